Background: an optimization exercise with open tools, aiming at small area and few clock cycles per item. Do not read the settings as production practice. At most, simulation tests tie the RTL to the original design; equivalence was not proved. Runs are listed by start time; runs that overlapped did not see each other's results, and the first one shown may already differ from the original design. Some runs may be left out. An edit can pass the tests and still lose a function that they never use. The RTL of runs 9 and 10 was laid out without a check of its function. No activity file was given, so power comes from the tool's default toggle rates.

==> design/flow/design.v <==
module cmpmac(
	input				wb_clk_i,
	input				rst_i,
	input  [2:0]	wb_adr_i,
	input  [15:0]	wb_dat_i,
	output [15:0]	wb_dat_o,
	input				wb_cyc_i,
	input				wb_we_i,
	input				wb_stb_i,
	input  [1:0]	wb_sel_i,
	output			wb_ack_o,
	input	 [1:0]	eth_pms_i,
	input				eth_macr_i,
	input  [47:0]	eth_macd_i,
	output			cmp_done_o,
	output			cmp_res_o
);
reg [47:0]	slot[0:13];        
reg [3:0]	rot;               
reg [3:0]	adr;
wire stpac   = eth_pms_i[0];
wire promisc = eth_pms_i[1] | eth_pms_i[0];
reg  [1:0]	ack;
always @(posedge wb_clk_i) begin
	ack[0] <= wb_cyc_i & wb_stb_i;
	ack[1] <= wb_cyc_i & ack[0];
end
assign wb_ack_o = wb_cyc_i & wb_stb_i & ack[1];
wire bus_write = wb_cyc_i & wb_stb_i & ~wb_ack_o & stpac & wb_we_i & wb_sel_i[1];
wire tab_write = bus_write & ~ack[0] & ~rst_i & ~wb_adr_i[2] & (wb_adr_i[1:0] != 2'b00);
wire [3:0]	rot1 = (rot >= 4'd13) ? 4'd0 : rot + 4'd1;
wire [4:0]	sum  = adr + rot1;
reg  [3:0]	sadr;
wire [3:0]	sadr1 = (sadr >= 4'd13) ? 4'd0 : sadr + 4'd1;
always @(posedge wb_clk_i) begin
	rot  <= rot1;
	sadr <= (sum >= 5'd14) ? sum - 5'd14 : sum[3:0];
end
reg [15:0]	pd;                
reg [1:0]	pw;                
reg [3:0]	pt;                
reg			pv;                
wire ins0  = pv & (pt == 4'd13);
wire ins4  = pv & (pt == 4'd3);
wire ins8  = pv & (pt == 4'd7);
wire ins11 = pv & (pt == 4'd10);
wire ins   = ins0 | ins4 | ins8 | ins11;
always @(posedge wb_clk_i) begin
	if(tab_write) begin
		pd <= wb_dat_i;
		pw <= wb_adr_i[1:0];
		pt <= sadr1;
		pv <= 1'b1;
	end
	else begin
		pt <= (pt >= 4'd13) ? 4'd0 : pt + 4'd1;
		if(ins)
			pv <= 1'b0;
	end
end
function [47:0] merge(input [47:0] e, input go);
	begin
		merge = e;
		if(go) begin
			case(pw)
				2'd1: merge[15:0]  = pd;
				2'd2: merge[31:16] = pd;
				2'd3: merge[47:32] = pd;
				default: ;
			endcase
		end
	end
endfunction
integer i;
always @(posedge wb_clk_i) begin
	for(i = 1; i < 14; i = i + 1)
		slot[i] <= slot[i-1];
	slot[0]  <= merge(slot[13], ins0);
	slot[4]  <= merge(slot[3],  ins4);
	slot[8]  <= merge(slot[7],  ins8);
	slot[11] <= merge(slot[10], ins11);
end
always @(posedge wb_clk_i, posedge rst_i) begin
	if(rst_i)
		adr <= 4'b0;
	else if(bus_write && wb_adr_i[2:0] == 3'b000)
		adr <= wb_dat_i[3:0];
end
reg [15:0] rdat;
always @(*) begin
	rdat = 16'b0;
	for(i = 0; i < 14; i = i + 1)
		if(sadr == i)
			case(wb_adr_i[1:0])
				2'b01: rdat = slot[i][15:0];
				2'b10: rdat = slot[i][31:16];
				default: rdat = slot[i][47:32];
			endcase
	if(wb_adr_i[1:0] == 2'b00)
		rdat = {12'b0, adr};
end
assign wb_dat_o = rdat;
reg hit;
always @(*) begin
	hit = 1'b0;
	for(i = 0; i < 14; i = i + 1)
		if(eth_macd_i == slot[i])
			hit = 1'b1;
end
assign cmp_done_o = promisc | ~pv;
assign cmp_res_o  = promisc | hit;
endmodule
==> design/flow/run.sh <==
#!/bin/bash
# synth_recipe.tcl (not shown) runs the flow's synth.tcl, then flattens the netlist and writes it again
# the make line also repeats each setting of config.mk as NAME=value (left out here)
make -C /OpenROAD-flow-scripts/flow DESIGN_CONFIG=/design/flow/config.mk WORK_HOME=/design/flow/orfs CLKGATE_MAP_FILE= SYNTH_SCRIPT=/design/flow/synth_recipe.tcl finish
==> design/flow/config.mk <==
export PLATFORM = sky130hd
export DESIGN_NAME = cmpmac
export DESIGN_NICKNAME = cmpmac
export VERILOG_FILES = /design/flow/design.v
export SDC_FILE = /design/flow/constraint.sdc
export NUM_CORES = 4
export LEC_CHECK = 0
export ABC_AREA = 1
export CAP_MARGIN = 20
export CORE_MARGIN = 2
export CORE_UTILIZATION = 40
export SLEW_MARGIN = 20
==> design/flow/constraint.sdc <==
create_clock -name core_clock -period 8.0 [get_ports {wb_clk_i}]
set_input_delay 1.6000 -clock core_clock [delete_from_list [all_inputs] [get_ports {wb_clk_i}]]
set_output_delay 1.6000 -clock core_clock [all_outputs]
set_load 0.01 [all_outputs]
==> results of run 1 <==
==> through the flow <==
step                std cells  area [um2]  power, uW
CTS                      5051       37000       9220
floorplan                3882       32100       4770
detailed placement       4908       34400       5540
global placement         4908       34400       5540
global route             5051       37000       9520
finish                   5054       37000       9330
==> final cells by class <==
class                           instances  area share
Antenna cell                            3    0.000203
Clock buffer                          110      0.0604
Clock inverter                         33     0.00997
Inverter                              254      0.0259
Multi-Input combinational cell       2655       0.422
Sequential cell                       709       0.389
Tap cell                             1050      0.0355
Timing Repair Buffer                  240      0.0578
==> worst reg2reg max path, stage by stage, from the launching register on <==
cell and delay [ns]:
edfxtp_1 0.51, nand2_1 0.14, buf_4 0.33, clkinv_1 0.78, nand2_1 1.10, o21ai_0 0.50
==> metal layers <==
| layer | wire length [um] | track usage | vias up |
|---|---|---|---|
| met5 | 37 | 0 | - |
| met4 | 14700 | 0.283 | 6 |
| met3 | 24300 | 0.137 | 627 |
| met2 | 72000 | 0.604 | 2604 |
| met1 | 69000 | 0.553 | 15048 |
| li1 | - | - | 13236 |
==> cell usage after synthesis (18+ instances only) <==
cell type / number
o22ai_1: 58
inv_1: 243
nor4_1: 42
a22o_1: 22
o21ai_0: 386
dfxtp_1: 687
xnor2_1: 432
edfxtp_1: 18
clkbuf_1: 113
nor2_1: 142
o211ai_1: 58
o2111ai_1: 55
nand4_1: 115
a221o_1: 22
nand3_1: 118
xor2_1: 88
nand2_1: 741
ha_1: 19
o221ai_1: 26
a221oi_1: 36
buf_2: 121
or2_2: 21
nor3_1: 30
a21oi_1: 184
==> where the power goes <==
part	switching, uW	leakage, uW	internal (uW)
logic	1060	0.00709	514
registers	250	0.00581	3740
clock network	1610	0.00128	2150
total	2920	0.0142	6400
==> registers in the layout (all words and copies together) (netlist names) <==
name and flops:
sadr 4, pw 2, rot 4, pd 16, pv 1, adr 4, pt 4, ack 2
slot 672
==> path summary, 6_finish.rpt <==
kind	end	from	slack, ns	cells after the start
max	wb_dat_o[11]	wb_adr_i[0]	0.34	20
min	slot[1][21]	slot[0][21]	0.34	0
max reg2reg	slot[4][5]	pw[0]	4.38	5
min reg2reg	slot[1][21]	slot[0][21]	0.34	0
max in group asynchronous	adr[3]	rst_i	6.67	2
min in group asynchronous	adr[2]	rst_i	1.17	2
==> cells by family (layout without fill, tap and decap cells) <==
kind of cell | Yosys count | in the layout | synth area share
AND/OR/NAND/NOR | 1225 | 1225 | 0.165
flip-flops | 709 | 709 | 0.448
adder cells (fa/ha/maj) | 20 | 20 | 0.00802
other | 0 | 3 | 0
buffers and inverters | 518 | 637 | 0.0677
multiplexers | 4 | 4 | 0.00140
XOR/XNOR | 520 | 520 | 0.142
AO/OA/AOI/OAI | 886 | 886 | 0.168
==> results.txt, run 1 <==
status complete, no violations; Top delay family on crit path simple AND/OR/NAND/NOR gates; EDFF count, synth 18; Core ar. 79,300 um2; FF+latch area 14,400 um2; Clk Latency, worst-skew pair 0.66 ns; hpwl dp 135,000 um; Most used DFF post-synth dfxtp_1; # nets final 4,037; Synth Cell Area 32,100 um2; most frequent CP cell nand2_1; All-Layer GR Usage 0.427; CP max stage cell clkdlybuf4s50_1; antenna viol nets, final 0; first-pass GRT wire length 241,000 um; Peak VDD IR 0.210 mV; Final Max Tran Viols 0; area leader, netlist dfxtp_1; average size of a mapped cell 8.28 um2; clock net sink count 709; gpl congestion 1.05; initial DRC count 4,887; DIE WIDTH 287 um; Critical Path, Cell by Cell clkdlybuf4s50_1 -> inv_1 -> ha_4 -> buf_4 -> nand2_1 -> a21oi_1 -> o311ai_0 -> nand2_1 -> nand2_1 -> nand2_1 -> nand2_1 -> nand2_1 -> nand2_1 -> nand2_1 -> nand2_1 -> nand2_1 -> nand3_1 -> nand2_1 -> inv_1 -> clkdlybuf4s50_1; path type of the worst min-delay path flip-flop to flip-flop; setup TNS 0 ns; Filler cells 7,898; crit path time final 7.66 ns; root buffer cell clkbuf_16; CTS Buffer Depth 3; startpoint types input pin; Max Fanout on Critical Path 33; # hold bufs at CTS 0; CTS tree built; die height 287 um; drt pass-1 iters 7; WS Path Type input pin to output pin; Multi-input gate area 15,600 um2; CTS H-tree lvls 3; Routed Wire Length 180,000 um; Buf/Inv on CP 5; Crit path arrival time 6.06 ns; fmax 131 MHz; Power Density 252 nW/um2; RSZ-0062 raised after global routing false; post-route setup slack 0.342 ns; post-CTS setup buffers 0; Yosys cell types 53; clk slew on worst S/H paths 0.06 ns; top cell type's share of synthesized area 0.428; DR WL/cell 35.6 um; cells after synthesis 3,882; Place WS 0.581 ns; final core utilization 0.467; post-CTS resize count 0; top post-synthesis cells by area dfxtp_1, xnor2_1, nand2_1, o21ai_0, a21oi_1; layout cells sized above 1 0.0822; Slew headroom 0.221; Boundary Pins 96; Via Count 31,521; sequential share of the synthesized area 0.448; largest net degree at the start of global routing 79; vias in the first global route 29,091; Final Cycle Share 0.957; drc violations 0; ys async rst share 0.00564; number of synthesized register bits 709; Yosys Warn Count 2; IO Port Bufs 93; area delta synth->final 15.3%; Die ar. 82,600 um2; Final Hold Fails 0; Pleak 0.0142 uW; final clock skew 0.0291 ns; WHS 0.341 ns; CP required 6.40 ns; max_cap viols 0; Largest stage delay, worst path 0.55 ns; TritonCTS Buffers 80; Crit. End Element output pin; post-DR vias/cell 6.24; num rows 103; endpoints failing setup 0; initial core utilization 0.405; commonest non-fill, non-tap cell in the layout nand2_1; Worst Tran Pin Value 1.16 ns; initial antenna violation count 14; GRT overflow 0; most frequent cells in the layout nand2_1, dfxtp_1, xnor2_1, o21ai_0, inv_1
Testbench counts, summed over its fixed seeds: cycles 18,432, lookups 9,216.
==> inputs of run 2 (changes only) <==
--- a/design/flow/config.mk
+++ b/design/flow/config.mk
@@ -11,2 +11,4 @@
 export CORE_UTILIZATION = 40
+export CTS_BUF_LIST = sky130_fd_sc_hd__clkbuf_4
+export CTS_CLUSTER_SIZE = 30
 export SLEW_MARGIN = 20
==> run 2 against run 1 <==
  * Still clean
  * Clock skew increased by 0.048 ns
  * Routed wire length increased by 0.48%
  * Die area unchanged
==> results.txt, run 2 <==
worst hold start slot[0][21] (unchanged); average size of a mapped cell 8.28 um2 (unchanged); Boundary Pins 96 (unchanged); RR Endpoint slot[4][12] (was slot[4][5]); Via Count 32,425 (was 31,521); WP depth 23 (was 20); total power draw 8860 uW (was 9330 uW); Synth Cell Area 32,100 um2 (unchanged); initial core utilization 0.405 (unchanged); CTS Buffer Depth 3 (unchanged); endpoints failing setup 0 (unchanged); clock net sink count 709 (unchanged); Largest stage delay, worst path 0.57 ns (was 0.55 ns); drt pass-1 iters 6 (was 7); path type of the worst min-delay path flip-flop to flip-flop (unchanged); vias in the first global route 29,995 (was 29,091); post-CTS setup buffers 0 (unchanged); DIE WIDTH 287 um (unchanged); top post-synthesis cells by area dfxtp_1, xnor2_1, nand2_1, o21ai_0, a21oi_1 (unchanged); Commonest cells post-synth nand2_1, dfxtp_1, xnor2_1 (unchanged); CP max stage cell clkdlybuf4s50_1 (unchanged); Pleak 0.0143 uW (was 0.0142 uW); Power Density 241 nW/um2 (was 252 nW/um2); WS Path Type input pin to output pin (unchanged); post-DR vias/cell 6.19 (was 6.24); TritonCTS Buffers 189 (was 80); post-CTS resize count 0 (unchanged); cells after synthesis 3,882 (unchanged); Yosys cell types 53 (unchanged); CTS tree built (unchanged); DR WL/cell 34.5 um (was 35.6 um); final clock skew 0.0770 ns (was 0.0291 ns); Max Fanout on Critical Path 27 (was 33); Slew headroom 0.196 (was 0.221); Critical Path Source wb_adr_i[0] (unchanged); sequential share of the synthesized area 0.448 (unchanged); status complete, no violations (unchanged); fmax 130 MHz (was 131 MHz); Reg with most FFs slot (unchanged); GRT overflow 0 (unchanged); EDFF count, synth 18 (unchanged); initial antenna violation count 17 (was 14); startpoint types input pin (unchanged); Core ar. 79,300 um2 (unchanged); root buffer cell clkbuf_4 (was clkbuf_16); Clk Latency, worst-skew pair 1.09 ns (was 0.66 ns); Critical Path, Cell by Cell clkdlybuf4s50_1 -> inv_1 -> ha_4 -> buf_4 -> nand2_1 -> nand3_1 -> nand3_1 -> nand3_1 -> nand3_1 -> nand3_1 -> nand2_1 -> nand3_1 -> nand2_1 -> nand3_1 -> nand2_1 -> nand2_1 -> nand2_1 -> nand2_1 -> nand2_1 -> nand3_1 -> nand2_1 -> a21oi_1 -> clkdlybuf4s50_1 (was clkdlybuf4s50_1 -> inv_1 -> ha_4 -> buf_4 -> nand2_1 -> a21oi_1 -> o311ai_0 -> nand2_1 -> nand2_1 -> nand2_1 -> nand2_1 -> nand2_1 -> nand2_1 -> nand2_1 -> nand2_1 -> nand2_1 -> nand3_1 -> nand2_1 -> inv_1 -> clkdlybuf4s50_1); hpwl dp 135,000 um (unchanged); Finished Layout Cells 5,242 (was 5,054); RSZ-0062 raised after global routing false (unchanged); top flop regs slot (672), pd (16) (unchanged); first-pass GRT wire length 243,000 um (was 241,000 um); gpl congestion 1.05 (unchanged); CP required 6.40 ns (about the same); Routed Wire Length 181,000 um (was 180,000 um); Top delay family on crit path simple AND/OR/NAND/NOR gates (unchanged); setup TNS 0 ns (unchanged); Buf/Inv on CP 4 (was 5); top cell type's share of synthesized area 0.428 (unchanged); num rows 103 (unchanged); Largest register FFs 672 (unchanged); R2R setup slack 4.33 ns (was 4.38 ns); worst r2r src pw[1] (was pw[0]); Most used DFF post-synth dfxtp_1 (unchanged); Peak VDD IR 0.160 mV (was 0.210 mV); most frequent CP cell nand2_1 (unchanged); layout cells sized above 1 0.123 (was 0.0822); drc violations 0 (unchanged); reg2reg path depth 6 (was 5); # nets final 4,146 (was 4,037); area delta synth->final 14.7% (was 15.3%); Final Cycle Share 0.960 (was 0.957); All-Layer GR Usage 0.429 (was 0.427); largest net degree at the start of global routing 79 (unchanged); max_cap viols 0 (unchanged); final core utilization 0.465 (was 0.467); initial DRC count 4,757 (was 4,887); ys async rst share 0.00564 (unchanged); crit path time final 7.68 ns (was 7.66 ns); count leader, synth nand2_1 (unchanged); CTS H-tree lvls 4 (was 3); number of synthesized register bits 709 (unchanged); Worst Tran Pin Value 1.20 ns (was 1.16 ns); commonest non-fill, non-tap cell in the layout nand2_1 (unchanged); Crit path arrival time 6.08 ns (was 6.06 ns); most frequent cells in the layout nand2_1, dfxtp_1, xnor2_1, o21ai_0, clkbuf_4 (was nand2_1, dfxtp_1, xnor2_1, o21ai_0, inv_1); antenna viol nets, final 0 (unchanged); Die ar. 82,600 um2 (unchanged); placed insts 4,908 (unchanged); Yosys Warn Count 2 (unchanged); clk slew on worst S/H paths 0.06 ns (about the same); Final Max Tran Viols 0 (unchanged); die height 287 um (unchanged); IO Port Bufs 93 (unchanged); # hold bufs at CTS 0 (unchanged); crit path to wb_dat_o[2] (was wb_dat_o[11]); Final Hold Fails 0 (unchanged); Crit. End Element output pin (unchanged); area leader, netlist dfxtp_1 (unchanged)
[run 2: cell counts after synthesis]
No cell type changed its count.
[run 2: power breakdown]
part	switching, uW	total, uW	leakage [uW]	internal [uW]
logic	1070	1580	0.00709	514
clock network	1630	3300	0.00142	1660
registers	249	3980	0.00581	3730
total	2950	8860	0.0143	5910
[run 2: worst reg2reg max path: stages, from the launching register on]
cell	delay (ns)
edfxtp_1	0.48
inv_1	0.09
nand2_1	0.08
buf_4	0.35
clkinv_1	0.81
nand2_1	1.12
o21ai_0	0.49
[run 2: layer usage]
layer / track usage / wire [um]
met1: 0.550 / 68800
met2: 0.600 / 71700
met3: 0.148 / 25000
met4: 0.303 / 15300
met5: 0 / 108
[run 2: worst min-delay path by stage]
stage | endpoint | depth (start not counted) | slack, ns
2_1_floorplan | slot[10][27] | 0 | 0.33
3_3_place_gp | slot[10][9] | 0 | 0.33
3_5_place_dp | slot[5][20] | 0 | 0.34
4_1_cts | slot[1][21] | 0 | 0.30
5_1_grt | slot[1][21] | 0 | 0.29
6_report | slot[1][21] | 0 | 0.30
[run 2: metrics by stage]
stage               area, um2  setup slack [ns]  hold slack, ns
floorplan               32100              2.91           0.331
global placement        34400             0.567           0.333
detailed placement      34400             0.581           0.336
CTS                     36800             0.552           0.295
global route            36800             0.159           0.293
finish                  36800             0.322           0.297
[run 2: logic make-up (layout without fill, tap and decap cells)]
logic type	Yosys count	count (layout)	synth area share
multiplexers	4	4	0.00140
buffers and inverters	518	825	0.0677
AND/OR/NAND/NOR	1225	1225	0.165
AO/OA/AOI/OAI	886	886	0.168
XOR/XNOR	520	520	0.142
other	0	3	0
flip-flops	709	709	0.448
adder cells (fa/ha/maj)	20	20	0.00802
[run 2: area by class of cell]
class	count	area [um2]
multi-input cells	2655	15600
clock buffers	286	2150
inverters	254	961
fillers	8022	42400
flip-flops and latches	709	14400
clock inverters	45	259
repair buffers	240	2140
well taps	1050	1310
diodes	3	7.51
==> inputs of run 3 (changes only) <==
--- a/design/flow/config.mk
+++ b/design/flow/config.mk
@@ -7,3 +7,2 @@
 export LEC_CHECK = 0
-export ABC_AREA = 1
 export CAP_MARGIN = 20
@@ -11,4 +10,2 @@
 export CORE_UTILIZATION = 40
-export CTS_BUF_LIST = sky130_fd_sc_hd__clkbuf_4
-export CTS_CLUSTER_SIZE = 30
 export SLEW_MARGIN = 20
==> run 3 against run 2 <==
  * Still clean
  * Register-to-register slack improved by 0.74 ns
  * Clock-buffer cell count fell by 162
  * Sequential power is 6.5% lower
  * Hold slack better by 0.075 ns
  * First-iteration DRC count decreased by 29%
  * Die area fell by 2.5%
  * Clock skew down 0.062 ns
  * Final cell count fell by 20%
  * Routed wire length down 17%
  * Sequential cell count did not move
  * Utilization rose by 0.15 points
  * Global-route usage decreased by 6.7 points
  * Largest cell class unchanged
==> results.txt, run 3 <==
post-CTS setup buffers 0 (unchanged); Largest stage delay, worst path 1.07 ns (was 0.57 ns); CP max stage cell clkdlybuf4s50_1 (unchanged); Commonest cells post-synth dfxtp_1, xor2_1, a22oi_1 (was nand2_1, dfxtp_1, xnor2_1); Final Cycle Share 0.909 (was 0.960); # nets final 3,194 (was 4,146); CTS Buffer Depth 3 (unchanged); top cell type's share of synthesized area 0.439 (was 0.428); max_cap viols 0 (unchanged); DIE WIDTH 284 um (was 287 um); CP required 6.40 ns (about the same); largest net degree at the start of global routing 113 (was 79); Worst Tran Pin Value 1.16 ns (was 1.20 ns); post-CTS resize count 0 (unchanged); endpoints failing setup 0 (unchanged); num rows 102 (was 103); Largest register FFs 672 (unchanged); Place WS 0.877 ns (was 0.581 ns); # hold bufs at CTS 0 (unchanged); initial antenna violation count 6 (was 17); post-DR vias/cell 6.17 (was 6.19); setup TNS 0 ns (unchanged); Crit. End Element output pin (unchanged); ys async rst share 0.00564 (unchanged); top flop regs slot (672), pd (16) (unchanged); Synth Cell Area 31,300 um2 (was 32,100 um2); hpwl dp 117,000 um (was 135,000 um); antenna viol nets, final 0 (unchanged); Critical Path, Cell by Cell clkdlybuf4s50_1 -> xor2_1 -> nor4_1 -> nand4_1 -> o31ai_1 -> nor3_1 -> nand4_1 -> clkdlybuf4s50_1 (was clkdlybuf4s50_1 -> inv_1 -> ha_4 -> buf_4 -> nand2_1 -> nand3_1 -> nand3_1 -> nand3_1 -> nand3_1 -> nand3_1 -> nand2_1 -> nand3_1 -> nand2_1 -> nand3_1 -> nand2_1 -> nand2_1 -> nand2_1 -> nand2_1 -> nand2_1 -> nand3_1 -> nand2_1 -> a21oi_1 -> clkdlybuf4s50_1); number of synthesized register bits 709 (unchanged); Final Hold Fails 0 (unchanged); Clk Latency, worst-skew pair 0.64 ns (was 1.09 ns); DR WL/cell 35.7 um (was 34.5 um); initial core utilization 0.404 (was 0.405); initial DRC count 3,359 (was 4,757); worst r2r src rot[0] (was pw[1]); area delta synth->final 15.4% (was 14.7%); Core ar. 77,500 um2 (was 79,300 um2); EDFF count, synth 18 (unchanged); average size of a mapped cell 10.2 um2 (was 8.28 um2); crit path time final 7.27 ns (was 7.68 ns); IO Port Bufs 93 (unchanged); CTS H-tree lvls 3 (was 4); WS Path Type input pin to output pin (unchanged); sequential share of the synthesized area 0.460 (was 0.448); internal power 6250 uW (was 5910 uW); All-Layer GR Usage 0.362 (was 0.429); Via Count 25,900 (was 32,425); drt pass-1 iters 6 (unchanged); clk slew on worst S/H paths 0.06 ns (about the same); Most used DFF post-synth dfxtp_1 (unchanged); root buffer cell clkbuf_16 (was clkbuf_4); Sw Ratio 0.277 (was 0.333); TritonCTS Buffers 81 (was 189); sequential power share 0.430 (was 0.449); Reg with most FFs slot (unchanged); Top delay family on crit path buffers and inverters (was simple AND/OR/NAND/NOR gates); status complete, no violations (unchanged); area leader, netlist dfxtp_1 (unchanged); Yosys Warn Count 2 (unchanged); Comb pwr share 0.122 (was 0.179); gpl congestion 1.05 (about the same); Routed Wire Length 150,000 um (was 181,000 um); Boundary Pins 96 (unchanged); RSZ-0062 raised after global routing false (unchanged); vias in the first global route 24,825 (was 29,995); Pleak 0.0153 uW (was 0.0143 uW); most frequent cells in the layout dfxtp_1, xor2_1, a22oi_1, mux2_2, nor4_1 (was nand2_1, dfxtp_1, xnor2_1, o21ai_0, clkbuf_4); Max Fanout on Critical Path 11 (was 27); Final Max Tran Viols 0 (unchanged); layout cells sized above 1 0.148 (was 0.123); die height 284 um (was 287 um); GRT overflow 0 (unchanged); cells after synthesis 3,069 (was 3,882); Crit path arrival time 5.67 ns (was 6.08 ns); Peak VDD IR 0.149 mV (was 0.160 mV); Slew headroom 0.221 (was 0.196); Yosys cell types 71 (was 53); clock net sink count 709 (unchanged); first-pass GRT wire length 203,000 um (was 243,000 um); final clock skew 0.0151 ns (was 0.0770 ns); NetSw 2390 uW (was 2950 uW); Critical Path Source eth_macd_i[18] (was wb_adr_i[0]); Clk network pwr share 0.448 (was 0.372); Buf/Inv on CP 2 (was 4); startpoint types input pin (unchanged); drc violations 0 (unchanged); count leader, synth dfxtp_1 (was nand2_1); worst hold start slot[11][47] (was slot[0][21]); path type of the worst min-delay path flip-flop to flip-flop (unchanged); CTS tree built (unchanged); post-route setup slack 0.729 ns (was 0.322 ns); Die ar. 80,500 um2 (was 82,600 um2); commonest non-fill, non-tap cell in the layout dfxtp_1 (was nand2_1); Power Density 239 nW/um2 (was 241 nW/um2); top post-synthesis cells by area dfxtp_1, xor2_1, mux2_2, a22oi_1, nor4_1 (was dfxtp_1, xnor2_1, nand2_1, o21ai_0, a21oi_1); fmax 138 MHz (was 130 MHz)
## run 3: per-layer routing
layer	GRT usage	routed length (um)	vias up
met2	0.548	64300	1563
met1	0.494	63300	13023
met3	0.0886	15100	293
met5	0	107	-
li1	-	-	11011
met4	0.145	7120	10
## run 3: metrics by stage
step                total power [uW]  hold WS (ns)  utilization  area, um2  instances
finish                          8640         0.372        0.466      36100       4201
global route                    8820         0.384        0.466      36100       4200
CTS                             8610         0.370        0.466      36100       4200
detailed placement              4790         0.368        0.431      33400       4054
global placement                4790         0.367        0.431      33400       4054
floorplan                       4310         0.357            -      31300       3069
## run 3: cells by family after synthesis
logic type                 share of synthesized area
xor gates and xnor gates                       0.190
buffers and inverters                         0.0401
adders and majority gates                    0.00823
DFF                                            0.460
and+or+nand+nor                               0.0920
muxes                                         0.0731
AOI/OAI and AO/OA                              0.137
## run 3: final cells by class
cell class | count | area [um2]
timing repair buffer | 212 | 1900
sequential | 709 | 14400
clock buffer | 124 | 2490
tap | 1040 | 1300
multi-input combinational | 2074 | 15700
clock inverter | 22 | 249
fill | 7380 | 41300
antenna | 1 | 2.50
inverter | 19 | 71.3
## run 3: final timing paths
kind | end | slack [ns] | depth (start not counted)
max in group asynchronous | adr[1] | 6.63 | 2
min in group asynchronous | adr[0] | 1.22 | 2
hold / removal | slot[12][47] | 0.37 | 0
setup / recovery | cmp_res_o | 0.73 | 8
setup reg to reg | sadr[2] | 5.07 | 11
hold reg to reg | slot[12][47] | 0.37 | 0
## run 3: power groups by stage
stage	clock network [uW]	registers (uW)	logic [uW]
after floorplan	0	3740	571
after global placement	0	3790	1000
after detailed placement	0	3790	1000
after CTS	3890	3710	1010
after global routing	4020	3720	1080
final	3870	3720	1050
==> inputs of run 4 (changes only) <==
==> design/flow/flow/run.sh (new file) <==
#!/bin/bash
# Standard layout with smaller port buffers, larger clock-sink clusters
# without dummy loads, and power recovery (downsizing) after global route.
bash standard.sh \
  BUFFER_PORTS_ARGS="-buffer_cell sky130_fd_sc_hd__buf_2" \
  CTS_ARGS="-sink_clustering_enable -repair_clock_nets -buf_list sky130_fd_sc_hd__clkbuf_16 -sink_clustering_size 30 -sink_clustering_max_diameter 100 -dont_use_dummy_load" \
  RECOVER_POWER=100 \
  finish > standard.log 2>&1
==> design/flow/standard.sh (new file) <==
#!/bin/bash
# synth_recipe.tcl (not shown) runs the flow's synth.tcl, then flattens the netlist and writes it again
# the make line also repeats each setting of config.mk as NAME=value (left out here)
make -C /OpenROAD-flow-scripts/flow DESIGN_CONFIG=/design/flow/config.mk WORK_HOME=/design/flow/orfs CLKGATE_MAP_FILE= SYNTH_SCRIPT=/design/flow/synth_recipe.tcl "${@:-finish}"
removed: design/flow/run.sh
==> run 4 against run 3 <==
  * The layout now fails its checks (max-capacitance violations, max-slew violations)
  * Non-clock buffer count decreased by 74
  * Utilization decreased by 4.0 points
  * Routed wire length decreased by 12%
  * Clock power decreased by 53%
  * Global-route usage decreased by 5.0 points
  * Synthesized area unchanged
  * Design area decreased by 8.6%
  * Via count decreased by 3.3%
==> results.txt, run 4 <==
Compound-Gate Fraction of Synth Area 0.137 (unchanged); endpoints failing setup 0 (unchanged); startpoint types input pin (unchanged); sequential share of the synthesized area 0.460 (unchanged); area leader, netlist dfxtp_1 (unchanged); CTS H-tree lvls 1 (was 3); hpwl dp 101,000 um (was 117,000 um); IO Port Bufs 93 (unchanged); antenna viol nets, final 0 (unchanged); layout cells sized above 1 0.120 (was 0.148); DIE WIDTH 284 um (unchanged); Largest stage delay, worst path 0.97 ns (was 1.07 ns); post-CTS resize count 0 (unchanged); adder-cell area share of the yosys netlist 0.00823 (unchanged); setup TNS 0 ns (unchanged); Worst Tran Pin Value 2.33 ns (was 1.16 ns); Filler cells 7,618 (was 7,380); fmax 148 MHz (was 138 MHz); Synth Cell Area 31,300 um2 (unchanged); R2R setup slack 4.80 ns (was 5.07 ns); DR WL/cell 32.8 um (was 35.7 um); Final Max Tran Viols 101 (was 0); Final Hold Fails 0 (unchanged); CTS tree built (unchanged); Commonest cells post-synth dfxtp_1, xor2_1, a22oi_1 (unchanged); Reg with most FFs slot (unchanged); vias in the first global route 22,854 (was 24,825); Clk Latency, worst-skew pair 0.67 ns (was 0.64 ns); gpl congestion 1.04 (was 1.05); initial core utilization 0.404 (unchanged); FF+latch area 14,400 um2 (unchanged); Pleak 0.0138 uW (was 0.0153 uW); Via Count 25,040 (was 25,900); top cell type's share of synthesized area 0.439 (unchanged); Core ar. 77,500 um2 (unchanged); Max Fanout on Critical Path 77 (was 11); average size of a mapped cell 10.2 um2 (unchanged); RSZ-0062 raised after global routing false (unchanged); most frequent cells in the layout dfxtp_1, xor2_1, a22oi_1, mux2_2, nor4_1 (unchanged); top post-synthesis cells by area dfxtp_1, xor2_1, mux2_2, a22oi_1, nor4_1 (unchanged); Boundary Pins 96 (unchanged); initial antenna violation count 9 (was 6); Yosys Warn Count 2 (unchanged); num rows 102 (unchanged); mux cell area share after synthesis 0.0731 (unchanged); CTS Buffer Depth 3 (unchanged); TritonCTS Buffers 30 (was 81); Power Density 196 nW/um2 (was 239 nW/um2); path type of the worst min-delay path flip-flop to flip-flop (unchanged); count leader, synth dfxtp_1 (unchanged); GRT overflow 0 (unchanged); Buf/Inv on CP 4 (was 2); post-synthesis xor/xnor area fraction 0.190 (unchanged); top flop regs slot (672), pd (16) (unchanged); post-DR vias/cell 6.24 (was 6.17); Slew headroom -0.557 (was 0.221); CP required 6.40 ns (about the same); largest net degree at the start of global routing 102 (was 113); drc violations 0 (unchanged); cells after synthesis 3,069 (unchanged); Die ar. 80,500 um2 (unchanged); number of synthesized register bits 709 (unchanged); clock net sink count 709 (unchanged); CP max stage cell clkbuf_2 (was clkdlybuf4s50_1); clk slew on worst S/H paths 0.11 ns (was 0.06 ns); ys async rst share 0.00564 (unchanged); WHS 0.331 ns (was 0.372 ns); # nets final 3,069 (was 3,194); crit path time final 6.75 ns (was 7.27 ns); die height 284 um (unchanged); # hold bufs at CTS 0 (unchanged); post-CTS setup buffers 0 (unchanged); commonest non-fill, non-tap cell in the layout dfxtp_1 (unchanged); Routed Wire Length 132,000 um (was 150,000 um); EDFF count, synth 18 (unchanged); Peak VDD IR 0.135 mV (was 0.149 mV); area delta synth->final 5.43% (was 15.4%); max_cap viols 7 (was 0); Largest register FFs 672 (unchanged); Critical Path, Cell by Cell clkbuf_1 -> inv_1 -> ha_4 -> clkbuf_2 -> a2111oi_0 -> nor3_1 -> o21ai_0 -> a221o_1 -> a41o_1 -> buf_2 (was clkdlybuf4s50_1 -> xor2_1 -> nor4_1 -> nand4_1 -> o31ai_1 -> nor3_1 -> nand4_1 -> clkdlybuf4s50_1); initial DRC count 4,049 (was 3,359); Most used DFF post-synth dfxtp_1 (unchanged); status complete, but fails checks (was complete, no violations); final clock skew 0.0653 ns (was 0.0151 ns); All-Layer GR Usage 0.312 (was 0.362); largest family of logic cells by synthesized area XOR/XNOR gates (unchanged); Multi-input gate area 15,700 um2 (about the same); root buffer cell clkbuf_16 (unchanged); Final Cycle Share 0.844 (was 0.909); layout check fault list max-capacitance violations, max-slew violations; Yosys cell types 71 (unchanged); first-pass GRT wire length 180,000 um (was 203,000 um); drt pass-1 iters 6 (unchanged); total power draw 6460 uW (was 8640 uW); Post-Synth Simple-Gate Area 0.0920 (unchanged); WS Path Type input pin to output pin (unchanged); Crit path arrival time 5.15 ns (was 5.67 ns); Crit. End Element output pin (unchanged); Top delay family on crit path buffers and inverters (unchanged)
==> run 4: changes by cell type in the layout (fill, tap and decap cells not counted), sizes merged <==
cell | before | now
buf | 119 | 109
bufinv | 5 | 0
clkbuf | 124 | 59
clkdlybuf4s50 | 93 | 0
clkinv | 13 | 0
clkinvlp | 1 | 0
diode | 1 | 3
inv | 22 | 19
==> run 4: layer usage <==
metal  GRT usage  part of all wire
met1       0.433              0.42
met2       0.488              0.44
met3      0.0776              0.12
met4      0.0701             0.029
met5           0           0.00053
==> run 4: power breakdown <==
part           internal, uW  switching [uW]  total (uW)
Clock                   672            1150        1820
Sequential             3620            94.5        3710
Combinational           270             659         928
Total                  4560            1900        6460
==> run 4: path summary, 6_finish.rpt <==
kind	startpoint	end	cells after the start
worst max-delay path	wb_adr_i[0]	wb_dat_o[3]	10
worst min-delay path	slot[11][41]	slot[12][41]	0
worst max register to register	pt[0]	slot[11][9]	5
worst min register to register	slot[11][41]	slot[12][41]	0
max in group asynchronous	rst_i	adr[3]	2
min in group asynchronous	rst_i	adr[1]	2
==> run 4: logic make-up (layout without fill, tap and decap cells) <==
group / after synthesis / after routing
flip-flops: 709 / 709
XOR/XNOR: 679 / 679
AO/OA/AOI/OAI: 621 / 621
AND/OR/NAND/NOR: 550 / 550
buffers and inverters: 286 / 187
multiplexers: 204 / 204
adder cells (fa/ha/maj): 20 / 20
other: 0 / 3
==> run 4: area by class of cell <==
class / instances / area share
Antenna cell: 3 / 0.000227
Clock buffer: 30 / 0.0227
Inverter: 19 / 0.00216
Multi-Input combinational cell: 2074 / 0.475
Sequential cell: 709 / 0.436
Tap cell: 1040 / 0.0394
Timing Repair Buffer: 138 / 0.0242
==> run 4: per-stage QoR <==
stage	setup WS, ns	utilization	cell area [um2]	std cells
floorplan	2.87	-	31300	3069
global placement	1.56	0.418	32300	3980
detailed placement	1.50	0.418	32300	3980
CTS	1.49	0.427	33100	4010
global route	1.00	0.426	33000	4010
finish	1.25	0.426	33000	4013
==> inputs of run 5 (changes only) <==
==> design/flow/run.sh (new file) <==
#!/bin/bash
# synth_recipe.tcl (not shown) runs the flow's synth.tcl, then flattens the netlist and writes it again
# the make line also repeats each setting of config.mk as NAME=value (left out here)
make -C /OpenROAD-flow-scripts/flow DESIGN_CONFIG=/design/flow/config.mk WORK_HOME=/design/flow/orfs CLKGATE_MAP_FILE= SYNTH_SCRIPT=/design/flow/synth_recipe.tcl finish
--- a/design/flow/config.mk
+++ b/design/flow/config.mk
@@ -9,3 +9,6 @@
 export CORE_MARGIN = 2
-export CORE_UTILIZATION = 40
+export CORE_UTILIZATION = 60
+export CTS_BUF_LIST = sky130_fd_sc_hd__clkbuf_16
+export CTS_CLUSTER_DIAMETER = 80
+export CTS_CLUSTER_SIZE = 22
 export SLEW_MARGIN = 20
removed: design/flow/flow/run.sh
removed: design/flow/standard.sh
==> run 5 against run 4 <==
  * Now clean on timing, DRC and antenna
  * Worst setup slack got worse by 0.57 ns
  * Hold slack improved by 0.048 ns
  * Design area grew 2.9%
  * Clock power increased by about 20%
  * Sequential share of layout area shrank 1.2 points
  * Via count increased by 6.7%
  * Non-clock buffer count grew 60
  * Register-to-register slack improved by 0.12 ns
  * Sequential power hardly changed
  * Global-route usage rose by 18 points
  * Critical endpoint is now cmp_res_o
==> results.txt, run 5 <==
status complete, no violations (was complete, but fails checks); ys async rst share 0.00564 (unchanged); startpoint types input pin (unchanged); sequential share of the synthesized area 0.460 (unchanged); top flop regs slot (672), pd (16) (unchanged); DIE WIDTH 232 um (was 284 um); Crit path arrival time 5.72 ns (was 5.15 ns); Die ar. 54,000 um2 (was 80,500 um2); crit path time final 7.32 ns (was 6.75 ns); Clk network pwr share 0.315 (was 0.282); layout cells sized above 1 0.121 (was 0.120); TritonCTS Buffers 39 (was 30); average size of a mapped cell 10.2 um2 (unchanged); endpoints failing setup 0 (unchanged); initial DRC count 4,352 (was 4,049); Power Density 204 nW/um2 (was 196 nW/um2); Final Hold Fails 0 (unchanged); area leader, netlist dfxtp_1 (unchanged); Worst Tran Pin Value 1.28 ns (was 2.33 ns); Reg with most FFs slot (unchanged); post-DR vias/cell 7.14 (was 6.24); Synth Cell Area 31,300 um2 (unchanged); cells after synthesis 3,069 (unchanged); largest net degree at the start of global routing 117 (was 102); top post-synthesis cells by area dfxtp_1, xor2_1, mux2_2, a22oi_1, nor4_1 (unchanged); gr busiest metal met2 (unchanged); drt pass-1 iters 8 (was 6); RSZ-0062 raised after global routing false (unchanged); initial core utilization 0.609 (was 0.404); hpwl dp 105,000 um (was 101,000 um); Most used DFF post-synth dfxtp_1 (unchanged); most frequent cells in the layout dfxtp_1, xor2_1, a22oi_1, mux2_2, nor4_1 (unchanged); Via Count 26,707 (was 25,040); root buffer cell clkbuf_16 (unchanged); CTS tree built (unchanged); All-Layer GR Usage 0.495 (was 0.312); vias in the first global route 24,765 (was 22,854); area delta synth->final 8.49% (was 5.43%); NetSw 2040 uW (was 1900 uW); path type of the worst min-delay path flip-flop to flip-flop (unchanged); Sw Ratio 0.295 (about the same); first-pass GRT wire length 187,000 um (was 180,000 um); max_cap viols 0 (was 7); antenna viol nets, final 0 (unchanged); top cell type's share of synthesized area 0.439 (unchanged); die height 232 um (was 284 um); Max Fanout on Critical Path 9 (was 77); WS Path Type input pin to output pin (unchanged); Global Route met1 Usage 0.633 (was 0.433); # nets final 3,138 (was 3,069); drc violations 0 (unchanged); Commonest cells post-synth dfxtp_1, xor2_1, a22oi_1 (unchanged); num rows 83 (was 102); Boundary Pins 96 (unchanged); fmax 137 MHz (was 148 MHz); final clock skew 0.0221 ns (was 0.0653 ns); gpl congestion 1.13 (was 1.04); clock net sink count 709 (unchanged); commonest non-fill, non-tap cell in the layout dfxtp_1 (unchanged); final core utilization 0.661 (was 0.426); Clk Latency, worst-skew pair 0.62 ns (was 0.67 ns); count leader, synth dfxtp_1 (unchanged); CTS Buffer Depth 3 (unchanged); initial antenna violation count 9 (unchanged); setup TNS 0 ns (unchanged); Routed Wire Length 136,000 um (was 132,000 um); Yosys Warn Count 2 (unchanged); CTS H-tree lvls 2 (was 1); CP required 6.40 ns (about the same); EDFF count, synth 18 (unchanged); Slew headroom 0.146 (was -0.557); Final Max Tran Viols 0 (was 101); DR WL/cell 36.5 um (was 32.8 um); met3 Track Usage GR 0.224 (was 0.0776); number of synthesized register bits 709 (unchanged); internal power 4880 uW (was 4560 uW); post-CTS resize count 0 (unchanged); Largest register FFs 672 (unchanged); post-CTS setup buffers 0 (unchanged); sequential power share 0.537 (was 0.574); Comb pwr share 0.148 (was 0.144); Core ar. 51,400 um2 (was 77,500 um2); Crit. End Element output pin (unchanged); Pleak 0.0144 uW (was 0.0138 uW); M2 GR Usage 0.714 (was 0.488); clk slew on worst S/H paths 0.09 ns (was 0.11 ns); # hold bufs at CTS 0 (unchanged); Peak VDD IR 0.187 mV (was 0.135 mV); IO Port Bufs 93 (unchanged); GRT overflow 0 (unchanged); Final Cycle Share 0.915 (was 0.844); Yosys cell types 71 (unchanged)
-- run 5: final timing paths --
| check | from | endpoint | slack (ns) | depth (start not counted) |
|---|---|---|---|---|
| worst min-delay path | slot[1][16] | slot[2][16] | 0.38 | 0 |
| worst max-delay path | eth_macd_i[19] | cmp_res_o | 0.68 | 8 |
| worst min register to register | slot[1][16] | slot[2][16] | 0.38 | 0 |
| worst max register to register | rot[0] | sadr[2] | 4.92 | 11 |
| min in group asynchronous | rst_i | adr[3] | 1.22 | 2 |
| max in group asynchronous | rst_i | adr[1] | 6.64 | 2 |
-- run 5: critical path, cell delays in order --
cell	delay, ns
clkdlybuf4s50_1	0.93
xor2_1	0.38
nor4_1	0.89
nand4_1	0.36
nor3_1	0.56
nor4_1	0.13
nand4_1	0.26
clkdlybuf4s50_1	0.59
-- run 5: logic make-up (layout without fill, tap and decap cells) --
logic type	Yosys count	count (layout)	share of synthesized area
fa+ha+maj	20	20	0.00823
other cells	0	2	0
mux	204	204	0.0731
xor+xnor	679	679	0.190
simple gates	550	550	0.0920
compound gates	621	621	0.137
buf+inv	286	273	0.0401
flops	709	709	0.460
-- run 5: routing by layer --
| layer | up-vias | part of all wire | wire length [um] |
|---|---|---|---|
| met2 | 2371 | 0.41 | 56100 |
| met4 | 14 | 0.057 | 7790 |
| met1 | 12983 | 0.37 | 50400 |
| met5 | - | 0.00066 | 90 |
| li1 | 10828 | - | - |
| met3 | 511 | 0.16 | 22100 |
-- run 5: cell type report --
cell class              count  area, um2
fillers                  4100      17400
multi-input cells        2074      15700
flip-flops and latches    709      14400
repair buffers            198       1820
clock buffers              41       1030
well taps                 680        851
clock inverters            15       85.1
inverters                  19       71.3
diodes                      2       5.00
-- run 5: per-stage QoR --
stage / hold WS, ns / cells / worst slack (ns) / total power [uW] / area [um2]
floorplan: 0.357 / 3069 / 2.87 / 4310 / 31300
global placement: 0.365 / 3680 / 0.917 / 4720 / 32800
detailed placement: 0.367 / 3680 / 0.844 / 4740 / 32900
CTS: 0.378 / 3736 / 0.812 / 6810 / 34000
global route: 0.386 / 3736 / 0.626 / 7030 / 34000
finish: 0.379 / 3738 / 0.681 / 6920 / 34000
-- run 5: power groups by stage --
stage	registers [uW]	logic (uW)	clock network (uW)
after detailed placement	3790	950	0
after CTS	3710	958	2150
after floorplan	3740	571	0
after global routing	3720	1040	2270
final	3710	1030	2180
after global placement	3790	939	0
==> inputs of run 6 (changes only) <==
==> design/flow/flow/run.sh (new file) <==
#!/bin/bash
# Standard layout with smaller port buffers and larger clock-sink clusters
# without dummy loads.
bash standard.sh \
  BUFFER_PORTS_ARGS="-buffer_cell sky130_fd_sc_hd__buf_2" \
  CTS_ARGS="-sink_clustering_enable -repair_clock_nets -buf_list sky130_fd_sc_hd__clkbuf_16 -sink_clustering_size 25 -sink_clustering_max_diameter 100 -dont_use_dummy_load" \
  finish > standard.log 2>&1
==> design/flow/standard.sh (new file) <==
#!/bin/bash
# synth_recipe.tcl (not shown) runs the flow's synth.tcl, then flattens the netlist and writes it again
# the make line also repeats each setting of config.mk as NAME=value (left out here)
make -C /OpenROAD-flow-scripts/flow DESIGN_CONFIG=/design/flow/config.mk WORK_HOME=/design/flow/orfs CLKGATE_MAP_FILE= SYNTH_SCRIPT=/design/flow/synth_recipe.tcl "${@:-finish}"
--- a/design/flow/config.mk
+++ b/design/flow/config.mk
@@ -9,6 +9,3 @@
 export CORE_MARGIN = 2
-export CORE_UTILIZATION = 60
-export CTS_BUF_LIST = sky130_fd_sc_hd__clkbuf_16
-export CTS_CLUSTER_DIAMETER = 80
-export CTS_CLUSTER_SIZE = 22
+export CORE_UTILIZATION = 40
 export SLEW_MARGIN = 20
removed: design/flow/run.sh
==> run 6 against run 5 <==
  * Still clean on timing, DRC and antenna
  * Critical path depth up 3
  * First-iteration DRC count down 6.8%
  * Non-clock buffer count decreased by 60
  * Critical endpoint is now wb_dat_o[13]
  * Highest routed layer unchanged
==> results.txt, run 6 <==
status complete, no violations (unchanged); Power Density 199 nW/um2 (was 204 nW/um2); Most used DFF post-synth dfxtp_1 (unchanged); Crit. End Element output pin (unchanged); clk slew on worst S/H paths 0.09 ns (about the same); setup TNS 0 ns (unchanged); gpl congestion 1.04 (was 1.13); reg2reg path depth 11 (unchanged); CTS Buffer Depth 3 (unchanged); Max Fanout on Critical Path 101 (was 9); drt pass-1 iters 6 (was 8); Yosys Warn Count 2 (unchanged); Worst Tran Pin Value 1.06 ns (was 1.28 ns); Critical Path, Cell by Cell buf_2 -> inv_1 -> ha_4 -> buf_4 -> nor2_1 -> a21oi_1 -> nor3_1 -> nor4b_1 -> o21ai_0 -> a21oi_1 -> buf_2 (was clkdlybuf4s50_1 -> xor2_1 -> nor4_1 -> nand4_1 -> nor3_1 -> nor4_1 -> nand4_1 -> clkdlybuf4s50_1); CP max stage cell buf_4 (was clkdlybuf4s50_1); TritonCTS Buffers 35 (was 39); Final Max Tran Viols 0 (unchanged); Die ar. 80,500 um2 (was 54,000 um2); Filler cells 7,592 (was 4,100); die height 284 um (was 232 um); CP required 6.40 ns (about the same); initial core utilization 0.404 (was 0.609); top post-synthesis cells by area dfxtp_1, xor2_1, mux2_2, a22oi_1, nor4_1 (unchanged); Reg with most FFs slot (unchanged); largest net degree at the start of global routing 102 (was 117); count leader, synth dfxtp_1 (unchanged); num rows 102 (was 83); first-pass GRT wire length 181,000 um (was 187,000 um); Final Cycle Share 0.830 (was 0.915); DIE WIDTH 284 um (was 232 um); Synth Cell Area 31,300 um2 (unchanged); path type of the worst min-delay path flip-flop to flip-flop (unchanged); initial DRC count 4,055 (was 4,352); startpoint types input pin (unchanged); Crit path arrival time 5.04 ns (was 5.72 ns); GRT overflow 0 (unchanged); root buffer cell clkbuf_16 (unchanged); post-DR vias/cell 6.27 (was 7.14); Routed Wire Length 132,000 um (was 136,000 um); antenna viol nets, final 0 (unchanged); Via Count 25,181 (was 26,707); average size of a mapped cell 10.2 um2 (unchanged); EDFF count, synth 18 (unchanged); Clk Latency, worst-skew pair 0.59 ns (was 0.62 ns); fmax 151 MHz (was 137 MHz); Final Hold Fails 0 (unchanged); RSZ-0062 raised after global routing false (unchanged); All-Layer GR Usage 0.314 (was 0.495); clock net sink count 709 (unchanged); post-CTS setup buffers 0 (unchanged); Pleak 0.0140 uW (was 0.0144 uW); top flop regs slot (672), pd (16) (unchanged); CTS H-tree lvls 2 (unchanged); # hold bufs at CTS 0 (unchanged); Hold Path Cell Cnt 0 (unchanged); final clock skew 0.0469 ns (was 0.0221 ns); hpwl dp 101,000 um (was 105,000 um); Largest register FFs 672 (unchanged); Yosys cell types 71 (unchanged); drc violations 0 (unchanged); WS Path Type input pin to output pin (unchanged); sequential share of the synthesized area 0.460 (unchanged); ys async rst share 0.00564 (unchanged); top cell type's share of synthesized area 0.439 (unchanged); initial antenna violation count 10 (was 9); post-CTS resize count 0 (unchanged); Core ar. 77,500 um2 (was 51,400 um2); IO Port Bufs 93 (unchanged); crit path time final 6.64 ns (was 7.32 ns); layout cells sized above 1 0.131 (was 0.121); area delta synth->final 6.13% (was 8.49%); max_cap viols 0 (unchanged); Boundary Pins 96 (unchanged); cells after synthesis 3,069 (unchanged); Commonest cells post-synth dfxtp_1, xor2_1, a22oi_1 (unchanged); Largest stage delay, worst path 0.87 ns (was 0.93 ns); DR WL/cell 32.8 um (was 36.5 um); area leader, netlist dfxtp_1 (unchanged); commonest non-fill, non-tap cell in the layout dfxtp_1 (unchanged); R2R setup slack 5.09 ns (was 4.92 ns); vias in the first global route 22,983 (was 24,765); # nets final 3,074 (was 3,138); Peak VDD IR 0.126 mV (was 0.187 mV); CTS tree built (unchanged); most frequent cells in the layout dfxtp_1, xor2_1, a22oi_1, mux2_2, nor4_1 (unchanged); number of synthesized register bits 709 (unchanged); endpoints failing setup 0 (unchanged); total power draw 6620 uW (was 6920 uW); Slew headroom 0.295 (was 0.146)
## run 6: cell counts after synthesis
No cell type changed its count.
## run 6: area by class of cell
| class | count | area, um2 | share of cell area |
|---|---|---|---|
| antenna | 1 | 2.50 | 0.0000753 |
| clock buffer | 35 | 876 | 0.0264 |
| inverter | 19 | 71.3 | 0.00215 |
| multi-input combinational | 2074 | 15700 | 0.473 |
| sequential | 709 | 14400 | 0.433 |
| tap | 1040 | 1300 | 0.0392 |
| timing repair buffer | 138 | 866 | 0.0261 |
## run 6: logic make-up (layout without fill, tap and decap cells)
family                   Yosys count  after routing  share of synthesized area
XOR/XNOR                         679            679                      0.190
flip-flops                       709            709                      0.460
AND/OR/NAND/NOR                  550            550                     0.0920
buffers and inverters            286            192                     0.0401
other                              0              1                          0
multiplexers                     204            204                     0.0731
adder cells (fa/ha/maj)           20             20                    0.00823
AO/OA/AOI/OAI                    621            621                      0.137
## run 6: layer usage
metal  track usage  wire length [um]  share of wire  vias to the layer above
met1         0.436             54700           0.42                    12635
met5             0                89        0.00068                        -
met4        0.0769              4010          0.030                       16
met3        0.0801             15000           0.11                      221
li1              -                 -              -                    10669
met2         0.486             57900           0.44                     1640
## run 6: where the power goes
group          internal (uW)  switching [uW]
registers               3620            96.3
logic                    272             659
clock network            791            1190
total                   4680            1940
## run 6: worst paths after layout
check                                 start           end
min in group asynchronous             rst_i        adr[2]
max in group asynchronous             rst_i        adr[1]
worst min-delay path            slot[2][19]   slot[3][19]
worst min register to register  slot[2][19]   slot[3][19]
worst max register to register       rot[0]       sadr[2]
worst max-delay path            wb_adr_i[0]  wb_dat_o[13]
## run 6: critical path, delay by kind of cell
family | cells | cell delay, ns
AO/OA/AOI/OAI | 3 | 0.67
adder cells (fa/ha/maj) | 1 | 0.86
buffers and inverters | 4 | 1.33
AND/OR/NAND/NOR | 3 | 0.50
## run 6: through the flow
stage	utilization	std cells	hold slack (ns)	cell area (um2)	setup slack [ns]
after floorplan	-	3069	0.357	31300	2.87
final	0.429	4016	0.342	33200	1.36
after global routing	0.429	4015	0.339	33200	1.14
after CTS	0.429	4015	0.341	33200	1.49
after detailed placement	0.418	3980	0.367	32300	1.50
after global placement	0.418	3980	0.368	32300	1.56
==> inputs of run 7 (changes only) <==
==> design/flow/flow/run.sh (replaced) <==
#!/bin/bash
# Standard layout with smaller port buffers, larger clock-sink clusters
# without dummy loads, and synthesis buffers removed before placement.
bash standard.sh \
  BUFFER_PORTS_ARGS="-buffer_cell sky130_fd_sc_hd__buf_2" \
  CTS_ARGS="-sink_clustering_enable -repair_clock_nets -buf_list sky130_fd_sc_hd__clkbuf_16 -sink_clustering_size 25 -sink_clustering_max_diameter 100 -dont_use_dummy_load" \
  REMOVE_ABC_BUFFERS=1 \
  finish > standard.log 2>&1
==> run 7 against run 6 <==
  * Still clean
  * Global-route usage is 2.6 points higher
  * Combinational power is 2.7% lower
  * First-iteration DRC count is 0.22% higher
  * Clock power hardly changed
  * Sequential power hardly changed
  * Final cell count hardly changed
  * Via count is 1.3% higher
  * Non-clock buffer count is 1 lower
  * Routed wire length is 7.8% higher
  * Critical path type unchanged
==> results.txt, run 7 <==
status complete, no violations (unchanged); Die ar. 80,500 um2 (unchanged); post-CTS setup buffers 0 (unchanged); path type of the worst min-delay path flip-flop to flip-flop (unchanged); Most used DFF post-synth dfxtp_1 (unchanged); WS Path Type input pin to output pin (unchanged); vias in the first global route 23,846 (was 22,983); Buf/Inv on CP 6 (was 4); worst hold start slot[2][19] (unchanged); Commonest cells post-synth dfxtp_1, xor2_1, a22oi_1 (unchanged); Routed Wire Length 142,000 um (was 132,000 um); R2R setup slack 4.89 ns (was 5.09 ns); CP max stage cell ha_4 (was buf_4); Slew headroom 0.146 (was 0.295); top cell type's share of synthesized area 0.439 (unchanged); sequential share of the synthesized area 0.460 (unchanged); cells after synthesis 3,069 (unchanged); post-CTS resize count 0 (unchanged); Yosys Warn Count 2 (unchanged); top flop regs slot (672), pd (16) (unchanged); DIE WIDTH 284 um (unchanged); Crit path arrival time 5.20 ns (was 5.04 ns); Reg with most FFs slot (unchanged); Critical Path, Cell by Cell buf_2 -> inv_1 -> ha_4 -> buf_12 -> buf_12 -> buf_4 -> nor2_1 -> a21oi_1 -> a21oi_1 -> a31oi_1 -> o31a_1 -> buf_2 (was buf_2 -> inv_1 -> ha_4 -> buf_4 -> nor2_1 -> a21oi_1 -> nor3_1 -> nor4b_1 -> o21ai_0 -> a21oi_1 -> buf_2); Worst Tran Pin Value 1.28 ns (was 1.06 ns); CTS H-tree lvls 2 (unchanged); crit path time final 6.80 ns (was 6.64 ns); reg2reg path depth 5 (was 11); Via Count 25,519 (was 25,181); initial DRC count 4,064 (was 4,055); Largest stage delay, worst path 0.78 ns (was 0.87 ns); GRT overflow 0 (unchanged); CTS tree built (unchanged); All-Layer GR Usage 0.340 (was 0.314); Power Density 198 nW/um2 (was 199 nW/um2); first-pass GRT wire length 192,000 um (was 181,000 um); drc violations 0 (unchanged); final instance area 33,300 um2 (was 33,200 um2); num rows 102 (unchanged); layout cells sized above 1 0.130 (was 0.131); max_cap viols 0 (unchanged); RSZ-0062 raised after global routing false (unchanged); Clk Latency, worst-skew pair 0.62 ns (was 0.59 ns); number of synthesized register bits 709 (unchanged); clk slew on worst S/H paths 0.10 ns (was 0.09 ns); Final Max Tran Viols 0 (unchanged); gpl congestion 0.991 (was 1.04); Pleak 0.0140 uW (about the same); initial antenna violation count 4 (was 10); CTS Buffer Depth 3 (unchanged); CP required 6.40 ns (about the same); fmax 147 MHz (was 151 MHz); Yosys cell types 71 (unchanged); area leader, netlist dfxtp_1 (unchanged); area delta synth->final 6.22% (was 6.13%); endpoints failing setup 0 (unchanged); Hold Path Cell Cnt 0 (unchanged); # nets final 3,072 (was 3,074); post-DR vias/cell 6.36 (was 6.27); Top delay family on crit path buffers and inverters (unchanged); die height 284 um (unchanged); startpoint types input pin (unchanged); Boundary Pins 96 (unchanged); hpwl dp 98,300 um (was 101,000 um); TritonCTS Buffers 34 (was 35); drt pass-1 iters 7 (was 6); hold path endpoint slot[3][19] (unchanged); IO Port Bufs 93 (unchanged); Final Hold Fails 0 (unchanged); Final Cycle Share 0.850 (was 0.830); worst r2r src pt[0] (was rot[0]); average size of a mapped cell 10.2 um2 (unchanged); # hold bufs at CTS 0 (unchanged); most frequent cells in the layout dfxtp_1, xor2_1, a22oi_1, mux2_2, nor4_1 (unchanged); antenna viol nets, final 0 (unchanged); DR WL/cell 35.4 um (was 32.8 um); Max Fanout on Critical Path 82 (was 101); DP Area 32,400 um2 (was 32,300 um2); final clock skew 0.0695 ns (was 0.0469 ns); Crit. End Element output pin (unchanged); final core utilization 0.429 (about the same); RR Endpoint slot[4][2] (was sadr[2]); largest net degree at the start of global routing 125 (was 102); ys async rst share 0.00564 (unchanged); top post-synthesis cells by area dfxtp_1, xor2_1, mux2_2, a22oi_1, nor4_1 (unchanged); commonest non-fill, non-tap cell in the layout dfxtp_1 (unchanged); WHS 0.359 ns (was 0.342 ns); Core ar. 77,500 um2 (unchanged); clock net sink count 709 (unchanged); initial core utilization 0.404 (unchanged); Synth Cell Area 31,300 um2 (unchanged); count leader, synth dfxtp_1 (unchanged); Peak VDD IR 0.156 mV (was 0.126 mV); EDFF count, synth 18 (unchanged); root buffer cell clkbuf_16 (unchanged); Largest register FFs 672 (unchanged)
==> run 7: metal layers <==
layer	global-route usage	up-vias	wire, um
met5	0	-	0
met4	0.200	0	10200
met3	0.0965	379	18100
met2	0.482	1993	56900
met1	0.459	12481	56800
li1	-	10666	-
==> run 7: metrics by stage <==
step | setup slack (ns) | power [uW] | instances | setup TNS [ns]
6_report | 1.20 | 6600 | 4015 | 0
5_1_grt | 1.08 | 6740 | 4013 | 0
4_1_cts | 1.39 | 6540 | 4012 | 0
3_5_place_dp | 1.40 | 4670 | 3978 | 0
3_3_place_gp | 1.42 | 4670 | 3978 | 0
2_1_floorplan | -2.91 | 4270 | 2802 | -41.05
==> run 7: where the power goes <==
part           internal (uW)  leakage, uW  switching, uW  total (uW)
clock network            770     0.000419           1190        1960
logic                    276      0.00782            630         906
registers               3620      0.00576            114        3730
==> run 7: cell type report <==
type / instances / area [um2]
fill: 7580 / 44200
multi-input combinational: 2074 / 15700
sequential: 709 / 14400
tap: 1040 / 1300
timing repair buffer: 137 / 928
clock buffer: 34 / 851
inverter: 19 / 71.3
antenna: 2 / 5.00
==> run 7: kinds of logic after synthesis <==
family / synth area share
flip-flops: 0.460
XOR/XNOR: 0.190
AO/OA/AOI/OAI: 0.137
AND/OR/NAND/NOR: 0.0920
buffers and inverters: 0.0401
multiplexers: 0.0731
adder cells (fa/ha/maj): 0.00823
==> run 7: how the worst max path moves through the flow <==
| stage | from | endpoint | slack (ns) | cells after the start |
|---|---|---|---|---|
| floorplan | wb_adr_i[0] | wb_dat_o[1] | -2.91 | 7 |
| global placement | wb_adr_i[0] | wb_dat_o[1] | 1.42 | 12 |
| detailed placement | wb_adr_i[0] | wb_dat_o[1] | 1.40 | 12 |
| CTS | wb_adr_i[0] | wb_dat_o[1] | 1.39 | 12 |
| global route | wb_adr_i[0] | wb_dat_o[8] | 1.08 | 9 |
| finish | wb_adr_i[0] | wb_dat_o[7] | 1.20 | 12 |
==> inputs of run 8 (changes only) <==
--- a/design/flow/design.v
+++ b/design/flow/design.v
@@ -17,2 +17,3 @@
 );
+localparam [13:0] INV = 14'b00_0111_0000_1111;	 
 reg [47:0]	slot[0:13];        
@@ -60,15 +61,14 @@
 end
-function [47:0] merge(input [47:0] e, input go);
-	begin
-		merge = e;
-		if(go) begin
-			case(pw)
-				2'd1: merge[15:0]  = pd;
-				2'd2: merge[31:16] = pd;
-				2'd3: merge[47:32] = pd;
-				default: ;
-			endcase
-		end
-	end
-endfunction
+wire [2:0] pwh = {pw == 2'd3, pw == 2'd2, pw == 2'd1};
+wire [47:0] sel0  = {{16{ins0  & pwh[2]}}, {16{ins0  & pwh[1]}}, {16{ins0  & pwh[0]}}};
+wire [47:0] sel4  = {{16{ins4  & pwh[2]}}, {16{ins4  & pwh[1]}}, {16{ins4  & pwh[0]}}};
+wire [47:0] sel8  = {{16{ins8  & pwh[2]}}, {16{ins8  & pwh[1]}}, {16{ins8  & pwh[0]}}};
+wire [47:0] sel11 = {{16{ins11 & pwh[2]}}, {16{ins11 & pwh[1]}}, {16{ins11 & pwh[0]}}};
+wire [47:0] seln0 = ~sel0, seln4 = ~sel4, seln8 = ~sel8, seln11 = ~sel11;
+wire [47:0] pd3  = {3{pd}};
+wire [47:0] d0, d4, d8, d11;
+cmpmac_imux #(48) m0 (.a(slot[13]), .b(pd3),  .s(sel0),  .sn(seln0),  .y(d0));
+cmpmac_imux #(48) m4 (.a(slot[3]),  .b(~pd3), .s(sel4),  .sn(seln4),  .y(d4));
+cmpmac_imux #(48) m8 (.a(slot[7]),  .b(pd3),  .s(sel8),  .sn(seln8),  .y(d8));
+cmpmac_imux #(48) m11(.a(slot[10]), .b(~pd3), .s(sel11), .sn(seln11), .y(d11));
 integer i;
@@ -77,6 +77,6 @@
 		slot[i] <= slot[i-1];
-	slot[0]  <= merge(slot[13], ins0);
-	slot[4]  <= merge(slot[3],  ins4);
-	slot[8]  <= merge(slot[7],  ins8);
-	slot[11] <= merge(slot[10], ins11);
+	slot[0]  <= d0;
+	slot[4]  <= d4;
+	slot[8]  <= d8;
+	slot[11] <= d11;
 end
@@ -88,23 +88,29 @@
 end
+wire		c0  = (sadr == 4'd13);
+wire		c4  = (sadr == 4'd3);
+wire		c8  = (sadr == 4'd7);
+wire		c11 = (sadr == 4'd10);
+reg  [47:0]	shadow;
+always @(posedge wb_clk_i)
+	if(c0 | c4 | c8 | c11)
+		shadow <= ({48{c0}} & ~d0) | ({48{c4}} & d4) | ({48{c8}} & ~d8) | ({48{c11}} & d11);
 reg [15:0] rdat;
 always @(*) begin
-	rdat = 16'b0;
-	for(i = 0; i < 14; i = i + 1)
-		if(sadr == i)
-			case(wb_adr_i[1:0])
-				2'b01: rdat = slot[i][15:0];
-				2'b10: rdat = slot[i][31:16];
-				default: rdat = slot[i][47:32];
-			endcase
-	if(wb_adr_i[1:0] == 2'b00)
-		rdat = {12'b0, adr};
+	case(wb_adr_i[1:0])
+		2'b00: rdat = {12'b0, adr};
+		2'b01: rdat = shadow[15:0];
+		2'b10: rdat = shadow[31:16];
+		default: rdat = shadow[47:32];
+	endcase
 end
 assign wb_dat_o = rdat;
-reg hit;
-always @(*) begin
-	hit = 1'b0;
-	for(i = 0; i < 14; i = i + 1)
-		if(eth_macd_i == slot[i])
-			hit = 1'b1;
-end
+wire [47:0]	macn = ~eth_macd_i;
+wire [13:0]	match;
+genvar s;
+generate
+	for(s = 0; s < 14; s = s + 1) begin : cmp
+		cmpmac_eq u(.t(slot[s]), .mn(INV[s] ? eth_macd_i : macn), .eq(match[s]));
+	end
+endgenerate
+wire hit = |match;
 assign cmp_done_o = promisc | ~pv;
@@ -112 +118,42 @@
 endmodule
+module cmpmac_imux #(parameter W = 1) (
+	input  [W-1:0]	a,
+	input  [W-1:0]	b,
+	input  [W-1:0]	s,
+	input  [W-1:0]	sn,
+	output [W-1:0]	y
+);
+genvar k;
+generate
+	for(k = 0; k < W; k = k + 1) begin : b1
+		cmpmac_imux1 u(.a(a[k]), .b(b[k]), .s(s[k]), .sn(sn[k]), .y(y[k]));
+	end
+endgenerate
+endmodule
+module cmpmac_imux1(input a, input b, input s, input sn, output y);
+assign y = ~((a | s) & (b | sn));
+endmodule
+module cmpmac_eq(
+	input  [47:0]	t,
+	input  [47:0]	mn,
+	output			eq
+);
+wire [15:0] q;      
+wire [23:0] np;     
+genvar k;
+generate
+	for(k = 0; k < 16; k = k + 1) begin : t3
+		cmpmac_q3 u(.t(t[3*k+2:3*k]), .mn(mn[3*k+2:3*k]), .q(q[k]));
+	end
+	for(k = 0; k < 24; k = k + 1) begin : pair
+		cmpmac_p2 u(.t(t[2*k+1:2*k]), .mn(mn[2*k+1:2*k]), .np(np[k]));
+	end
+endgenerate
+assign eq = &q & ~|np;
+endmodule
+module cmpmac_q3(input [2:0] t, input [2:0] mn, output q);
+assign q = ~((t[0] & mn[0]) | (t[1] & mn[1]) | (t[2] & mn[2]));
+endmodule
+module cmpmac_p2(input [1:0] t, input [1:0] mn, output np);
+assign np = ~((t[0] | mn[0]) & (t[1] | mn[1]));
+endmodule
==> design/flow/flow/run.sh (replaced) <==
#!/bin/bash
# Standard synthesis, but ABC maps with the ORFS speed script minus its
# upsizing pass (flow/abc_area_nosize.script); registers are untouched.
# Layout: smaller port buffers, larger clock-sink clusters without dummy
# loads, synthesis buffers removed before placement.
here=$(pwd)
{ head -n 1 synth_recipe.tcl
  echo "proc abc {args} { set i [lsearch \$args -script]; if {\$i >= 0} { lset args [expr {\$i+1}] $here/flow/abc_area_nosize.script }; yosys abc {*}\$args }"
  tail -n +2 synth_recipe.tcl; } > my_synth.tcl
bash standard.sh \
  SYNTH_SCRIPT=$here/my_synth.tcl \
  BUFFER_PORTS_ARGS="-buffer_cell sky130_fd_sc_hd__buf_2" \
  CTS_ARGS="-sink_clustering_enable -repair_clock_nets -buf_list sky130_fd_sc_hd__clkbuf_16 -sink_clustering_size 25 -sink_clustering_max_diameter 100 -dont_use_dummy_load" \
  REMOVE_ABC_BUFFERS=1 \
  finish > standard.log 2>&1
==> design/flow/flow/abc_area_nosize.script (new file) <==
&get -n
&st
&dch
&nf
&st
&syn2
&if -g -K 6
&synch2
&nf
&st
&syn2
&if -g -K 6
&synch2
&nf
&put
buffer -c
topo
stime -c
dnsize -c
--- a/design/flow/config.mk
+++ b/design/flow/config.mk
@@ -11 +11,3 @@
 export SLEW_MARGIN = 20
+export SYNTH_HIERARCHICAL = 1
+export SYNTH_MINIMUM_KEEP_SIZE = 0
==> run 8 against run 7 <==
  * Final cell count down 22%
  * Non-clock buffer count down 20
  * Maximum frequency up 1.4%
  * Highest routed layer is now met5
  * Critical path type unchanged
  * Global-route usage up 0.20 points
  * Total power down 4.0%
  * Die area down 19%
  * Clock skew down 0.035 ns
==> results.txt, run 8 <==
status complete, no violations (unchanged); number of synthesized register bits 757 (was 709); CP required 6.40 ns (about the same); worst hold start slot[1][37] (was slot[2][19]); Final Cycle Share 0.838 (was 0.850); top flop regs slot (672), shadow (48), pd (16) (was slot (672), pd (16)); area delta synth->final 10.1% (was 6.22%); clock net sink count 757 (was 709); CTS H-tree lvls 2 (unchanged); startpoint types input pin (unchanged); count leader, synth dfxtp_1 (unchanged); post-DR vias/cell 7.01 (was 6.36); Core ar. 62,600 um2 (was 77,500 um2); initial DRC count 3,596 (was 4,064); top cell type's share of synthesized area 0.546 (was 0.439); Boundary Pins 96 (unchanged); WS Path Type input pin to output pin (unchanged); Final Hold Fails 0 (unchanged); fmax 149 MHz (was 147 MHz); CTS Buffer Depth 3 (unchanged); initial antenna violation count 9 (was 4); Hold Path Cell Cnt 0 (unchanged); Pleak 0.00965 uW (was 0.0140 uW); root buffer cell clkbuf_16 (unchanged); Reg with most FFs slot (unchanged); All-Layer GR Usage 0.342 (was 0.340); die height 255 um (was 284 um); hpwl dp 88,700 um (was 98,300 um); drc violations 0 (unchanged); Yosys cell types 43 (was 71); worst r2r src pt[0] (unchanged); gpl congestion 1.07 (was 0.991); Crit path arrival time 5.10 ns (was 5.20 ns); DIE WIDTH 255 um (was 284 um); Yosys Warn Count 9 (was 2); average size of a mapped cell 11.7 um2 (was 10.2 um2); top post-synthesis cells by area dfxtp_1, o22ai_1, a222oi_1, edfxtp_1, nor4_1 (was dfxtp_1, xor2_1, mux2_2, a22oi_1, nor4_1); ys async rst share 0.00528 (was 0.00564); IO Port Bufs 93 (unchanged); Die ar. 65,000 um2 (was 80,500 um2); GRT overflow 0 (unchanged); Routed Wire Length 114,000 um (was 142,000 um); Power Density 228 nW/um2 (was 198 nW/um2); Slew headroom 0.237 (was 0.146); Comb pwr share 0.064 (was 0.137); CTS tree built (unchanged); crit path time final 6.70 ns (was 6.80 ns); post-CTS resize count 0 (unchanged); EDFF count, synth 66 (was 18); R2R setup slack 4.41 ns (was 4.89 ns); Most used DFF post-synth dfxtp_1 (unchanged); total power draw 6330 uW (was 6600 uW); post-CTS setup buffers 0 (unchanged); commonest non-fill, non-tap cell in the layout dfxtp_1 (unchanged); Synth Cell Area 25,200 um2 (was 31,300 um2); sequential share of the synthesized area 0.628 (was 0.460); cells after synthesis 2,160 (was 3,069); clk slew on worst S/H paths 0.10 ns (about the same); Commonest cells post-synth dfxtp_1, o22ai_1, a222oi_1 (was dfxtp_1, xor2_1, a22oi_1); path type of the worst min-delay path flip-flop to flip-flop (unchanged); Max Fanout on Critical Path 15 (was 82); final clock skew 0.0346 ns (was 0.0695 ns); final core utilization 0.443 (was 0.429); TritonCTS Buffers 36 (was 34); RSZ-0062 raised after global routing false (unchanged); DR WL/cell 36.3 um (was 35.4 um); reg2reg path depth 9 (was 5); setup TNS 0 ns (unchanged); most frequent cells in the layout dfxtp_1, o22ai_1, a222oi_1, buf_2, nand2_1 (was dfxtp_1, xor2_1, a22oi_1, mux2_2, nor4_1); Worst Tran Pin Value 1.13 ns (was 1.28 ns); first-pass GRT wire length 156,000 um (was 192,000 um); endpoints failing setup 0 (unchanged); sequential power share 0.620 (was 0.565); layout cells sized above 1 0.0875 (was 0.130); # hold bufs at CTS 0 (unchanged); max_cap viols 0 (unchanged); vias in the first global route 20,801 (was 23,846); NetSw 1520 uW (was 1940 uW); Final Max Tran Viols 0 (unchanged); internal power 4820 uW (was 4660 uW); Peak VDD IR 0.147 mV (was 0.156 mV); Via Count 21,984 (was 25,519); Filler cells 5,962 (was 7,580); area leader, netlist dfxtp_1 (unchanged); drt pass-1 iters 11 (was 7); Clk Latency, worst-skew pair 0.61 ns (was 0.62 ns); hold path endpoint slot[2][37] (was slot[3][19]); initial core utilization 0.402 (was 0.404); RR Endpoint shadow[33] (was slot[4][2]); largest net degree at the start of global routing 50 (was 125); antenna viol nets, final 0 (unchanged); Largest register FFs 672 (unchanged); # nets final 2,383 (was 3,072); Sw Ratio 0.239 (was 0.293); Crit. End Element output pin (unchanged); num rows 92 (was 102); Clk network pwr share 0.316 (was 0.297)
[run 8: cell type report]
type,count,area [um2],share of cell area
repair buffers,117,646,0.0233
flip-flops and latches,757,15800,0.571
well taps,846,1060,0.0381
inverters,89,334,0.0120
multi-input cells,1288,8960,0.323
clock buffers,36,901,0.0325
diodes,4,10.0,0.000361
[run 8: logic make-up after synthesis]
family | share of synthesized area
buffers and inverters | 0.0174
AO/OA/AOI/OAI | 0.254
flip-flops | 0.628
AND/OR/NAND/NOR | 0.0775
XOR/XNOR | 0.00243
multiplexers | 0.0116
adder cells (fa/ha/maj) | 0.00874
[run 8: critical path: stages]
cell and delay [ns]:
buf_2 0.29, inv_1 0.32, a222oi_1 0.91, nor4b_1 0.53, nand4_1 0.24, nor4_1 0.59
nor4_1 0.10, nand4_1 0.30, buf_2 0.19
[run 8: metrics by stage]
| step | setup WS (ns) | hold slack, ns | cells | cell area [um2] |
|---|---|---|---|---|
| floorplan | 3.20 | 0.350 | 2134 | 25100 |
| global placement | 1.60 | 0.354 | 3097 | 26800 |
| detailed placement | 1.58 | 0.357 | 3097 | 26800 |
| CTS | 1.57 | 0.352 | 3133 | 27700 |
| global route | 1.37 | 0.368 | 3134 | 27700 |
| finish | 1.30 | 0.352 | 3137 | 27700 |
[run 8: per-layer routing]
layer  vias to the layer above  global-route usage  wire, um
met3                       306              0.0760     12000
met4                         4               0.196      7530
met1                     10874               0.442     44100
li1                       9350                   -         -
met5                         -                   0        29
met2                      1450               0.528     50000
[run 8: worst max-delay path by stage]
stage,from,end,slack [ns],cells past startpoint
global placement,eth_macd_i[24],cmp_res_o,1.60,8
finish,eth_macd_i[30],cmp_res_o,1.30,9
CTS,eth_macd_i[24],cmp_res_o,1.57,8
global route,eth_macd_i[30],cmp_res_o,1.37,9
detailed placement,eth_macd_i[24],cmp_res_o,1.58,8
floorplan,eth_macd_i[27],cmp_res_o,3.20,7
[run 8: modules after synthesis (local to each module, per instance), a selection]
module	flops+latches	cell area [um2]	times used
cmpmac	757	18300	1
cmpmac_eq	0	93.8	14
cmpmac_q3	0	10.0	224
cmpmac_imux1	0	6.26	192
cmpmac_p2	0	6.26	336
[run 8: power groups by stage]
stage	combinational (uW)	clock [uW]	sequential [uW]
after global routing	428	2150	3930
after detailed placement	393	0	4010
final	405	2000	3930
after global placement	385	0	4010
after CTS	394	2020	3920
after floorplan	207	0	3990
Testbench counts for the RTL of run 8, summed over its fixed seeds: cycles 18,432, lookups 9,216.
==> inputs of run 9 (changes only) <==
--- a/design/flow/design.v
+++ b/design/flow/design.v
@@ -34,3 +34,2 @@
 reg  [3:0]	sadr;
-wire [3:0]	sadr1 = (sadr >= 4'd13) ? 4'd0 : sadr + 4'd1;
 always @(posedge wb_clk_i) begin
@@ -39,10 +38,13 @@
 end
+wire		c0  = (sadr == 4'd13);
+wire		c4  = (sadr == 4'd3);
+wire		c8  = (sadr == 4'd7);
+wire		c11 = (sadr == 4'd10);
 reg [15:0]	pd;                
 reg [1:0]	pw;                
-reg [3:0]	pt;                
 reg			pv;                
-wire ins0  = pv & (pt == 4'd13);
-wire ins4  = pv & (pt == 4'd3);
-wire ins8  = pv & (pt == 4'd7);
-wire ins11 = pv & (pt == 4'd10);
+wire ins0  = pv & c0;
+wire ins4  = pv & c4;
+wire ins8  = pv & c8;
+wire ins11 = pv & c11;
 wire ins   = ins0 | ins4 | ins8 | ins11;
@@ -52,10 +54,6 @@
 		pw <= wb_adr_i[1:0];
-		pt <= sadr1;
 		pv <= 1'b1;
 	end
-	else begin
-		pt <= (pt >= 4'd13) ? 4'd0 : pt + 4'd1;
-		if(ins)
-			pv <= 1'b0;
-	end
+	else if(ins)
+		pv <= 1'b0;
 end
@@ -88,6 +86,2 @@
 end
-wire		c0  = (sadr == 4'd13);
-wire		c4  = (sadr == 4'd3);
-wire		c8  = (sadr == 4'd7);
-wire		c11 = (sadr == 4'd10);
 reg  [47:0]	shadow;
==> run 9 against run 8 <==
  * Synthesized cell count shrank 0.97%
  * Final cell count fell by 1.4%
  * First-iteration DRC count grew 11%
  * Largest cell class unchanged
  * Largest power group unchanged
==> results.txt, run 9 <==
hpwl dp 87,200 um (was 88,700 um); Core ar. 61,800 um2 (was 62,600 um2); clock net sink count 753 (was 757); startpoint types input pin (unchanged); initial antenna violation count 8 (was 9); Hold Path Cell Cnt 0 (unchanged); FF+latch area 15,800 um2 (about the same); GRT overflow 0 (unchanged); fmax 149 MHz (about the same); ys async rst share 0.00531 (was 0.00528); antenna viol nets, final 0 (unchanged); DIE WIDTH 254 um (was 255 um); Routed Wire Length 113,000 um (was 114,000 um); top post-synthesis cells by area dfxtp_1, o22ai_1, a222oi_1, edfxtp_1, a221o_1 (was dfxtp_1, o22ai_1, a222oi_1, edfxtp_1, nor4_1); CTS Buffer Depth 3 (unchanged); Finished Layout Cells 3,094 (was 3,137); cells after synthesis 2,139 (was 2,160); reg2reg path depth 6 (was 9); CP required 6.40 ns (about the same); WS Path Type input pin to output pin (unchanged); Reg with most FFs slot (unchanged); top cell type's share of synthesized area 0.546 (about the same); max_cap viols 0 (unchanged); num rows 91 (was 92); # nets final 2,338 (was 2,383); Commonest cells post-synth dfxtp_1, o22ai_1, a222oi_1 (unchanged); area leader, netlist dfxtp_1 (unchanged); # hold bufs at CTS 0 (unchanged); Peak VDD IR 0.128 mV (was 0.147 mV); Final Hold Fails 0 (unchanged); most frequent cells in the layout dfxtp_1, o22ai_1, a222oi_1, buf_2, nand2_1 (unchanged); Slew headroom 0.158 (was 0.237); CTS H-tree lvls 2 (unchanged); EDFF count, synth 66 (unchanged); top flop regs slot (672), shadow (48), pd (16) (unchanged); hold path endpoint slot[5][19] (was slot[2][37]); DR WL/cell 36.6 um (was 36.3 um); first-pass GRT wire length 154,000 um (was 156,000 um); post-CTS resize count 0 (unchanged); final core utilization 0.445 (was 0.443); path type of the worst min-delay path flip-flop to flip-flop (unchanged); RSZ-0062 raised after global routing false (unchanged); root buffer cell clkbuf_16 (unchanged); die height 254 um (was 255 um); status complete, no violations (unchanged); area delta synth->final 9.78% (was 10.1%); commonest non-fill, non-tap cell in the layout dfxtp_1 (unchanged); final instance area 27,500 um2 (was 27,700 um2); number of synthesized register bits 753 (was 757); initial core utilization 0.405 (was 0.402); crit path time final 6.71 ns (was 6.70 ns); average size of a mapped cell 11.7 um2 (about the same); clk slew on worst S/H paths 0.10 ns (about the same); gpl congestion 1.05 (was 1.07); CTS tree built (unchanged); Max Fanout on Critical Path 15 (unchanged); Die ar. 64,700 um2 (was 65,000 um2); initial DRC count 4,004 (was 3,596); R2R setup slack 3.75 ns (was 4.41 ns); TritonCTS Buffers 36 (unchanged); Crit. End Element output pin (unchanged); Yosys Warn Count 9 (unchanged); Pleak 0.00977 uW (was 0.00965 uW); DP Area 26,600 um2 (was 26,800 um2); Filler cells 5,824 (was 5,962); post-DR vias/cell 7.16 (was 7.01); All-Layer GR Usage 0.341 (was 0.342); Largest register FFs 672 (unchanged); drc violations 0 (unchanged); Clk Latency, worst-skew pair 0.60 ns (was 0.61 ns); Yosys cell types 39 (was 43); drt pass-1 iters 10 (was 11); Synth Cell Area 25,100 um2 (was 25,200 um2); placed insts 3,051 (was 3,097); worst r2r src sadr[3] (was pt[0]); IO Port Bufs 93 (unchanged); post-route setup slack 1.29 ns (was 1.30 ns); Worst Tran Pin Value 1.26 ns (was 1.13 ns); largest net degree at the start of global routing 59 (was 50); final clock skew 0.0370 ns (was 0.0346 ns); Via Count 22,145 (was 21,984); Final Max Tran Viols 0 (unchanged); Final Cycle Share 0.839 (was 0.838); Multi-input gate area 8890 um2 (was 8960 um2); vias in the first global route 20,791 (was 20,801); endpoints failing setup 0 (unchanged); RR Endpoint shadow[12] (was shadow[33]); Boundary Pins 96 (unchanged); worst hold start slot[4][19] (was slot[1][37]); post-CTS setup buffers 0 (unchanged); count leader, synth dfxtp_1 (unchanged); Crit path arrival time 5.11 ns (was 5.10 ns); Critical Path Source eth_macd_i[32] (was eth_macd_i[30]); layout cells sized above 1 0.0840 (was 0.0875); setup TNS 0 ns (unchanged); sequential share of the synthesized area 0.629 (was 0.628); Most used DFF post-synth dfxtp_1 (unchanged); Place WS 1.60 ns (was 1.58 ns); Power Density 224 nW/um2 (was 228 nW/um2)
## run 9: cell types whose count changed after synthesis, sizes merged, moves of 8 or more
cell | previous run | this run
a21oi | 51 | 3
o21ai | 3 | 53
clkbuf | 14 | 33
a221o | 0 | 48
ha | 16 | 8
buf | 12 | 1
o211ai | 50 | 0
## run 9: how the worst max path moves through the flow
stage,to
2_1_floorplan,shadow[46]
3_3_place_gp,cmp_res_o
3_5_place_dp,cmp_res_o
4_1_cts,cmp_res_o
5_1_grt,cmp_res_o
6_report,cmp_res_o
## run 9: layer usage
layer  vias to the layer above  track usage  routed length, um
li1                       9291            -                  -
met4                         4        0.210               7840
met5                         -            0                 23
met1                     10994        0.426              42500
met2                      1544        0.519              49500
met3                       312       0.0968              13500
## run 9: per-module statistics from Yosys (local to each module, per instance), a selection
module | copies in the design | cells inside | flops+latches
cmpmac_p2 | 336 | 1 | 0
cmpmac_q3 | 224 | 1 | 0
cmpmac | 1 | 1177 | 753
cmpmac_eq | 14 | 15 | 0
cmpmac_imux1 | 192 | 1 | 0
## run 9: layout make-up
class                      count  share of cell area
antenna                        7            0.000637
clock buffer                  36              0.0327
sequential                   753               0.573
multi-input combinational   1269               0.323
inverter                      83              0.0113
timing repair buffer         109              0.0213
tap                          837              0.0381
## run 9: kinds of logic (layout without fill, tap and decap cells)
family / after synthesis / count (layout) / share of synthesized area
adders and majority gates: 9 / 9 / 0.00479
muxes: 21 / 21 / 0.0112
other: 0 / 7 / 0
AOI/OAI and AO/OA: 876 / 876 / 0.258
and+or+nand+nor: 360 / 360 / 0.0785
xor gates and xnor gates: 3 / 3 / 0.00105
buffers and inverters: 117 / 228 / 0.0175
DFF: 753 / 753 / 0.629
## run 9: power breakdown
part / internal, uW / switching, uW / total, uW / leakage (uW)
Combinational: 99.8 / 233 / 333 / 0.00306
Clock: 812 / 1180 / 2000 / 0.000444
Sequential: 3810 / 23.3 / 3830 / 0.00626
## run 9: worst max-delay path, cell delays in order
cell and delay [ns]:
buf_2 0.32, inv_1 0.36, a222oi_1 0.99, nor4b_1 0.55
nand4_1 0.21, nor4_1 0.53, nor4_1 0.10, nand4_1 0.25
buf_2 0.18
## run 9: per-stage QoR
stage / hold slack (ns) / power [uW]
6_report: 0.344 / 6160
5_1_grt: 0.348 / 6320
4_1_cts: 0.343 / 6170
3_5_place_dp: 0.356 / 4240
3_3_place_gp: 0.354 / 4240
2_1_floorplan: 0.350 / 4070
==> inputs of run 10 (changes only) <==
--- a/design/flow/design.v
+++ b/design/flow/design.v
@@ -31,3 +31,21 @@
 wire tab_write = bus_write & ~ack[0] & ~rst_i & ~wb_adr_i[2] & (wb_adr_i[1:0] != 2'b00);
-wire [3:0]	rot1 = (rot >= 4'd13) ? 4'd0 : rot + 4'd1;
+function [3:0] next14(input [3:0] r);
+	case(r)
+		4'd0:  next14 = 4'd1;
+		4'd1:  next14 = 4'd2;
+		4'd2:  next14 = 4'd3;
+		4'd3:  next14 = 4'd4;
+		4'd4:  next14 = 4'd5;
+		4'd5:  next14 = 4'd6;
+		4'd6:  next14 = 4'd7;
+		4'd7:  next14 = 4'd8;
+		4'd8:  next14 = 4'd9;
+		4'd9:  next14 = 4'd10;
+		4'd10: next14 = 4'd11;
+		4'd11: next14 = 4'd12;
+		4'd12: next14 = 4'd13;
+		default: next14 = 4'd0;
+	endcase
+endfunction
+wire [3:0]	rot1 = next14(rot);
 wire [4:0]	sum  = adr + rot1;
@@ -54,6 +72,9 @@
 		pw <= wb_adr_i[1:0];
-		pv <= 1'b1;
 	end
-	else if(ins)
-		pv <= 1'b0;
+	case({tab_write, ins})
+		2'b00: pv <= pv;
+		2'b01: pv <= 1'b0;
+		2'b10, 2'b11: pv <= 1'b1;
+		default: pv <= 1'b0;	 
+	endcase
 end
--- a/design/flow/flow/run.sh
+++ b/design/flow/flow/run.sh
@@ -11,4 +11,4 @@
   SYNTH_SCRIPT=$here/my_synth.tcl \
-  BUFFER_PORTS_ARGS="-buffer_cell sky130_fd_sc_hd__buf_2" \
-  CTS_ARGS="-sink_clustering_enable -repair_clock_nets -buf_list sky130_fd_sc_hd__clkbuf_16 -sink_clustering_size 25 -sink_clustering_max_diameter 100 -dont_use_dummy_load" \
+  BUFFER_PORTS_ARGS="-buffer_cell sky130_fd_sc_hd__buf_1" \
+  CTS_ARGS="-sink_clustering_enable -repair_clock_nets -buf_list sky130_fd_sc_hd__clkbuf_8 -sink_clustering_size 14 -sink_clustering_max_diameter 60 -dont_use_dummy_load" \
   REMOVE_ABC_BUFFERS=1 \
==> run 10 against run 9 <==
  * Worst setup slack lost 0.051 ns
  * Combinational power grew 6.0%
  * Register-to-register slack gained 0.04 ns
  * Die area is essentially flat
  * Critical endpoint unchanged
  * Highest routed layer unchanged
==> results.txt, run 10 <==
drc violations 0 (unchanged); antenna viol nets, final 0 (unchanged); layout cells sized above 1 0.0639 (was 0.0840); Largest register FFs 672 (unchanged); TritonCTS Buffers 61 (was 36); post-route setup slack 1.24 ns (was 1.29 ns); Max Fanout on Critical Path 15 (unchanged); total power draw 6060 uW (was 6160 uW); Synth Cell Area 25,100 um2 (about the same); post-CTS setup buffers 0 (unchanged); crit path time final 6.76 ns (was 6.71 ns); Commonest cells post-synth dfxtp_1, o22ai_1, a222oi_1 (unchanged); first-pass GRT wire length 157,000 um (was 154,000 um); Largest stage delay, worst path 0.88 ns (was 0.99 ns); Peak VDD IR 0.133 mV (was 0.128 mV); path type of the worst min-delay path flip-flop to flip-flop (unchanged); Boundary Pins 96 (unchanged); R2R setup slack 3.79 ns (was 3.75 ns); cells after synthesis 2,138 (was 2,139); # hold bufs at CTS 0 (unchanged); IO Port Bufs 93 (unchanged); Final Max Tran Viols 0 (unchanged); final instance area 27,500 um2 (about the same); top flop regs slot (672), shadow (48), pd (16) (unchanged); initial DRC count 4,866 (was 4,004); DR WL/cell 36.1 um (was 36.6 um); Most used DFF post-synth dfxtp_1 (unchanged); DP Area 26,700 um2 (was 26,600 um2); Core ar. 61,800 um2 (unchanged); average size of a mapped cell 11.7 um2 (about the same); fmax 148 MHz (was 149 MHz); largest net degree at the start of global routing 59 (unchanged); final clock skew 0.0812 ns (was 0.0370 ns); Clk Latency, worst-skew pair 0.74 ns (was 0.60 ns); Yosys cell types 38 (was 39); reg2reg path depth 7 (was 6); All-Layer GR Usage 0.344 (was 0.341); gr busiest metal met2 (unchanged); area delta synth->final 9.88% (was 9.78%); Die ar. 64,700 um2 (about the same); drt pass-1 iters 13 (was 10); top post-synthesis cells by area dfxtp_1, o22ai_1, a222oi_1, edfxtp_1, a221o_1 (unchanged); CTS tree built (unchanged); startpoint types input pin (unchanged); Pleak 0.00967 uW (was 0.00977 uW); Final Cycle Share 0.845 (was 0.839); area leader, netlist dfxtp_1 (unchanged); Final Hold Fails 0 (unchanged); CTS H-tree lvls 2 (unchanged); initial antenna violation count 15 (was 8); CTS Buffer Depth 3 (unchanged); GRT overflow 0 (unchanged); Via Count 22,451 (was 22,145); met3 Track Usage GR 0.0844 (was 0.0968); post-CTS resize count 0 (unchanged); worst hold start slot[9][0] (was slot[4][19]); RSZ-0062 raised after global routing false (unchanged); # nets final 2,389 (was 2,338); WS Path Type input pin to output pin (unchanged); Crit path arrival time 5.16 ns (was 5.11 ns); Hold Path Cell Cnt 0 (unchanged); setup TNS 0 ns (unchanged); CP max stage cell a222oi_1 (unchanged); number of synthesized register bits 753 (unchanged); hpwl dp 88,400 um (was 87,200 um); RR Endpoint shadow[0] (was shadow[12]); endpoints failing setup 0 (unchanged); post-DR vias/cell 7.14 (was 7.16); Critical Path, Cell by Cell buf_1 -> inv_1 -> a222oi_1 -> nor4b_1 -> nand4_1 -> nor4_1 -> nor4_1 -> nand4_1 -> buf_1 (was buf_2 -> inv_1 -> a222oi_1 -> nor4b_1 -> nand4_1 -> nor4_1 -> nor4_1 -> nand4_1 -> buf_2); count leader, synth dfxtp_1 (unchanged); status complete, no violations (unchanged); Crit. End Element output pin (unchanged); DIE WIDTH 254 um (about the same); num rows 91 (unchanged); ys async rst share 0.00531 (unchanged); vias in the first global route 21,028 (was 20,791); Reg with most FFs slot (unchanged); initial core utilization 0.405 (about the same); gpl congestion 1.04 (was 1.05); clk slew on worst S/H paths 0.09 ns (was 0.10 ns); EDFF count, synth 67 (was 66); top cell type's share of synthesized area 0.545 (was 0.546); hold path endpoint slot[10][0] (was slot[5][19]); M2 GR Usage 0.526 (was 0.519); Power Density 220 nW/um2 (was 224 nW/um2); max_cap viols 0 (unchanged); commonest non-fill, non-tap cell in the layout dfxtp_1 (unchanged); CP required 6.40 ns (about the same); root buffer cell clkbuf_8 (was clkbuf_16); Yosys Warn Count 9 (unchanged); worst r2r src sadr[3] (unchanged); Global Route met1 Usage 0.448 (was 0.426); sequential share of the synthesized area 0.629 (about the same); Routed Wire Length 114,000 um (was 113,000 um); Worst Tran Pin Value 1.16 ns (was 1.26 ns); most frequent cells in the layout dfxtp_1, o22ai_1, a222oi_1, nand2_1, buf_1 (was dfxtp_1, o22ai_1, a222oi_1, buf_2, nand2_1); Place WS 1.51 ns (was 1.60 ns); clock net sink count 753 (unchanged); Slew headroom 0.217 (was 0.158); die height 254 um (about the same)
==> run 10: per-stage QoR <==
| stage | util | instances | hold slack (ns) |
|---|---|---|---|
| finish | 0.445 | 3144 | 0.332 |
| global route | 0.445 | 3139 | 0.332 |
| CTS | 0.445 | 3139 | 0.331 |
| detailed placement | 0.432 | 3078 | 0.356 |
| global placement | 0.432 | 3078 | 0.354 |
| floorplan | - | 2104 | 0.350 |
==> run 10: worst max path at each step <==
stage	from	end	slack (ns)	cells past startpoint
after global routing	eth_macd_i[32]	cmp_res_o	1.09	9
after global placement	eth_macd_i[26]	cmp_res_o	1.50	9
after floorplan	sadr[3]	shadow[46]	2.15	5
after CTS	eth_macd_i[32]	cmp_res_o	1.42	9
final	eth_macd_i[32]	cmp_res_o	1.24	9
after detailed placement	eth_macd_i[32]	cmp_res_o	1.51	9
==> run 10: power breakdown <==
group          switching, uW  internal, uW  leakage (uW)
Combinational            249           104       0.00296
Sequential              20.4          3810       0.00627
Clock                   1200           677      0.000439
Total                   1470          4600       0.00967
==> run 10: cell families (layout without fill, tap and decap cells) <==
family                     after synthesis  after routing  share of synthesized area
AOI/OAI and AO/OA                      875            875                      0.258
DFF                                    753            753                      0.629
and+or+nand+nor                        363            363                     0.0787
buffers and inverters                  114            278                     0.0171
muxes                                   22             22                     0.0117
adders and majority gates                8              8                    0.00429
xor gates and xnor gates                 3              3                    0.00105
other                                    0              5                          0
==> run 10: Yosys stat by module, one instance, submodules excluded, excerpt <==
module	copies in the design	flops+latches
cmpmac_imux1	192	0
cmpmac	1	753
cmpmac_q3	224	0
cmpmac_p2	336	0
cmpmac_eq	14	0
==> run 10: cell type report <==
type                            count  area [um2]
Sequential cell                   753       15800
Antenna cell                        5        12.5
Multi-Input combinational cell   1271        8890
Timing Repair Buffer              137         679
Fill cell                        5775       34300
Inverter                           80         300
Tap cell                          837        1050
Clock buffer                       61         840
==> run 10: critical path: cells and delay by family <==
| kind | cells | cell delay, ns |
|---|---|---|
| AOI/OAI and AO/OA | 1 | 0.88 |
| and+or+nand+nor | 5 | 1.48 |
| buffers and inverters | 3 | 1.19 |
==> run 10: routing by layer <==
| layer | wire [um] | part of all wire |
|---|---|---|
| met5 | 81 | 0.00071 |
| met4 | 7090 | 0.062 |
| met3 | 13100 | 0.12 |
| met2 | 49600 | 0.44 |
| met1 | 43700 | 0.38 |
==> inputs of run 11 (changes only) <==
--- a/design/flow/design.v
+++ b/design/flow/design.v
@@ -108,5 +108,13 @@
 reg  [47:0]	shadow;
+wire [47:0]	shadow_d;
+wire		hold = ~(c0 | c4 | c8 | c11);
+genvar n;
+generate
+	for(n = 0; n < 48; n = n + 1) begin : sh
+		cmpmac_shbit u(.i0(d0[n]), .i4(d4[n]), .i8(d8[n]), .i11(d11[n]), .q(shadow[n]),
+			.c0n(~c0), .c4(c4), .c8n(~c8), .c11(c11), .h(hold), .d(shadow_d[n]));
+	end
+endgenerate
 always @(posedge wb_clk_i)
-	if(c0 | c4 | c8 | c11)
-		shadow <= ({48{c0}} & ~d0) | ({48{c4}} & d4) | ({48{c8}} & ~d8) | ({48{c11}} & d11);
+	shadow <= shadow_d;
 reg [15:0] rdat;
@@ -174 +182,10 @@
 endmodule
+module cmpmac_shbit(
+	input	i0, i4, i8, i11, q,
+	input	c0n, c4, c8n, c11, h,
+	output	d
+);
+wire x = ~((c0n | i0) & (c8n | i8));           
+wire y = ~((c4 & i4) | (c11 & i11) | (h & q));  
+assign d = x | ~y;
+endmodule
--- a/design/flow/flow/run.sh
+++ b/design/flow/flow/run.sh
@@ -11,4 +11,4 @@
   SYNTH_SCRIPT=$here/my_synth.tcl \
-  BUFFER_PORTS_ARGS="-buffer_cell sky130_fd_sc_hd__buf_1" \
-  CTS_ARGS="-sink_clustering_enable -repair_clock_nets -buf_list sky130_fd_sc_hd__clkbuf_8 -sink_clustering_size 14 -sink_clustering_max_diameter 60 -dont_use_dummy_load" \
+  BUFFER_PORTS_ARGS="-buffer_cell sky130_fd_sc_hd__buf_2" \
+  CTS_ARGS="-sink_clustering_enable -repair_clock_nets -buf_list sky130_fd_sc_hd__clkbuf_16 -sink_clustering_size 25 -sink_clustering_max_diameter 100 -dont_use_dummy_load" \
   REMOVE_ABC_BUFFERS=1 \
==> run 11 against run 10 <==
  * Worst setup slack gained 0.11 ns
  * Clock-buffer cell count shrank 24
  * Largest cell class unchanged
  * Critical path type unchanged
  * Clock power grew 7%
  * Total power grew 4.4%
  * Die area shrank 1.9%
  * Design area shrank 1.5%
  * Synthesized cell count shrank 3.3%
  * Final cell count shrank 4.5%
  * Critical path depth is the same
  * Non-clock buffer count shrank 18
==> results.txt, run 11 <==
status complete, no violations (unchanged); top post-synthesis cells by area dfxtp_1, o22ai_1, a222oi_1, edfxtp_1, nor4_1 (was dfxtp_1, o22ai_1, a222oi_1, edfxtp_1, a221o_1); Power Density 233 nW/um2 (was 220 nW/um2); worst hold start slot[5][9] (was slot[9][0]); number of synthesized register bits 753 (unchanged); die height 252 um (was 254 um); area leader, netlist dfxtp_1 (unchanged); Pleak 0.00981 uW (was 0.00967 uW); startpoint types input pin (unchanged); EDFF count, synth 19 (was 67); Yosys Warn Count 9 (unchanged); count leader, synth dfxtp_1 (unchanged); Core ar. 60,600 um2 (was 61,800 um2); area delta synth->final 10.4% (was 9.88%); cells after synthesis 2,068 (was 2,138); Final Hold Fails 0 (unchanged); max_cap viols 0 (unchanged); All-Layer GR Usage 0.350 (was 0.344); met1 WL 43,800 um (was 43,700 um); vias in the first global route 20,563 (was 21,028); IO Port Bufs 93 (unchanged); average size of a mapped cell 11.9 um2 (was 11.7 um2); routed length on met3 12,200 um (was 13,100 um); root buffer cell clkbuf_16 (was clkbuf_8); Crit path arrival time 5.05 ns (was 5.16 ns); commonest non-fill, non-tap cell in the layout dfxtp_1 (unchanged); initial core utilization 0.405 (about the same); ys async rst share 0.00531 (unchanged); DR WL/cell 38.2 um (was 36.1 um); drt pass-1 iters 9 (was 13); top flop regs slot (672), shadow (48), pd (16) (unchanged); RR Endpoint shadow[7] (was shadow[0]); antenna viol nets, final 0 (unchanged); drc violations 0 (unchanged); Via Count 21,793 (was 22,451); Largest register FFs 672 (unchanged); GRT overflow 0 (unchanged); RSZ-0062 raised after global routing false (unchanged); Synth Cell Area 24,600 um2 (was 25,100 um2); hpwl dp 90,600 um (was 88,400 um); most frequent cells in the layout dfxtp_1, o22ai_1, a222oi_1, buf_2, inv_1 (was dfxtp_1, o22ai_1, a222oi_1, nand2_1, buf_1); Die ar. 63,400 um2 (was 64,700 um2); total power draw 6330 uW (was 6060 uW); Boundary Pins 96 (unchanged); initial antenna violation count 8 (was 15); final core utilization 0.448 (was 0.445); # hold bufs at CTS 0 (unchanged); setup TNS 0 ns (unchanged); gpl congestion 1.03 (was 1.04); Worst Tran Pin Value 1.16 ns (about the same); post-CTS resize count 0 (unchanged); Final Cycle Share 0.831 (was 0.845); first-pass GRT wire length 156,000 um (was 157,000 um); Filler cells 5,756 (was 5,775); worst r2r src sadr[2] (was sadr[3]); CTS H-tree lvls 2 (unchanged); met2 routed WL 51,000 um (was 49,600 um); top sig layer met5 (unchanged); Slew headroom 0.228 (was 0.217); largest net degree at the start of global routing 51 (was 59); crit path time final 6.65 ns (was 6.76 ns); post-CTS setup buffers 0 (unchanged); WS Path Type input pin to output pin (unchanged); Clk Latency, worst-skew pair 0.59 ns (was 0.74 ns); Reg with most FFs slot (unchanged); sequential share of the synthesized area 0.622 (was 0.629); CTS tree built (unchanged); Final Max Tran Viols 0 (unchanged); clock net sink count 753 (unchanged); Hold Path Cell Cnt 0 (unchanged); CTS Buffer Depth 3 (unchanged); endpoints failing setup 0 (unchanged); layout cells sized above 1 0.0898 (was 0.0639); R2R setup slack 4.64 ns (was 3.79 ns); Peak VDD IR 0.190 mV (was 0.133 mV); CP required 6.40 ns (about the same); path type of the worst min-delay path flip-flop to flip-flop (unchanged); Crit. End Element output pin (unchanged); Yosys cell types 39 (was 38); initial DRC count 3,960 (was 4,866); top cell type's share of synthesized area 0.595 (was 0.545); Commonest cells post-synth dfxtp_1, o22ai_1, a222oi_1 (unchanged); num rows 90 (was 91); # nets final 2,304 (was 2,389); Routed Wire Length 115,000 um (was 114,000 um); TritonCTS Buffers 37 (was 61); final clock skew 0.0496 ns (was 0.0812 ns); DIE WIDTH 252 um (was 254 um); clk slew on worst S/H paths 0.09 ns (about the same); Max Fanout on Critical Path 15 (unchanged); Most used DFF post-synth dfxtp_1 (unchanged); reg2reg path depth 8 (was 7); post-DR vias/cell 7.26 (was 7.14); hold path endpoint slot[6][9] (was slot[10][0]); fmax 150 MHz (was 148 MHz)
[run 11: kinds of logic (layout without fill, tap and decap cells)]
group | after synthesis | in the layout | synth area share
AOI/OAI and AO/OA | 922 | 922 | 0.280
xor gates and xnor gates | 2 | 2 | 0.000713
adders and majority gates | 8 | 8 | 0.00438
buffers and inverters | 85 | 234 | 0.0132
DFF | 753 | 753 | 0.622
muxes | 22 | 22 | 0.0119
other | 0 | 4 | 0
and+or+nand+nor | 276 | 276 | 0.0676
[run 11: power by group]
part / leakage [uW] / switching (uW) / internal (uW)
Sequential: 0.00629 / 71.9 / 3820
Combinational: 0.00306 / 274 / 142
Clock: 0.000456 / 1190 / 833
[run 11: layout make-up]
| cell class | count | area [um2] | area share |
|---|---|---|---|
| sequential | 753 | 15300 | 0.564 |
| multi-input combinational | 1230 | 8970 | 0.331 |
| tap | 782 | 978 | 0.0361 |
| clock buffer | 37 | 926 | 0.0341 |
| timing repair buffer | 119 | 661 | 0.0244 |
| inverter | 78 | 293 | 0.0108 |
| antenna | 4 | 10.0 | 0.000369 |
[run 11: how the worst max path moves through the flow]
stage | start | end | depth (start not counted)
floorplan | eth_macd_i[27] | cmp_res_o | 7
global placement | eth_macd_i[20] | cmp_res_o | 9
detailed placement | eth_macd_i[20] | cmp_res_o | 9
CTS | eth_macd_i[20] | cmp_res_o | 9
global route | eth_macd_i[20] | cmp_res_o | 9
finish | eth_macd_i[32] | cmp_res_o | 9
[run 11: metal layers]
layer	global-route usage	up-vias
met5	0	-
met4	0.203	6
met3	0.0952	314
met2	0.552	1461
met1	0.432	10784
li1	-	9228
[run 11: modules after synthesis, one instance, submodules excluded, excerpt]
module	area [um2]	cells inside
cmpmac_eq	93.8	15
cmpmac_q3	10.0	1
cmpmac	16600	962
cmpmac_shbit	23.8	3
cmpmac_imux1	6.26	1
cmpmac_p2	6.26	1
[run 11: critical path: stages]
cell and delay, ns:
buf_2 0.30, inv_1 0.37, a222oi_1 0.89, nor4b_1 0.45
nand4_1 0.20, nor4_1 0.65, nor4_1 0.10, nand4_1 0.27
buf_2 0.20
[run 11: stage by stage]
step	area [um2]	hold slack, ns	setup slack (ns)	std cells
detailed placement	26200	0.356	1.51	2962
global route	27100	0.336	1.29	3000
CTS	27100	0.323	1.50	2999
floorplan	24500	0.350	3.20	2061
finish	27100	0.319	1.35	3003
global placement	26200	0.354	1.50	2962
Testbench counts for the RTL of run 11, summed over its fixed seeds: cycles 18,432, lookups 9,216.
==> inputs of run 12 (changes only) <==
--- a/design/flow/flow/run.sh
+++ b/design/flow/flow/run.sh
@@ -11,3 +11,3 @@
   SYNTH_SCRIPT=$here/my_synth.tcl \
-  BUFFER_PORTS_ARGS="-buffer_cell sky130_fd_sc_hd__buf_2" \
+  BUFFER_PORTS_ARGS="-buffer_cell sky130_fd_sc_hd__buf_1" \
   CTS_ARGS="-sink_clustering_enable -repair_clock_nets -buf_list sky130_fd_sc_hd__clkbuf_16 -sink_clustering_size 25 -sink_clustering_max_diameter 100 -dont_use_dummy_load" \
==> run 12 against run 11 <==
  * Largest cell class unchanged
  * Final cell count rose by 1.3%
  * Critical path type unchanged
  * Global-route usage hardly changed
  * Maximum frequency down 5.1%
  * Non-clock buffer count grew 42
  * Combinational power grew 1%
  * Highest routed layer unchanged
  * Critical endpoint unchanged
  * First-iteration DRC count is 0.23% higher
==> results.txt, run 12 <==
Finished Layout Cells 3,043 (was 3,003); hpwl dp 90,200 um (was 90,600 um); post-route setup slack 0.990 ns (was 1.35 ns); Core ar. 60,600 um2 (unchanged); sequential share of the synthesized area 0.622 (unchanged); placed insts 3,004 (was 2,962); CTS Buffer Depth 3 (unchanged); DR WL/cell 37.4 um (was 38.2 um); num rows 90 (unchanged); Largest register FFs 672 (unchanged); Most used DFF post-synth dfxtp_1 (unchanged); post-CTS setup buffers 0 (unchanged); gpl congestion 1.03 (unchanged); endpoints failing setup 0 (unchanged); Yosys cell types 39 (unchanged); initial antenna violation count 6 (was 8); root buffer cell clkbuf_16 (unchanged); antenna viol nets, final 0 (unchanged); first-pass GRT wire length 156,000 um (about the same); clk slew on worst S/H paths 0.09 ns (about the same); Boundary Pins 96 (unchanged); WS Path Type input pin to output pin (unchanged); Pleak 0.00974 uW (was 0.00981 uW); All-Layer GR Usage 0.350 (about the same); status complete, no violations (unchanged); Die ar. 63,400 um2 (unchanged); RSZ-0062 raised after global routing false (unchanged); final core utilization 0.451 (was 0.448); Reg with most FFs slot (unchanged); Crit path arrival time 5.41 ns (was 5.05 ns); top cell type's share of synthesized area 0.595 (unchanged); Via Count 21,863 (was 21,793); Worst Tran Pin Value 1.09 ns (was 1.16 ns); post-DR vias/cell 7.18 (was 7.26); count leader, synth dfxtp_1 (unchanged); startpoint types input pin (unchanged); layout cells sized above 1 0.0646 (was 0.0898); CP required 6.40 ns (about the same); Final Hold Fails 0 (unchanged); cells after synthesis 2,068 (unchanged); CTS H-tree lvls 2 (unchanged); final clock skew 0.0378 ns (was 0.0496 ns); Max Fanout on Critical Path 15 (unchanged); Crit. End Element output pin (unchanged); Commonest cells post-synth dfxtp_1, o22ai_1, a222oi_1 (unchanged); # nets final 2,346 (was 2,304); initial core utilization 0.405 (unchanged); largest net degree at the start of global routing 51 (unchanged); commonest non-fill, non-tap cell in the layout dfxtp_1 (unchanged); Clk Latency, worst-skew pair 0.60 ns (was 0.59 ns); # hold bufs at CTS 0 (unchanged); drt pass-1 iters 13 (was 9); vias in the first global route 20,749 (was 20,563); fmax 143 MHz (was 150 MHz); crit path time final 7.01 ns (was 6.65 ns); top flop regs slot (672), shadow (48), pd (16) (unchanged); most frequent cells in the layout dfxtp_1, o22ai_1, a222oi_1, buf_1, inv_1 (was dfxtp_1, o22ai_1, a222oi_1, buf_2, inv_1); initial DRC count 3,969 (was 3,960); top post-synthesis cells by area dfxtp_1, o22ai_1, a222oi_1, edfxtp_1, nor4_1 (unchanged); DP Area 26,400 um2 (was 26,200 um2); DIE WIDTH 252 um (unchanged); Final Cycle Share 0.876 (was 0.831); clock net sink count 753 (unchanged); Routed Wire Length 114,000 um (was 115,000 um); final instance area 27,300 um2 (was 27,100 um2); CTS tree built (unchanged); path type of the worst min-delay path flip-flop to flip-flop (unchanged); Place WS 1.12 ns (was 1.51 ns); Synth Cell Area 24,600 um2 (unchanged); TritonCTS Buffers 37 (unchanged); Final Max Tran Viols 0 (unchanged); Power Density 231 nW/um2 (was 233 nW/um2); Yosys Warn Count 9 (unchanged); Slew headroom 0.274 (was 0.228); max_cap viols 0 (unchanged); IO Port Bufs 93 (unchanged); area leader, netlist dfxtp_1 (unchanged); setup TNS 0 ns (unchanged); EDFF count, synth 19 (unchanged); drc violations 0 (unchanged); ys async rst share 0.00531 (unchanged); post-CTS resize count 0 (unchanged); area delta synth->final 11.2% (was 10.4%); die height 252 um (unchanged); average size of a mapped cell 11.9 um2 (unchanged); Peak VDD IR 0.127 mV (was 0.190 mV); GRT overflow 0 (unchanged); number of synthesized register bits 753 (unchanged)
==> run 12: changes by cell type in the layout (fill, tap and decap cells not counted), sizes merged <==
cell / delta
diode: -2
buf: +41
clkbuf: +1
==> run 12: critical path: stages <==
cell and delay [ns]:
buf_1 0.54, inv_1 0.46, a222oi_1 0.48, nand4_1 0.31, or4b_2 0.73, nor4_1 0.70
nor4_1 0.11, nand4_1 0.27, buf_1 0.19
==> run 12: area by class of cell <==
type	count	area, um2
inverters	78	293
repair buffers	161	861
diodes	2	5.00
clock buffers	37	926
fillers	5730	33300
multi-input cells	1230	8960
flip-flops and latches	753	15300
well taps	782	978
==> run 12: through the flow <==
| step | total power (uW) | hold slack, ns |
|---|---|---|
| 3_5_place_dp | 4370 | 0.357 |
| 6_report | 6320 | 0.340 |
| 3_3_place_gp | 4370 | 0.352 |
| 2_1_floorplan | 4140 | 0.350 |
| 5_1_grt | 6500 | 0.345 |
| 4_1_cts | 6330 | 0.338 |
==> run 12: path summary, 6_finish.rpt <==
path,from,endpoint,slack [ns],depth (start not counted)
max,eth_macd_i[20],cmp_res_o,0.99,9
min,slot[5][1],slot[6][1],0.34,0
max reg2reg,sadr[2],shadow[15],4.51,8
min reg2reg,slot[5][1],slot[6][1],0.34,0
max in group asynchronous,rst_i,adr[3],6.95,2
min in group asynchronous,rst_i,adr[0],0.88,2
==> run 12: metal layers <==
metal	share of wire	routed length, um	GRT usage	up-vias
li1	-	-	-	9315
met1	0.39	44300	0.447	10836
met2	0.43	49500	0.534	1398
met3	0.10	11600	0.0792	308
met4	0.074	8400	0.224	6
met5	0.00033	38	0	-
==> run 12: per-module statistics from Yosys, one instance, submodules excluded, excerpt <==
| module | cells | cell area, um2 | flip-flops and latches |
|---|---|---|---|
| cmpmac | 962 | 16600 | 753 |
| cmpmac_eq | 15 | 93.8 | 0 |
| cmpmac_imux1 | 1 | 6.26 | 0 |
| cmpmac_p2 | 1 | 6.26 | 0 |
| cmpmac_q3 | 1 | 10.0 | 0 |
| cmpmac_shbit | 3 | 23.8 | 0 |
==> run 12: cells by family (layout without fill, tap and decap cells) <==
kind of cell    Yosys count  after routing  share of synthesized area
simple gates            276            276                     0.0676
buf+inv                  85            276                     0.0132
other cells               0              2                          0
fa+ha+maj                 8              8                    0.00438
flops                   753            753                      0.622
compound gates          922            922                      0.280
mux                      22             22                     0.0119
xor+xnor                  2              2                   0.000713
==> run 12: power by group <==
part           switching [uW]  internal [uW]  leakage [uW]
registers                72.3           3820       0.00629
clock network            1170            833      0.000456
logic                     274            148       0.00299
total                    1520           4800       0.00974
==> inputs of run 13 (changes only) <==
--- a/design/flow/flow/run.sh
+++ b/design/flow/flow/run.sh
@@ -11,4 +11,4 @@
   SYNTH_SCRIPT=$here/my_synth.tcl \
-  BUFFER_PORTS_ARGS="-buffer_cell sky130_fd_sc_hd__buf_1" \
-  CTS_ARGS="-sink_clustering_enable -repair_clock_nets -buf_list sky130_fd_sc_hd__clkbuf_16 -sink_clustering_size 25 -sink_clustering_max_diameter 100 -dont_use_dummy_load" \
+  BUFFER_PORTS_ARGS="-buffer_cell sky130_fd_sc_hd__buf_2" \
+  CTS_ARGS="-sink_clustering_enable -repair_clock_nets -buf_list sky130_fd_sc_hd__clkbuf_16 -sink_clustering_size 28 -sink_clustering_max_diameter 90 -dont_use_dummy_load" \
   REMOVE_ABC_BUFFERS=1 \
==> run 13 against run 12 <==
  * Sequential cell count unchanged
  * Utilization down 0.33 points
  * Combinational power shrank 2%
  * First-iteration DRC count grew 2.8%
  * Synthesized cell count did not move
  * Critical endpoint unchanged
  * Non-clock buffer count fell by 42
  * Global-route usage hardly changed
  * Final cell count down 1.2%
  * Total power shrank 0.37%
  * Clock power about the same
  * Via count shrank 0.79%
==> results.txt, run 13 <==
status complete, no violations (unchanged); post-synthesis xor/xnor area fraction 0.000713 (unchanged); largest family of logic cells by synthesized area compound AO/OA/AOI/OAI gates (unchanged); endpoints failing setup 0 (unchanged); # nets final 2,303 (was 2,346); Core ar. 60,600 um2 (unchanged); ys async rst share 0.00531 (unchanged); top flop regs slot (672), shadow (48), pd (16) (unchanged); path type of the worst min-delay path flip-flop to flip-flop (unchanged); Via Count 21,691 (was 21,863); initial DRC count 4,079 (was 3,969); Clk Latency, worst-skew pair 0.60 ns (about the same); DR WL/cell 38.2 um (was 37.4 um); WHS 0.294 ns (was 0.340 ns); Die ar. 63,400 um2 (unchanged); hpwl dp 90,600 um (was 90,200 um); IO Port Bufs 93 (unchanged); Filler cells 5,764 (was 5,730); DIE WIDTH 252 um (unchanged); EDFF count, synth 19 (unchanged); Yosys cell types 39 (unchanged); layout cells sized above 1 0.0894 (was 0.0646); area leader, netlist dfxtp_1 (unchanged); initial antenna violation count 10 (was 6); most frequent cells in the layout dfxtp_1, o22ai_1, a222oi_1, buf_2, inv_1 (was dfxtp_1, o22ai_1, a222oi_1, buf_1, inv_1); Worst Tran Pin Value 1.09 ns (about the same); count leader, synth dfxtp_1 (unchanged); Finished Layout Cells 3,006 (was 3,043); placed insts 2,962 (was 3,004); Commonest cells post-synth dfxtp_1, o22ai_1, a222oi_1 (unchanged); final instance area 27,100 um2 (was 27,300 um2); Crit. End Element output pin (unchanged); vias in the first global route 20,585 (was 20,749); Yosys Warn Count 9 (unchanged); die height 252 um (unchanged); final core utilization 0.447 (was 0.451); Routed Wire Length 115,000 um (was 114,000 um); max_cap viols 0 (unchanged); initial core utilization 0.405 (unchanged); drt pass-1 iters 12 (was 13); CTS Buffer Depth 3 (unchanged); FF+latch area 15,300 um2 (unchanged); Slew headroom 0.274 (about the same); final clock skew 0.0826 ns (was 0.0378 ns); post-CTS setup buffers 0 (unchanged); largest net degree at the start of global routing 51 (unchanged); gpl congestion 1.03 (unchanged); commonest non-fill, non-tap cell in the layout dfxtp_1 (unchanged); All-Layer GR Usage 0.350 (about the same); Largest register FFs 672 (unchanged); mux cell area share after synthesis 0.0119 (unchanged); RSZ-0062 raised after global routing false (unchanged); setup TNS 0 ns (unchanged); # hold bufs at CTS 0 (unchanged); CTS tree built (unchanged); number of synthesized register bits 753 (unchanged); GRT overflow 0 (unchanged); Compound-Gate Fraction of Synth Area 0.280 (unchanged); clk slew on worst S/H paths 0.10 ns (was 0.09 ns); post-DR vias/cell 7.22 (was 7.18); fmax 151 MHz (was 143 MHz); average size of a mapped cell 11.9 um2 (unchanged); WS Path Type input pin to output pin (unchanged); Power Density 232 nW/um2 (was 231 nW/um2); sequential share of the synthesized area 0.622 (unchanged); clock net sink count 753 (unchanged); crit path time final 6.61 ns (was 7.01 ns); Peak VDD IR 0.187 mV (was 0.127 mV); num rows 90 (unchanged); Pleak 0.00980 uW (was 0.00974 uW); Most used DFF post-synth dfxtp_1 (unchanged); Final Cycle Share 0.827 (was 0.876); area delta synth->final 10.4% (was 11.2%); root buffer cell clkbuf_16 (unchanged); drc violations 0 (unchanged); Hold Path Cell Cnt 0 (unchanged); post-CTS resize count 0 (unchanged); cells after synthesis 2,068 (unchanged); CP required 6.40 ns (about the same); Final Hold Fails 0 (unchanged); Synth Cell Area 24,600 um2 (unchanged); TritonCTS Buffers 36 (was 37); Multi-input gate area 8970 um2 (was 8960 um2); first-pass GRT wire length 155,000 um (was 156,000 um); Reg with most FFs slot (unchanged); startpoint types input pin (unchanged); DP Area 26,200 um2 (was 26,400 um2); Final Max Tran Viols 0 (unchanged); adder-cell area share of the yosys netlist 0.00438 (unchanged); Crit path arrival time 5.01 ns (was 5.41 ns); Boundary Pins 96 (unchanged); CTS H-tree lvls 2 (unchanged); reg2reg path depth 8 (unchanged); Post-Synth Simple-Gate Area 0.0676 (unchanged); top cell type's share of synthesized area 0.595 (unchanged); Max Fanout on Critical Path 15 (unchanged); antenna viol nets, final 0 (unchanged); top post-synthesis cells by area dfxtp_1, o22ai_1, a222oi_1, edfxtp_1, nor4_1 (unchanged)
[run 13: cell counts after synthesis]
No cell type changed its count.
[run 13: cell families after synthesis]
| logic type | count (synthesis) |
|---|---|
| multiplexers | 22 |
| flip-flops | 753 |
| AO/OA/AOI/OAI | 922 |
| XOR/XNOR | 2 |
| adder cells (fa/ha/maj) | 8 |
| AND/OR/NAND/NOR | 276 |
| buffers and inverters | 85 |
[run 13: path summary, 6_finish.rpt]
path	start	endpoint	slack (ns)
setup / recovery	eth_macd_i[20]	cmp_res_o	1.39
hold / removal	slot[11][5]	slot[12][5]	0.29
setup reg to reg	sadr[2]	shadow[2]	4.60
hold reg to reg	slot[11][5]	slot[12][5]	0.29
max in group asynchronous	rst_i	adr[1]	6.95
min in group asynchronous	rst_i	adr[0]	0.89
[run 13: final cells by class]
class	count	share of cell area
multi-input combinational	1230	0.331
inverter	78	0.0108
clock buffer	36	0.0332
antenna	8	0.000739
timing repair buffer	119	0.0244
sequential	753	0.564
tap	782	0.0361
[run 13: worst max-delay path: stages]
cell and delay (ns):
buf_2 0.29, inv_1 0.33, a222oi_1 0.50, nand4_1 0.34, or4b_2 0.68, nor4_1 0.68
nor4_1 0.10, nand4_1 0.28, buf_2 0.20
[run 13: metrics by stage]
stage               setup slack (ns)  total power, uW
detailed placement              1.51             4370
CTS                             1.50             6290
global route                    1.29             6460
floorplan                       3.20             4140
global placement                1.50             4360
finish                          1.39             6300
[run 13: routing by layer]
metal,wire length [um],track usage,up-vias,share of wire
met3,12100,0.0889,333,0.11
met4,8070,0.211,8,0.070
met1,43800,0.435,10683,0.38
met2,50700,0.548,1448,0.44
met5,84,0,-,0.00073
li1,-,-,9219,-
[run 13: Yosys stat by module, one instance, submodules excluded, a selection]
module | copies in the design | cell area (um2) | flip-flops and latches
cmpmac_eq | 14 | 93.8 | 0
cmpmac_p2 | 336 | 6.26 | 0
cmpmac | 1 | 16600 | 753
cmpmac_imux1 | 192 | 6.26 | 0
cmpmac_shbit | 48 | 23.8 | 0
cmpmac_q3 | 224 | 10.0 | 0
[run 13: report_power, final]
part           internal [uW]  switching (uW)
registers               3820            70.1
clock network            811            1180
logic                    142             272
==> inputs of run 14 (changes only) <==
--- a/design/flow/design.v
+++ b/design/flow/design.v
@@ -17,3 +17,3 @@
 );
-localparam [13:0] INV = 14'b00_0111_0000_1111;	 
+localparam [13:0] INV = 14'b00_0011_0000_1111;	 
 reg [47:0]	slot[0:13];        
@@ -59,3 +59,3 @@
 wire		c8  = (sadr == 4'd7);
-wire		c11 = (sadr == 4'd10);
+wire		c10 = (sadr == 4'd9);
 reg [15:0]	pd;                
@@ -66,4 +66,4 @@
 wire ins8  = pv & c8;
-wire ins11 = pv & c11;
-wire ins   = ins0 | ins4 | ins8 | ins11;
+wire ins10 = pv & c10;
+wire ins   = ins0 | ins4 | ins8 | ins10;
 always @(posedge wb_clk_i) begin
@@ -84,6 +84,6 @@
 wire [47:0] sel8  = {{16{ins8  & pwh[2]}}, {16{ins8  & pwh[1]}}, {16{ins8  & pwh[0]}}};
-wire [47:0] sel11 = {{16{ins11 & pwh[2]}}, {16{ins11 & pwh[1]}}, {16{ins11 & pwh[0]}}};
-wire [47:0] seln0 = ~sel0, seln4 = ~sel4, seln8 = ~sel8, seln11 = ~sel11;
+wire [47:0] sel10 = {{16{ins10 & pwh[2]}}, {16{ins10 & pwh[1]}}, {16{ins10 & pwh[0]}}};
+wire [47:0] seln0 = ~sel0, seln4 = ~sel4, seln8 = ~sel8, seln10 = ~sel10;
 wire [47:0] pd3  = {3{pd}};
-wire [47:0] d0, d4, d8, d11;
+wire [47:0] d0, d4, d8, d10;
 cmpmac_imux #(48) m0 (.a(slot[13]), .b(pd3),  .s(sel0),  .sn(seln0),  .y(d0));
@@ -91,3 +91,3 @@
 cmpmac_imux #(48) m8 (.a(slot[7]),  .b(pd3),  .s(sel8),  .sn(seln8),  .y(d8));
-cmpmac_imux #(48) m11(.a(slot[10]), .b(~pd3), .s(sel11), .sn(seln11), .y(d11));
+cmpmac_imux #(48) m10(.a(slot[9]),  .b(~pd3), .s(sel10), .sn(seln10), .y(d10));
 integer i;
@@ -99,3 +99,3 @@
 	slot[8]  <= d8;
-	slot[11] <= d11;
+	slot[10] <= d10;
 end
@@ -107,10 +107,21 @@
 end
-reg  [47:0]	shadow;
-wire [47:0]	shadow_d;
-wire		hold = ~(c0 | c4 | c8 | c11);
+reg  [15:0]	rdat;
+wire [2:0]	rw = {wb_adr_i[1:0] == 2'd3, wb_adr_i[1:0] == 2'd2, wb_adr_i[1:0] == 2'd1};
+wire [6:0]	at = {sadr == 4'd12, sadr == 4'd10, sadr == 4'd8, sadr == 4'd6,
+			      sadr == 4'd4, sadr == 4'd2, sadr == 4'd0};
+wire		rhold = ~|at;
+wire [8:0]	si = {{3{at[4]}} & rw, {3{at[1]}} & rw, {3{at[0]}} & rw};
+wire [11:0]	sv = {{3{at[6]}} & rw, {3{at[5]}} & rw, {3{at[3]}} & rw, {3{at[2]}} & rw};
+wire [15:0]	rdat_d;
 genvar n;
 generate
-	for(n = 0; n < 48; n = n + 1) begin : sh
-		cmpmac_shbit u(.i0(d0[n]), .i4(d4[n]), .i8(d8[n]), .i11(d11[n]), .q(shadow[n]),
-			.c0n(~c0), .c4(c4), .c8n(~c8), .c11(c11), .h(hold), .d(shadow_d[n]));
+	for(n = 0; n < 16; n = n + 1) begin : rd
+		cmpmac_rdbit u(
+			.sin(~si),
+			.qi({slot[8][32+n], slot[8][16+n], slot[8][n], slot[2][32+n], slot[2][16+n], slot[2][n],
+			     slot[0][32+n], slot[0][16+n], slot[0][n]}),
+			.sv(sv),
+			.qv({slot[12][32+n], slot[12][16+n], slot[12][n], slot[10][32+n], slot[10][16+n], slot[10][n],
+			     slot[6][32+n], slot[6][16+n], slot[6][n], slot[4][32+n], slot[4][16+n], slot[4][n]}),
+			.h(rhold), .q(rdat[n]), .d(rdat_d[n]));
 	end
@@ -118,13 +129,4 @@
 always @(posedge wb_clk_i)
-	shadow <= shadow_d;
-reg [15:0] rdat;
-always @(*) begin
-	case(wb_adr_i[1:0])
-		2'b00: rdat = {12'b0, adr};
-		2'b01: rdat = shadow[15:0];
-		2'b10: rdat = shadow[31:16];
-		default: rdat = shadow[47:32];
-	endcase
-end
-assign wb_dat_o = rdat;
+	rdat <= rdat_d;
+assign wb_dat_o = (wb_adr_i[1:0] == 2'b00) ? {12'b0, adr} : rdat;
 wire [47:0]	macn = ~eth_macd_i;
@@ -174,3 +176,19 @@
 endgenerate
-assign eq = &q & ~|np;
+wire [5:0] okp;
+wire [3:0] badq;
+generate
+	for(k = 0; k < 6; k = k + 1) begin : gp
+		cmpmac_nor4 u(.a(np[4*k+3:4*k]), .y(okp[k]));
+	end
+	for(k = 0; k < 4; k = k + 1) begin : gq
+		cmpmac_nand4 u(.a(q[4*k+3:4*k]), .y(badq[k]));
+	end
+endgenerate
+assign eq = &okp & ~|badq;
+endmodule
+module cmpmac_nor4(input [3:0] a, output y);
+assign y = ~|a;
+endmodule
+module cmpmac_nand4(input [3:0] a, output y);
+assign y = ~&a;
 endmodule
@@ -182,10 +200,24 @@
 endmodule
-module cmpmac_shbit(
-	input	i0, i4, i8, i11, q,
-	input	c0n, c4, c8n, c11, h,
-	output	d
-);
-wire x = ~((c0n | i0) & (c8n | i8));           
-wire y = ~((c4 & i4) | (c11 & i11) | (h & q));  
-assign d = x | ~y;
-endmodule
+module cmpmac_rdbit(
+	input  [8:0]	sin,
+	input  [8:0]	qi,
+	input  [11:0]	sv,
+	input  [11:0]	qv,
+	input			h,
+	input			q,
+	output			d
+);
+wire [4:0] x;       
+wire [4:0] y;       
+cmpmac_p2 ux0(.t(sin[1:0]), .mn(qi[1:0]), .np(x[0]));
+cmpmac_p2 ux1(.t(sin[3:2]), .mn(qi[3:2]), .np(x[1]));
+cmpmac_p2 ux2(.t(sin[5:4]), .mn(qi[5:4]), .np(x[2]));
+cmpmac_p2 ux3(.t(sin[7:6]), .mn(qi[7:6]), .np(x[3]));
+assign x[4] = ~(sin[8] | qi[8]);
+cmpmac_q3 uy0(.t(sv[2:0]),  .mn(qv[2:0]),  .q(y[0]));
+cmpmac_q3 uy1(.t(sv[5:3]),  .mn(qv[5:3]),  .q(y[1]));
+cmpmac_q3 uy2(.t(sv[8:6]),  .mn(qv[8:6]),  .q(y[2]));
+cmpmac_q3 uy3(.t(sv[11:9]), .mn(qv[11:9]), .q(y[3]));
+assign y[4] = ~(h & q);
+assign d = |x | ~&y;
+endmodule
--- a/design/flow/flow/run.sh
+++ b/design/flow/flow/run.sh
@@ -12,3 +12,3 @@
   BUFFER_PORTS_ARGS="-buffer_cell sky130_fd_sc_hd__buf_2" \
-  CTS_ARGS="-sink_clustering_enable -repair_clock_nets -buf_list sky130_fd_sc_hd__clkbuf_16 -sink_clustering_size 28 -sink_clustering_max_diameter 90 -dont_use_dummy_load" \
+  CTS_ARGS="-sink_clustering_enable -repair_clock_nets -buf_list sky130_fd_sc_hd__clkbuf_16 -sink_clustering_size 25 -sink_clustering_max_diameter 100 -dont_use_dummy_load" \
   REMOVE_ABC_BUFFERS=1 \
==> run 14 against run 13 <==
  * Final cell count about the same
  * Critical path type unchanged
  * Design area decreased by 2.2%
  * First-iteration DRC count increased by 34%
  * Worst setup slack better by 0.11 ns
  * Maximum frequency grew 1.8%
  * Register-to-register slack about the same
  * Non-clock buffer count shrank 13
  * Synthesized area down 2.0%
  * Sequential cell count decreased by 32
  * Clock skew about the same
==> results.txt, run 14 <==
initial antenna violation count 12 (was 10); crit path time final 6.50 ns (was 6.61 ns); CP required 6.40 ns (about the same); Boundary Pins 96 (unchanged); RR Endpoint slot[10][45] (was shadow[2]); hold path endpoint slot[6][12] (was slot[12][5]); total power draw 5950 uW (was 6300 uW); initial DRC count 5,485 (was 4,079); post-CTS resize count 0 (unchanged); path type of the worst min-delay path flip-flop to flip-flop (unchanged); CTS H-tree lvls 2 (unchanged); first-pass GRT wire length 174,000 um (was 155,000 um); root buffer cell clkbuf_16 (unchanged); Filler cells 5,629 (was 5,764); largest net degree at the start of global routing 26 (was 51); commonest non-fill, non-tap cell in the layout dfxtp_1 (unchanged); Yosys Warn Count 9 (unchanged); Clk Latency, worst-skew pair 0.60 ns (about the same); fmax 154 MHz (was 151 MHz); top post-synthesis cells by area dfxtp_1, o22ai_1, a222oi_1, nor4_1, edfxtp_1 (was dfxtp_1, o22ai_1, a222oi_1, edfxtp_1, nor4_1); sequential share of the synthesized area 0.608 (was 0.622); Hold Path Cell Cnt 0 (unchanged); drc violations 0 (unchanged); Most used DFF post-synth dfxtp_1 (unchanged); Worst Tran Pin Value 1.17 ns (was 1.09 ns); Crit. End Element output pin (unchanged); setup TNS 0 ns (unchanged); clock net sink count 721 (was 753); CTS Buffer Depth 3 (unchanged); die height 249 um (was 252 um); All-Layer GR Usage 0.400 (was 0.350); Yosys cell types 37 (was 39); Commonest cells post-synth dfxtp_1, o22ai_1, a222oi_1 (unchanged); TritonCTS Buffers 35 (was 36); Crit path arrival time 4.90 ns (was 5.01 ns); average size of a mapped cell 11.5 um2 (was 11.9 um2); R2R setup slack 4.60 ns (about the same); antenna viol nets, final 0 (unchanged); cells after synthesis 2,089 (was 2,068); endpoints failing setup 0 (unchanged); Largest stage delay, worst path 0.62 ns (was 0.68 ns); Peak VDD IR 0.133 mV (was 0.187 mV); EDFF count, synth 19 (unchanged); max_cap viols 0 (unchanged); vias in the first global route 21,546 (was 20,585); GRT overflow 0 (unchanged); Reg with most FFs slot (unchanged); FF+latch area 14,600 um2 (was 15,300 um2); hpwl dp 102,000 um (was 90,600 um); layout cells sized above 1 0.0739 (was 0.0894); Final Max Tran Viols 0 (unchanged); IO Port Bufs 93 (unchanged); Final Hold Fails 0 (unchanged); CTS tree built (unchanged); status complete, no violations (unchanged); DIE WIDTH 249 um (was 252 um); Via Count 23,465 (was 21,691); Multi-input gate area 9140 um2 (was 8970 um2); count leader, synth dfxtp_1 (unchanged); worst hold start slot[5][12] (was slot[11][5]); WS Path Type input pin to output pin (unchanged); # hold bufs at CTS 0 (unchanged); Routed Wire Length 129,000 um (was 115,000 um); Max Fanout on Critical Path 16 (was 15); DR WL/cell 43.0 um (was 38.2 um); Top delay family on crit path simple AND/OR/NAND/NOR gates (unchanged); Power Density 224 nW/um2 (was 232 nW/um2); Largest register FFs 672 (unchanged); area delta synth->final 10.1% (was 10.4%); worst r2r src sadr[3] (was sadr[2]); startpoint types input pin (unchanged); gpl congestion 1.15 (was 1.03); Final Cycle Share 0.812 (was 0.827); area leader, netlist dfxtp_1 (unchanged); Slew headroom 0.215 (was 0.274); most frequent cells in the layout dfxtp_1, o22ai_1, a222oi_1, nor4_1, buf_2 (was dfxtp_1, o22ai_1, a222oi_1, buf_2, inv_1); Synth Cell Area 24,100 um2 (was 24,600 um2); CP max stage cell or4_1 (was or4b_2); Buf/Inv on CP 3 (unchanged); ys async rst share 0.00555 (was 0.00531); number of synthesized register bits 721 (was 753); post-DR vias/cell 7.81 (was 7.22); post-CTS setup buffers 0 (unchanged); clk slew on worst S/H paths 0.11 ns (was 0.10 ns); Pleak 0.00930 uW (was 0.00980 uW); top cell type's share of synthesized area 0.580 (was 0.595); final clock skew 0.0825 ns (was 0.0826 ns); top flop regs slot (672), pd (16), rdat (16) (was slot (672), shadow (48), pd (16)); Critical Path, Cell by Cell buf_2 -> inv_1 -> a222oi_1 -> nand4_1 -> or4_1 -> nor3_1 -> nor4_1 -> nand4_1 -> buf_2 (was buf_2 -> inv_1 -> a222oi_1 -> nand4_1 -> or4b_2 -> nor4_1 -> nor4_1 -> nand4_1 -> buf_2); # nets final 2,307 (was 2,303); Core ar. 59,200 um2 (was 60,600 um2); Die ar. 62,200 um2 (was 63,400 um2); RSZ-0062 raised after global routing false (unchanged); drt pass-1 iters 14 (was 12); num rows 89 (was 90); initial core utilization 0.406 (was 0.405); reg2reg path depth 5 (was 8)
run 14: changes by cell type in the layout (fill, tap and decap cells not counted), moves of 18 or more:
cell / previous run / this run
nor4_1: 75 / 105
nor3_1: 0 / 18
dfxtp_1: 730 / 698
o211ai_1: 49 / 0
a2bb2oi_1: 48 / 0
o22ai_1: 529 / 594
a22oi_1: 48 / 0
a222oi_1: 224 / 288
run 14: metal layers:
metal | share of wire | wire length (um) | vias to the layer above | track usage
met5 | 0.00080 | 103 | - | 0
met4 | 0.063 | 8130 | 10 | 0.202
li1 | - | - | 9438 | -
met3 | 0.15 | 20000 | 347 | 0.162
met2 | 0.41 | 53000 | 2129 | 0.580
met1 | 0.37 | 48000 | 11541 | 0.510
run 14: cell families after synthesis:
group,synth area share
compound gates,0.283
flops,0.608
simple gates,0.0841
buf+inv,0.0135
mux,0.00468
fa+ha+maj,0.00447
xor+xnor,0.00146
run 14: worst max-delay path by stage:
stage | slack [ns] | endpoint | cells past startpoint | startpoint
floorplan | 3.34 | cmp_res_o | 7 | eth_macd_i[21]
global placement | 1.74 | cmp_res_o | 9 | eth_macd_i[33]
detailed placement | 1.73 | cmp_res_o | 9 | eth_macd_i[35]
CTS | 1.74 | cmp_res_o | 9 | eth_macd_i[33]
global route | 1.61 | cmp_res_o | 9 | eth_macd_i[11]
finish | 1.50 | cmp_res_o | 9 | eth_macd_i[11]
run 14: layout make-up:
cell class              count  share of cell area
multi-input cells        1282               0.345
inverters                  76              0.0108
clock buffers              35              0.0330
flip-flops and latches    721               0.552
repair buffers            106              0.0212
diodes                     12             0.00113
well taps                 773              0.0365
run 14: metrics by stage:
stage | setup WS (ns) | hold WS [ns] | cell area, um2 | utilization | std cells
after floorplan | 3.34 | 0.350 | 24000 | - | 2079
after global placement | 1.74 | 0.352 | 25600 | 0.432 | 2957
after detailed placement | 1.73 | 0.357 | 25600 | 0.432 | 2957
after CTS | 1.74 | 0.349 | 26500 | 0.447 | 2992
after global routing | 1.61 | 0.375 | 26500 | 0.447 | 2993
final | 1.50 | 0.364 | 26500 | 0.447 | 3005
run 14: where the power goes:
part | internal, uW | switching (uW) | leakage (uW)
sequential | 3620 | 32.5 | 0.00600
clock | 789 | 1150 | 0.000431
combinational | 104 | 244 | 0.00287
run 14: modules after synthesis (local to each module, per instance), excerpt:
module,cell area [um2],cells inside
cmpmac,15900,949
cmpmac_rdbit,27.5,4
cmpmac_eq,22.5,4
cmpmac_q3,10.0,1
cmpmac_imux1,6.26,1
cmpmac_nand4,6.26,1
cmpmac_nor4,6.26,1
cmpmac_p2,6.26,1
Testbench counts for the RTL of run 14, summed over its fixed seeds: cycles 18,432, lookups 9,216.
==> inputs of run 15 (changes only) <==
--- a/design/flow/flow/run.sh
+++ b/design/flow/flow/run.sh
@@ -12,3 +12,3 @@
   BUFFER_PORTS_ARGS="-buffer_cell sky130_fd_sc_hd__buf_2" \
-  CTS_ARGS="-sink_clustering_enable -repair_clock_nets -buf_list sky130_fd_sc_hd__clkbuf_16 -sink_clustering_size 25 -sink_clustering_max_diameter 100 -dont_use_dummy_load" \
+  CTS_ARGS="-sink_clustering_enable -repair_clock_nets -buf_list sky130_fd_sc_hd__clkbuf_16 -sink_clustering_size 28 -sink_clustering_max_diameter 90 -dont_use_dummy_load" \
   REMOVE_ABC_BUFFERS=1 \
==> run 15 against run 14 <==
  * Critical endpoint unchanged
  * Sequential power about the same
  * Register-to-register slack about the same
  * Global-route usage decreased by 0.30 points
  * Highest routed layer unchanged
  * Die area unchanged
  * Synthesized cell count unchanged
==> results.txt, run 15 <==
status complete, no violations (unchanged); crit path time final 6.46 ns (was 6.50 ns); Final Cycle Share 0.808 (was 0.812); Slew headroom 0.234 (was 0.215); Top delay family on crit path simple AND/OR/NAND/NOR gates (unchanged); CTS H-tree lvls 1 (was 2); num rows 89 (unchanged); startpoint types input pin (unchanged); clock net sink count 721 (unchanged); antenna viol nets, final 0 (unchanged); top cell type's share of synthesized area 0.580 (unchanged); post-DR vias/cell 7.86 (was 7.81); initial DRC count 5,668 (was 5,485); CTS tree built (unchanged); Pleak 0.00925 uW (was 0.00930 uW); GRT overflow 0 (unchanged); most frequent cells in the layout dfxtp_1, o22ai_1, a222oi_1, nor4_1, buf_2 (unchanged); Largest register FFs 672 (unchanged); Crit. End Element output pin (unchanged); top flop regs slot (672), pd (16), rdat (16) (unchanged); WS Path Type input pin to output pin (unchanged); Clk network pwr share 0.310 (was 0.326); fmax 155 MHz (was 154 MHz); Yosys cell types 37 (unchanged); area delta synth->final 9.63% (was 10.1%); ys async rst share 0.00555 (unchanged); Final Hold Fails 0 (unchanged); DR WL/cell 43.0 um (about the same); Yosys Warn Count 9 (unchanged); Routed Wire Length 129,000 um (about the same); number of synthesized register bits 721 (unchanged); Reg with most FFs slot (unchanged); # hold bufs at CTS 0 (unchanged); drt pass-1 iters 13 (was 14); EDFF count, synth 19 (unchanged); post-CTS setup buffers 0 (unchanged); RSZ-0062 raised after global routing false (unchanged); post-CTS resize count 0 (unchanged); die height 249 um (unchanged); Comb pwr share 0.060 (was 0.058); final instance area 26,400 um2 (was 26,500 um2); Via Count 23,521 (was 23,465); sequential share of the synthesized area 0.608 (unchanged); commonest non-fill, non-tap cell in the layout dfxtp_1 (unchanged); layout cells sized above 1 0.0722 (was 0.0739); NetSw 1390 uW (was 1430 uW); hpwl dp 102,000 um (unchanged); endpoints failing setup 0 (unchanged); initial antenna violation count 14 (was 12); top post-synthesis cells by area dfxtp_1, o22ai_1, a222oi_1, nor4_1, edfxtp_1 (unchanged); Die ar. 62,200 um2 (unchanged); Synth Cell Area 24,100 um2 (unchanged); Worst Tran Pin Value 1.14 ns (was 1.17 ns); setup TNS 0 ns (unchanged); path type of the worst min-delay path flip-flop to flip-flop (unchanged); CTS Buffer Depth 3 (unchanged); Crit path arrival time 4.86 ns (was 4.90 ns); All-Layer GR Usage 0.397 (was 0.400); Final Max Tran Viols 0 (unchanged); largest net degree at the start of global routing 29 (was 26); internal power 4420 uW (was 4520 uW); root buffer cell clkbuf_16 (unchanged); DIE WIDTH 249 um (unchanged); # nets final 2,303 (was 2,307); Boundary Pins 96 (unchanged); vias in the first global route 21,475 (was 21,546); Core ar. 59,200 um2 (unchanged); cells after synthesis 2,089 (unchanged); IO Port Bufs 93 (unchanged); drc violations 0 (unchanged); CP required 6.40 ns (about the same); first-pass GRT wire length 173,000 um (was 174,000 um); Peak VDD IR 0.192 mV (was 0.133 mV); CP max stage cell a222oi_1 (was or4_1); clk slew on worst S/H paths 0.10 ns (was 0.11 ns); final clock skew 0.0487 ns (was 0.0825 ns); TritonCTS Buffers 31 (was 35); sequential power share 0.630 (was 0.615); count leader, synth dfxtp_1 (unchanged); Power Density 220 nW/um2 (was 224 nW/um2); average size of a mapped cell 11.5 um2 (unchanged); Sw Ratio 0.239 (was 0.240); Most used DFF post-synth dfxtp_1 (unchanged); initial core utilization 0.406 (unchanged); Clk Latency, worst-skew pair 0.66 ns (was 0.60 ns); Largest stage delay, worst path 0.85 ns (was 0.62 ns); max_cap viols 0 (unchanged); area leader, netlist dfxtp_1 (unchanged); Commonest cells post-synth dfxtp_1, o22ai_1, a222oi_1 (unchanged); Max Fanout on Critical Path 16 (unchanged); DP Area 25,600 um2 (unchanged); gpl congestion 1.15 (unchanged); Critical Path, Cell by Cell buf_2 -> inv_1 -> a222oi_1 -> nand4_1 -> or4_1 -> nor3_1 -> nor4_1 -> nand4_1 -> buf_2 (unchanged); Buf/Inv on CP 3 (unchanged)
run 15: changes by cell type in the layout (fill, tap and decap cells not counted):
cell       previous run  this run
clkbuf_16            35        31
diode_2              12         5
run 15: power by group through the flow:
stage / sequential [uW] / combinational [uW] / clock (uW)
after global routing: 3660 / 360 / 1940
after global placement: 3740 / 326 / 0
after floorplan: 3720 / 170 / 0
after detailed placement: 3740 / 331 / 0
after CTS: 3650 / 332 / 1810
final: 3660 / 347 / 1800
run 15: layout make-up:
cell class	count	area [um2]
diodes	5	12.5
clock buffers	31	776
fillers	5646	32900
inverters	76	285
multi-input cells	1282	9140
flip-flops and latches	721	14600
well taps	773	967
repair buffers	106	563
run 15: kinds of logic after synthesis:
logic type | share of synthesized area
muxes | 0.00468
adders and majority gates | 0.00447
buffers and inverters | 0.0135
DFF | 0.608
xor gates and xnor gates | 0.00146
AOI/OAI and AO/OA | 0.283
and+or+nand+nor | 0.0841
run 15: metrics by stage:
stage           util  hold WS [ns]  total power [uW]  setup WS, ns  instances
2_1_floorplan      -         0.350              3890          3.34       2079
4_1_cts        0.445         0.353              5800          1.74       2988
6_report       0.445         0.349              5810          1.54       2994
5_1_grt        0.445         0.358              5960          1.61       2989
3_5_place_dp   0.432         0.357              4070          1.73       2957
3_3_place_gp   0.432         0.352              4060          1.74       2957
run 15: final timing paths:
| path | start | endpoint | slack [ns] | cells past startpoint |
|---|---|---|---|---|
| worst max register to register | sadr[3] | slot[10][45] | 4.60 | 5 |
| worst min register to register | slot[5][41] | slot[6][41] | 0.35 | 0 |
| max in group asynchronous | rst_i | adr[3] | 7.02 | 2 |
| min in group asynchronous | rst_i | adr[1] | 0.83 | 2 |
| worst max-delay path | eth_macd_i[33] | cmp_res_o | 1.54 | 9 |
| worst min-delay path | slot[5][41] | slot[6][41] | 0.35 | 0 |
run 15: modules after synthesis, one instance, submodules excluded, excerpt:
module | flip-flops and latches | area, um2 | cells
cmpmac | 721 | 15900 | 949
cmpmac_p2 | 0 | 6.26 | 1
cmpmac_rdbit | 0 | 27.5 | 4
cmpmac_nand4 | 0 | 6.26 | 1
cmpmac_imux1 | 0 | 6.26 | 1
cmpmac_q3 | 0 | 10.0 | 1
cmpmac_eq | 0 | 22.5 | 4
cmpmac_nor4 | 0 | 6.26 | 1
run 15: layer usage:
| metal | routed length, um | track usage | up-vias |
|---|---|---|---|
| met5 | 66 | 0 | - |
| met3 | 19200 | 0.157 | 353 |
| li1 | - | - | 9432 |
| met1 | 48300 | 0.509 | 11620 |
| met4 | 7730 | 0.186 | 10 |
| met2 | 53500 | 0.582 | 2106 |
==> inputs of run 16 (changes only) <==
--- a/design/flow/config.mk
+++ b/design/flow/config.mk
@@ -10,2 +10,3 @@
 export CORE_UTILIZATION = 40
+export GPL_TIMING_DRIVEN = 0
 export SLEW_MARGIN = 20
==> run 16 against run 15 <==
  * Still clean
  * Maximum frequency decreased by 2.1%
  * Non-clock buffer count fell by 9
  * Clock skew is 0.0063 ns higher
  * Sequential cell count stayed put
  * Register-to-register slack improved by 0.09 ns
  * Synthesized cell count stayed put
  * Highest routed layer unchanged
==> results.txt, run 16 <==
# nets final 2,298 (was 2,303); area delta synth->final 9.82% (was 9.63%); hpwl dp 109,000 um (was 102,000 um); vias in the first global route 21,564 (was 21,475); ys async rst share 0.00555 (unchanged); R2R setup slack 4.69 ns (was 4.60 ns); root buffer cell clkbuf_16 (unchanged); WHS 0.333 ns (was 0.349 ns); post-CTS setup buffers 0 (unchanged); IO Port Bufs 93 (unchanged); die height 249 um (unchanged); Crit. End Element output pin (unchanged); Yosys Warn Count 9 (unchanged); Slew headroom 0.201 (was 0.234); post-route setup slack 1.40 ns (was 1.54 ns); WS Path Type input pin to output pin (unchanged); Final Cycle Share 0.825 (was 0.808); DIE WIDTH 249 um (unchanged); Final Hold Fails 0 (unchanged); crit path time final 6.60 ns (was 6.46 ns); startpoint types input pin (unchanged); first-pass GRT wire length 179,000 um (was 173,000 um); Clk Latency, worst-skew pair 0.61 ns (was 0.66 ns); Pleak 0.00926 uW (was 0.00925 uW); Sw Ratio 0.241 (was 0.239); TritonCTS Buffers 35 (was 31); initial core utilization 0.406 (unchanged); top post-synthesis cells by area dfxtp_1, o22ai_1, a222oi_1, nor4_1, edfxtp_1 (unchanged); All-Layer GR Usage 0.420 (was 0.397); Max Fanout on Critical Path 16 (unchanged); Most used DFF post-synth dfxtp_1 (unchanged); Via Count 23,268 (was 23,521); Clk network pwr share 0.327 (was 0.310); RR Endpoint slot[8][41] (was slot[10][45]); RSZ-0062 raised after global routing false (unchanged); hold path endpoint slot[1][12] (was slot[6][41]); gpl congestion 1.02 (was 1.15); Critical Path, Cell by Cell buf_2 -> inv_1 -> o22ai_1 -> nor4_1 -> nand4_1 -> nor3_1 -> nor4_1 -> nand4_1 -> buf_2 (was buf_2 -> inv_1 -> a222oi_1 -> nand4_1 -> or4_1 -> nor3_1 -> nor4_1 -> nand4_1 -> buf_2); Largest register FFs 672 (unchanged); area leader, netlist dfxtp_1 (unchanged); Die ar. 62,200 um2 (unchanged); internal power 4520 uW (was 4420 uW); EDFF count, synth 19 (unchanged); clk slew on worst S/H paths 0.11 ns (was 0.10 ns); CTS H-tree lvls 2 (was 1); sequential share of the synthesized area 0.608 (unchanged); CTS Buffer Depth 3 (unchanged); Synth Cell Area 24,100 um2 (unchanged); drc violations 0 (unchanged); drt pass-1 iters 9 (was 13); sequential power share 0.615 (was 0.630); status complete, no violations (unchanged); count leader, synth dfxtp_1 (unchanged); worst hold start slot[0][12] (was slot[5][41]); antenna viol nets, final 0 (unchanged); setup TNS 0 ns (unchanged); top flop regs slot (672), pd (16), rdat (16) (unchanged); path type of the worst min-delay path flip-flop to flip-flop (unchanged); Yosys cell types 37 (unchanged); Routed Wire Length 136,000 um (was 129,000 um); clock net sink count 721 (unchanged); Critical Path Source eth_macd_i[32] (was eth_macd_i[33]); Final Max Tran Viols 0 (unchanged); layout cells sized above 1 0.0719 (was 0.0722); Core ar. 59,200 um2 (unchanged); NetSw 1440 uW (was 1390 uW); Peak VDD IR 0.154 mV (was 0.192 mV); initial antenna violation count 16 (was 14); cells after synthesis 2,089 (unchanged); Filler cells 5,608 (was 5,646); worst r2r src sadr[1] (was sadr[3]); final clock skew 0.0550 ns (was 0.0487 ns); endpoints failing setup 0 (unchanged); Hold Path Cell Cnt 0 (unchanged); post-CTS resize count 0 (unchanged); commonest non-fill, non-tap cell in the layout dfxtp_1 (unchanged); largest net degree at the start of global routing 29 (unchanged); Crit path arrival time 5.00 ns (was 4.86 ns); most frequent cells in the layout dfxtp_1, o22ai_1, a222oi_1, nor4_1, buf_2 (unchanged); Commonest cells post-synth dfxtp_1, o22ai_1, a222oi_1 (unchanged); top cell type's share of synthesized area 0.580 (unchanged); Reg with most FFs slot (unchanged); Worst Tran Pin Value 1.19 ns (was 1.14 ns); reg2reg path depth 5 (unchanged); max_cap viols 0 (unchanged); Largest stage delay, worst path 1.00 ns (was 0.85 ns); initial DRC count 5,129 (was 5,668); Comb pwr share 0.059 (was 0.060); Place WS 1.61 ns (was 1.73 ns); post-DR vias/cell 7.78 (was 7.86); total power draw 5960 uW (was 5810 uW); CP max stage cell nor4_1 (was a222oi_1); GRT overflow 0 (unchanged); DR WL/cell 45.4 um (was 43.0 um); num rows 89 (unchanged); fmax 152 MHz (was 155 MHz); Power Density 225 nW/um2 (was 220 nW/um2); CP required 6.40 ns (about the same); # hold bufs at CTS 0 (unchanged); CTS tree built (unchanged); Boundary Pins 96 (unchanged); number of synthesized register bits 721 (unchanged); average size of a mapped cell 11.5 um2 (unchanged)
-- run 16: changes by cell type in the layout (fill, tap and decap cells not counted), sizes merged --
cell    previous run  this run
buf              106        97
clkbuf            31        35
diode              5         7
-- run 16: worst max-delay path by stage --
stage | to | slack, ns
5_1_grt | cmp_res_o | 1.53
6_report | cmp_res_o | 1.40
3_5_place_dp | cmp_res_o | 1.61
3_3_place_gp | cmp_res_o | 1.61
4_1_cts | cmp_res_o | 1.60
2_1_floorplan | cmp_res_o | 3.34
-- run 16: Yosys stat by module, one instance, submodules excluded, a selection --
module        copies in the design  cells  flip-flops and latches  cell area (um2)
cmpmac_rdbit                    16      4                       0             27.5
cmpmac_nand4                    56      1                       0             6.26
cmpmac_imux1                   192      1                       0             6.26
cmpmac                           1    949                     721            15900
cmpmac_q3                      288      1                       0             10.0
cmpmac_p2                      400      1                       0             6.26
cmpmac_nor4                     84      1                       0             6.26
cmpmac_eq                       14      4                       0             22.5
-- run 16: layer usage --
layer | global-route usage | wire length, um
met1 | 0.540 | 52500
met2 | 0.619 | 57400
met3 | 0.160 | 18600
met4 | 0.199 | 7370
met5 | 0 | 90
-- run 16: critical path, delay by kind of cell --
kind	cells	cell delay, ns
AO/OA/AOI/OAI	1	0.47
AND/OR/NAND/NOR	5	1.78
buffers and inverters	3	1.12
-- run 16: per-stage QoR --
stage	cells	area (um2)	util
after floorplan	2079	24000	-
after global placement	2945	25500	0.430
after detailed placement	2949	25500	0.431
after CTS	2984	26400	0.446
after global routing	2984	26400	0.446
final	2991	26400	0.446
-- run 16: power groups by stage --
stage	sequential (uW)	clock [uW]	combinational, uW
6_report	3660	1940	351
2_1_floorplan	3720	0	170
3_3_place_gp	3740	0	329
5_1_grt	3660	2070	363
4_1_cts	3660	1940	336
3_5_place_dp	3740	0	335
-- run 16: final cells by class --
class / count / area, um2 / share of cell area
antenna: 7 / 17.5 / 0.000663
multi-input combinational: 1282 / 9150 / 0.346
tap: 773 / 967 / 0.0366
sequential: 721 / 14600 / 0.554
inverter: 76 / 285 / 0.0108
clock buffer: 35 / 876 / 0.0331
timing repair buffer: 97 / 500 / 0.0189
-- run 16: cell families (layout without fill, tap and decap cells) --
kind of cell,after synthesis,after routing,share of synthesized area
simple gates,349,349,0.0841
buf+inv,86,208,0.0135
compound gates,911,911,0.283
fa+ha+maj,8,8,0.00447
mux,10,10,0.00468
flops,721,721,0.608
other cells,0,7,0
xor+xnor,4,4,0.00146
==> inputs of run 17 (changes only) <==
--- a/design/flow/flow/run.sh
+++ b/design/flow/flow/run.sh
@@ -12,3 +12,3 @@
   BUFFER_PORTS_ARGS="-buffer_cell sky130_fd_sc_hd__buf_2" \
-  CTS_ARGS="-sink_clustering_enable -repair_clock_nets -buf_list sky130_fd_sc_hd__clkbuf_16 -sink_clustering_size 28 -sink_clustering_max_diameter 90 -dont_use_dummy_load" \
+  CTS_ARGS="-sink_clustering_enable -repair_clock_nets -buf_list sky130_fd_sc_hd__clkbuf_16 -root_buf sky130_fd_sc_hd__clkbuf_8 -sink_clustering_size 28 -sink_clustering_max_diameter 90 -dont_use_dummy_load" \
   REMOVE_ABC_BUFFERS=1 \
--- a/design/flow/config.mk
+++ b/design/flow/config.mk
@@ -10,3 +10,2 @@
 export CORE_UTILIZATION = 40
-export GPL_TIMING_DRIVEN = 0
 export SLEW_MARGIN = 20
==> run 17 against run 16 <==
  * Critical path type unchanged
  * Utilization is 0.13 points lower
  * Clock power is 9% lower
  * Highest routed layer unchanged
  * Critical endpoint unchanged
  * Routed wire length is 5.2% lower
  * Maximum frequency is 2.2% higher
  * Still clean on timing, DRC and antenna
==> results.txt, run 17 <==
Top delay family on crit path simple AND/OR/NAND/NOR gates (unchanged); hold path endpoint slot[6][41] (was slot[1][12]); Die ar. 62,200 um2 (unchanged); initial DRC count 5,593 (was 5,129); post-CTS resize count 0 (unchanged); hpwl dp 102,000 um (was 109,000 um); die height 249 um (unchanged); Largest stage delay, worst path 0.84 ns (was 1.00 ns); top post-synthesis cells by area dfxtp_1, o22ai_1, a222oi_1, nor4_1, edfxtp_1 (unchanged); commonest non-fill, non-tap cell in the layout dfxtp_1 (unchanged); layout cells sized above 1 0.0722 (was 0.0719); RSZ-0062 raised after global routing false (unchanged); final core utilization 0.445 (was 0.446); Place WS 1.73 ns (was 1.61 ns); worst hold start slot[5][41] (was slot[0][12]); DP Area 25,600 um2 (was 25,500 um2); cells after synthesis 2,089 (unchanged); Commonest cells post-synth dfxtp_1, o22ai_1, a222oi_1 (unchanged); # hold bufs at CTS 0 (unchanged); final instance area 26,400 um2 (about the same); Final Max Tran Viols 0 (unchanged); Via Count 23,463 (was 23,268); gpl congestion 1.15 (was 1.02); num rows 89 (unchanged); Crit path arrival time 4.86 ns (was 5.00 ns); drc violations 0 (unchanged); CP max stage cell a222oi_1 (was nor4_1); top flop regs slot (672), pd (16), rdat (16) (unchanged); post-route setup slack 1.54 ns (was 1.40 ns); CTS H-tree lvls 1 (was 2); Reg with most FFs slot (unchanged); path type of the worst min-delay path flip-flop to flip-flop (unchanged); Hold Path Cell Cnt 0 (unchanged); final clock skew 0.0566 ns (was 0.0550 ns); CTS Buffer Depth 3 (unchanged); sequential share of the synthesized area 0.608 (unchanged); clk slew on worst S/H paths 0.11 ns (about the same); placed insts 2,957 (was 2,949); Pleak 0.00923 uW (was 0.00926 uW); RR Endpoint slot[10][45] (was slot[8][41]); Core ar. 59,200 um2 (unchanged); Buf/Inv on CP 3 (unchanged); first-pass GRT wire length 173,000 um (was 179,000 um); Power Density 219 nW/um2 (was 225 nW/um2); Final Hold Fails 0 (unchanged); DR WL/cell 43.0 um (was 45.4 um); count leader, synth dfxtp_1 (unchanged); Yosys cell types 37 (unchanged); initial antenna violation count 14 (was 16); worst r2r src sadr[3] (was sadr[1]); root buffer cell clkbuf_8 (was clkbuf_16); R2R setup slack 4.49 ns (was 4.69 ns); Synth Cell Area 24,100 um2 (unchanged); Peak VDD IR 0.175 mV (was 0.154 mV); Largest register FFs 672 (unchanged); startpoint types input pin (unchanged); clock net sink count 721 (unchanged); Yosys Warn Count 9 (unchanged); Most used DFF post-synth dfxtp_1 (unchanged); Filler cells 5,646 (was 5,608); Max Fanout on Critical Path 16 (unchanged); IO Port Bufs 93 (unchanged); endpoints failing setup 0 (unchanged); drt pass-1 iters 14 (was 9); number of synthesized register bits 721 (unchanged); All-Layer GR Usage 0.397 (was 0.420); vias in the first global route 21,464 (was 21,564); CP required 6.40 ns (about the same); Worst Tran Pin Value 1.13 ns (was 1.19 ns); # nets final 2,303 (was 2,298); post-DR vias/cell 7.83 (was 7.78); area leader, netlist dfxtp_1 (unchanged); Clk Latency, worst-skew pair 0.80 ns (was 0.61 ns); crit path time final 6.46 ns (was 6.60 ns); initial core utilization 0.406 (unchanged); area delta synth->final 9.50% (was 9.82%); CTS tree built (unchanged); ys async rst share 0.00555 (unchanged); Critical Path, Cell by Cell buf_2 -> inv_1 -> a222oi_1 -> nand4_1 -> or4_1 -> nor3_1 -> nor4_1 -> nand4_1 -> buf_2 (was buf_2 -> inv_1 -> o22ai_1 -> nor4_1 -> nand4_1 -> nor3_1 -> nor4_1 -> nand4_1 -> buf_2); average size of a mapped cell 11.5 um2 (unchanged); Boundary Pins 96 (unchanged); GRT overflow 0 (unchanged); most frequent cells in the layout dfxtp_1, o22ai_1, a222oi_1, nor4_1, buf_2 (unchanged); reg2reg path depth 5 (unchanged); Routed Wire Length 129,000 um (was 136,000 um); status complete, no violations (unchanged); Final Cycle Share 0.807 (was 0.825); EDFF count, synth 19 (unchanged); Finished Layout Cells 2,995 (was 2,991); top cell type's share of synthesized area 0.580 (unchanged); TritonCTS Buffers 31 (was 35); WS Path Type input pin to output pin (unchanged); max_cap viols 0 (unchanged); post-CTS setup buffers 0 (unchanged); largest net degree at the start of global routing 29 (unchanged); DIE WIDTH 249 um (unchanged); Slew headroom 0.246 (was 0.201); antenna viol nets, final 0 (unchanged); setup TNS 0 ns (unchanged); Crit. End Element output pin (unchanged); fmax 155 MHz (was 152 MHz)
-- run 17: cell counts after synthesis --
Identical to the previous run, type by type.
-- run 17: area by class of cell --
cell class,instances,area [um2],area share
Antenna cell,6,15.0,0.000570
Multi-Input combinational cell,1282,9140,0.347
Inverter,76,285,0.0108
Sequential cell,721,14600,0.556
Clock buffer,31,742,0.0281
Tap cell,773,967,0.0367
Timing Repair Buffer,106,563,0.0214
-- run 17: kinds of logic (layout without fill, tap and decap cells) --
logic type	count (synthesis)	in the layout	synth area share
other	0	6	0
DFF	721	721	0.608
AOI/OAI and AO/OA	911	911	0.283
adders and majority gates	8	8	0.00447
and+or+nand+nor	349	349	0.0841
muxes	10	10	0.00468
buffers and inverters	86	213	0.0135
xor gates and xnor gates	4	4	0.00146
-- run 17: layer usage --
layer	GRT usage	routed length (um)
met5	0	89
met2	0.580	53900
met4	0.192	7430
met1	0.509	48000
met3	0.157	19500
-- run 17: power by group --
part	internal [uW]	switching (uW)	total [uW]
registers	3630	32.5	3660
clock network	652	1110	1760
logic	104	244	348
total	4380	1380	5770
-- run 17: per-stage QoR --
stage               total power [uW]  hold WS, ns
floorplan                       3890        0.350
finish                          5770        0.346
global route                    5910        0.358
CTS                             5760        0.353
detailed placement              4070        0.357
global placement                4060        0.352
-- run 17: how the worst max path moves through the flow --
stage,from,to,slack [ns],depth (start not counted)
detailed placement,eth_macd_i[35],cmp_res_o,1.73,9
finish,eth_macd_i[33],cmp_res_o,1.54,9
floorplan,eth_macd_i[21],cmp_res_o,3.34,7
global route,eth_macd_i[1],cmp_res_o,1.61,9
global placement,eth_macd_i[33],cmp_res_o,1.74,9
CTS,eth_macd_i[33],cmp_res_o,1.74,9
-- run 17: Yosys stat by module, one instance, submodules excluded, excerpt --
module        flip-flops and latches  cell area [um2]  times used  cells inside
cmpmac                           721            15900           1           949
cmpmac_eq                          0             22.5          14             4
cmpmac_imux1                       0             6.26         192             1
cmpmac_nand4                       0             6.26          56             1
cmpmac_nor4                        0             6.26          84             1
cmpmac_p2                          0             6.26         400             1
cmpmac_q3                          0             10.0         288             1
cmpmac_rdbit                       0             27.5          16             4
==> inputs of run 18 (changes only) <==
--- a/design/flow/flow/run.sh
+++ b/design/flow/flow/run.sh
@@ -12,3 +12,3 @@
   BUFFER_PORTS_ARGS="-buffer_cell sky130_fd_sc_hd__buf_2" \
-  CTS_ARGS="-sink_clustering_enable -repair_clock_nets -buf_list sky130_fd_sc_hd__clkbuf_16 -root_buf sky130_fd_sc_hd__clkbuf_8 -sink_clustering_size 28 -sink_clustering_max_diameter 90 -dont_use_dummy_load" \
+  CTS_ARGS="-sink_clustering_enable -repair_clock_nets -buf_list sky130_fd_sc_hd__clkbuf_16 -sink_clustering_size 28 -sink_clustering_max_diameter 120 -dont_use_dummy_load" \
   REMOVE_ABC_BUFFERS=1 \
==> run 18 against run 17 <==
  * Largest power group unchanged
  * Hold slack better by 0.0040 ns
  * Sequential share of layout area about the same
  * Design area about the same
  * Worst setup slack better by 0.077 ns
  * Maximum frequency up 1.2%
==> results.txt, run 18 <==
initial DRC count 5,828 (was 5,593); ys async rst share 0.00555 (unchanged); top cell type's share of synthesized area 0.580 (unchanged); IO Port Bufs 93 (unchanged); R2R setup slack 4.57 ns (was 4.49 ns); Worst Tran Pin Value 1.13 ns (about the same); Final Max Tran Viols 0 (unchanged); Reg with most FFs slot (unchanged); Routed Wire Length 129,000 um (about the same); initial antenna violation count 11 (was 14); CTS Buffer Depth 3 (unchanged); clock net sink count 721 (unchanged); Finished Layout Cells 2,994 (was 2,995); number of synthesized register bits 721 (unchanged); DR WL/cell 43.1 um (was 43.0 um); # nets final 2,300 (was 2,303); layout cells sized above 1 0.0709 (was 0.0722); Crit path arrival time 4.78 ns (was 4.86 ns); Synth Cell Area 24,100 um2 (unchanged); All-Layer GR Usage 0.397 (about the same); Max Fanout on Critical Path 16 (unchanged); num rows 89 (unchanged); setup TNS 0 ns (unchanged); Pleak 0.00922 uW (was 0.00923 uW); GRT overflow 0 (unchanged); Boundary Pins 96 (unchanged); EDFF count, synth 19 (unchanged); status complete, no violations (unchanged); total power draw 5770 uW (about the same); RSZ-0062 raised after global routing false (unchanged); DIE WIDTH 249 um (unchanged); Yosys Warn Count 9 (unchanged); Largest register FFs 672 (unchanged); Slew headroom 0.243 (was 0.246); Final Hold Fails 0 (unchanged); Clk Latency, worst-skew pair 0.65 ns (was 0.80 ns); placed insts 2,957 (unchanged); FF+latch area 14,600 um2 (unchanged); Core ar. 59,200 um2 (unchanged); fmax 157 MHz (was 155 MHz); Via Count 23,487 (was 23,463); largest net degree at the start of global routing 29 (unchanged); TritonCTS Buffers 29 (was 31); WS Path Type input pin to output pin (unchanged); post-CTS resize count 0 (unchanged); post-DR vias/cell 7.84 (was 7.83); Most used DFF post-synth dfxtp_1 (unchanged); first-pass GRT wire length 173,000 um (about the same); top post-synthesis cells by area dfxtp_1, o22ai_1, a222oi_1, nor4_1, edfxtp_1 (unchanged); max_cap viols 0 (unchanged); commonest non-fill, non-tap cell in the layout dfxtp_1 (unchanged); area leader, netlist dfxtp_1 (unchanged); Power Density 219 nW/um2 (about the same); average size of a mapped cell 11.5 um2 (unchanged); # hold bufs at CTS 0 (unchanged); Filler cells 5,645 (was 5,646); Crit. End Element output pin (unchanged); endpoints failing setup 0 (unchanged); crit path time final 6.38 ns (was 6.46 ns); most frequent cells in the layout dfxtp_1, o22ai_1, a222oi_1, nor4_1, buf_2 (unchanged); Peak VDD IR 0.180 mV (was 0.175 mV); final clock skew 0.0339 ns (was 0.0566 ns); Multi-input gate area 9140 um2 (unchanged); cells after synthesis 2,089 (unchanged); die height 249 um (unchanged); post-CTS setup buffers 0 (unchanged); clk slew on worst S/H paths 0.10 ns (was 0.11 ns); CTS tree built (unchanged); Yosys cell types 37 (unchanged); initial core utilization 0.406 (unchanged); CP required 6.40 ns (about the same); antenna viol nets, final 0 (unchanged); Final Cycle Share 0.797 (was 0.807); vias in the first global route 21,518 (was 21,464); count leader, synth dfxtp_1 (unchanged); root buffer cell clkbuf_16 (was clkbuf_8); drc violations 0 (unchanged); hpwl dp 102,000 um (unchanged); Commonest cells post-synth dfxtp_1, o22ai_1, a222oi_1 (unchanged); top flop regs slot (672), pd (16), rdat (16) (unchanged); area delta synth->final 9.42% (was 9.50%); sequential share of the synthesized area 0.608 (unchanged); drt pass-1 iters 11 (was 14); CTS H-tree lvls 1 (unchanged); gpl congestion 1.15 (unchanged); Die ar. 62,200 um2 (unchanged); path type of the worst min-delay path flip-flop to flip-flop (unchanged); startpoint types input pin (unchanged)
-- run 18: cell counts after synthesis --
Identical to the previous run, type by type.
-- run 18: power by group --
group / internal, uW / switching [uW]
registers: 3630 / 32.5
clock network: 651 / 1110
logic: 104 / 244
-- run 18: kinds of logic after synthesis --
kind of cell | after synthesis | share of synthesized area
XOR/XNOR | 4 | 0.00146
buffers and inverters | 86 | 0.0135
multiplexers | 10 | 0.00468
flip-flops | 721 | 0.608
adder cells (fa/ha/maj) | 8 | 0.00447
AND/OR/NAND/NOR | 349 | 0.0841
AO/OA/AOI/OAI | 911 | 0.283
-- run 18: cell type report --
type,count,share of cell area
multi-input cells,1282,0.347
diodes,8,0.000760
inverters,76,0.0108
flip-flops and latches,721,0.556
repair buffers,105,0.0211
well taps,773,0.0367
clock buffers,29,0.0275
-- run 18: path summary, 6_finish.rpt --
check                                from            to  depth (start not counted)
hold / removal                slot[1][28]   slot[2][28]                          0
max in group asynchronous           rst_i        adr[0]                          2
setup / recovery           eth_macd_i[33]     cmp_res_o                          9
setup reg to reg                  sadr[3]  slot[10][45]                          5
hold reg to reg               slot[1][28]   slot[2][28]                          0
min in group asynchronous           rst_i        adr[3]                          2
-- run 18: critical path: stages --
cell and delay [ns]:
buf_2 0.27, inv_1 0.33, a222oi_1 0.82, nand4_1 0.29, or4_1 0.45, nor3_1 0.51
nor4_1 0.10, nand4_1 0.21, buf_2 0.17
-- run 18: Yosys stat by module, one instance, submodules excluded, excerpt --
module        area (um2)  cells inside  flops+latches  copies in the design
cmpmac             15900           949            721                     1
cmpmac_rdbit        27.5             4              0                    16
cmpmac_eq           22.5             4              0                    14
cmpmac_q3           10.0             1              0                   288
cmpmac_imux1        6.26             1              0                   192
cmpmac_nand4        6.26             1              0                    56
cmpmac_nor4         6.26             1              0                    84
cmpmac_p2           6.26             1              0                   400
-- run 18: routing by layer --
layer / up-vias / wire length [um] / track usage
met5: - / 126 / 0
met4: 6 / 8160 / 0.208
met3: 339 / 19000 / 0.156
met2: 2046 / 53300 / 0.574
met1: 11675 / 48600 / 0.511
li1: 9421 / - / -
-- run 18: through the flow --
stage	cell area [um2]	hold WS, ns	setup WS (ns)	util
floorplan	24000	0.350	3.34	-
global placement	25600	0.352	1.74	0.432
detailed placement	25600	0.357	1.73	0.432
CTS	26300	0.354	1.74	0.444
global route	26300	0.354	1.62	0.444
finish	26300	0.350	1.62	0.445
==> inputs of run 19 (changes only) <==
--- a/design/flow/design.v
+++ b/design/flow/design.v
@@ -60,3 +60,2 @@
 wire		c10 = (sadr == 4'd9);
-reg [15:0]	pd;                
 reg [1:0]	pw;                
@@ -69,6 +68,4 @@
 always @(posedge wb_clk_i) begin
-	if(tab_write) begin
-		pd <= wb_dat_i;
+	if(tab_write)
 		pw <= wb_adr_i[1:0];
-	end
 	case({tab_write, ins})
@@ -86,3 +83,4 @@
 wire [47:0] seln0 = ~sel0, seln4 = ~sel4, seln8 = ~sel8, seln10 = ~sel10;
-wire [47:0] pd3  = {3{pd}};
+reg  [15:0]	rdat;              
+wire [47:0] pd3  = {3{rdat}};
 wire [47:0] d0, d4, d8, d10;
@@ -107,7 +105,7 @@
 end
-reg  [15:0]	rdat;
 wire [2:0]	rw = {wb_adr_i[1:0] == 2'd3, wb_adr_i[1:0] == 2'd2, wb_adr_i[1:0] == 2'd1};
+wire		rcap = ~pv & ~tab_write;
 wire [6:0]	at = {sadr == 4'd12, sadr == 4'd10, sadr == 4'd8, sadr == 4'd6,
-			      sadr == 4'd4, sadr == 4'd2, sadr == 4'd0};
-wire		rhold = ~|at;
+			      sadr == 4'd4, sadr == 4'd2, sadr == 4'd0} & {7{rcap}};
+wire		rhold = ~|at & ~tab_write;
 wire [8:0]	si = {{3{at[4]}} & rw, {3{at[1]}} & rw, {3{at[0]}} & rw};
@@ -125,3 +123,3 @@
 			     slot[6][32+n], slot[6][16+n], slot[6][n], slot[4][32+n], slot[4][16+n], slot[4][n]}),
-			.h(rhold), .q(rdat[n]), .d(rdat_d[n]));
+			.h(rhold), .q(rdat[n]), .w(tab_write), .wd(wb_dat_i[n]), .d(rdat_d[n]));
 	end
@@ -207,5 +205,7 @@
 	input			q,
+	input			w,
+	input			wd,
 	output			d
 );
-wire [4:0] x;       
+wire [3:0] x;       
 wire [4:0] y;       
@@ -215,3 +215,2 @@
 cmpmac_p2 ux3(.t(sin[7:6]), .mn(qi[7:6]), .np(x[3]));
-assign x[4] = ~(sin[8] | qi[8]);
 cmpmac_q3 uy0(.t(sv[2:0]),  .mn(qv[2:0]),  .q(y[0]));
@@ -220,4 +219,16 @@
 cmpmac_q3 uy3(.t(sv[11:9]), .mn(qv[11:9]), .q(y[3]));
-assign y[4] = ~(h & q);
-assign d = |x | ~&y;
-endmodule
+cmpmac_q2 uy4(.t({h, w}), .mn({q, wd}), .q(y[4]));
+wire nx, ay;
+cmpmac_nor4 ux(.a(x[3:0]), .y(nx));
+cmpmac_and4 uy(.a(y[3:0]), .y(ay));
+cmpmac_o2111 uo(.a1(sin[8]), .a2(qi[8]), .b(nx), .c(ay), .e(y[4]), .y(d));
+endmodule
+module cmpmac_q2(input [1:0] t, input [1:0] mn, output q);
+assign q = ~((t[0] & mn[0]) | (t[1] & mn[1]));
+endmodule
+module cmpmac_and4(input [3:0] a, output y);
+assign y = &a;
+endmodule
+module cmpmac_o2111(input a1, input a2, input b, input c, input e, output y);
+assign y = ~((a1 | a2) & b & c & e);
+endmodule
--- a/design/flow/flow/run.sh
+++ b/design/flow/flow/run.sh
@@ -12,3 +12,3 @@
   BUFFER_PORTS_ARGS="-buffer_cell sky130_fd_sc_hd__buf_2" \
-  CTS_ARGS="-sink_clustering_enable -repair_clock_nets -buf_list sky130_fd_sc_hd__clkbuf_16 -sink_clustering_size 28 -sink_clustering_max_diameter 120 -dont_use_dummy_load" \
+  CTS_ARGS="-sink_clustering_enable -repair_clock_nets -buf_list sky130_fd_sc_hd__clkbuf_16 -sink_clustering_size 28 -sink_clustering_max_diameter 90 -dont_use_dummy_load" \
   REMOVE_ABC_BUFFERS=1 \
==> run 19 against run 18 <==
  * Critical endpoint unchanged
  * Design area decreased by 1.4%
  * Maximum frequency decreased by 7.2%
  * Sequential power decreased by 2%
  * Hold slack got worse by 0.0076 ns
  * Combinational power increased by 11%
  * Sequential cell count decreased by 16
  * Utilization increased by 0.39 points
  * Sequential share of layout area decreased by 1.1 points
  * Synthesized cell count decreased by 0.96%
  * Non-clock buffer count increased by 18
==> results.txt, run 19 <==
status complete, no violations (unchanged); total power draw 5760 uW (was 5770 uW); Commonest cells post-synth dfxtp_1, o22ai_1, a222oi_1 (unchanged); Yosys cell types 36 (was 37); CP required 6.40 ns (about the same); drt pass-1 iters 15 (was 11); setup TNS 0 ns (unchanged); initial antenna violation count 7 (was 11); Via Count 23,466 (was 23,487); root buffer cell clkbuf_16 (unchanged); Synth Cell Area 23,600 um2 (was 24,100 um2); mux cell area share after synthesis 0.00287 (was 0.00468); worst r2r src ack[1] (was sadr[3]); hpwl dp 96,300 um (was 102,000 um); Clk Latency, worst-skew pair 0.66 ns (was 0.65 ns); sequential share of the synthesized area 0.601 (was 0.608); gpl congestion 1.08 (was 1.15); crit path time final 6.88 ns (was 6.38 ns); Post-Synth Simple-Gate Area 0.0812 (was 0.0841); Pleak 0.00922 uW (about the same); TritonCTS Buffers 31 (was 29); count leader, synth dfxtp_1 (unchanged); Slew headroom 0.185 (was 0.243); hold path endpoint slot[12][4] (was slot[2][28]); clock net sink count 705 (was 721); CTS H-tree lvls 1 (unchanged); IO Port Bufs 93 (unchanged); vias in the first global route 21,051 (was 21,518); Core ar. 57,900 um2 (was 59,200 um2); most frequent cells in the layout dfxtp_1, o22ai_1, a222oi_1, nor4_1, buf_2 (unchanged); Die ar. 60,800 um2 (was 62,200 um2); WS Path Type input pin to output pin (unchanged); adder-cell area share of the yosys netlist 0.00510 (was 0.00447); post-CTS resize count 0 (unchanged); area delta synth->final 10.3% (was 9.42%); number of synthesized register bits 705 (was 721); Final Hold Fails 0 (unchanged); Final Cycle Share 0.859 (was 0.797); commonest non-fill, non-tap cell in the layout dfxtp_1 (unchanged); GRT overflow 0 (unchanged); post-DR vias/cell 7.85 (was 7.84); CTS tree built (unchanged); first-pass GRT wire length 166,000 um (was 173,000 um); Max Fanout on Critical Path 16 (unchanged); RR Endpoint rdat[15] (was slot[10][45]); DR WL/cell 40.9 um (was 43.1 um); average size of a mapped cell 11.4 um2 (was 11.5 um2); Boundary Pins 96 (unchanged); top flop regs slot (672), rdat (16) (was slot (672), pd (16), rdat (16)); Final Max Tran Viols 0 (unchanged); worst hold start slot[11][4] (was slot[1][28]); EDFF count, synth 3 (was 19); All-Layer GR Usage 0.388 (was 0.397); path type of the worst min-delay path flip-flop to flip-flop (unchanged); Worst Tran Pin Value 1.21 ns (was 1.13 ns); R2R setup slack 3.97 ns (was 4.57 ns); antenna viol nets, final 0 (unchanged); # hold bufs at CTS 0 (unchanged); placed insts 2,953 (was 2,957); initial core utilization 0.407 (was 0.406); CTS Buffer Depth 3 (unchanged); largest net degree at the start of global routing 29 (unchanged); die height 247 um (was 249 um); Hold Path Cell Cnt 0 (unchanged); reg2reg path depth 9 (was 5); WHS 0.342 ns (was 0.350 ns); Crit path arrival time 5.28 ns (was 4.78 ns); ys async rst share 0.00567 (was 0.00555); largest family of logic cells by synthesized area compound AO/OA/AOI/OAI gates (unchanged); area leader, netlist dfxtp_1 (unchanged); Filler cells 5,510 (was 5,645); post-CTS setup buffers 0 (unchanged); initial DRC count 5,889 (was 5,828); endpoints failing setup 0 (unchanged); layout cells sized above 1 0.0735 (was 0.0709); fmax 145 MHz (was 157 MHz); Largest register FFs 672 (unchanged); Most used DFF post-synth dfxtp_1 (unchanged); num rows 88 (was 89); Peak VDD IR 0.199 mV (was 0.180 mV); final clock skew 0.0433 ns (was 0.0339 ns); post-synthesis xor/xnor area fraction 0.00149 (was 0.00146); cells after synthesis 2,069 (was 2,089); Finished Layout Cells 2,988 (was 2,994); Routed Wire Length 122,000 um (was 129,000 um); Compound-Gate Fraction of Synth Area 0.295 (was 0.283); RSZ-0062 raised after global routing false (unchanged); DIE WIDTH 247 um (was 249 um); Yosys Warn Count 9 (unchanged); clk slew on worst S/H paths 0.10 ns (about the same); Crit. End Element output pin (unchanged); drc violations 0 (unchanged); top cell type's share of synthesized area 0.593 (was 0.580); startpoint types input pin (unchanged); # nets final 2,307 (was 2,300); max_cap viols 0 (unchanged); Power Density 222 nW/um2 (was 219 nW/um2); top post-synthesis cells by area dfxtp_1, o22ai_1, a222oi_1, nor4_1, nand4_1 (was dfxtp_1, o22ai_1, a222oi_1, nor4_1, edfxtp_1); Reg with most FFs slot (unchanged)
run 19: cell count changes in the layout (fill, tap and decap cells not counted), sizes merged, moves of 4 or more:
cell and delta:
inv +4, diode -4, nand2 -13, edfxtp -16, buf +18, nor2 +11
o21ai +5, nor2b -13, a22oi +16, mux2 -4
run 19: final cells by class:
class                   instances  area [um2]  share of cell area
clock buffers                  31         776              0.0299
well taps                     765         957              0.0368
flip-flops and latches        705       14200               0.545
diodes                          4        10.0            0.000385
repair buffers                123         691              0.0266
multi-input cells            1279        9080               0.349
inverters                      81         304              0.0117
run 19: cell families (layout without fill, tap and decap cells):
kind of cell | count (synthesis) | in the layout
DFF | 705 | 705
xor gates and xnor gates | 4 | 4
adders and majority gates | 9 | 9
other | 0 | 4
AOI/OAI and AO/OA | 928 | 928
muxes | 6 | 6
buffers and inverters | 85 | 235
and+or+nand+nor | 332 | 332
run 19: worst max path at each step:
stage | startpoint | endpoint | depth (start not counted)
finish | eth_macd_i[36] | cmp_res_o | 9
global route | eth_macd_i[36] | cmp_res_o | 9
CTS | eth_macd_i[12] | cmp_res_o | 9
detailed placement | eth_macd_i[12] | cmp_res_o | 9
global placement | eth_macd_i[12] | cmp_res_o | 9
floorplan | eth_macd_i[21] | cmp_res_o | 7
run 19: critical path, cell delays in order:
cell      delay, ns
buf_2          0.25
inv_1          0.29
a222oi_1       0.86
nand4_1        0.48
or4_1          0.58
nor3_1         0.66
nor4_1         0.17
nand4_1        0.21
buf_2          0.16
run 19: power by group:
| group | internal (uW) | total [uW] | switching (uW) | leakage, uW |
|---|---|---|---|---|
| clock | 691 | 1790 | 1100 | 0.000382 |
| sequential | 3530 | 3580 | 56.1 | 0.00586 |
| combinational | 112 | 388 | 275 | 0.00298 |
| total | 4330 | 5760 | 1430 | 0.00922 |
run 19: metrics by stage:
| step | cell area, um2 | setup WS [ns] | utilization |
|---|---|---|---|
| floorplan | 23500 | 3.34 | - |
| CTS | 26000 | 1.54 | 0.448 |
| detailed placement | 25200 | 1.53 | 0.435 |
| finish | 26000 | 1.12 | 0.449 |
| global placement | 25200 | 1.55 | 0.435 |
| global route | 26000 | 1.41 | 0.448 |
run 19: per-module statistics from Yosys (local to each module, per instance), excerpt:
module | flops+latches | cells inside | cell area, um2 | copies in the design
cmpmac | 705 | 929 | 15300 | 1
cmpmac_eq | 0 | 4 | 22.5 | 14
cmpmac_p2 | 0 | 1 | 6.26 | 400
cmpmac_and4 | 0 | 1 | 8.76 | 16
cmpmac_o2111 | 0 | 1 | 8.76 | 16
cmpmac_q2 | 0 | 1 | 7.51 | 16
cmpmac_q3 | 0 | 1 | 10.0 | 288
run 19: layer usage:
layer  vias to the layer above  wire, um  part of all wire  global-route usage
met1                     11455     45200              0.37               0.518
met3                       376     17500              0.14              0.0938
met4                         2      7340             0.060               0.180
met2                      2201     52100              0.43               0.592
met5                         -        11          0.000090                   0
li1                       9432         -                 -                   -
Testbench counts for the RTL of run 19, summed over its fixed seeds: cycles 18,432, lookups 9,216.
==> inputs of run 20 (changes only) <==
==> design/flow/flow/run.sh (replaced) <==
#!/bin/bash
# Standard synthesis, but ABC maps with the ORFS speed script minus its
# upsizing pass (flow/abc_area_nosize.script); registers are untouched.
# Layout (standard.sh): smaller port buffers, larger clock-sink
# clusters without dummy loads and a smaller clock root buffer, synthesis
# buffers removed before placement. ORFS writes each step's log under orfs/logs.
here=$(pwd)
{ head -n 1 synth_recipe.tcl
  echo "proc abc {args} { set i [lsearch \$args -script]; if {\$i >= 0} { lset args [expr {\$i+1}] $here/flow/abc_area_nosize.script }; yosys abc {*}\$args }"
  tail -n +2 synth_recipe.tcl; } > my_synth.tcl
bash standard.sh \
  SYNTH_SCRIPT=$here/my_synth.tcl \
  BUFFER_PORTS_ARGS="-buffer_cell sky130_fd_sc_hd__buf_2" \
  CTS_ARGS="-sink_clustering_enable -repair_clock_nets -buf_list sky130_fd_sc_hd__clkbuf_16 -root_buf sky130_fd_sc_hd__clkbuf_8 -sink_clustering_size 28 -sink_clustering_max_diameter 120 -dont_use_dummy_load" \
  REMOVE_ABC_BUFFERS=1 \
  finish > standard.log 2>&1
==> run 20 against run 19 <==
  * Critical path depth did not move
  * Register-to-register slack lost 0.04 ns
  * Total power shrank 1.7%
  * Final cell count fell by 0.10%
  * Synthesized area did not move
  * Clock power is 6% lower
  * Non-clock buffer count stayed put
  * Sequential power barely moved
  * Utilization is 0.15 points lower
  * Die area is the same
  * Critical endpoint unchanged
==> results.txt, run 20 <==
Worst Tran Pin Value 1.19 ns (was 1.21 ns); GRT overflow 0 (unchanged); drc violations 0 (unchanged); ys async rst share 0.00567 (unchanged); status complete, no violations (unchanged); initial DRC count 6,186 (was 5,889); # nets final 2,305 (was 2,307); WS Path Type input pin to output pin (unchanged); CTS H-tree lvls 1 (unchanged); largest net degree at the start of global routing 29 (unchanged); All-Layer GR Usage 0.388 (about the same); hpwl dp 96,300 um (unchanged); final core utilization 0.447 (was 0.449); count leader, synth dfxtp_1 (unchanged); Post-Synth Simple-Gate Area 0.0812 (unchanged); CP required 6.40 ns (about the same); fmax 149 MHz (was 145 MHz); commonest non-fill, non-tap cell in the layout dfxtp_1 (unchanged); total power draw 5660 uW (was 5760 uW); post-CTS setup buffers 0 (unchanged); top flop regs slot (672), rdat (16) (unchanged); Largest register FFs 672 (unchanged); setup TNS 0 ns (unchanged); # hold bufs at CTS 0 (unchanged); crit path time final 6.70 ns (was 6.88 ns); Power Density 218 nW/um2 (was 222 nW/um2); post-CTS resize count 0 (unchanged); root buffer cell clkbuf_8 (was clkbuf_16); TritonCTS Buffers 29 (was 31); DR WL/cell 40.9 um (about the same); Final Hold Fails 0 (unchanged); Yosys Warn Count 9 (unchanged); Crit path arrival time 5.10 ns (was 5.28 ns); average size of a mapped cell 11.4 um2 (unchanged); Routed Wire Length 122,000 um (about the same); Die ar. 60,800 um2 (unchanged); vias in the first global route 21,028 (was 21,051); mux cell area share after synthesis 0.00287 (unchanged); largest family of logic cells by synthesized area compound AO/OA/AOI/OAI gates (unchanged); number of synthesized register bits 705 (unchanged); first-pass GRT wire length 166,000 um (about the same); num rows 88 (unchanged); initial core utilization 0.407 (unchanged); R2R setup slack 3.93 ns (was 3.97 ns); Most used DFF post-synth dfxtp_1 (unchanged); clk slew on worst S/H paths 0.11 ns (was 0.10 ns); reg2reg path depth 9 (unchanged); hold path endpoint slot[2][23] (was slot[12][4]); most frequent cells in the layout dfxtp_1, o22ai_1, a222oi_1, nor4_1, buf_2 (unchanged); cells after synthesis 2,069 (unchanged); Max Fanout on Critical Path 16 (unchanged); area leader, netlist dfxtp_1 (unchanged); Final Max Tran Viols 0 (unchanged); endpoints failing setup 0 (unchanged); Place WS 1.53 ns (unchanged); IO Port Bufs 93 (unchanged); CTS Buffer Depth 3 (unchanged); post-synthesis xor/xnor area fraction 0.00149 (unchanged); area delta synth->final 9.92% (was 10.3%); Compound-Gate Fraction of Synth Area 0.295 (unchanged); RR Endpoint rdat[9] (was rdat[15]); initial antenna violation count 9 (was 7); Crit. End Element output pin (unchanged); Core ar. 57,900 um2 (unchanged); final clock skew 0.0702 ns (was 0.0433 ns); layout cells sized above 1 0.0726 (was 0.0735); Slew headroom 0.201 (was 0.185); RSZ-0062 raised after global routing false (unchanged); adder-cell area share of the yosys netlist 0.00510 (unchanged); Pleak 0.00918 uW (was 0.00922 uW); die height 247 um (unchanged); Yosys cell types 36 (unchanged); max_cap viols 0 (unchanged); Commonest cells post-synth dfxtp_1, o22ai_1, a222oi_1 (unchanged); post-DR vias/cell 7.82 (was 7.85); Hold Path Cell Cnt 0 (unchanged); gpl congestion 1.08 (unchanged); Boundary Pins 96 (unchanged); post-route setup slack 1.30 ns (was 1.12 ns); Clk Latency, worst-skew pair 0.79 ns (was 0.66 ns); CTS tree built (unchanged); EDFF count, synth 3 (unchanged); top cell type's share of synthesized area 0.593 (unchanged); worst hold start slot[1][23] (was slot[11][4]); drt pass-1 iters 13 (was 15); Synth Cell Area 23,600 um2 (unchanged); top post-synthesis cells by area dfxtp_1, o22ai_1, a222oi_1, nor4_1, nand4_1 (unchanged); clock net sink count 705 (unchanged); Via Count 23,340 (was 23,466); path type of the worst min-delay path flip-flop to flip-flop (unchanged); sequential share of the synthesized area 0.601 (unchanged); Peak VDD IR 0.208 mV (was 0.199 mV); startpoint types input pin (unchanged); Reg with most FFs slot (unchanged); worst r2r src ack[1] (unchanged); antenna viol nets, final 0 (unchanged); Final Cycle Share 0.838 (was 0.859); DIE WIDTH 247 um (unchanged)
[run 20: cell counts after synthesis]
Identical to the previous run, type by type.
[run 20: worst max-delay path, cell delays in order]
cell	delay (ns)
buf_2	0.26
inv_1	0.30
a222oi_1	0.85
nand4_1	0.43
or4_1	0.60
nor3_1	0.58
nor4_1	0.10
nand4_1	0.20
buf_2	0.16
[run 20: cell families (layout without fill, tap and decap cells)]
logic type / count (synthesis) / count (layout)
AOI/OAI and AO/OA: 928 / 928
DFF: 705 / 705
and+or+nand+nor: 332 / 332
buffers and inverters: 85 / 233
adders and majority gates: 9 / 9
muxes: 6 / 6
xor gates and xnor gates: 4 / 4
other: 0 / 3
[run 20: final cells by class]
class                      instances  area [um2]
fill                            5505       32000
sequential                       705       14200
multi-input combinational       1279        9080
tap                              765         957
clock buffer                      29         692
timing repair buffer             123         691
inverter                          81         304
antenna                            3        7.51
[run 20: modules after synthesis, one instance, submodules excluded, a selection]
module | flip-flops and latches | cell area (um2)
cmpmac_and4 | 0 | 8.76
cmpmac_imux1 | 0 | 6.26
cmpmac | 705 | 15300
cmpmac_nand4 | 0 | 6.26
cmpmac_p2 | 0 | 6.26
cmpmac_q3 | 0 | 10.0
cmpmac_eq | 0 | 22.5
cmpmac_nor4 | 0 | 6.26
cmpmac_q2 | 0 | 7.51
cmpmac_o2111 | 0 | 8.76
[run 20: routing by layer]
metal	part of all wire	track usage	vias to the layer above
li1	-	-	9436
met1	0.37	0.516	11340
met2	0.42	0.591	2144
met3	0.14	0.0946	412
met4	0.064	0.184	8
met5	0.00043	0	-
[run 20: report_power, final]
part           internal (uW)  switching, uW  leakage [uW]
logic                    112            275       0.00298
clock network            610           1080      0.000342
registers               3530           55.5       0.00586
[run 20: metrics by stage]
stage                     hold slack [ns]  area, um2  instances
final                               0.297      25900       2985
after global routing                0.296      25900       2983
after CTS                           0.296      25900       2982
after detailed placement            0.357      25200       2953
after global placement              0.354      25200       2953
after floorplan                     0.350      23500       2065
[run 20: how the worst max path moves through the flow]
stage	from	end	depth (start not counted)
final	eth_macd_i[12]	cmp_res_o	9
after global routing	eth_macd_i[36]	cmp_res_o	9
after CTS	eth_macd_i[12]	cmp_res_o	9
after detailed placement	eth_macd_i[12]	cmp_res_o	9
after global placement	eth_macd_i[12]	cmp_res_o	9
after floorplan	eth_macd_i[21]	cmp_res_o	7
==> inputs of run 21 (changes only) <==
--- a/design/flow/config.mk
+++ b/design/flow/config.mk
@@ -7,6 +7,6 @@
 export LEC_CHECK = 0
-export CAP_MARGIN = 20
+export CAP_MARGIN = 5
 export CORE_MARGIN = 2
 export CORE_UTILIZATION = 40
-export SLEW_MARGIN = 20
+export SLEW_MARGIN = 5
 export SYNTH_HIERARCHICAL = 1
==> run 21 against run 20 <==
  * Critical path depth unchanged
  * Worst setup slack unchanged
  * Non-clock buffer count is the same
  * Utilization did not move
==> results.txt, run 21 <==
status complete, no violations (unchanged); post-route setup slack 1.30 ns (unchanged); startpoint types input pin (unchanged); Finished Layout Cells 2,985 (unchanged); Boundary Pins 96 (unchanged); crit path to cmp_res_o (unchanged); Yosys Warn Count 9 (unchanged); drt pass-1 iters 13 (unchanged); initial DRC count 6,186 (unchanged); Filler cells 5,505 (unchanged); DP Area 25,200 um2 (unchanged); GRT overflow 0 (unchanged); WHS 0.297 ns (unchanged); antenna viol nets, final 0 (unchanged); gpl congestion 1.08 (unchanged); top flop regs slot (672), rdat (16) (unchanged); setup TNS 0 ns (unchanged); crit path time final 6.70 ns (unchanged); Multi-input gate area 9080 um2 (unchanged); largest net degree at the start of global routing 29 (unchanged); average size of a mapped cell 11.4 um2 (unchanged); CP max stage cell a222oi_1 (unchanged); Slew headroom 0.201 (unchanged); placed insts 2,953 (unchanged); fmax 149 MHz (unchanged); IO Port Bufs 93 (unchanged); top cell type's share of synthesized area 0.593 (unchanged); initial core utilization 0.407 (unchanged); RR Endpoint rdat[9] (unchanged); post-CTS resize count 0 (unchanged); TritonCTS Buffers 29 (unchanged); drc violations 0 (unchanged); final instance area 25,900 um2 (unchanged); clock net sink count 705 (unchanged); Commonest cells post-synth dfxtp_1, o22ai_1, a222oi_1 (unchanged); Most used DFF post-synth dfxtp_1 (unchanged); Crit. End Element output pin (unchanged); Final Cycle Share 0.838 (unchanged); R2R setup slack 3.93 ns (about the same); Worst Tran Pin Value 1.19 ns (unchanged); FF+latch area 14,200 um2 (unchanged); reg2reg path depth 9 (unchanged); first-pass GRT wire length 166,000 um (unchanged); All-Layer GR Usage 0.388 (unchanged); Routed Wire Length 122,000 um (unchanged); Die ar. 60,800 um2 (unchanged); Crit path arrival time 5.10 ns (about the same); initial antenna violation count 9 (unchanged); # hold bufs at CTS 0 (unchanged); most frequent cells in the layout dfxtp_1, o22ai_1, a222oi_1, nor4_1, buf_2 (unchanged); top post-synthesis cells by area dfxtp_1, o22ai_1, a222oi_1, nor4_1, nand4_1 (unchanged); Critical Path, Cell by Cell buf_2 -> inv_1 -> a222oi_1 -> nand4_1 -> or4_1 -> nor3_1 -> nor4_1 -> nand4_1 -> buf_2 (unchanged); Core ar. 57,900 um2 (unchanged); Largest stage delay, worst path 0.85 ns (about the same); endpoints failing setup 0 (unchanged); cells after synthesis 2,069 (unchanged); root buffer cell clkbuf_8 (unchanged); Via Count 23,340 (unchanged); layout cells sized above 1 0.0726 (unchanged); clk slew on worst S/H paths 0.11 ns (about the same); hpwl dp 96,300 um (unchanged); Pleak 0.00918 uW (unchanged); commonest non-fill, non-tap cell in the layout dfxtp_1 (unchanged); area delta synth->final 9.92% (unchanged); path type of the worst min-delay path flip-flop to flip-flop (unchanged); CP required 6.40 ns (about the same); Place WS 1.53 ns (unchanged); # nets final 2,305 (unchanged); CTS H-tree lvls 1 (unchanged); count leader, synth dfxtp_1 (unchanged); num rows 88 (unchanged); EDFF count, synth 3 (unchanged); area leader, netlist dfxtp_1 (unchanged); Final Max Tran Viols 0 (unchanged); Synth Cell Area 23,600 um2 (unchanged); vias in the first global route 21,028 (unchanged); Power Density 218 nW/um2 (unchanged); Critical Path Source eth_macd_i[12] (unchanged); Yosys cell types 36 (unchanged); sequential share of the synthesized area 0.601 (unchanged); Reg with most FFs slot (unchanged); Peak VDD IR 0.208 mV (unchanged); post-DR vias/cell 7.82 (unchanged); worst r2r src ack[1] (unchanged); max_cap viols 0 (unchanged); DR WL/cell 40.9 um (unchanged); CTS Buffer Depth 3 (unchanged); Clk Latency, worst-skew pair 0.79 ns (about the same); post-CTS setup buffers 0 (unchanged); RSZ-0062 raised after global routing false (unchanged); ys async rst share 0.00567 (unchanged); WS Path Type input pin to output pin (unchanged); Max Fanout on Critical Path 16 (unchanged); Final Hold Fails 0 (unchanged); die height 247 um (unchanged); number of synthesized register bits 705 (unchanged); DIE WIDTH 247 um (unchanged); final clock skew 0.0702 ns (unchanged); CTS tree built (unchanged); Largest register FFs 672 (unchanged)
## run 21: cell counts in the layout (fill, tap and decap cells not counted)
No cell type changed its count.
## run 21: metal layers
| metal | global-route usage | share of wire | wire [um] |
|---|---|---|---|
| met5 | 0 | 0.00043 | 53 |
| met4 | 0.184 | 0.064 | 7850 |
| met3 | 0.0946 | 0.14 | 17100 |
| met2 | 0.591 | 0.42 | 51600 |
| met1 | 0.516 | 0.37 | 45500 |
## run 21: worst min-delay path by stage
stage	start	end	slack, ns	depth (start not counted)
2_1_floorplan	slot[11][10]	slot[12][10]	0.35	0
3_3_place_gp	slot[1][33]	slot[2][33]	0.35	0
3_5_place_dp	slot[11][21]	slot[12][21]	0.36	0
4_1_cts	slot[1][23]	slot[2][23]	0.30	0
5_1_grt	slot[1][23]	slot[2][23]	0.30	0
6_report	slot[1][23]	slot[2][23]	0.30	0
## run 21: final cells by class
| class | count | share of cell area |
|---|---|---|
| Sequential cell | 705 | 0.547 |
| Multi-Input combinational cell | 1279 | 0.351 |
| Tap cell | 765 | 0.0370 |
| Clock buffer | 29 | 0.0267 |
| Timing Repair Buffer | 123 | 0.0267 |
| Inverter | 81 | 0.0117 |
| Antenna cell | 3 | 0.000290 |
## run 21: Yosys stat by module (local to each module, per instance), excerpt
module / area [um2] / times used
cmpmac_eq: 22.5 / 14
cmpmac_q2: 7.51 / 16
cmpmac_q3: 10.0 / 288
cmpmac_p2: 6.26 / 400
cmpmac_and4: 8.76 / 16
cmpmac_imux1: 6.26 / 192
cmpmac_o2111: 8.76 / 16
cmpmac_nand4: 6.26 / 56
cmpmac: 15300 / 1
cmpmac_nor4: 6.26 / 100
## run 21: power by group
group          internal (uW)  switching, uW
Clock                    610           1080
Combinational            112            275
Sequential              3530           55.5
## run 21: kinds of logic after synthesis
logic type,Yosys count,share of synthesized area
adder cells (fa/ha/maj),9,0.00510
multiplexers,6,0.00287
XOR/XNOR,4,0.00149
AND/OR/NAND/NOR,332,0.0812
flip-flops,705,0.601
buffers and inverters,85,0.0135
AO/OA/AOI/OAI,928,0.295
## run 21: critical path: cells and delay by family
family | cells | cell delay (ns)
AND/OR/NAND/NOR | 5 | 1.91
AO/OA/AOI/OAI | 1 | 0.85
buffers and inverters | 3 | 0.72
## run 21: per-stage QoR
stage / power [uW] / utilization
finish: 5660 / 0.447
floorplan: 3820 / -
detailed placement: 4030 / 0.435
global route: 5800 / 0.447
CTS: 5640 / 0.447
global placement: 4020 / 0.435

what the ideal ports hide:
In the flow no input, the clock included, has a driving cell. The finished layouts below were timed again as built, in two steps. Step 1, drivers: a clkbuf_16 drives wb_clk_i and a buf_2 each remaining input, both assumed. Step 2, shift: input delay + t, output delay - t, t = (earliest + latest rising clock arrival at the registers) / 2. This alone moves slack from input paths to output paths. Three values: no drivers, after step 1, after step 2; two values: the first two.
run | t, ns | setup WS [ns] | worst setup path at the end | worst data-port slew with drivers (ns)
run 1 | 0.717 | 0.342 / 0.319 / 0.319 | input to output | 0.06
run 2 | 1.115 | 0.322 / 0.301 / 0.301 | input to output | 0.06
run 3 | 0.704 | 0.729 / 0.695 / 0.695 | input to output | 0.06
run 4 | 0.702 | 1.248 / 1.227 / 1.227 | input to output | 0.08
run 5 | 0.672 | 0.681 / 0.646 / 0.646 | input to output | 0.05
run 6 | 0.643 | 1.360 / 1.341 / 1.341 | input to output | 0.08
run 7 | 0.654 | 1.203 / 1.181 / 1.181 | input to output | 0.05
run 8 | 0.652 | 1.297 / 1.272 / 1.272 | input to output | 0.07
run 9 | 0.649 | 1.290 / 1.264 / 1.264 | input to output | 0.05
run 10 | 0.766 | 1.240 / 1.129 / 1.129 | input to output | 0.11
run 11 | 0.637 | 1.350 / 1.323 / 1.323 | input to output | 0.07
run 12 | 0.646 | 0.990 / 0.965 / 0.965 | input to output | 0.06
run 13 | 0.632 | 1.386 / 1.361 / 1.361 | input to output | 0.08
run 14 | 0.616 | 1.501 / 1.443 / 1.443 | input to output | 0.07
run 15 | 0.694 | 1.538 / 1.473 / 1.473 | input to output | 0.07
run 16 | 0.650 | 1.402 / 1.379 / 1.379 | input to output | 0.04
run 17 | 0.830 | 1.543 / 1.495 / 1.495 | input to output | 0.07
run 18 | 0.692 | 1.620 / 1.581 / 1.581 | input to output | 0.07
run 19 | 0.696 | 1.124 / 1.101 / 1.101 | input to output | 0.11
run 20 | 0.809 | 1.295 / 1.181 / 1.181 | input to output | 0.11
run 21 | 0.809 | 1.295 / 1.181 / 1.181 | input to output | 0.11
